Context: an optimization exercise on an open-source flow, tuned for small area and a short achievable clock period. The choices shown serve that exercise and are no tape-out recipe.
Only simulation tests tie the RTL to the original design; equivalence was not proved.
Order is by start time. A run may have started before the one above it ended, and the first run may already hold edits.
The series may have gaps, and a smaller design here may also do less where the tests do not look.
No activity file was given, so power comes from the tool's default toggle rates.

<file path="design/flow/config.mk">
export PLATFORM = sky130hd
export DESIGN_NAME = top
export DESIGN_NICKNAME = top
export VERILOG_FILES = /design/flow/design.v
export SDC_FILE = /design/flow/constraint.sdc
export NUM_CORES = 4
export LEC_CHECK = 0
export CAP_MARGIN = 20
export CORE_MARGIN = 2
export CORE_UTILIZATION = 40
export PLACE_DENSITY = 0.6
export SLEW_MARGIN = 20
</file>
<file path="design/flow/run.sh">
#!/bin/bash
# synth_recipe.tcl (not shown) runs the flow's synth.tcl, then flattens the netlist and writes it again
# the make line also repeats each setting of config.mk as NAME=value (left out here)
make -C /OpenROAD-flow-scripts/flow DESIGN_CONFIG=/design/flow/config.mk WORK_HOME=/design/flow/orfs CLKGATE_MAP_FILE= SYNTH_SCRIPT=/design/flow/synth_recipe.tcl finish
</file>
<file path="design/flow/constraint.sdc">
create_clock -name core_clock -period 14.0 [get_ports {clk}]
set_input_delay 2.8000 -clock core_clock [delete_from_list [all_inputs] [get_ports {clk}]]
set_output_delay 2.8000 -clock core_clock [all_outputs]
set_load 0.01 [all_outputs]
</file>
<file path="design/flow/design.v">
module tmds(
	input wire clk,
	input wire rst,
	input wire [7:0] din,
	output reg [9:0] encoded
);
	logic [8:0] q_m;
	logic [9:0] q_out;
	logic signed [31:0] n1, n0, n1q7, n0q7;
	logic signed [31:0] cnt;
	logic signed [31:0] cnt_next;
	function logic signed [31:0] countones(input logic [7:0] in);
		countones = 0;
		for (int i = 0; i < 8; i++) begin
			countones = countones + {31'b0, in[i]};
		end
	endfunction
	always @(posedge clk) begin
		n1 = countones(din);
		cnt_next = cnt;
		if (n1 > 4 || (n1 == 4 && din[0] == 0)) begin
			q_m[0] = din[0];
			q_m[1] = !(q_m[0] ^ din[1]);
			q_m[2] = !(q_m[1] ^ din[2]);
			q_m[3] = !(q_m[2] ^ din[3]);
			q_m[4] = !(q_m[3] ^ din[4]);
			q_m[5] = !(q_m[4] ^ din[5]);
			q_m[6] = !(q_m[5] ^ din[6]);
			q_m[7] = !(q_m[6] ^ din[7]);
			q_m[8] = 0;
		end else begin
			q_m[0] = din[0];
			q_m[1] = q_m[0] ^ din[1];
			q_m[2] = q_m[1] ^ din[2];
			q_m[3] = q_m[2] ^ din[3];
			q_m[4] = q_m[3] ^ din[4];
			q_m[5] = q_m[4] ^ din[5];
			q_m[6] = q_m[5] ^ din[6];
			q_m[7] = q_m[6] ^ din[7];
			q_m[8] = 1;
		end
		n1q7 = countones(q_m[7:0]);
		n0q7 = 8 - n1q7;
		if (cnt_next == 0 || n1q7 == n0q7) begin
			q_out[9] = ~q_m[8];
			q_out[8] = q_m[8];
			q_out[7:0] = q_m[8] ? q_m[7:0] : ~q_m[7:0];
			if (q_m[8] == 0) begin
				cnt_next = cnt_next + (n0q7 - n1q7);
			end else begin
				cnt_next = cnt_next + (n1q7 - n0q7);
			end
		end else begin
			if ((cnt_next > 0 && n1q7 > n0q7) || (cnt_next < 0 && n0q7 > n1q7)) begin
				q_out[9] = 1;
				q_out[8] = q_m[8];
				q_out[7:0] = ~q_m[7:0];
				cnt_next = cnt_next + 2 * q_m[8] + (n0q7 - n1q7);
			end else begin
				q_out[9] = 0;
				q_out[8] = q_m[8];
				q_out[7:0] = q_m[7:0];
				cnt_next = cnt_next - 2 * !q_m[8] + (n1q7 - n0q7);
			end
		end
		encoded <= q_out;
		cnt <= rst ? 0 : cnt_next;
	end
endmodule
module gol(
	input wire clk,
	input wire rst,
	input wire [2:0] left,
	input wire [2:0] right,
	input logic [9:0] x,
	input logic [9:0] y,
	output logic [7:0] r,
	output logic [7:0] g,
	output logic [7:0] b
);
	parameter WIDTH  = 10;
	parameter HEIGHT = 9;
	parameter DELAY_BIT = 10;
	logic board[HEIGHT][WIDTH];
	assign board[0][0] = 1'b0;
	assign board[1][0] = 1'b0;
	assign board[2][0] = 1'b0;
	assign board[3][0] = left[0];
	assign board[4][0] = left[1];
	assign board[5][0] = left[2];
	assign board[6][0] = 1'b0;
	assign board[7][0] = 1'b0;
	assign board[8][0] = 1'b0;
	assign board[0][WIDTH - 1] = 1'b0;
	assign board[1][WIDTH - 1] = 1'b0;
	assign board[2][WIDTH - 1] = 1'b0;
	assign board[3][WIDTH - 1] = right[0];
	assign board[4][WIDTH - 1] = right[1];
	assign board[5][WIDTH - 1] = right[2];
	assign board[6][WIDTH - 1] = 1'b0;
	assign board[7][WIDTH - 1] = 1'b0;
	assign board[8][WIDTH - 1] = 1'b0;
	logic [9:0] l_score;
	logic [9:0] r_score;
	reg [DELAY_BIT:0] delay_counter;
	always @(posedge clk) begin
		if (rst) delay_counter <= 0;
		else delay_counter <= delay_counter[DELAY_BIT] ? 0 : delay_counter + 1;
	end
	wire step = !rst && delay_counter == {1'b0, {DELAY_BIT{1'b1}}};
	always @(posedge clk) begin
		if (rst) begin
			r_score <= 0;
			l_score <= 0;
		end else if (step) begin
			r_score <= r_score + ($countones({
			  1'b0, board[0][1], board[2][1]
			}) == 3) + ($countones({
			  board[0][1], board[1][1], board[2][1]
			}) == 3) + ($countones({
			  board[1][1], board[2][1], board[3][1]
			}) == 3) + ($countones({
			  board[5][1], board[6][1], board[7][1]
			}) == 3) + ($countones({
			  board[6][1], board[7][1], board[8][1]
			}) == 3) + ($countones({
			  board[7][1], board[8][1], board[0][1]
			}) == 3);
			l_score <= l_score + ($countones({
			  1'b0, board[0][8], board[2][8]
			}) == 3) + ($countones({
			  board[0][8], board[1][8], board[2][8]
			}) == 3) + ($countones({
			  board[1][8], board[2][8], board[3][8]
			}) == 3) + ($countones({
			  board[5][8], board[6][8], board[7][8]
			}) == 3) + ($countones({
			  board[6][8], board[7][8], board[8][8]
			}) == 3) + ($countones({
			  board[7][8], board[8][8], board[0][8]
			}) == 3);
		end
	end
always @(posedge clk) begin
if (rst) begin
for (int i = 0; i < HEIGHT; i++) begin
	for (int j = 1; j < WIDTH - 1; j++) begin
		board[i][j] <=
			(i == 6 && j == 6) ||
			(i == 7 && j == 7) ||
			(i == 8 && j == 5) ||
			(i == 8 && j == 6) ||
			(i == 8 && j == 7);
	end
end
end else if (step) begin
board[0][1] <= ((board[0][1] && $countones({
                  board[8][0],
                  board[8][1],
                  board[8][2],
                  board[0][0],
                  board[0][2],
                  board[1][0],
                  board[1][1],
                  board[1][2]
                })
             == 2) || $countones({
                  board[8][0],
                  board[8][1],
                  board[8][2],
                  board[0][0],
                  board[0][2],
                  board[1][0],
                  board[1][1],
                  board[1][2]
                })
             == 3);
board[1][1] <= ((board[1][1] && $countones({
                  board[0][0],
                  board[0][1],
                  board[0][2],
                  board[1][0],
                  board[1][2],
                  board[2][0],
                  board[2][1],
                  board[2][2]
                })
             == 2) || $countones({
                  board[0][0],
                  board[0][1],
                  board[0][2],
                  board[1][0],
                  board[1][2],
                  board[2][0],
                  board[2][1],
                  board[2][2]
                })
             == 3);
board[2][1] <= ((board[2][1] && $countones({
                  board[1][0],
                  board[1][1],
                  board[1][2],
                  board[2][0],
                  board[2][2],
                  board[3][0],
                  board[3][1],
                  board[3][2]
                })
             == 2) || $countones({
                  board[1][0],
                  board[1][1],
                  board[1][2],
                  board[2][0],
                  board[2][2],
                  board[3][0],
                  board[3][1],
                  board[3][2]
                })
             == 3);
board[3][1] <= ((board[3][1] && $countones({
                  board[2][0],
                  board[2][1],
                  board[2][2],
                  board[3][0],
                  board[3][2],
                  board[4][0],
                  board[4][1],
                  board[4][2]
                })
             == 2) || $countones({
                  board[2][0],
                  board[2][1],
                  board[2][2],
                  board[3][0],
                  board[3][2],
                  board[4][0],
                  board[4][1],
                  board[4][2]
                })
             == 3);
board[4][1] <= ((board[4][1] && $countones({
                  board[3][0],
                  board[3][1],
                  board[3][2],
                  board[4][0],
                  board[4][2],
                  board[5][0],
                  board[5][1],
                  board[5][2]
                })
             == 2) || $countones({
                  board[3][0],
                  board[3][1],
                  board[3][2],
                  board[4][0],
                  board[4][2],
                  board[5][0],
                  board[5][1],
                  board[5][2]
                })
             == 3);
board[5][1] <= ((board[5][1] && $countones({
                  board[4][0],
                  board[4][1],
                  board[4][2],
                  board[5][0],
                  board[5][2],
                  board[6][0],
                  board[6][1],
                  board[6][2]
                })
             == 2) || $countones({
                  board[4][0],
                  board[4][1],
                  board[4][2],
                  board[5][0],
                  board[5][2],
                  board[6][0],
                  board[6][1],
                  board[6][2]
                })
             == 3);
board[6][1] <= ((board[6][1] && $countones({
                  board[5][0],
                  board[5][1],
                  board[5][2],
                  board[6][0],
                  board[6][2],
                  board[7][0],
                  board[7][1],
                  board[7][2]
                })
             == 2) || $countones({
                  board[5][0],
                  board[5][1],
                  board[5][2],
                  board[6][0],
                  board[6][2],
                  board[7][0],
                  board[7][1],
                  board[7][2]
                })
             == 3);
board[7][1] <= ((board[7][1] && $countones({
                  board[6][0],
                  board[6][1],
                  board[6][2],
                  board[7][0],
                  board[7][2],
                  board[8][0],
                  board[8][1],
                  board[8][2]
                })
             == 2) || $countones({
                  board[6][0],
                  board[6][1],
                  board[6][2],
                  board[7][0],
                  board[7][2],
                  board[8][0],
                  board[8][1],
                  board[8][2]
                })
             == 3);
board[8][1] <= ((board[8][1] && $countones({
                  board[7][0],
                  board[7][1],
                  board[7][2],
                  board[8][0],
                  board[8][2],
                  board[0][0],
                  board[0][1],
                  board[0][2]
                })
             == 2) || $countones({
                  board[7][0],
                  board[7][1],
                  board[7][2],
                  board[8][0],
                  board[8][2],
                  board[0][0],
                  board[0][1],
                  board[0][2]
                })
             == 3);
board[0][2] <= ((board[0][2] && $countones({
                  board[8][1],
                  board[8][2],
                  board[8][3],
                  board[0][1],
                  board[0][3],
                  board[1][1],
                  board[1][2],
                  board[1][3]
                })
             == 2) || $countones({
                  board[8][1],
                  board[8][2],
                  board[8][3],
                  board[0][1],
                  board[0][3],
                  board[1][1],
                  board[1][2],
                  board[1][3]
                })
             == 3);
board[1][2] <= ((board[1][2] && $countones({
                  board[0][1],
                  board[0][2],
                  board[0][3],
                  board[1][1],
                  board[1][3],
                  board[2][1],
                  board[2][2],
                  board[2][3]
                })
             == 2) || $countones({
                  board[0][1],
                  board[0][2],
                  board[0][3],
                  board[1][1],
                  board[1][3],
                  board[2][1],
                  board[2][2],
                  board[2][3]
                })
             == 3);
board[2][2] <= ((board[2][2] && $countones({
                  board[1][1],
                  board[1][2],
                  board[1][3],
                  board[2][1],
                  board[2][3],
                  board[3][1],
                  board[3][2],
                  board[3][3]
                })
             == 2) || $countones({
                  board[1][1],
                  board[1][2],
                  board[1][3],
                  board[2][1],
                  board[2][3],
                  board[3][1],
                  board[3][2],
                  board[3][3]
                })
             == 3);
board[3][2] <= ((board[3][2] && $countones({
                  board[2][1],
                  board[2][2],
                  board[2][3],
                  board[3][1],
                  board[3][3],
                  board[4][1],
                  board[4][2],
                  board[4][3]
                })
             == 2) || $countones({
                  board[2][1],
                  board[2][2],
                  board[2][3],
                  board[3][1],
                  board[3][3],
                  board[4][1],
                  board[4][2],
                  board[4][3]
                })
             == 3);
board[4][2] <= ((board[4][2] && $countones({
                  board[3][1],
                  board[3][2],
                  board[3][3],
                  board[4][1],
                  board[4][3],
                  board[5][1],
                  board[5][2],
                  board[5][3]
                })
             == 2) || $countones({
                  board[3][1],
                  board[3][2],
                  board[3][3],
                  board[4][1],
                  board[4][3],
                  board[5][1],
                  board[5][2],
                  board[5][3]
                })
             == 3);
board[5][2] <= ((board[5][2] && $countones({
                  board[4][1],
                  board[4][2],
                  board[4][3],
                  board[5][1],
                  board[5][3],
                  board[6][1],
                  board[6][2],
                  board[6][3]
                })
             == 2) || $countones({
                  board[4][1],
                  board[4][2],
                  board[4][3],
                  board[5][1],
                  board[5][3],
                  board[6][1],
                  board[6][2],
                  board[6][3]
                })
             == 3);
board[6][2] <= ((board[6][2] && $countones({
                  board[5][1],
                  board[5][2],
                  board[5][3],
                  board[6][1],
                  board[6][3],
                  board[7][1],
                  board[7][2],
                  board[7][3]
                })
             == 2) || $countones({
                  board[5][1],
                  board[5][2],
                  board[5][3],
                  board[6][1],
                  board[6][3],
                  board[7][1],
                  board[7][2],
                  board[7][3]
                })
             == 3);
board[7][2] <= ((board[7][2] && $countones({
                  board[6][1],
                  board[6][2],
                  board[6][3],
                  board[7][1],
                  board[7][3],
                  board[8][1],
                  board[8][2],
                  board[8][3]
                })
             == 2) || $countones({
                  board[6][1],
                  board[6][2],
                  board[6][3],
                  board[7][1],
                  board[7][3],
                  board[8][1],
                  board[8][2],
                  board[8][3]
                })
             == 3);
board[8][2] <= ((board[8][2] && $countones({
                  board[7][1],
                  board[7][2],
                  board[7][3],
                  board[8][1],
                  board[8][3],
                  board[0][1],
                  board[0][2],
                  board[0][3]
                })
             == 2) || $countones({
                  board[7][1],
                  board[7][2],
                  board[7][3],
                  board[8][1],
                  board[8][3],
                  board[0][1],
                  board[0][2],
                  board[0][3]
                })
             == 3);
board[0][3] <= ((board[0][3] && $countones({
                  board[8][2],
                  board[8][3],
                  board[8][4],
                  board[0][2],
                  board[0][4],
                  board[1][2],
                  board[1][3],
                  board[1][4]
                })
             == 2) || $countones({
                  board[8][2],
                  board[8][3],
                  board[8][4],
                  board[0][2],
                  board[0][4],
                  board[1][2],
                  board[1][3],
                  board[1][4]
                })
             == 3);
board[1][3] <= ((board[1][3] && $countones({
                  board[0][2],
                  board[0][3],
                  board[0][4],
                  board[1][2],
                  board[1][4],
                  board[2][2],
                  board[2][3],
                  board[2][4]
                })
             == 2) || $countones({
                  board[0][2],
                  board[0][3],
                  board[0][4],
                  board[1][2],
                  board[1][4],
                  board[2][2],
                  board[2][3],
                  board[2][4]
                })
             == 3);
board[2][3] <= ((board[2][3] && $countones({
                  board[1][2],
                  board[1][3],
                  board[1][4],
                  board[2][2],
                  board[2][4],
                  board[3][2],
                  board[3][3],
                  board[3][4]
                })
             == 2) || $countones({
                  board[1][2],
                  board[1][3],
                  board[1][4],
                  board[2][2],
                  board[2][4],
                  board[3][2],
                  board[3][3],
                  board[3][4]
                })
             == 3);
board[3][3] <= ((board[3][3] && $countones({
                  board[2][2],
                  board[2][3],
                  board[2][4],
                  board[3][2],
                  board[3][4],
                  board[4][2],
                  board[4][3],
                  board[4][4]
                })
             == 2) || $countones({
                  board[2][2],
                  board[2][3],
                  board[2][4],
                  board[3][2],
                  board[3][4],
                  board[4][2],
                  board[4][3],
                  board[4][4]
                })
             == 3);
board[4][3] <= ((board[4][3] && $countones({
                  board[3][2],
                  board[3][3],
                  board[3][4],
                  board[4][2],
                  board[4][4],
                  board[5][2],
                  board[5][3],
                  board[5][4]
                })
             == 2) || $countones({
                  board[3][2],
                  board[3][3],
                  board[3][4],
                  board[4][2],
                  board[4][4],
                  board[5][2],
                  board[5][3],
                  board[5][4]
                })
             == 3);
board[5][3] <= ((board[5][3] && $countones({
                  board[4][2],
                  board[4][3],
                  board[4][4],
                  board[5][2],
                  board[5][4],
                  board[6][2],
                  board[6][3],
                  board[6][4]
                })
             == 2) || $countones({
                  board[4][2],
                  board[4][3],
                  board[4][4],
                  board[5][2],
                  board[5][4],
                  board[6][2],
                  board[6][3],
                  board[6][4]
                })
             == 3);
board[6][3] <= ((board[6][3] && $countones({
                  board[5][2],
                  board[5][3],
                  board[5][4],
                  board[6][2],
                  board[6][4],
                  board[7][2],
                  board[7][3],
                  board[7][4]
                })
             == 2) || $countones({
                  board[5][2],
                  board[5][3],
                  board[5][4],
                  board[6][2],
                  board[6][4],
                  board[7][2],
                  board[7][3],
                  board[7][4]
                })
             == 3);
board[7][3] <= ((board[7][3] && $countones({
                  board[6][2],
                  board[6][3],
                  board[6][4],
                  board[7][2],
                  board[7][4],
                  board[8][2],
                  board[8][3],
                  board[8][4]
                })
             == 2) || $countones({
                  board[6][2],
                  board[6][3],
                  board[6][4],
                  board[7][2],
                  board[7][4],
                  board[8][2],
                  board[8][3],
                  board[8][4]
                })
             == 3);
board[8][3] <= ((board[8][3] && $countones({
                  board[7][2],
                  board[7][3],
                  board[7][4],
                  board[8][2],
                  board[8][4],
                  board[0][2],
                  board[0][3],
                  board[0][4]
                })
             == 2) || $countones({
                  board[7][2],
                  board[7][3],
                  board[7][4],
                  board[8][2],
                  board[8][4],
                  board[0][2],
                  board[0][3],
                  board[0][4]
                })
             == 3);
board[0][4] <= ((board[0][4] && $countones({
                  board[8][3],
                  board[8][4],
                  board[8][5],
                  board[0][3],
                  board[0][5],
                  board[1][3],
                  board[1][4],
                  board[1][5]
                })
             == 2) || $countones({
                  board[8][3],
                  board[8][4],
                  board[8][5],
                  board[0][3],
                  board[0][5],
                  board[1][3],
                  board[1][4],
                  board[1][5]
                })
             == 3);
board[1][4] <= ((board[1][4] && $countones({
                  board[0][3],
                  board[0][4],
                  board[0][5],
                  board[1][3],
                  board[1][5],
                  board[2][3],
                  board[2][4],
                  board[2][5]
                })
             == 2) || $countones({
                  board[0][3],
                  board[0][4],
                  board[0][5],
                  board[1][3],
                  board[1][5],
                  board[2][3],
                  board[2][4],
                  board[2][5]
                })
             == 3);
board[2][4] <= ((board[2][4] && $countones({
                  board[1][3],
                  board[1][4],
                  board[1][5],
                  board[2][3],
                  board[2][5],
                  board[3][3],
                  board[3][4],
                  board[3][5]
                })
             == 2) || $countones({
                  board[1][3],
                  board[1][4],
                  board[1][5],
                  board[2][3],
                  board[2][5],
                  board[3][3],
                  board[3][4],
                  board[3][5]
                })
             == 3);
board[3][4] <= ((board[3][4] && $countones({
                  board[2][3],
                  board[2][4],
                  board[2][5],
                  board[3][3],
                  board[3][5],
                  board[4][3],
                  board[4][4],
                  board[4][5]
                })
             == 2) || $countones({
                  board[2][3],
                  board[2][4],
                  board[2][5],
                  board[3][3],
                  board[3][5],
                  board[4][3],
                  board[4][4],
                  board[4][5]
                })
             == 3);
board[4][4] <= ((board[4][4] && $countones({
                  board[3][3],
                  board[3][4],
                  board[3][5],
                  board[4][3],
                  board[4][5],
                  board[5][3],
                  board[5][4],
                  board[5][5]
                })
             == 2) || $countones({
                  board[3][3],
                  board[3][4],
                  board[3][5],
                  board[4][3],
                  board[4][5],
                  board[5][3],
                  board[5][4],
                  board[5][5]
                })
             == 3);
board[5][4] <= ((board[5][4] && $countones({
                  board[4][3],
                  board[4][4],
                  board[4][5],
                  board[5][3],
                  board[5][5],
                  board[6][3],
                  board[6][4],
                  board[6][5]
                })
             == 2) || $countones({
                  board[4][3],
                  board[4][4],
                  board[4][5],
                  board[5][3],
                  board[5][5],
                  board[6][3],
                  board[6][4],
                  board[6][5]
                })
             == 3);
board[6][4] <= ((board[6][4] && $countones({
                  board[5][3],
                  board[5][4],
                  board[5][5],
                  board[6][3],
                  board[6][5],
                  board[7][3],
                  board[7][4],
                  board[7][5]
                })
             == 2) || $countones({
                  board[5][3],
                  board[5][4],
                  board[5][5],
                  board[6][3],
                  board[6][5],
                  board[7][3],
                  board[7][4],
                  board[7][5]
                })
             == 3);
board[7][4] <= ((board[7][4] && $countones({
                  board[6][3],
                  board[6][4],
                  board[6][5],
                  board[7][3],
                  board[7][5],
                  board[8][3],
                  board[8][4],
                  board[8][5]
                })
             == 2) || $countones({
                  board[6][3],
                  board[6][4],
                  board[6][5],
                  board[7][3],
                  board[7][5],
                  board[8][3],
                  board[8][4],
                  board[8][5]
                })
             == 3);
board[8][4] <= ((board[8][4] && $countones({
                  board[7][3],
                  board[7][4],
                  board[7][5],
                  board[8][3],
                  board[8][5],
                  board[0][3],
                  board[0][4],
                  board[0][5]
                })
             == 2) || $countones({
                  board[7][3],
                  board[7][4],
                  board[7][5],
                  board[8][3],
                  board[8][5],
                  board[0][3],
                  board[0][4],
                  board[0][5]
                })
             == 3);
board[0][5] <= ((board[0][5] && $countones({
                  board[8][4],
                  board[8][5],
                  board[8][6],
                  board[0][4],
                  board[0][6],
                  board[1][4],
                  board[1][5],
                  board[1][6]
                })
             == 2) || $countones({
                  board[8][4],
                  board[8][5],
                  board[8][6],
                  board[0][4],
                  board[0][6],
                  board[1][4],
                  board[1][5],
                  board[1][6]
                })
             == 3);
board[1][5] <= ((board[1][5] && $countones({
                  board[0][4],
                  board[0][5],
                  board[0][6],
                  board[1][4],
                  board[1][6],
                  board[2][4],
                  board[2][5],
                  board[2][6]
                })
             == 2) || $countones({
                  board[0][4],
                  board[0][5],
                  board[0][6],
                  board[1][4],
                  board[1][6],
                  board[2][4],
                  board[2][5],
                  board[2][6]
                })
             == 3);
board[2][5] <= ((board[2][5] && $countones({
                  board[1][4],
                  board[1][5],
                  board[1][6],
                  board[2][4],
                  board[2][6],
                  board[3][4],
                  board[3][5],
                  board[3][6]
                })
             == 2) || $countones({
                  board[1][4],
                  board[1][5],
                  board[1][6],
                  board[2][4],
                  board[2][6],
                  board[3][4],
                  board[3][5],
                  board[3][6]
                })
             == 3);
board[3][5] <= ((board[3][5] && $countones({
                  board[2][4],
                  board[2][5],
                  board[2][6],
                  board[3][4],
                  board[3][6],
                  board[4][4],
                  board[4][5],
                  board[4][6]
                })
             == 2) || $countones({
                  board[2][4],
                  board[2][5],
                  board[2][6],
                  board[3][4],
                  board[3][6],
                  board[4][4],
                  board[4][5],
                  board[4][6]
                })
             == 3);
board[4][5] <= ((board[4][5] && $countones({
                  board[3][4],
                  board[3][5],
                  board[3][6],
                  board[4][4],
                  board[4][6],
                  board[5][4],
                  board[5][5],
                  board[5][6]
                })
             == 2) || $countones({
                  board[3][4],
                  board[3][5],
                  board[3][6],
                  board[4][4],
                  board[4][6],
                  board[5][4],
                  board[5][5],
                  board[5][6]
                })
             == 3);
board[5][5] <= ((board[5][5] && $countones({
                  board[4][4],
                  board[4][5],
                  board[4][6],
                  board[5][4],
                  board[5][6],
                  board[6][4],
                  board[6][5],
                  board[6][6]
                })
             == 2) || $countones({
                  board[4][4],
                  board[4][5],
                  board[4][6],
                  board[5][4],
                  board[5][6],
                  board[6][4],
                  board[6][5],
                  board[6][6]
                })
             == 3);
board[6][5] <= ((board[6][5] && $countones({
                  board[5][4],
                  board[5][5],
                  board[5][6],
                  board[6][4],
                  board[6][6],
                  board[7][4],
                  board[7][5],
                  board[7][6]
                })
             == 2) || $countones({
                  board[5][4],
                  board[5][5],
                  board[5][6],
                  board[6][4],
                  board[6][6],
                  board[7][4],
                  board[7][5],
                  board[7][6]
                })
             == 3);
board[7][5] <= ((board[7][5] && $countones({
                  board[6][4],
                  board[6][5],
                  board[6][6],
                  board[7][4],
                  board[7][6],
                  board[8][4],
                  board[8][5],
                  board[8][6]
                })
             == 2) || $countones({
                  board[6][4],
                  board[6][5],
                  board[6][6],
                  board[7][4],
                  board[7][6],
                  board[8][4],
                  board[8][5],
                  board[8][6]
                })
             == 3);
board[8][5] <= ((board[8][5] && $countones({
                  board[7][4],
                  board[7][5],
                  board[7][6],
                  board[8][4],
                  board[8][6],
                  board[0][4],
                  board[0][5],
                  board[0][6]
                })
             == 2) || $countones({
                  board[7][4],
                  board[7][5],
                  board[7][6],
                  board[8][4],
                  board[8][6],
                  board[0][4],
                  board[0][5],
                  board[0][6]
                })
             == 3);
board[0][6] <= ((board[0][6] && $countones({
                  board[8][5],
                  board[8][6],
                  board[8][7],
                  board[0][5],
                  board[0][7],
                  board[1][5],
                  board[1][6],
                  board[1][7]
                })
             == 2) || $countones({
                  board[8][5],
                  board[8][6],
                  board[8][7],
                  board[0][5],
                  board[0][7],
                  board[1][5],
                  board[1][6],
                  board[1][7]
                })
             == 3);
board[1][6] <= ((board[1][6] && $countones({
                  board[0][5],
                  board[0][6],
                  board[0][7],
                  board[1][5],
                  board[1][7],
                  board[2][5],
                  board[2][6],
                  board[2][7]
                })
             == 2) || $countones({
                  board[0][5],
                  board[0][6],
                  board[0][7],
                  board[1][5],
                  board[1][7],
                  board[2][5],
                  board[2][6],
                  board[2][7]
                })
             == 3);
board[2][6] <= ((board[2][6] && $countones({
                  board[1][5],
                  board[1][6],
                  board[1][7],
                  board[2][5],
                  board[2][7],
                  board[3][5],
                  board[3][6],
                  board[3][7]
                })
             == 2) || $countones({
                  board[1][5],
                  board[1][6],
                  board[1][7],
                  board[2][5],
                  board[2][7],
                  board[3][5],
                  board[3][6],
                  board[3][7]
                })
             == 3);
board[3][6] <= ((board[3][6] && $countones({
                  board[2][5],
                  board[2][6],
                  board[2][7],
                  board[3][5],
                  board[3][7],
                  board[4][5],
                  board[4][6],
                  board[4][7]
                })
             == 2) || $countones({
                  board[2][5],
                  board[2][6],
                  board[2][7],
                  board[3][5],
                  board[3][7],
                  board[4][5],
                  board[4][6],
                  board[4][7]
                })
             == 3);
board[4][6] <= ((board[4][6] && $countones({
                  board[3][5],
                  board[3][6],
                  board[3][7],
                  board[4][5],
                  board[4][7],
                  board[5][5],
                  board[5][6],
                  board[5][7]
                })
             == 2) || $countones({
                  board[3][5],
                  board[3][6],
                  board[3][7],
                  board[4][5],
                  board[4][7],
                  board[5][5],
                  board[5][6],
                  board[5][7]
                })
             == 3);
board[5][6] <= ((board[5][6] && $countones({
                  board[4][5],
                  board[4][6],
                  board[4][7],
                  board[5][5],
                  board[5][7],
                  board[6][5],
                  board[6][6],
                  board[6][7]
                })
             == 2) || $countones({
                  board[4][5],
                  board[4][6],
                  board[4][7],
                  board[5][5],
                  board[5][7],
                  board[6][5],
                  board[6][6],
                  board[6][7]
                })
             == 3);
board[6][6] <= ((board[6][6] && $countones({
                  board[5][5],
                  board[5][6],
                  board[5][7],
                  board[6][5],
                  board[6][7],
                  board[7][5],
                  board[7][6],
                  board[7][7]
                })
             == 2) || $countones({
                  board[5][5],
                  board[5][6],
                  board[5][7],
                  board[6][5],
                  board[6][7],
                  board[7][5],
                  board[7][6],
                  board[7][7]
                })
             == 3);
board[7][6] <= ((board[7][6] && $countones({
                  board[6][5],
                  board[6][6],
                  board[6][7],
                  board[7][5],
                  board[7][7],
                  board[8][5],
                  board[8][6],
                  board[8][7]
                })
             == 2) || $countones({
                  board[6][5],
                  board[6][6],
                  board[6][7],
                  board[7][5],
                  board[7][7],
                  board[8][5],
                  board[8][6],
                  board[8][7]
                })
             == 3);
board[8][6] <= ((board[8][6] && $countones({
                  board[7][5],
                  board[7][6],
                  board[7][7],
                  board[8][5],
                  board[8][7],
                  board[0][5],
                  board[0][6],
                  board[0][7]
                })
             == 2) || $countones({
                  board[7][5],
                  board[7][6],
                  board[7][7],
                  board[8][5],
                  board[8][7],
                  board[0][5],
                  board[0][6],
                  board[0][7]
                })
             == 3);
board[0][7] <= ((board[0][7] && $countones({
                  board[8][6],
                  board[8][7],
                  board[8][8],
                  board[0][6],
                  board[0][8],
                  board[1][6],
                  board[1][7],
                  board[1][8]
                })
             == 2) || $countones({
                  board[8][6],
                  board[8][7],
                  board[8][8],
                  board[0][6],
                  board[0][8],
                  board[1][6],
                  board[1][7],
                  board[1][8]
                })
             == 3);
board[1][7] <= ((board[1][7] && $countones({
                  board[0][6],
                  board[0][7],
                  board[0][8],
                  board[1][6],
                  board[1][8],
                  board[2][6],
                  board[2][7],
                  board[2][8]
                })
             == 2) || $countones({
                  board[0][6],
                  board[0][7],
                  board[0][8],
                  board[1][6],
                  board[1][8],
                  board[2][6],
                  board[2][7],
                  board[2][8]
                })
             == 3);
board[2][7] <= ((board[2][7] && $countones({
                  board[1][6],
                  board[1][7],
                  board[1][8],
                  board[2][6],
                  board[2][8],
                  board[3][6],
                  board[3][7],
                  board[3][8]
                })
             == 2) || $countones({
                  board[1][6],
                  board[1][7],
                  board[1][8],
                  board[2][6],
                  board[2][8],
                  board[3][6],
                  board[3][7],
                  board[3][8]
                })
             == 3);
board[3][7] <= ((board[3][7] && $countones({
                  board[2][6],
                  board[2][7],
                  board[2][8],
                  board[3][6],
                  board[3][8],
                  board[4][6],
                  board[4][7],
                  board[4][8]
                })
             == 2) || $countones({
                  board[2][6],
                  board[2][7],
                  board[2][8],
                  board[3][6],
                  board[3][8],
                  board[4][6],
                  board[4][7],
                  board[4][8]
                })
             == 3);
board[4][7] <= ((board[4][7] && $countones({
                  board[3][6],
                  board[3][7],
                  board[3][8],
                  board[4][6],
                  board[4][8],
                  board[5][6],
                  board[5][7],
                  board[5][8]
                })
             == 2) || $countones({
                  board[3][6],
                  board[3][7],
                  board[3][8],
                  board[4][6],
                  board[4][8],
                  board[5][6],
                  board[5][7],
                  board[5][8]
                })
             == 3);
board[5][7] <= ((board[5][7] && $countones({
                  board[4][6],
                  board[4][7],
                  board[4][8],
                  board[5][6],
                  board[5][8],
                  board[6][6],
                  board[6][7],
                  board[6][8]
                })
             == 2) || $countones({
                  board[4][6],
                  board[4][7],
                  board[4][8],
                  board[5][6],
                  board[5][8],
                  board[6][6],
                  board[6][7],
                  board[6][8]
                })
             == 3);
board[6][7] <= ((board[6][7] && $countones({
                  board[5][6],
                  board[5][7],
                  board[5][8],
                  board[6][6],
                  board[6][8],
                  board[7][6],
                  board[7][7],
                  board[7][8]
                })
             == 2) || $countones({
                  board[5][6],
                  board[5][7],
                  board[5][8],
                  board[6][6],
                  board[6][8],
                  board[7][6],
                  board[7][7],
                  board[7][8]
                })
             == 3);
board[7][7] <= ((board[7][7] && $countones({
                  board[6][6],
                  board[6][7],
                  board[6][8],
                  board[7][6],
                  board[7][8],
                  board[8][6],
                  board[8][7],
                  board[8][8]
                })
             == 2) || $countones({
                  board[6][6],
                  board[6][7],
                  board[6][8],
                  board[7][6],
                  board[7][8],
                  board[8][6],
                  board[8][7],
                  board[8][8]
                })
             == 3);
board[8][7] <= ((board[8][7] && $countones({
                  board[7][6],
                  board[7][7],
                  board[7][8],
                  board[8][6],
                  board[8][8],
                  board[0][6],
                  board[0][7],
                  board[0][8]
                })
             == 2) || $countones({
                  board[7][6],
                  board[7][7],
                  board[7][8],
                  board[8][6],
                  board[8][8],
                  board[0][6],
                  board[0][7],
                  board[0][8]
                })
             == 3);
board[0][8] <= ((board[0][8] && $countones({
                  board[8][7],
                  board[8][8],
                  board[8][9],
                  board[0][7],
                  board[0][9],
                  board[1][7],
                  board[1][8],
                  board[1][9]
                })
             == 2) || $countones({
                  board[8][7],
                  board[8][8],
                  board[8][9],
                  board[0][7],
                  board[0][9],
                  board[1][7],
                  board[1][8],
                  board[1][9]
                })
             == 3);
board[1][8] <= ((board[1][8] && $countones({
                  board[0][7],
                  board[0][8],
                  board[0][9],
                  board[1][7],
                  board[1][9],
                  board[2][7],
                  board[2][8],
                  board[2][9]
                })
             == 2) || $countones({
                  board[0][7],
                  board[0][8],
                  board[0][9],
                  board[1][7],
                  board[1][9],
                  board[2][7],
                  board[2][8],
                  board[2][9]
                })
             == 3);
board[2][8] <= ((board[2][8] && $countones({
                  board[1][7],
                  board[1][8],
                  board[1][9],
                  board[2][7],
                  board[2][9],
                  board[3][7],
                  board[3][8],
                  board[3][9]
                })
             == 2) || $countones({
                  board[1][7],
                  board[1][8],
                  board[1][9],
                  board[2][7],
                  board[2][9],
                  board[3][7],
                  board[3][8],
                  board[3][9]
                })
             == 3);
board[3][8] <= ((board[3][8] && $countones({
                  board[2][7],
                  board[2][8],
                  board[2][9],
                  board[3][7],
                  board[3][9],
                  board[4][7],
                  board[4][8],
                  board[4][9]
                })
             == 2) || $countones({
                  board[2][7],
                  board[2][8],
                  board[2][9],
                  board[3][7],
                  board[3][9],
                  board[4][7],
                  board[4][8],
                  board[4][9]
                })
             == 3);
board[4][8] <= ((board[4][8] && $countones({
                  board[3][7],
                  board[3][8],
                  board[3][9],
                  board[4][7],
                  board[4][9],
                  board[5][7],
                  board[5][8],
                  board[5][9]
                })
             == 2) || $countones({
                  board[3][7],
                  board[3][8],
                  board[3][9],
                  board[4][7],
                  board[4][9],
                  board[5][7],
                  board[5][8],
                  board[5][9]
                })
             == 3);
board[5][8] <= ((board[5][8] && $countones({
                  board[4][7],
                  board[4][8],
                  board[4][9],
                  board[5][7],
                  board[5][9],
                  board[6][7],
                  board[6][8],
                  board[6][9]
                })
             == 2) || $countones({
                  board[4][7],
                  board[4][8],
                  board[4][9],
                  board[5][7],
                  board[5][9],
                  board[6][7],
                  board[6][8],
                  board[6][9]
                })
             == 3);
board[6][8] <= ((board[6][8] && $countones({
                  board[5][7],
                  board[5][8],
                  board[5][9],
                  board[6][7],
                  board[6][9],
                  board[7][7],
                  board[7][8],
                  board[7][9]
                })
             == 2) || $countones({
                  board[5][7],
                  board[5][8],
                  board[5][9],
                  board[6][7],
                  board[6][9],
                  board[7][7],
                  board[7][8],
                  board[7][9]
                })
             == 3);
board[7][8] <= ((board[7][8] && $countones({
                  board[6][7],
                  board[6][8],
                  board[6][9],
                  board[7][7],
                  board[7][9],
                  board[8][7],
                  board[8][8],
                  board[8][9]
                })
             == 2) || $countones({
                  board[6][7],
                  board[6][8],
                  board[6][9],
                  board[7][7],
                  board[7][9],
                  board[8][7],
                  board[8][8],
                  board[8][9]
                })
             == 3);
board[8][8] <= ((board[8][8] && $countones({
                  board[7][7],
                  board[7][8],
                  board[7][9],
                  board[8][7],
                  board[8][9],
                  board[0][7],
                  board[0][8],
                  board[0][9]
                })
             == 2) || $countones({
                  board[7][7],
                  board[7][8],
                  board[7][9],
                  board[8][7],
                  board[8][9],
                  board[0][7],
                  board[0][8],
                  board[0][9]
                })
             == 3);
end
end
	always_comb begin
		if (x % 32 == 0 || y % 32 == 0) begin
			{r, g, b} = 24'h180802;
		end else if (x > 32 * 1 && x < 32 * 2 && y < 32 * 12 && y > 32 * 3) begin
			{r, g, b} = l_score[y / 32 - 3] ? 24'h8d479b : 0;
		end else if (x > 32 * 18 && x < 32 * 19 && y < 32 * 12 && y > 32 * 3) begin
			{r, g, b} = r_score[y / 32 - 3] ? 24'h479b7c : 0;
		end else if (x < 32 * 5 || x > 32 * 15 || y < 32 * 3 || y > 32 * 12) begin
			{r, g, b} = 24'h000000;
		end else begin
			{r, g, b} = board[y / 32 - 3][x / 32 - 5] ? 0 : 24'hffffff;
		end
	end
endmodule
`default_nettype none
module top(
	input wire clk,
	input wire rst,
	input wire [2:0] left,
	input wire [2:0] right,
	output wire [9:0] tmds_ch0,
	output wire [9:0] tmds_ch1,
	output wire [9:0] tmds_ch2,
	output wire [5:0] leds
);
	assign leds[5:0] = {left, right};
	localparam [9:0] FRAME_WIDTH = 800;
	localparam [9:0] FRAME_HEIGHT = 525;
	localparam [9:0] SCREEN_WIDTH = 640;
	localparam [9:0] SCREEN_HEIGHT = 480;
	localparam [9:0] HSYNC_PULSE_START = 16;
	localparam [9:0] HSYNC_PULSE_SIZE = 96;
	localparam [9:0] VSYNC_PULSE_START = 10;
	localparam [9:0] VSYNC_PULSE_SIZE = 2;
	wire pxl_clk = clk;
	logic [9:0] x;
	logic [9:0] y;
	logic hsync, vsync;
	logic data_enable;
	always @(posedge pxl_clk) begin
		if (rst) begin
			x <= 0;
			y <= 0;
		end else begin
			if (x == FRAME_WIDTH - 1) begin
				x <= 0;
				y <= y == FRAME_HEIGHT - 1 ? 0 : y + 1;
			end else x <= x + 1;
		end
	end
	always @(posedge pxl_clk) begin
		hsync <= !(SCREEN_WIDTH + HSYNC_PULSE_START <= x && x < SCREEN_WIDTH + HSYNC_PULSE_START + HSYNC_PULSE_SIZE);
		if (y == SCREEN_HEIGHT + VSYNC_PULSE_START) vsync <= !(x >= SCREEN_WIDTH + HSYNC_PULSE_START);
		else if (y == SCREEN_HEIGHT + VSYNC_PULSE_START + VSYNC_PULSE_SIZE) vsync <= 1'b0;  
		else vsync <= !(y >= SCREEN_HEIGHT + VSYNC_PULSE_START && y < SCREEN_HEIGHT + VSYNC_PULSE_START + VSYNC_PULSE_SIZE);
	end
	always @(posedge pxl_clk) begin
		if (rst) begin
			data_enable <= 0;
		end else begin
			data_enable <= x < SCREEN_WIDTH && y < SCREEN_HEIGHT;
		end
	end
	logic [7:0] r, g, b;
	logic [9:0] r_enc, g_enc, b_enc;
	tmds r_t(pxl_clk, rst, r, r_enc);
	tmds g_t(pxl_clk, rst, g, g_enc);
	tmds b_t(pxl_clk, rst, b, b_enc);
	gol gol(clk, rst, left, right, x, y, r, g, b);
	reg [9:0] tmds_logical_vals[2:0];
	always @(posedge pxl_clk) begin
		if (data_enable) begin
			tmds_logical_vals[0] <= b_enc;
		end else begin
		    case({vsync, hsync})
			2'b00: tmds_logical_vals[0] <= 10'b1101010100;
			2'b01: tmds_logical_vals[0] <= 10'b0010101011;
			2'b10: tmds_logical_vals[0] <= 10'b0101010100;
			2'b11: tmds_logical_vals[0] <= 10'b1010101011;
		    endcase
		end
		tmds_logical_vals[1] <= data_enable ? g_enc : 10'b1101010100;
		tmds_logical_vals[2] <= data_enable ? r_enc : 10'b1101010100;
	end
	assign tmds_ch0 = tmds_logical_vals[0];
	assign tmds_ch1 = tmds_logical_vals[1];
	assign tmds_ch2 = tmds_logical_vals[2];
endmodule
</file>
==> key figures, run 1 <==
Outcome
  – Status: timing/DRC/antenna clean

Power
  – Total power per unit cell area: 214 mW/mm^2
  – Leak pwr: about 26 nW
  – VDD IR max: ~160 uV
  – Overall power: 11.8 mW

Clock tree
  – Worst-skew pair later-pin latency: roughly 630 ps
  – CTS sink count: 278
  – CTS tree: built
  – CTS Hold Bufs: 0
  – Root Driver: clkbuf_16
  – # H-tree levels: 2
  – Clk slew on worst S/H paths: around 60 ps
  – Clk buf depth: 3
  – Number of buffers created by CTS: 42

Critical path
  – R2R setup slack: 840 ps
  – Critical Path Fanout Max: 3
  – Slowest CP cell: fa_1
  – WS Path Type: primary input to flip-flop
  – Critical R2R Launch: y[6]
  – Critical path's largest stage delay: approximately 570 ps
  – Critical path startpoint: right[2]
  – Reg-to-Reg End: g_t.cnt[31]
  – Most frequent cell on the critical path: fa_1
  – Critical path endpoint: r_t.cnt[30]
  – Setup crit end kind: flip-flop
  – Arr. time, crit path: around 14000 ps
  – Critical path data required time: approximately 15000 ps
  – R2R cell count: between 50 and 60
  – Startpoint Class: primary input

Final layout
  – Antenna Cells: 0
  – Final cell count without fillers: 7861
  – Post-layout util: between 40% and 50%
  – Final instance area: about 0.055 mm^2
  – Fraction of layout instances using a drive strength above 1: 6.26%
  – Most common cell after layout, fill and taps aside: inv_1
  – Area Overhead vs Synth: 9.85%
  – Nets@finish: around 7500
  – Filler instances: ~12000
  – Most frequent cells in the layout: inv_1, ha_1, fa_1

STA
  – Setup ws final: 541 ps
  – Final setup violation count: 0
  – Period utilization: a little over nine tenths
  – Slew HR: a little under a third
  – Hold Vio Cnt, Final: 0
  – Pins Over Slew Limit: 0
  – RSZ-0062 raised after global routing: true
  – F_max: roughly 74 MHz
  – Fin Hold WS: approximately 410 ps
  – Slew @ Worst Pin: ~1000 ps
  – Worst Clk Skew: 39.0 ps
  – Fin crit period: ~13000 ps
  – Setup TNS: 0 ps

Flow run
  – MaxCap Viol Count: 0

Placement
  – Dpl ws: -219 ps
  – IO Port Bufs: 43
  – Placed Area: about 0.054 mm^2
  – Detail Placement HPWL: between 100000 and 150000 um
  – Cell count after placement: slightly below 8000
  – Routability cong.: about 0.9

Synthesis
  – Syn Area/Cell: between 8 and 9 um^2
  – Post-Syn Area: between 0.05 and 0.06 mm^2
  – Seq/Total Area, Yosys: 11.0%
  – Seq cells post-synth: 278
  – FFs w/ async S/R, synth: 0%
  – Syn_nets: 7361
  – Synth unique cells: 108
  – Post-synth top flop: dfxtp_1
  – Syn. warnings: 5
  – Post-Synthesis Cells: roughly 6100
  – Post-synth EDFFs: 0

Die
  – Placeable core area: 0.125 mm^2
  – Die Height: 359 um
  – Die area: 0.129 mm^2
  – Row cnt: 130
  – Initial Util: approximately two fifths
  – Die width: ~360 um
  – IO Count: 44

Route
  – Starting DRT DRC Count: 2568
  – DR pass1 iterations: 6
  – Antenna viol nets, final: 0
  – Routed wire length: 144000 um
  – Drt drc: 0
  – Vias post-DR: ~42000
  – Number of vias per cell: approximately 5.4
  – WL/cell: between 15 and 20 um

Global route
  – Number of global-route vias before repair: roughly 43000
  – Largest net degree at the start of global routing: 74
  – First-pass GRT wire length: between 200000 and 250000 um
  – GRT overflow: 0
  – Initial antenna violation count: 1
  – Tot GR Track Use: approximately 22%

Min path
  – Hold Path Class: flip-flop to flip-flop
  – Worst Hold Depth: 1
-- Yosys cell counts (28+ instances only) --
master	n	area share, %
inv_1	1030	7.7
ha_1	835	21
fa_1	468	19
nor2_1	434	3.2
a21oi_1	423	4.2
nand2_1	312	2.3
dfxtp_1	278	11
o21ai_0	268	2.7
xnor2_1	260	4.5
nor3_1	175	1.7
xor2_1	160	2.8
a21o_1	108	1.6
clkbuf_1	106	0.79
a211oi_1	96	1.4
nand3_1	91	0.90
nor2b_1	65	0.81
o21a_1	65	0.97
nand2b_1	63	0.78
mux2i_1	57	1.1
a31oi_1	56	0.70
o21bai_1	54	0.80
o211ai_1	41	0.61
nor4_1	34	0.42
or3_1	33	0.41
and3_1	32	0.40
o211a_1	32	0.64
nand4_1	31	0.38
and2_1	30	0.37
a2111oi_0	28	0.49
buf_2	28	0.28
-- worst max-delay path: cells and delay by family --
family | cells | cell delay [ps]
AO/OA/AOI/OAI | 17 | 3550
AND/OR/NAND/NOR | 5 | 630
XOR/XNOR | 3 | 480
multiplexers | 1 | 530
buffers and inverters | 7 | 1130
adder cells (fa/ha/maj) | 13 | 4830
-- registers in the layout, summed over array words and instances, names as in the netlist --
name and cells:
b_t.cnt 32, b_t.encoded 8, data_enable 1, g_t.cnt 32
g_t.encoded 10, gol.board 72, gol.delay_counter 11, gol.l_score 10
gol.r_score 10, hsync 1, r_t.cnt 32, r_t.encoded 10
tmds_logical_vals 28, vsync 1, x 10, y 10
-- cells by family (layout without fill, tap and decap cells) --
group,after synthesis,count (layout),share of synthesized area [%]
compound gates,1414,1414,18.5
simple gates,1366,1366,12.8
fa+ha+maj,1303,1303,39.3
buf+inv,1189,1350,9.12
xor+xnor,426,426,7.54
flops,278,278,11.0
mux,74,74,1.68
-- cell type report --
class	instances	area [um^2]	share of cell area, %
timing repair buffer	244	1970	3.55
clock buffer	58	1180	2.14
clock inverter	16	226	0.409
tap	1650	2060	3.73
sequential	278	5570	10.1
inverter	1032	3880	7.01
multi-input combinational	4583	40500	73.1
-- how the worst min path moves through the flow --
stage                         from                      end  slack [ps]
floorplan           g_t.encoded[2]  tmds_logical_vals[1][2]         390
global placement    g_t.encoded[9]  tmds_logical_vals[1][9]         390
detailed placement  r_t.encoded[8]  tmds_logical_vals[2][8]         390
CTS                 g_t.encoded[9]  tmds_logical_vals[1][9]         410
global route        g_t.encoded[9]  tmds_logical_vals[1][9]         410
finish              g_t.encoded[9]  tmds_logical_vals[1][9]         410
-- report_power, final --
part / internal (mW) / switching, mW
clock network: 0.682 / 0.463
logic: 4.16 / 5.40
registers: 0.975 / 0.153
total: 5.82 / 6.02
-- routing by layer --
layer	vias to the layer above	part of all wire [%]	global-route usage [%]
met4	2	2.2	5.11
met3	176	4.2	2.15
met2	893	47	37.4
met5	-	0.0091	0
met1	20600	47	30.4
li1	20700	-	-
-- timing repair --
| item | in CTS | in global routing |
|---|---|---|
| setup buffers | 0 | 0 |
| gates resized for setup | 0 | 25 |
| setup endpoints to repair | 0 | 28 |
==> run 2, diff against run 1 <==
==> design/flow/design.v (replaced) <==
module tmds #(
	parameter [7:0] C0 = 8'h00,  
	parameter [7:0] C1 = 8'hff,  
	parameter [7:0] C2 = 8'h00,  
	parameter [7:0] C3 = 8'h00,  
	parameter [7:0] C4 = 8'h00   
) (
	input wire clk,
	input wire rst_c,
	input wire [2:0] cls,
	output wire [9:0] encoded
);
	function automatic [8:0] qm_of(input [7:0] d);
		integer i, n1;
		reg xn;
		begin
			n1 = 0;
			for (i = 0; i < 8; i = i + 1) n1 = n1 + d[i];
			xn = (n1 > 4) || (n1 == 4 && d[0] == 1'b0);
			qm_of[0] = d[0];
			for (i = 1; i < 8; i = i + 1) qm_of[i] = qm_of[i-1] ^ d[i] ^ xn;
			qm_of[8] = !xn;
		end
	endfunction
	function automatic signed [3:0] dh_of(input [8:0] q);
		integer i, n1;
		begin
			n1 = 0;
			for (i = 0; i < 8; i = i + 1) n1 = n1 + q[i];
			dh_of = n1 - 4;
		end
	endfunction
	localparam [8:0] Q0 = qm_of(C0), Q1 = qm_of(C1), Q2 = qm_of(C2), Q3 = qm_of(C3), Q4 = qm_of(C4);
	localparam signed [3:0] D0 = dh_of(Q0), D1 = dh_of(Q1), D2 = dh_of(Q2), D3 = dh_of(Q3), D4 = dh_of(Q4);
	reg [8:0] qm;
	reg signed [3:0] dh;
	always @(*) begin
		case (cls)
			3'd0: begin qm = Q0; dh = D0; end
			3'd1: begin qm = Q1; dh = D1; end
			3'd2: begin qm = Q2; dh = D2; end
			3'd3: begin qm = Q3; dh = D3; end
			default: begin qm = Q4; dh = D4; end
		endcase
	end
	reg signed [3:0] h;
	wire hz = h == 0;
	wire inv = hz ? !qm[8] : (h[3] == dh[3]);
	reg signed [3:0] h_next;
	always @(*) begin
		if (hz) h_next = qm[8] ? dh : -dh;
		else if (inv) h_next = h + {3'b0, qm[8]} - dh;
		else h_next = h - {3'b0, !qm[8]} + dh;
	end
	always @(posedge clk) h <= rst_c ? 4'sd0 : h_next;
	assign encoded = {inv, qm[8], qm[7:0] ^ {8{inv}}};
endmodule
module gol(
	input wire clk,
	input wire rst,
	input wire [2:0] left,
	input wire [2:0] right,
	input wire [9:0] x,
	input wire [9:0] y,
	output reg [2:0] cls
);
	localparam H = 9;
	reg [71:0] b;
	wire [9:0] fb[0:H-1];
	genvar gr, gc;
	generate
		for (gr = 0; gr < H; gr = gr + 1) begin : fbr
			assign fb[gr][0] = (gr >= 3 && gr <= 5) ? left[gr-3] : 1'b0;
			assign fb[gr][9] = (gr >= 3 && gr <= 5) ? right[gr-3] : 1'b0;
			assign fb[gr][8:1] = b[gr*8 +: 8];
		end
	endgenerate
	reg [10:0] dc;
	always @(posedge clk) begin
		if (rst) dc <= 0;
		else dc <= dc[10] ? 11'd0 : dc + 11'd1;
	end
	wire step = dc == 11'd1023;
	wire vs[0:H-1][0:9];
	wire vk[0:H-1][0:9];
	generate
		for (gr = 0; gr < H; gr = gr + 1) begin : vr
			for (gc = 0; gc < 10; gc = gc + 1) begin : vc
				wire a = fb[(gr + H - 1) % H][gc];
				wire m = fb[gr][gc];
				wire d = fb[(gr + 1) % H][gc];
				assign vs[gr][gc] = a ^ m ^ d;
				assign vk[gr][gc] = (a & m) | (a & d) | (m & d);
			end
		end
	endgenerate
	wire [71:0] nb;
	generate
		for (gr = 0; gr < H; gr = gr + 1) begin : nr
			for (gc = 1; gc < 9; gc = gc + 1) begin : nc
				wire s0 = vs[gr][gc-1] ^ vs[gr][gc] ^ vs[gr][gc+1];
				wire k0 = (vs[gr][gc-1] & vs[gr][gc]) | (vs[gr][gc-1] & vs[gr][gc+1]) | (vs[gr][gc] & vs[gr][gc+1]);
				wire m0 = vk[gr][gc-1] ^ vk[gr][gc] ^ vk[gr][gc+1];
				wire m1 = (vk[gr][gc-1] & vk[gr][gc]) | (vk[gr][gc-1] & vk[gr][gc+1]) | (vk[gr][gc] & vk[gr][gc+1]);
				wire one = !m1 & (m0 ^ k0);
				wire two = (m1 & !m0 & !k0) | (m0 & !m1 & k0);
				assign nb[gr*8 + gc-1] = s0 ? one : (two & b[gr*8 + gc-1]);
			end
		end
	endgenerate
	localparam [71:0] GLIDER = (72'd1 << (6*8 + 6-1)) | (72'd1 << (7*8 + 7-1))
		| (72'd1 << (8*8 + 5-1)) | (72'd1 << (8*8 + 6-1)) | (72'd1 << (8*8 + 7-1));
	always @(posedge clk) begin
		if (rst) b <= GLIDER;
		else if (step) b <= nb;
	end
	function automatic [2:0] tri_count(input [71:0] bb, input integer c);
		tri_count = (bb[0*8+c-1] & bb[1*8+c-1] & bb[2*8+c-1])
			+ (bb[1*8+c-1] & bb[2*8+c-1] & bb[3*8+c-1])
			+ (bb[5*8+c-1] & bb[6*8+c-1] & bb[7*8+c-1])
			+ (bb[6*8+c-1] & bb[7*8+c-1] & bb[8*8+c-1])
			+ (bb[7*8+c-1] & bb[8*8+c-1] & bb[0*8+c-1]);
	endfunction
	reg [8:0] l_score, r_score;
	always @(posedge clk) begin
		if (rst) begin
			l_score <= 0;
			r_score <= 0;
		end else if (step) begin
			r_score <= r_score + tri_count(b, 1);
			l_score <= l_score + tri_count(b, 8);
		end
	end
	wire [4:0] xc = x[9:5];
	wire [4:0] yc = y[9:5];
	wire grid = x[4:0] == 0 || y[4:0] == 0;
	wire yin = yc >= 3 && yc <= 11;
	wire [3:0] row = yc - 5'd3;
	wire [3:0] col = xc - 5'd5;
	reg alive;
	always @(*) begin
		alive = 1'b0;
		for (int r = 0; r < H; r++)
			for (int c = 0; c < 10; c++)
				if (row == r && col == c) alive = fb[r][c];
	end
	always @(*) begin
		if (grid) cls = 3'd2;
		else if (xc == 1 && yin) cls = l_score[row] ? 3'd3 : 3'd0;
		else if (xc == 18 && yin) cls = r_score[row] ? 3'd4 : 3'd0;
		else if (xc < 5 || xc > 14 || !yin) cls = 3'd0;
		else cls = alive ? 3'd0 : 3'd1;
	end
endmodule
`default_nettype none
module top(
	input wire clk,
	input wire rst,
	input wire [2:0] left,
	input wire [2:0] right,
	output wire [9:0] tmds_ch0,
	output wire [9:0] tmds_ch1,
	output wire [9:0] tmds_ch2,
	output wire [5:0] leds
);
	assign leds[5:0] = {left, right};
	reg [9:0] x;
	reg [9:0] y;
	always @(posedge clk) begin
		if (rst) begin
			x <= 0;
			y <= 0;
		end else if (x == 10'd799) begin
			x <= 0;
			y <= y == 10'd524 ? 10'd0 : y + 10'd1;
		end else x <= x + 10'd1;
	end
	wire [2:0] cls;
	gol gol(clk, rst, left, right, x, y, cls);
	reg [2:0] cls1;
	always @(posedge clk) cls1 <= rst ? 3'd7 : cls;
	wire x0 = x == 10'd0;
	wire de_p = x >= 10'd1 && x <= 10'd640 && y < 10'd480;
	wire hs_p = !(x >= 10'd657 && x <= 10'd752);
	wire vs_p = !((y == 10'd490 && x >= 10'd657) || y == 10'd491 || y == 10'd492 || (y == 10'd493 && x0));
	reg [3:0] s;
	always @(posedge clk) begin
		if (cls1 == 3'd7) s <= 4'b0111;
		else if (de_p) s <= {1'b1, cls1};
		else s <= {2'b00, vs_p, hs_p};
	end
	wire grid_pp = x[4:0] == 5'd2 || (x >= 10'd2 ? y[4:0] == 5'd0 : y[4:0] == 5'd1);
	wire [2:0] ecls = s[3] ? s[2:0] : (grid_pp ? 3'd2 : 3'd0);
	wire rst_c = !s[3] && s[2];
	wire [9:0] r_enc, g_enc, b_enc;
	tmds #(.C0(8'h00), .C1(8'hff), .C2(8'h18), .C3(8'h8d), .C4(8'h47)) r_t(clk, rst_c, ecls, r_enc);
	tmds #(.C0(8'h00), .C1(8'hff), .C2(8'h08), .C3(8'h47), .C4(8'h9b)) g_t(clk, rst_c, ecls, g_enc);
	tmds #(.C0(8'h00), .C1(8'hff), .C2(8'h02), .C3(8'h9b), .C4(8'h7c)) b_t(clk, rst_c, ecls, b_enc);
	reg [9:0] ctl;
	always @(*) begin
		case (s[1:0])
			2'b00: ctl = 10'b1101010100;
			2'b01: ctl = 10'b0010101011;
			2'b10: ctl = 10'b0101010100;
			default: ctl = 10'b1010101011;
		endcase
	end
	assign tmds_ch0 = s[3] ? b_enc : ctl;
	assign tmds_ch1 = s[3] ? g_enc : 10'b1101010100;
	assign tmds_ch2 = s[3] ? r_enc : 10'b1101010100;
endmodule
==> key figures, run 2 <==
Synthesis
  – Most frequent cell after synthesis: nor2_1
  – Post-synth top flop: dfxtp_1
  – Synth area leaders: fa_1, dfxtp_1, ha_1
  – Synth unique cells: 86 (-20%)
  – FFs w/ async S/R, synth: 0% (unchanged)
  – Post-synth EDFFs: 0 (unchanged)
  – Commonest cells in the netlist: nor2_1, inv_1, a21oi_1
  – Syn_nets: 2348 (-68%)
  – Synth top area share: 24.4% (+3.7 points)
  – Post-Synthesis Cells: 2029 (-66%)
  – Seq cells post-synth: 140 (-50%)
  – Syn. warnings: 5 (unchanged)
  – Seq/Total Area, Yosys: 16.3% (+5.3 points)
  – Yosys top cell by area: fa_1
  – Syn Area/Cell: 8.45 um^2 (+1.4%)
  – Post-Syn Area: 0.0171 mm^2 (-66%)

Placement
  – Routability cong.: 0.947 (+3.4%)
  – Detail Placement HPWL: 35100 um (-69%)
  – IO Port Bufs: 43 (unchanged)
  – Dpl ws: 6970 ps (+7190 ps)
  – Cell count after placement: 2539 (-67%)

Critical path
  – Critical path's largest stage delay: 800 ps (+230 ps)
  – Slowest CP cell: clkdlybuf4s50_1
  – Levels on crit path: 2 (-96%)
  – R2R cell count: 12 (-78%)
  – Startpoint Class: primary input
  – Most frequent cell on the critical path: clkdlybuf4s50_1
  – Setup crit end kind: output port
  – WS Path Type: primary input to output port
  – Critical path data required time: 11200 ps (-3340 ps)
  – Cell breakdown of the critical path: clkdlybuf4s50_1 -> clkdlybuf4s50_1
  – Arr. time, crit path: 4240 ps (-9760 ps)
  – CP bufs+invs: 2 (-5)
  – Critical Path Fanout Max: 5 (+2)
  – R2R setup slack: 9590 ps (+8750 ps)
  – CP delay by family, top: buffers and inverters

Die
  – IO Count: 44 (unchanged)
  – Die Height: 211 um (-41%)
  – Placeable core area: 0.0421 mm^2 (-66%)
  – Die width: 211 um (-41%)
  – Row cnt: 75 (-42%)
  – Initial Util: 40.7% (+0.45 points)
  – Die area: 0.0445 mm^2 (-65%)

Clock tree
  – Clk buf depth: 2 (-1)
  – Clk slew on worst S/H paths: 60 ps (about the same)
  – Number of buffers created by CTS: 17 (-60%)
  – Root Driver: clkbuf_16
  – CTS sink count: 140 (-50%)
  – # H-tree levels: 4 (+2)
  – Post-CTS Setup Repair Bufs: 0 (unchanged)
  – CTS tree: built
  – Worst-skew pair later-pin latency: 450 ps (-180 ps)
  – CTS Hold Bufs: 0 (unchanged)
  – Post-CTS sizing: 0 (unchanged)

Final layout
  – Nets@finish: 2338 (-69%)
  – Final cell count without fillers: 2570 (-67%)
  – Leading registers by flop count: gol.b x72, gol.dc x11
  – Area Overhead vs Synth: 8.28%
  – Most common cell after layout, fill and taps aside: nor2_1
  – Fraction of layout instances using a drive strength above 1: 5.96% (-0.31 points)
  – Max FFs per register: 72 (unchanged)
  – Antenna Cells: 0 (unchanged)
  – Most flop-heavy register: gol.b
  – Most frequent cells in the layout: nor2_1, inv_1, a21oi_1

STA
  – Worst Clk Skew: 8.55 ps (-30.5 ps)
  – Setup ws final: 6960 ps (+6420 ps)
  – Final setup violation count: 0 (unchanged)
  – Pins Over Slew Limit: 0 (unchanged)
  – Slew @ Worst Pin: 1040 ps (+16.9 ps)
  – F_max: 142 MHz (+91%)
  – Setup TNS: 0 ps (unchanged)
  – Fin crit period: 7040 ps (-6420 ps)
  – Slew HR: 30.4% (-1.2 points)
  – Period utilization: 50.3% (-46 points)
  – Hold Vio Cnt, Final: 0 (unchanged)
  – RSZ-0062 raised after global routing: false

Power
  – VDD IR max: 70.2 uV (-55%)
  – Leak pwr: 7.14 nW (-73%)
  – Total power per unit cell area: 85.0 mW/mm^2 (-60%)

Outcome
  – Status: timing/DRC/antenna clean

Global route
  – First-pass GRT wire length: 75500 um (-68%)
  – Number of global-route vias before repair: 14400 (-66%)
  – Initial antenna violation count: 0 (-1)
  – Largest net degree at the start of global routing: 73 (-1.4%)
  – GRT overflow: 0 (unchanged)
  – Tot GR Track Use: 21.4% (-0.69 points)

Route
  – Number of vias per cell: 5.63 (+4.4%)
  – Antenna viol nets, final: 0 (unchanged)
  – WL/cell: 18.0 um (-1.5%)
  – Starting DRT DRC Count: 1088 (-58%)
  – DR pass1 iterations: 5 (-1)
  – Drt drc: 0 (unchanged)
  – Vias post-DR: 14500 (-66%)
  – Routed wire length: 46200 um (-68%)

Min path
  – Hold Path Class: flip-flop to flip-flop
  – Worst Hold Depth: 1 (unchanged)

Flow run
  – MaxCap Viol Count: 0 (unchanged)
## run 2: cell count changes in the layout (fill, tap and decap cells not counted), moves of 136 or more
cell     delta
inv_1     -796
ha_1      -729
fa_1      -258
xnor2_1   -224
a21oi_1   -205
buf_4     -187
o21ai_0   -187
nor2_1    -175
nand2_1   -164
nor3_1    -155
dfxtp_1   -136
## run 2: area by class of cell
type | count | area, um^2
flip-flops and latches | 140 | 2810
inverters | 231 | 867
fillers | 4041 | 23600
well taps | 539 | 674
clock inverters | 12 | 139
clock buffers | 19 | 453
repair buffers | 55 | 515
multi-input cells | 1574 | 13100
## run 2: cell families (layout without fill, tap and decap cells)
kind of cell | Yosys count | count (layout) | synth area share (%)
flops | 140 | 140 | 16.3
fa+ha+maj | 311 | 311 | 31.9
mux | 37 | 37 | 2.54
simple gates | 645 | 645 | 18.4
compound gates | 463 | 463 | 17.6
xor+xnor | 118 | 118 | 6.07
buf+inv | 315 | 317 | 7.20
## run 2: stage by stage
| stage | utilization, % | power, mW | instance area (um^2) | hold slack [ps] |
|---|---|---|---|---|
| 2_1_floorplan | - | 0.930 | 17100 | 431 |
| 3_3_place_gp | 42.7 | 1.10 | 18000 | 444 |
| 3_5_place_dp | 42.7 | 1.12 | 18000 | 456 |
| 4_1_cts | 44.1 | 1.59 | 18600 | 470 |
| 5_1_grt | 44.1 | 1.70 | 18600 | 513 |
| 6_report | 44.1 | 1.58 | 18600 | 467 |
## run 2: worst paths after layout
path,from,endpoint
worst min register to register,gol.dc[0],gol.dc[0]
worst max register to register,x[5],b_t.h[1]
worst min-delay path,gol.dc[0],gol.dc[0]
worst max-delay path,right[1],leds[1]
## run 2: layer usage
layer	routed length, um	track usage (%)
met5	0	0
met4	1180	7.38
met3	2870	3.57
met2	21200	34.2
met1	21000	29.5
## run 2: report_power, final
group,internal (mW),switching [mW]
clock,0.272,0.199
sequential,0.424,0.0291
combinational,0.328,0.325
total,1.02,0.553
==> run 3, diff against run 2 <==
==> design/flow/design.v (replaced) <==
module tmds_r(
	input wire [3:0] h,
	input wire [2:0] c,
	output wire [3:0] hn,
	output wire inv
);
	assign hn[0] = (h[0] & h[2] & !c[1]) | (!h[0] & !h[2] & !h[3] & !c[1]) | (h[3] & c[1]) | (h[0] & !h[2] & c[1]) | (h[2] & !h[3] & c[2]) | (!h[0] & h[2] & !c[0] & c[1]);
	assign hn[1] = (h[1] & h[2] & !c[1]) | (!h[1] & !h[2] & c[0] & c[1]) | (h[2] & h[3] & !c[0] & !c[2]) | (!h[0] & h[1] & !c[0] & !c[1]) | (h[2] & h[3] & c[0] & !c[1]) | (h[0] & !h[1] & !h[2] & c[2]) | (h[0] & !h[1] & h[2] & !c[0] & c[1]) | (h[0] & h[1] & !h[2] & !c[0] & c[1]) | (!h[0] & !h[1] & !h[2] & !h[3] & c[0]);
	assign hn[2] = (h[1] & c[1]) | (!h[1] & !h[2] & !c[0] & !c[2]) | (h[2] & c[2]) | (h[2] & c[0] & c[1]) | (!h[2] & h[3] & !c[2]) | (!h[0] & h[1] & !c[2]) | (h[0] & !h[2] & c[0] & !c[1]) | (h[0] & h[1] & c[2]);
	assign hn[3] = (h[3] & c[2]) | (h[0] & !h[2] & !c[0] & !c[1] & !c[2]) | (!h[0] & h[1] & !c[0] & c[1]) | (h[1] & h[2] & c[0] & c[1]) | (!h[0] & h[2] & !h[3] & c[0] & c[1]) | (h[0] & h[1] & !h[2] & !c[1] & !c[2]);
	assign inv = (!h[2] & !h[3] & !c[0] & !c[2]) | (h[3] & c[0]) | (h[0] & h[2] & c[0]) | (h[3] & c[2]) | (h[0] & h[2] & c[2]) | (h[2] & c[0] & !c[1]);
endmodule
module tmds_g(
	input wire [3:0] h,
	input wire [2:0] c,
	output wire [3:0] hn,
	output wire inv
);
	assign hn[0] = (!h[2] & !h[3] & !c[1] & !c[2]) | (!h[0] & h[3] & c[1]) | (!h[0] & h[3] & c[2]) | (!h[0] & !h[1] & h[3] & c[0]) | (!h[0] & h[1] & !h[2] & !c[1]);
	assign hn[1] = (h[1] & c[1]) | (!h[1] & !h[3] & !c[1]) | (h[1] & c[2]) | (h[3] & c[0] & !c[1]) | (!h[2] & h[3] & c[1]) | (!h[1] & h[2] & !c[1] & !c[2]) | (!h[2] & c[2]);
	assign hn[2] = (h[0]) | (h[2] & !h[3]);
	assign hn[3] = (!h[1] & h[3] & c[1]) | (h[1] & !h[3] & !c[1] & !c[2]) | (!h[1] & h[3] & c[2]) | (h[2] & !h[3] & !c[1] & !c[2]) | (h[0] & h[2] & c[0]) | (h[1] & h[2] & !h[3] & !c[1]);
	assign inv = (!h[0] & !h[3] & c[1]) | (h[3] & !c[0] & !c[1]) | (!h[3] & c[0] & !c[1]) | (h[0] & c[2]);
endmodule
module tmds_b(
	input wire [3:0] h,
	input wire [2:0] c,
	output wire [3:0] hn,
	output wire inv
);
	assign hn[0] = (h[0] & !h[1] & !h[2]) | (h[2] & !h[3] & c[1]) | (!h[2] & h[3] & !c[1] & !c[2]) | (h[2] & c[2]) | (!h[0] & !h[3] & c[1]) | (!h[2] & h[3] & !c[0] & c[1]) | (h[0] & !h[2] & !c[1] & !c[2]) | (h[2] & c[0] & c[1]) | (!h[0] & !h[3] & c[2]) | (!h[0] & h[2] & !c[0] & !c[1]);
	assign hn[1] = (h[0] & c[1]) | (!h[1] & !h[3]) | (h[0] & c[2]) | (h[3] & c[0] & !c[1]) | (!h[0] & !h[1] & !c[0] & !c[2]) | (!h[3] & c[0] & c[1]);
	assign hn[2] = (!h[1] & !h[2] & !h[3] & c[1]) | (h[1] & h[2] & !c[1] & !c[2]) | (!h[0] & !h[2] & c[0] & c[1]) | (!h[0] & !h[1] & !h[2] & !c[0] & !c[1]) | (!h[1] & !h[2] & !h[3] & c[2]) | (h[0] & !h[1] & h[3] & !c[0] & c[1]) | (h[0] & !h[1] & h[3] & c[0] & !c[1]) | (h[1] & h[3] & !c[0] & !c[1] & !c[2]);
	assign hn[3] = (!h[2] & !h[3] & !c[1] & !c[2]) | (h[1] & h[2]) | (!h[0] & c[2]) | (!h[1] & h[3] & c[0] & c[1]) | (!h[1] & h[3] & c[2]) | (!h[0] & !h[1] & !h[2] & c[0]) | (!h[0] & !h[2] & h[3] & c[1]);
	assign inv = (!h[3] & c[2]) | (!h[3] & c[0] & !c[1]) | (h[3] & c[0] & c[1]) | (h[0] & !h[3] & !c[0] & c[1]) | (h[3] & !c[0] & !c[1] & !c[2]) | (!h[0] & h[1] & c[0]);
endmodule
module gol(
	input wire clk,
	input wire rst,
	input wire [2:0] left,
	input wire [2:0] right,
	input wire [9:0] x,
	input wire [9:0] y,
	output reg [2:0] cls
);
	function automatic life(input [1:0] vl, input [1:0] vr, input [1:0] u, input self);
		reg c0, n0, m0, m1;
		begin
			{c0, n0} = vl[0] + vr[0] + u[0];
			{m1, m0} = vl[1] + vr[1] + u[1];
			life = !m1 && (m0 ^ c0) && (n0 || self);
		end
	endfunction
	function automatic [1:0] vsum(input a, input b, input c);
		vsum = a + b + c;
	endfunction
	function automatic [1:0] hsum(input a, input b);
		hsum = a + b;
	endfunction
	reg [10:0] dc;
	always @(posedge clk) begin
		if (rst) dc <= 0;
		else dc <= dc[10] ? 11'd0 : dc + 11'd1;
	end
	wire step = dc == 11'd1023;
	wire turn = dc >= 11'd1014 && dc <= 11'd1022;
	reg [71:0] ring;
	wire [7:0] rrow[0:8];
	genvar gp;
	generate
		for (gp = 0; gp < 9; gp = gp + 1) begin : rr
			assign rrow[gp] = ring[gp*8 +: 8];
		end
	endgenerate
	wire [1:0] ev_v[0:9];
	wire [8:1] ev;
	genvar gc;
	generate
		assign ev_v[0] = 2'd0;
		assign ev_v[9] = 2'd0;
		for (gc = 1; gc <= 8; gc = gc + 1) begin : evv
			assign ev_v[gc] = vsum(rrow[1][gc-1], rrow[2][gc-1], rrow[3][gc-1]);
		end
		for (gc = 1; gc <= 8; gc = gc + 1) begin : evc
			assign ev[gc] = life(ev_v[gc-1], ev_v[gc+1], hsum(rrow[1][gc-1], rrow[3][gc-1]), rrow[2][gc-1]);
		end
	endgenerate
	reg [5:0] q[0:8];
	reg [1:0] z[0:3];
	integer i;
	always @(posedge clk) begin
		q[0] <= ev[7:2];
		for (i = 1; i < 9; i = i + 1) q[i] <= q[i-1];
		z[0] <= {ev[8], ev[1]};
		for (i = 1; i < 4; i = i + 1) z[i] <= z[i-1];
	end
	wire [4:0] el, er;
	wire [1:0] lv[2:6];
	wire [1:0] rv[2:6];
	assign lv[2] = vsum(1'b0, 1'b0, left[0]);
	assign lv[3] = vsum(1'b0, left[0], left[1]);
	assign lv[4] = vsum(left[0], left[1], left[2]);
	assign lv[5] = vsum(left[1], left[2], 1'b0);
	assign lv[6] = vsum(left[2], 1'b0, 1'b0);
	assign rv[2] = vsum(1'b0, 1'b0, right[0]);
	assign rv[3] = vsum(1'b0, right[0], right[1]);
	assign rv[4] = vsum(right[0], right[1], right[2]);
	assign rv[5] = vsum(right[1], right[2], 1'b0);
	assign rv[6] = vsum(right[2], 1'b0, 1'b0);
	generate
		for (gp = 2; gp <= 6; gp = gp + 1) begin : edge_cells
			wire [1:0] u1 = hsum(rrow[gp-1][0], rrow[gp+1][0]);
			wire [1:0] v2 = vsum(rrow[gp-1][1], rrow[gp][1], rrow[gp+1][1]);
			wire [1:0] v7 = vsum(rrow[gp-1][6], rrow[gp][6], rrow[gp+1][6]);
			wire [1:0] u8 = hsum(rrow[gp-1][7], rrow[gp+1][7]);
			assign el[gp-2] = life(lv[gp], v2, u1, rrow[gp][0]);
			assign er[gp-2] = life(v7, rv[gp], u8, rrow[gp][7]);
		end
	endgenerate
	wire [71:0] nb;
	generate
		for (gp = 0; gp < 9; gp = gp + 1) begin : nbr
			if (gp >= 2 && gp <= 6) begin : mid
				assign nb[gp*8 +: 8] = {er[gp-2], q[(10 - gp) % 9], el[gp-2]};
			end else begin : outer
				assign nb[gp*8 +: 8] = {z[(10 - gp) % 9][1], q[(10 - gp) % 9], z[(10 - gp) % 9][0]};
			end
		end
	endgenerate
	localparam [71:0] GLIDER = (72'd1 << (6*8 + 6-1)) | (72'd1 << (7*8 + 7-1))
		| (72'd1 << (8*8 + 5-1)) | (72'd1 << (8*8 + 6-1)) | (72'd1 << (8*8 + 7-1));
	always @(posedge clk) begin
		if (rst) ring <= GLIDER;
		else if (step) ring <= nb;
		else if (turn) ring <= {ring[7:0], ring[71:8]};
	end
	function automatic [2:0] tri_count(input [71:0] bb, input integer c);
		tri_count = (bb[0*8+c-1] & bb[1*8+c-1] & bb[2*8+c-1])
			+ (bb[1*8+c-1] & bb[2*8+c-1] & bb[3*8+c-1])
			+ (bb[5*8+c-1] & bb[6*8+c-1] & bb[7*8+c-1])
			+ (bb[6*8+c-1] & bb[7*8+c-1] & bb[8*8+c-1])
			+ (bb[7*8+c-1] & bb[8*8+c-1] & bb[0*8+c-1]);
	endfunction
	reg [8:0] l_score, r_score;
	always @(posedge clk) begin
		if (rst) begin
			l_score <= 0;
			r_score <= 0;
		end else if (step) begin
			r_score <= r_score + tri_count(ring, 1);
			l_score <= l_score + tri_count(ring, 8);
		end
	end
	wire [4:0] xc = x[9:5];
	wire [4:0] yc = y[9:5];
	wire grid = x[4:0] == 0 || y[4:0] == 0;
	wire yin = yc >= 3 && yc <= 11;
	wire [3:0] row = yc - 5'd3;
	wire [3:0] col = xc - 5'd5;
	wire [3:0] jt = dc[3:0] - 4'd6;
	wire [4:0] pd = {1'b0, row} + 5'd9 - {1'b0, jt};
	wire [3:0] pos = (turn && dc != 11'd1014) ? (pd >= 5'd9 ? pd - 5'd9 : pd) : row;
	wire [7:0] prow = rrow[pos];
	reg alive;
	always @(*) begin
		alive = 1'b0;
		for (int r = 0; r < 9; r++)
			for (int c = 1; c < 9; c++)
				alive = alive | (pos == r && col == c && rrow[r][c-1]);
		alive = alive | (col == 0 && ((row == 3 && left[0]) || (row == 4 && left[1]) || (row == 5 && left[2])));
		alive = alive | (col == 9 && ((row == 3 && right[0]) || (row == 4 && right[1]) || (row == 5 && right[2])));
	end
	always @(*) begin
		if (grid) cls = 3'd2;
		else if (xc == 1 && yin) cls = l_score[row] ? 3'd3 : 3'd0;
		else if (xc == 18 && yin) cls = r_score[row] ? 3'd4 : 3'd0;
		else if (xc < 5 || xc > 14 || !yin) cls = 3'd0;
		else cls = alive ? 3'd0 : 3'd1;
	end
endmodule
`default_nettype none
module top(
	input wire clk,
	input wire rst,
	input wire [2:0] left,
	input wire [2:0] right,
	output wire [9:0] tmds_ch0,
	output wire [9:0] tmds_ch1,
	output wire [9:0] tmds_ch2,
	output wire [5:0] leds
);
	assign leds[5:0] = {left, right};
	reg [9:0] x;
	reg [9:0] y;
	always @(posedge clk) begin
		if (rst) begin
			x <= 0;
			y <= 0;
		end else if (x == 10'd799) begin
			x <= 0;
			y <= y == 10'd524 ? 10'd0 : y + 10'd1;
		end else x <= x + 10'd1;
	end
	wire [2:0] cls;
	gol gol(clk, rst, left, right, x, y, cls);
	reg [2:0] cls1;
	always @(posedge clk) cls1 <= rst ? 3'd7 : cls;
	wire x0 = x == 10'd0;
	wire de_p = x >= 10'd1 && x <= 10'd640 && y < 10'd480;
	wire hs_p = !(x >= 10'd657 && x <= 10'd752);
	wire vs_p = !((y == 10'd490 && x >= 10'd657) || y == 10'd491 || y == 10'd492 || (y == 10'd493 && x0));
	reg [3:0] s;
	always @(posedge clk) begin
		if (cls1 == 3'd7) s <= 4'b0111;
		else if (de_p) s <= {1'b1, cls1};
		else s <= {2'b00, vs_p, hs_p};
	end
	wire grid_pp = x[4:0] == 5'd2 || (x >= 10'd2 ? y[4:0] == 5'd0 : y[4:0] == 5'd1);
	wire [2:0] ecls = s[3] ? s[2:0] : (grid_pp ? 3'd2 : 3'd0);
	wire rst_c = !s[3] && s[2];
	reg [3:0] h_r, h_g, h_b;
	wire [3:0] hn_r, hn_g, hn_b;
	wire inv_r, inv_g, inv_b;
	tmds_r r_t(h_r, ecls, hn_r, inv_r);
	tmds_g g_t(h_g, ecls, hn_g, inv_g);
	tmds_b b_t(h_b, ecls, hn_b, inv_b);
	always @(posedge clk) begin
		h_r <= rst_c ? 4'd4 : hn_r;
		h_g <= rst_c ? 4'd3 : hn_g;
		h_b <= rst_c ? 4'd2 : hn_b;
	end
	reg [8:0] qm_r, qm_g, qm_b;
	always @(*) begin
		case (s[2:0])
			3'd0: begin qm_r = 9'h100; qm_g = 9'h100; qm_b = 9'h100; end
			3'd1: begin qm_r = 9'h0ff; qm_g = 9'h0ff; qm_b = 9'h0ff; end
			3'd2: begin qm_r = 9'h108; qm_g = 9'h1f8; qm_b = 9'h1fe; end
			3'd3: begin qm_r = 9'h17b; qm_g = 9'h13d; qm_b = 9'h023; end
			default: begin qm_r = 9'h13d; qm_g = 9'h023; qm_b = 9'h07e; end
		endcase
	end
	wire [9:0] r_enc = {inv_r, qm_r[8], qm_r[7:0] ^ {8{inv_r}}};
	wire [9:0] g_enc = {inv_g, qm_g[8], qm_g[7:0] ^ {8{inv_g}}};
	wire [9:0] b_enc = {inv_b, qm_b[8], qm_b[7:0] ^ {8{inv_b}}};
	reg [9:0] ctl;
	always @(*) begin
		case (s[1:0])
			2'b00: ctl = 10'b1101010100;
			2'b01: ctl = 10'b0010101011;
			2'b10: ctl = 10'b0101010100;
			default: ctl = 10'b1010101011;
		endcase
	end
	assign tmds_ch0 = s[3] ? b_enc : ctl;
	assign tmds_ch1 = s[3] ? g_enc : 10'b1101010100;
	assign tmds_ch2 = s[3] ? r_enc : 10'b1101010100;
endmodule
==> key figures, run 3 <==
Power
  – Clock power share: 37.7% (+7.8 points)
  – Gate power share: 22.0% (-19 points)
  – Sw frac: 30.2% (-4.8 points)
  – Total power per unit cell area: 119 mW/mm^2 (+41%)
  – Internal power: 1.10 mW (+7.4%)
  – NetSw: 0.477 mW (-14%)
  – Overall power: 1.58 mW (about the same)
  – VDD IR max: 71.3 uV (+1.6%)
  – Leak pwr: 4.91 nW (-31%)
  – Sequential share of power: 40.4% (+12 points)

Clock tree
  – Worst-skew pair later-pin latency: 520 ps (+70 ps)
  – CTS tree: built
  – Clk slew on worst S/H paths: 70 ps (about the same)
  – Root Driver: clkbuf_16
  – CTS Hold Bufs: 0 (unchanged)
  – Post-CTS sizing: 0 (unchanged)
  – CTS sink count: 202 (+44%)
  – Number of buffers created by CTS: 23 (+6)
  – Post-CTS Setup Repair Bufs: 0 (unchanged)
  – # H-tree levels: 1 (-3)
  – Clk buf depth: 3 (+1)

Critical path
  – Critical path startpoint: x[7]
  – Critical path data required time: 11200 ps (about the same)
  – Slowest CP cell: or4_4
  – Critical R2R Launch: y[5]
  – Reg-to-Reg End: cls1[0]
  – Critical path's largest stage delay: 670 ps (-130 ps)
  – Arr. time, crit path: 4670 ps (+430 ps)
  – Startpoint Class: flip-flop
  – R2R cell count: 15 (+3)
  – WS Path Type: flip-flop to output port
  – Setup crit end kind: output port
  – R2R setup slack: 8870 ps (-720 ps)
  – Critical Path Fanout Max: 26 (+21)
  – Cell breakdown of the critical path: or4_4 -> o41ai_1 -> o2111a_2 -> or2_0 -> a211o_1 -> o21bai_1 -> a31oi_1 -> clkdlybuf4s50_1

Synthesis
  – Synth unique cells: 80 (-7.0%)
  – Commonest cells in the netlist: dfxtp_1, nand2_1, a21oi_1, nor2_1, inv_1
  – Post-synth EDFFs: 0 (unchanged)
  – Syn Area/Cell: 8.72 um^2 (+3.2%)
  – Synth top area share: 33.9% (+9.5 points)
  – Syn_nets: 1491 (-36%)
  – Most frequent cell after synthesis: dfxtp_1
  – Yosys top cell by area: dfxtp_1
  – Seq/Total Area, Yosys: 33.9% (+18 points)
  – Synth area leaders: dfxtp_1, fa_1, ha_1
  – Syn. warnings: 4 (-1)
  – Post-Synthesis Cells: 1367 (-33%)
  – Post-Syn Area: 0.0119 mm^2 (-30%)
  – Post-synth top flop: dfxtp_1
  – Seq cells post-synth: 202 (+44%)
  – FFs w/ async S/R, synth: 0% (unchanged)

Min path
  – Hold Path Class: flip-flop to flip-flop
  – Hold Crit Start: gol.q[3][3]
  – Worst Hold Depth: 0 (-1)
  – Min-Delay Endpoint: gol.q[4][3]

Global route
  – Tot GR Track Use: 19.7% (-1.7 points)
  – Number of global-route vias before repair: 9285 (-36%)
  – GRT overflow: 0 (unchanged)
  – Largest net degree at the start of global routing: 70 (-4.1%)
  – First-pass GRT wire length: 49800 um (-34%)
  – Initial antenna violation count: 0 (unchanged)

Outcome
  – Status: timing/DRC/antenna clean

Final layout
  – Nets@finish: 1475 (-37%)
  – Most frequent cells in the layout: dfxtp_1, nand2_1, a21oi_1
  – Most flop-heavy register: gol.ring
  – Most common cell after layout, fill and taps aside: dfxtp_1
  – Fraction of layout instances using a drive strength above 1: 6.22% (+0.26 points)
  – Leading registers by flop count: gol.ring x72, gol.q x54, gol.dc x11
  – Antenna Cells: 0 (unchanged)
  – Area Overhead vs Synth: 10.9%
  – Filler instances: 2891 (-28%)
  – Post-layout util: 44.8% (+0.75 points)
  – Max FFs per register: 72 (unchanged)

STA
  – F_max: 134 MHz (-5.7%)
  – Slew HR: 34.6% (+4.2 points)
  – Final setup violation count: 0 (unchanged)
  – Setup TNS: 0 ps (unchanged)
  – Period utilization: 53.3% (+3.0 points)
  – Worst Clk Skew: 26.8 ps (+18.3 ps)
  – Pins Over Slew Limit: 0 (unchanged)
  – Hold Vio Cnt, Final: 0 (unchanged)
  – Slew @ Worst Pin: 977 ps (-64.5 ps)
  – Fin crit period: 7470 ps (+426 ps)
  – RSZ-0062 raised after global routing: false

Die
  – Die Height: 177 um (-16%)
  – Initial Util: 40.4% (-0.26 points)
  – Row cnt: 63 (-16%)
  – Placeable core area: 0.0295 mm^2 (-30%)
  – Die area: 0.0312 mm^2 (-30%)
  – Die width: 177 um (-16%)
  – IO Count: 44 (unchanged)

Route
  – Starting DRT DRC Count: 804 (-26%)
  – DR pass1 iterations: 7 (+2)
  – WL/cell: 17.4 um (-3.2%)
  – Drt drc: 0 (unchanged)
  – Routed wire length: 30600 um (-34%)
  – Vias post-DR: 9823 (-32%)
  – Antenna viol nets, final: 0 (unchanged)
  – Number of vias per cell: 5.59 (-0.66%)

Placement
  – Routability cong.: 0.913 (-3.6%)
  – Detail Placement HPWL: 21800 um (-38%)
  – IO Port Bufs: 43 (unchanged)

Flow run
  – MaxCap Viol Count: 0 (unchanged)
## run 3: how the worst max path moves through the flow
stage                              to  slack (ps)
after global placement        leds[5]        7110
after CTS                 tmds_ch0[4]        6560
after floorplan           tmds_ch0[5]        8170
after detailed placement      leds[5]        7110
final                     tmds_ch0[4]        6530
after global routing      tmds_ch0[2]        6270
## run 3: stage by stage
| step | setup WS, ps | cells | hold WS (ps) | cell area (um^2) |
|---|---|---|---|---|
| floorplan | 8170 | 1367 | 331 | 11900 |
| global placement | 7110 | 1716 | 336 | 12500 |
| detailed placement | 7110 | 1716 | 336 | 12500 |
| CTS | 6560 | 1757 | 333 | 13200 |
| global route | 6270 | 1757 | 341 | 13200 |
| finish | 6530 | 1757 | 331 | 13200 |
## run 3: logic make-up after synthesis
family | share of synthesized area, %
AND/OR/NAND/NOR | 16.2
AO/OA/AOI/OAI | 19.7
flip-flops | 33.9
buffers and inverters | 6.99
adder cells (fa/ha/maj) | 15.5
XOR/XNOR | 4.56
multiplexers | 3.15
## run 3: layout make-up
type / instances / area [um^2] / area share [%]
Inverter: 102 / 383 / 2.90
Sequential cell: 202 / 4040 / 30.6
Tap cell: 390 / 488 / 3.69
Clock buffer: 27 / 621 / 4.70
Timing Repair Buffer: 52 / 495 / 3.75
Multi-Input combinational cell: 970 / 7060 / 53.4
Clock inverter: 14 / 124 / 0.938
## run 3: metal layers
layer	global-route usage (%)	vias up	part of all wire, %
met4	3.62	0	1.3
met5	0	-	0
met1	27.9	4761	47
met3	4.09	30	6.6
met2	31.3	250	45
li1	-	4782	-
## run 3: power by group through the flow
stage,Sequential (mW),Clock [mW],Combinational [mW]
after floorplan,0.619,0,0.274
after CTS,0.636,0.606,0.348
after detailed placement,0.648,0,0.347
after global placement,0.648,0,0.344
final,0.637,0.594,0.347
after global routing,0.642,0.628,0.384
## run 3: worst max-delay path, delay by kind of cell (launching register included)
| family | cells | cell delay [ps] |
|---|---|---|
| compound gates | 5 | 1650 |
| buf+inv | 1 | 600 |
| flops | 1 | 580 |
| simple gates | 2 | 1310 |
==> run 4, diff against run 3 <==
==> design/flow/flow/run.sh (new file) <==
#!/bin/bash
# The standard layout (standard.sh, unchanged synthesis and steps),
# except that the port buffers are sky130_fd_sc_hd__buf_4 rather than the
# cell buffer_ports picks by itself (a slow clkdlybuf4s50_1).
set -euo pipefail
cd "$(dirname "$0")/.."
export BUFFER_PORTS_ARGS="-buffer_cell sky130_fd_sc_hd__buf_4"
bash standard.sh finish > flow_standard.log 2>&1
==> design/flow/standard.sh (new file) <==
#!/bin/bash
# synth_recipe.tcl (not shown) runs the flow's synth.tcl, then flattens the netlist and writes it again
# the make line also repeats each setting of config.mk as NAME=value (left out here)
make -C /OpenROAD-flow-scripts/flow DESIGN_CONFIG=/design/flow/config.mk WORK_HOME=/design/flow/orfs CLKGATE_MAP_FILE= SYNTH_SCRIPT=/design/flow/synth_recipe.tcl "${@:-finish}"
removed: design/flow/run.sh
==> key figures, run 4 <==
Clock tree
  – Worst-skew pair later-pin latency: 510 ps (about the same)
  – Clk buf depth: 3 (unchanged)
  – CTS sink count: 202 (unchanged)
  – CTS tree: built
  – Clk slew on worst S/H paths: 60 ps (about the same)
  – # H-tree levels: 1 (unchanged)
  – Post-CTS Setup Repair Bufs: 0 (unchanged)
  – Root Driver: clkbuf_16
  – CTS Hold Bufs: 0 (unchanged)
  – Post-CTS sizing: 0 (unchanged)
  – Number of buffers created by CTS: 23 (unchanged)

Final layout
  – Leading registers by flop count: gol.ring x72, gol.q x54, gol.dc x11
  – Nets@finish: 1472 (-0.20%)
  – Most frequent cells in the layout: dfxtp_1, nand2_1, a21oi_1
  – Final instance area: 0.0131 mm^2 (-0.78%)
  – Filler instances: 2942 (+1.8%)
  – Fraction of layout instances using a drive strength above 1: 8.95% (+2.7 points)
  – Area Overhead vs Synth: 10.0%
  – Max FFs per register: 72 (unchanged)
  – Most flop-heavy register: gol.ring
  – Post-layout util: 44.5% (-0.35 points)
  – Most common cell after layout, fill and taps aside: dfxtp_1

Global route
  – Initial antenna violation count: 1 (+1)
  – Tot GR Track Use: 19.6% (-0.091 points)
  – GRT overflow: 0 (unchanged)
  – Number of global-route vias before repair: 9087 (-2.1%)
  – Largest net degree at the start of global routing: 70 (unchanged)
  – First-pass GRT wire length: 49600 um (-0.43%)

Placement
  – Routability cong.: 0.906 (-0.79%)
  – IO Port Bufs: 43 (unchanged)
  – Dpl ws: 7580 ps (+475 ps)
  – Placed Area: 0.0123 mm^2 (-1.0%)
  – Detail Placement HPWL: 21400 um (-1.8%)

STA
  – Final setup violation count: 0 (unchanged)
  – Worst Clk Skew: 12.2 ps (-14.6 ps)
  – Period utilization: 49.9% (-3.5 points)
  – Slew @ Worst Pin: 1130 ps (+150 ps)
  – Setup ws final: 7020 ps (+485 ps)
  – Slew HR: 23.8% (-11 points)
  – F_max: 143 MHz (+6.9%)
  – Fin crit period: 6980 ps (-485 ps)
  – Pins Over Slew Limit: 0 (unchanged)
  – Setup TNS: 0 ps (unchanged)
  – Hold Vio Cnt, Final: 0 (unchanged)
  – RSZ-0062 raised after global routing: false

Critical path
  – CP bufs+invs: 1 (unchanged)
  – WS Path Type: flip-flop to output port
  – CP delay by family, top: compound AO/OA/AOI/OAI gates
  – Arr. time, crit path: 4180 ps (-490 ps)
  – Startpoint Class: flip-flop
  – Setup crit end kind: output port
  – Cell breakdown of the critical path: or4_4 -> o41ai_1 -> o2111a_2 -> or2_0 -> a211o_1 -> o21bai_1 -> a31oi_1 -> buf_4
  – Slowest CP cell: or4_4
  – Critical path data required time: 11200 ps (about the same)
  – Critical Path Fanout Max: 26 (unchanged)
  – Critical path's largest stage delay: 660 ps (about the same)

Die
  – Row cnt: 63 (unchanged)
  – Die area: 0.0312 mm^2 (unchanged)
  – Initial Util: 40.4% (unchanged)
  – Die Height: 177 um (unchanged)
  – IO Count: 44 (unchanged)
  – Placeable core area: 0.0295 mm^2 (unchanged)
  – Die width: 177 um (unchanged)

Route
  – Antenna viol nets, final: 0 (unchanged)
  – Number of vias per cell: 5.59 (about the same)
  – Routed wire length: 30400 um (-0.57%)
  – WL/cell: 17.3 um (-0.40%)
  – Starting DRT DRC Count: 957 (+19%)
  – Vias post-DR: 9807 (-0.16%)
  – DR pass1 iterations: 5 (-2)
  – Drt drc: 0 (unchanged)

Synthesis
  – Post-Syn Area: 0.0119 mm^2 (unchanged)
  – Post-Synthesis Cells: 1367 (unchanged)
  – Post-synth top flop: dfxtp_1
  – Most frequent cell after synthesis: dfxtp_1
  – Syn. warnings: 4 (unchanged)
  – Synth top area share: 33.9% (unchanged)
  – Seq/Total Area, Yosys: 33.9% (unchanged)
  – Synth unique cells: 80 (unchanged)
  – Commonest cells in the netlist: dfxtp_1, nand2_1, a21oi_1, nor2_1, inv_1
  – Post-synth EDFFs: 0 (unchanged)
  – Yosys top cell by area: dfxtp_1
  – Synth area leaders: dfxtp_1, fa_1, ha_1
  – FFs w/ async S/R, synth: 0% (unchanged)
  – Seq cells post-synth: 202 (unchanged)
  – Syn_nets: 1491 (unchanged)
  – Syn Area/Cell: 8.72 um^2 (unchanged)

Flow run
  – MaxCap Viol Count: 0 (unchanged)

Power
  – Internal power: 1.11 mW (+1.1%)
  – Clock power share: 38.6% (+0.9 points)
  – Gate power share: 20.7% (-1.3 points)
  – VDD IR max: 66.9 uV (-6.2%)
  – Leak pwr: 4.95 nW (+0.75%)
  – NetSw: 0.464 mW (-2.7%)
  – Sw frac: 29.4% (-0.80 points)
  – Sequential share of power: 40.6% (+0.2 points)
  – Total power per unit cell area: 120 mW/mm^2 (+0.69%)

Outcome
  – Status: timing/DRC/antenna clean

Min path
  – Hold Path Class: flip-flop to flip-flop
## run 4: cell counts after synthesis
Identical to the previous run, type by type.
## run 4: layout make-up
type | instances | area (um^2) | area share [%]
Inverter | 102 | 383 | 2.92
Clock inverter | 9 | 101 | 0.773
Timing Repair Buffer | 49 | 368 | 2.81
Clock buffer | 31 | 666 | 5.08
Tap cell | 390 | 488 | 3.72
Sequential cell | 202 | 4040 | 30.9
Multi-Input combinational cell | 970 | 7060 | 53.8
Antenna cell | 1 | 2.50 | 0.0191
## run 4: path summary, 6_finish.rpt
path,from,end,slack (ps),depth (start not counted)
worst max register to register,y[5],cls1[0],8800,15
worst min register to register,gol.q[3][2],gol.q[4][2],340,0
worst max-delay path,x[7],tmds_ch0[4],7020,8
worst min-delay path,gol.q[3][2],gol.q[4][2],340,0
## run 4: routing by layer
metal	share of wire, %	wire length, um	vias to the layer above	track usage (%)
li1	-	-	4767	-
met1	48	14500	4705	28.6
met2	44	13400	295	30.9
met3	6.4	1940	40	3.14
met4	1.6	491	0	3.68
met5	0	0	-	0
## run 4: through the flow
step | total power [mW] | cells | hold WS [ps]
floorplan | 0.893 | 1367 | 331
global placement | 0.974 | 1713 | 334
detailed placement | 0.979 | 1713 | 335
CTS | 1.59 | 1753 | 345
global route | 1.66 | 1753 | 348
finish | 1.58 | 1754 | 344
## run 4: kinds of logic after synthesis
| group | count (synthesis) | synth area share, % |
|---|---|---|
| adder cells (fa/ha/maj) | 116 | 15.5 |
| flip-flops | 202 | 33.9 |
| multiplexers | 29 | 3.15 |
| AO/OA/AOI/OAI | 357 | 19.7 |
| buffers and inverters | 195 | 6.99 |
| AND/OR/NAND/NOR | 406 | 16.2 |
| XOR/XNOR | 62 | 4.56 |
## run 4: power groups by stage
| stage | logic [mW] | registers, mW | clock network, mW |
|---|---|---|---|
| after global routing | 0.366 | 0.647 | 0.644 |
| after CTS | 0.328 | 0.639 | 0.622 |
| after global placement | 0.323 | 0.651 | 0 |
| after detailed placement | 0.327 | 0.652 | 0 |
| after floorplan | 0.274 | 0.619 | 0 |
| final | 0.326 | 0.641 | 0.609 |
==> run 5, diff against run 4 <==
--- a/design/flow/design.v
+++ b/design/flow/design.v
@@ -1,9 +1,12 @@
 module tmds_r(
-	input wire [3:0] h,
+	input wire clk,
+	input wire rst_c,
 	input wire [2:0] c,
-	output wire [3:0] hn,
 	output wire inv
 );
+	reg [3:0] h;
+	wire [3:0] hn;
+	always @(posedge clk) h <= rst_c ? 4'd4 : hn;
 	assign hn[0] = (h[0] & h[2] & !c[1]) | (!h[0] & !h[2] & !h[3] & !c[1]) | (h[3] & c[1]) | (h[0] & !h[2] & c[1]) | (h[2] & !h[3] & c[2]) | (!h[0] & h[2] & !c[0] & c[1]);
 	assign hn[1] = (h[1] & h[2] & !c[1]) | (!h[1] & !h[2] & c[0] & c[1]) | (h[2] & h[3] & !c[0] & !c[2]) | (!h[0] & h[1] & !c[0] & !c[1]) | (h[2] & h[3] & c[0] & !c[1]) | (h[0] & !h[1] & !h[2] & c[2]) | (h[0] & !h[1] & h[2] & !c[0] & c[1]) | (h[0] & h[1] & !h[2] & !c[0] & c[1]) | (!h[0] & !h[1] & !h[2] & !h[3] & c[0]);
 	assign hn[2] = (h[1] & c[1]) | (!h[1] & !h[2] & !c[0] & !c[2]) | (h[2] & c[2]) | (h[2] & c[0] & c[1]) | (!h[2] & h[3] & !c[2]) | (!h[0] & h[1] & !c[2]) | (h[0] & !h[2] & c[0] & !c[1]) | (h[0] & h[1] & c[2]);
@@ -11,11 +14,14 @@
 	assign inv = (!h[2] & !h[3] & !c[0] & !c[2]) | (h[3] & c[0]) | (h[0] & h[2] & c[0]) | (h[3] & c[2]) | (h[0] & h[2] & c[2]) | (h[2] & c[0] & !c[1]);
 endmodule
 module tmds_g(
-	input wire [3:0] h,
+	input wire clk,
+	input wire rst_c,
 	input wire [2:0] c,
-	output wire [3:0] hn,
 	output wire inv
 );
+	reg [3:0] h;
+	wire [3:0] hn;
+	always @(posedge clk) h <= rst_c ? 4'd3 : hn;
 	assign hn[0] = (!h[2] & !h[3] & !c[1] & !c[2]) | (!h[0] & h[3] & c[1]) | (!h[0] & h[3] & c[2]) | (!h[0] & !h[1] & h[3] & c[0]) | (!h[0] & h[1] & !h[2] & !c[1]);
 	assign hn[1] = (h[1] & c[1]) | (!h[1] & !h[3] & !c[1]) | (h[1] & c[2]) | (h[3] & c[0] & !c[1]) | (!h[2] & h[3] & c[1]) | (!h[1] & h[2] & !c[1] & !c[2]) | (!h[2] & c[2]);
 	assign hn[2] = (h[0]) | (h[2] & !h[3]);
@@ -23,11 +29,14 @@
 	assign inv = (!h[0] & !h[3] & c[1]) | (h[3] & !c[0] & !c[1]) | (!h[3] & c[0] & !c[1]) | (h[0] & c[2]);
 endmodule
 module tmds_b(
-	input wire [3:0] h,
+	input wire clk,
+	input wire rst_c,
 	input wire [2:0] c,
-	output wire [3:0] hn,
 	output wire inv
 );
+	reg [3:0] h;
+	wire [3:0] hn;
+	always @(posedge clk) h <= rst_c ? 4'd2 : hn;
 	assign hn[0] = (h[0] & !h[1] & !h[2]) | (h[2] & !h[3] & c[1]) | (!h[2] & h[3] & !c[1] & !c[2]) | (h[2] & c[2]) | (!h[0] & !h[3] & c[1]) | (!h[2] & h[3] & !c[0] & c[1]) | (h[0] & !h[2] & !c[1] & !c[2]) | (h[2] & c[0] & c[1]) | (!h[0] & !h[3] & c[2]) | (!h[0] & h[2] & !c[0] & !c[1]);
 	assign hn[1] = (h[0] & c[1]) | (!h[1] & !h[3]) | (h[0] & c[2]) | (h[3] & c[0] & !c[1]) | (!h[0] & !h[1] & !c[0] & !c[2]) | (!h[3] & c[0] & c[1]);
 	assign hn[2] = (!h[1] & !h[2] & !h[3] & c[1]) | (h[1] & h[2] & !c[1] & !c[2]) | (!h[0] & !h[2] & c[0] & c[1]) | (!h[0] & !h[1] & !h[2] & !c[0] & !c[1]) | (!h[1] & !h[2] & !h[3] & c[2]) | (h[0] & !h[1] & h[3] & !c[0] & c[1]) | (h[0] & !h[1] & h[3] & c[0] & !c[1]) | (h[1] & h[3] & !c[0] & !c[1] & !c[2]);
@@ -170,12 +179,13 @@
 		alive = alive | (col == 0 && ((row == 3 && left[0]) || (row == 4 && left[1]) || (row == 5 && left[2])));
 		alive = alive | (col == 9 && ((row == 3 && right[0]) || (row == 4 && right[1]) || (row == 5 && right[2])));
 	end
-	always @(*) begin
-		if (grid) cls = 3'd2;
-		else if (xc == 1 && yin) cls = l_score[row] ? 3'd3 : 3'd0;
-		else if (xc == 18 && yin) cls = r_score[row] ? 3'd4 : 3'd0;
-		else if (xc < 5 || xc > 14 || !yin) cls = 3'd0;
-		else cls = alive ? 3'd0 : 3'd1;
+	localparam [2:0] CK = 3'd0, CW = 3'd1, CG = 3'd2, CL = 3'd3, CR = 3'd4, CX = 3'd7;
+	always @(*) begin
+		if (grid) cls = CG;
+		else if (xc == 1 && yin) cls = l_score[row] ? CL : CK;
+		else if (xc == 18 && yin) cls = r_score[row] ? CR : CK;
+		else if (xc < 5 || xc > 14 || !yin) cls = CK;
+		else cls = alive ? CK : CW;
 	end
 endmodule
 `default_nettype none
@@ -204,38 +214,32 @@
 	wire [2:0] cls;
 	gol gol(clk, rst, left, right, x, y, cls);
 	reg [2:0] cls1;
-	always @(posedge clk) cls1 <= rst ? 3'd7 : cls;
+	localparam [2:0] CK = 3'd0, CW = 3'd1, CG = 3'd2, CL = 3'd3, CR = 3'd4, CX = 3'd7;
+	always @(posedge clk) cls1 <= rst ? CX : cls;
 	wire x0 = x == 10'd0;
 	wire de_p = x >= 10'd1 && x <= 10'd640 && y < 10'd480;
 	wire hs_p = !(x >= 10'd657 && x <= 10'd752);
 	wire vs_p = !((y == 10'd490 && x >= 10'd657) || y == 10'd491 || y == 10'd492 || (y == 10'd493 && x0));
-	reg [3:0] s;
-	always @(posedge clk) begin
-		if (cls1 == 3'd7) s <= 4'b0111;
-		else if (de_p) s <= {1'b1, cls1};
-		else s <= {2'b00, vs_p, hs_p};
-	end
-	wire grid_pp = x[4:0] == 5'd2 || (x >= 10'd2 ? y[4:0] == 5'd0 : y[4:0] == 5'd1);
-	wire [2:0] ecls = s[3] ? s[2:0] : (grid_pp ? 3'd2 : 3'd0);
-	wire rst_c = !s[3] && s[2];
-	reg [3:0] h_r, h_g, h_b;
-	wire [3:0] hn_r, hn_g, hn_b;
+	reg [2:0] c2;
+	reg de2, vs2, hs2;
+	always @(posedge clk) begin
+		c2 <= cls1;
+		de2 <= de_p;
+		vs2 <= vs_p;
+		hs2 <= hs_p;
+	end
+	wire rst_c = c2 == CX;
 	wire inv_r, inv_g, inv_b;
-	tmds_r r_t(h_r, ecls, hn_r, inv_r);
-	tmds_g g_t(h_g, ecls, hn_g, inv_g);
-	tmds_b b_t(h_b, ecls, hn_b, inv_b);
-	always @(posedge clk) begin
-		h_r <= rst_c ? 4'd4 : hn_r;
-		h_g <= rst_c ? 4'd3 : hn_g;
-		h_b <= rst_c ? 4'd2 : hn_b;
-	end
+	tmds_r r_t(clk, rst_c, c2, inv_r);
+	tmds_g g_t(clk, rst_c, c2, inv_g);
+	tmds_b b_t(clk, rst_c, c2, inv_b);
 	reg [8:0] qm_r, qm_g, qm_b;
 	always @(*) begin
-		case (s[2:0])
-			3'd0: begin qm_r = 9'h100; qm_g = 9'h100; qm_b = 9'h100; end
-			3'd1: begin qm_r = 9'h0ff; qm_g = 9'h0ff; qm_b = 9'h0ff; end
-			3'd2: begin qm_r = 9'h108; qm_g = 9'h1f8; qm_b = 9'h1fe; end
-			3'd3: begin qm_r = 9'h17b; qm_g = 9'h13d; qm_b = 9'h023; end
+		case (c2)
+			CK: begin qm_r = 9'h100; qm_g = 9'h100; qm_b = 9'h100; end
+			CW: begin qm_r = 9'h0ff; qm_g = 9'h0ff; qm_b = 9'h0ff; end
+			CG: begin qm_r = 9'h108; qm_g = 9'h1f8; qm_b = 9'h1fe; end
+			CL: begin qm_r = 9'h17b; qm_g = 9'h13d; qm_b = 9'h023; end
 			default: begin qm_r = 9'h13d; qm_g = 9'h023; qm_b = 9'h07e; end
 		endcase
 	end
@@ -244,14 +248,14 @@
 	wire [9:0] b_enc = {inv_b, qm_b[8], qm_b[7:0] ^ {8{inv_b}}};
 	reg [9:0] ctl;
 	always @(*) begin
-		case (s[1:0])
+		case ({vs2, hs2})
 			2'b00: ctl = 10'b1101010100;
 			2'b01: ctl = 10'b0010101011;
 			2'b10: ctl = 10'b0101010100;
 			default: ctl = 10'b1010101011;
 		endcase
 	end
-	assign tmds_ch0 = s[3] ? b_enc : ctl;
-	assign tmds_ch1 = s[3] ? g_enc : 10'b1101010100;
-	assign tmds_ch2 = s[3] ? r_enc : 10'b1101010100;
-endmodule
+	assign tmds_ch0 = de2 ? b_enc : ctl;
+	assign tmds_ch1 = de2 ? g_enc : 10'b1101010100;
+	assign tmds_ch2 = de2 ? r_enc : 10'b1101010100;
+endmodule
==> key figures, run 5 <==
Outcome
  – Status: timing/DRC/antenna clean

Critical path
  – CP delay by family, top: buffers and inverters
  – Arr. time, crit path: 3090 ps (-1090 ps)
  – CP bufs+invs: 2 (+1)
  – Setup crit end kind: output port
  – Most frequent cell on the critical path: buf_4
  – Slowest CP cell: buf_4
  – Cell breakdown of the critical path: buf_4 -> buf_4
  – Critical Path Fanout Max: 5 (-81%)
  – R2R setup slack: 8770 ps (-30 ps)
  – Critical path data required time: 11200 ps (about the same)
  – WS Path Type: primary input to output port
  – Critical path's largest stage delay: 150 ps (-510 ps)
  – Startpoint Class: primary input

Placement
  – Routability cong.: 0.862 (-4.9%)
  – IO Port Bufs: 43 (unchanged)
  – Cell count after placement: 1712 (-0.058%)
  – Detail Placement HPWL: 20500 um (-4.2%)
  – Placed Area: 0.0126 mm^2 (+2.5%)

Min path
  – Hold Path Class: flip-flop to flip-flop

Clock tree
  – Clk slew on worst S/H paths: 60 ps (about the same)
  – CTS Hold Bufs: 0 (unchanged)
  – Clk buf depth: 3 (unchanged)
  – CTS sink count: 204 (+0.99%)
  – Worst-skew pair later-pin latency: 530 ps (+20 ps)
  – Number of buffers created by CTS: 23 (unchanged)
  – Root Driver: clkbuf_16
  – # H-tree levels: 1 (unchanged)
  – Post-CTS sizing: 0 (unchanged)
  – Post-CTS Setup Repair Bufs: 0 (unchanged)
  – CTS tree: built

Final layout
  – Fraction of layout instances using a drive strength above 1: 8.82% (-0.13 points)
  – Area Overhead vs Synth: 10.3%
  – Nets@finish: 1470 (-0.14%)
  – Antenna Cells: 0 (-1)
  – Final cell count without fillers: 1751 (-0.17%)
  – Final instance area: 0.0134 mm^2 (+2.3%)
  – Filler instances: 2925 (-0.58%)
  – Most common cell after layout, fill and taps aside: dfxtp_1
  – Most frequent cells in the layout: dfxtp_1, nor2_1, mux2i_1
  – Most flop-heavy register: gol.ring
  – Leading registers by flop count: gol.ring x72, gol.q x54, gol.dc x11
  – Max FFs per register: 72 (unchanged)

STA
  – Setup TNS: 0 ps (unchanged)
  – Hold Vio Cnt, Final: 0 (unchanged)
  – F_max: 170 MHz (+19%)
  – Final setup violation count: 0 (unchanged)
  – RSZ-0062 raised after global routing: false
  – Worst Clk Skew: 23.6 ps (+11.4 ps)
  – Fin crit period: 5890 ps (-1090 ps)
  – Slew @ Worst Pin: 993 ps (-134 ps)
  – Slew HR: 33.7% (+9.9 points)
  – Period utilization: 42.1% (-7.8 points)
  – Pins Over Slew Limit: 0 (unchanged)

Route
  – WL/cell: 16.7 um (-3.5%)
  – Drt drc: 0 (unchanged)
  – Antenna viol nets, final: 0 (unchanged)
  – DR pass1 iterations: 5 (unchanged)
  – Number of vias per cell: 5.43 (-2.9%)
  – Routed wire length: 29300 um (-3.7%)
  – Starting DRT DRC Count: 642 (-33%)
  – Vias post-DR: 9502 (-3.1%)

Die
  – Die width: 178 um (+0.99%)
  – IO Count: 44 (unchanged)
  – Row cnt: 63 (unchanged)
  – Die Height: 178 um (+0.99%)
  – Initial Util: 40.8% (+0.38 points)
  – Placeable core area: 0.0298 mm^2 (+1.1%)
  – Die area: 0.0318 mm^2 (+2.0%)

Global route
  – Largest net degree at the start of global routing: 78 (+11%)
  – GRT overflow: 0 (unchanged)
  – Tot GR Track Use: 18.8% (-0.85 points)
  – First-pass GRT wire length: 48500 um (-2.2%)
  – Initial antenna violation count: 0 (-1)
  – Number of global-route vias before repair: 9087 (unchanged)

Synthesis
  – Synth area leaders: dfxtp_1, fa_1, mux2i_1
  – Post-Synthesis Cells: 1362 (-0.37%)
  – Synth top area share: 33.6% (-0.34 points)
  – Synth unique cells: 78 (-2.5%)
  – Seq/Total Area, Yosys: 33.6% (-0.34 points)
  – Yosys top cell by area: dfxtp_1
  – Most frequent cell after synthesis: dfxtp_1
  – Syn Area/Cell: 8.93 um^2 (+2.4%)
  – Post-synth EDFFs: 0 (unchanged)
  – Post-Syn Area: 0.0122 mm^2 (+2.0%)
  – Syn. warnings: 7 (+3)
  – Syn_nets: 1485 (-0.40%)
  – Commonest cells in the netlist: dfxtp_1, nor2_1, mux2i_1
  – Post-synth top flop: dfxtp_1
  – FFs w/ async S/R, synth: 0% (unchanged)
  – Seq cells post-synth: 204 (+0.99%)

Flow run
  – MaxCap Viol Count: 0 (unchanged)

Power
  – VDD IR max: 75.5 uV (+13%)
  – Total power per unit cell area: 111 mW/mm^2 (-7.7%)
  – Leak pwr: 5.14 nW (+3.9%)
run 5: per-stage QoR:
stage	setup WS [ps]	util [%]	hold WS, ps	total power [mW]
6_report	8110	45.0	326	1.49
5_1_grt	7880	45.0	341	1.56
4_1_cts	8080	45.0	326	1.50
3_5_place_dp	8110	42.4	312	0.891
3_3_place_gp	8110	42.4	312	0.887
2_1_floorplan	8280	-	310	0.818
run 5: path summary, 6_finish.rpt:
kind,from,endpoint,cells after the start
max,right[0],leds[0],2
min,cls1[1],c2[1],0
max reg2reg,y[5],cls1[0],16
min reg2reg,cls1[1],c2[1],0
run 5: kinds of logic (layout without fill, tap and decap cells):
group	after synthesis	count (layout)	share of synthesized area [%]
AO/OA/AOI/OAI	278	278	15.4
XOR/XNOR	64	64	4.61
adder cells (fa/ha/maj)	116	116	15.2
buffers and inverters	188	187	6.28
flip-flops	204	204	33.6
multiplexers	110	110	9.67
AND/OR/NAND/NOR	402	402	15.3
run 5: cell type report:
cell class                 count  area, um^2  share of cell area, %
clock buffer                  31         656                   4.89
clock inverter                 8         105                  0.784
inverter                      96         360                   2.69
multi-input combinational    970        7330                   54.6
sequential                   204        4080                   30.5
tap                          390         488                   3.64
timing repair buffer          52         390                   2.91
run 5: metal layers:
metal / share of wire [%] / track usage [%] / vias to the layer above / wire (um)
met3: 3.4 / 2.17 / 33 / 1000
met2: 46 / 30.3 / 147 / 13500
met1: 48 / 26.8 / 4600 / 14100
met5: 0 / 0 / - / 0
met4: 2.2 / 4.64 / 0 / 645
li1: - / - / 4722 / -
run 5: power breakdown:
part           internal (mW)  switching [mW]
Sequential             0.596          0.0432
Combinational          0.114           0.125
Clock                  0.365           0.245
==> run 6, diff against run 5 <==
==> design/flow/flow/run.sh (replaced) <==
#!/bin/bash
# The standard layout (standard.sh, unchanged synthesis and steps),
# except that the port buffers are sky130_fd_sc_hd__buf_2 rather than the
# cell buffer_ports picks by itself (a slow clkdlybuf4s50_1).
set -euo pipefail
cd "$(dirname "$0")/.."
export BUFFER_PORTS_ARGS="-buffer_cell sky130_fd_sc_hd__buf_2"
bash standard.sh finish > flow_standard.log 2>&1
--- a/design/flow/config.mk
+++ b/design/flow/config.mk
@@ -8,5 +8,6 @@
 export CAP_MARGIN = 20
 export CORE_MARGIN = 2
 export CORE_UTILIZATION = 40
+export CTS_BUF_LIST = sky130_fd_sc_hd__clkbuf_2 sky130_fd_sc_hd__clkbuf_4
 export PLACE_DENSITY = 0.6
 export SLEW_MARGIN = 20
==> key figures, run 6 <==
Outcome
  – Status: timing/DRC/antenna clean

Power
  – Internal power: 0.960 mW (-11%)
  – Overall power: 1.38 mW (-7.3%)
  – VDD IR max: 91.3 uV (+21%)
  – NetSw: 0.419 mW (+1.5%)
  – Sw frac: 30.4% (+2.6 points)
  – Leak pwr: 5.15 nW (about the same)
  – Gate power share: 16.1% (about the same)
  – Total power per unit cell area: 104 mW/mm^2 (-6.3%)
  – Sequential share of power: 46.1% (+3.2 points)
  – Clock power share: 37.8% (-3.2 points)

Critical path
  – CP delay by family, top: buffers and inverters
  – Critical path data required time: 11200 ps (about the same)
  – Levels on crit path: 2 (unchanged)
  – Cell breakdown of the critical path: buf_2 -> buf_2
  – WS Path Type: primary input to output port
  – Arr. time, crit path: 3140 ps (+50 ps)
  – Startpoint Class: primary input
  – Critical Path Fanout Max: 5 (unchanged)
  – R2R cell count: 16 (unchanged)
  – Slowest CP cell: buf_2
  – Critical path's largest stage delay: 180 ps (+30 ps)
  – Setup crit end kind: output port
  – CP bufs+invs: 2 (unchanged)
  – Most frequent cell on the critical path: buf_2

Synthesis
  – Post-synth top flop: dfxtp_1
  – Post-synth EDFFs: 0 (unchanged)
  – Synth unique cells: 78 (unchanged)
  – Syn_nets: 1485 (unchanged)
  – Post-Syn Area: 0.0122 mm^2 (unchanged)
  – Seq cells post-synth: 204 (unchanged)
  – Post-Synthesis Cells: 1362 (unchanged)
  – Commonest cells in the netlist: dfxtp_1, nor2_1, mux2i_1
  – Synth area leaders: dfxtp_1, fa_1, mux2i_1
  – Yosys top cell by area: dfxtp_1
  – FFs w/ async S/R, synth: 0% (unchanged)
  – Synth top area share: 33.6% (unchanged)
  – Seq/Total Area, Yosys: 33.6% (unchanged)
  – Syn. warnings: 7 (unchanged)
  – Most frequent cell after synthesis: dfxtp_1
  – Syn Area/Cell: 8.93 um^2 (unchanged)

Route
  – Drt drc: 0 (unchanged)
  – Antenna viol nets, final: 0 (unchanged)
  – Routed wire length: 29500 um (+0.67%)
  – Vias post-DR: 9681 (+1.9%)
  – Number of vias per cell: 5.34 (-1.7%)
  – Starting DRT DRC Count: 573 (-11%)
  – WL/cell: 16.3 um (-2.8%)
  – DR pass1 iterations: 5 (unchanged)

Final layout
  – Most flop-heavy register: gol.ring
  – Nets@finish: 1504 (+2.3%)
  – Final cell count without fillers: 1814 (+3.6%)
  – Fraction of layout instances using a drive strength above 1: 12.1% (+3.3 points)
  – Area Overhead vs Synth: 9.16%
  – Most common cell after layout, fill and taps aside: dfxtp_1
  – Leading registers by flop count: gol.ring x72, gol.q x54, gol.dc x11
  – Most frequent cells in the layout: dfxtp_1, nor2_1, mux2i_1
  – Max FFs per register: 72 (unchanged)

STA
  – Period utilization: 42.4% (+0.36 points)
  – Fin Hold WS: 326 ps (+0.782 ps)
  – Slew @ Worst Pin: 1010 ps (+12.9 ps)
  – Pins Over Slew Limit: 0 (unchanged)
  – Final setup violation count: 0 (unchanged)
  – RSZ-0062 raised after global routing: false
  – Fin crit period: 5940 ps (+50.9 ps)
  – Worst Clk Skew: 29.9 ps (+6.24 ps)
  – Hold Vio Cnt, Final: 0 (unchanged)
  – Setup ws final: 8060 ps (-50.9 ps)
  – Setup TNS: 0 ps (unchanged)
  – Slew HR: 32.4% (-1.2 points)
  – F_max: 168 MHz (-0.86%)

Die
  – IO Count: 44 (unchanged)
  – Die area: 0.0318 mm^2 (unchanged)
  – Row cnt: 63 (unchanged)
  – Initial Util: 40.8% (unchanged)
  – Die width: 178 um (unchanged)
  – Die Height: 178 um (unchanged)
  – Placeable core area: 0.0298 mm^2 (unchanged)

Clock tree
  – CTS sink count: 204 (unchanged)
  – Post-CTS sizing: 0 (unchanged)
  – Number of buffers created by CTS: 55 (+140%)
  – Worst-skew pair later-pin latency: 670 ps (+140 ps)
  – CTS Hold Bufs: 0 (unchanged)
  – Post-CTS Setup Repair Bufs: 0 (unchanged)
  – Clk slew on worst S/H paths: 60 ps (about the same)
  – CTS tree: built
  – Root Driver: clkbuf_4
  – # H-tree levels: 2 (+1)
  – Clk buf depth: 3 (unchanged)

Global route
  – Largest net degree at the start of global routing: 97 (+24%)
  – Tot GR Track Use: 19.3% (+0.46 points)
  – First-pass GRT wire length: 49300 um (+1.8%)
  – Number of global-route vias before repair: 9565 (+5.3%)
  – Initial antenna violation count: 1 (+1)
  – GRT overflow: 0 (unchanged)

Placement
  – Routability cong.: 0.827 (-4.0%)
  – Dpl ws: 8060 ps (-42.8 ps)
  – IO Port Bufs: 43 (unchanged)
  – Cell count after placement: 1713 (+0.058%)
  – Detail Placement HPWL: 20500 um (-0.13%)

Min path
  – Worst Hold Depth: 0 (unchanged)
  – Hold Path Class: flip-flop to flip-flop

Flow run
  – MaxCap Viol Count: 0 (unchanged)
[run 6: cell count changes in the layout (fill, tap and decap cells not counted), sizes merged]
cell | previous run | this run
clkinvlp | 0 | 2
clkbuf | 31 | 81
diode | 0 | 1
bufinv | 2 | 0
buf | 52 | 54
clkinv | 7 | 17
[run 6: cell type report]
class                      instances  area [um^2]
antenna                            1         2.50
clock buffer                      81          608
clock inverter                    18         82.6
fill                            2947        16500
inverter                          96          360
multi-input combinational        970         7330
sequential                       204         4080
tap                              390          488
timing repair buffer              54          320
[run 6: per-layer routing]
layer / vias to the layer above / track usage (%) / share of wire [%]
met1: 4588 / 26.2 / 47
li1: 4819 / - / -
met3: 60 / 3.41 / 4.6
met5: - / 0 / 0
met2: 214 / 30.8 / 46
met4: 0 / 6.61 / 2.7
[run 6: final timing paths]
| kind | to | start | slack [ps] |
|---|---|---|---|
| hold reg to reg | c2[2] | cls1[2] | 330 |
| setup / recovery | leds[0] | right[0] | 8060 |
| setup reg to reg | cls1[0] | y[5] | 8880 |
| hold / removal | c2[2] | cls1[2] | 330 |
[run 6: metrics by stage]
stage	util (%)	instance area [um^2]
floorplan	-	12200
global placement	42.1	12600
detailed placement	42.1	12600
CTS	44.4	13200
global route	44.5	13300
finish	44.5	13300
[run 6: power by group through the flow]
| stage | Clock, mW | Combinational, mW | Sequential (mW) |
|---|---|---|---|
| after floorplan | 0 | 0.203 | 0.615 |
| after detailed placement | 0 | 0.223 | 0.648 |
| after global routing | 0.575 | 0.253 | 0.642 |
| final | 0.522 | 0.222 | 0.636 |
| after global placement | 0 | 0.220 | 0.649 |
| after CTS | 0.540 | 0.224 | 0.635 |
[run 6: cell families (layout without fill, tap and decap cells)]
group | after synthesis | after routing | synth area share, %
flip-flops | 204 | 204 | 33.6
XOR/XNOR | 64 | 64 | 4.61
buffers and inverters | 188 | 249 | 6.28
AO/OA/AOI/OAI | 278 | 278 | 15.4
other | 0 | 1 | 0
multiplexers | 110 | 110 | 9.67
AND/OR/NAND/NOR | 402 | 402 | 15.3
adder cells (fa/ha/maj) | 116 | 116 | 15.2
[run 6: worst register-to-register path, delay by kind of cell (launching register included)]
kind	cells	cell delay [ps]
adder cells (fa/ha/maj)	4	1620
AO/OA/AOI/OAI	5	1010
flip-flops	1	730
buffers and inverters	4	480
AND/OR/NAND/NOR	3	1220
==> run 7, diff against run 6 <==
==> design/flow/flow/run.sh (replaced) <==
#!/bin/bash
# The standard layout (standard.sh, unchanged synthesis and steps),
# except that the port buffers are sky130_fd_sc_hd__buf_4 rather than the
# cell buffer_ports picks by itself (a slow clkdlybuf4s50_1).
set -euo pipefail
cd "$(dirname "$0")/.."
export BUFFER_PORTS_ARGS="-buffer_cell sky130_fd_sc_hd__buf_4"
bash standard.sh finish > flow_standard.log 2>&1
--- a/design/flow/config.mk
+++ b/design/flow/config.mk
@@ -8,6 +8,6 @@
 export CAP_MARGIN = 20
 export CORE_MARGIN = 2
 export CORE_UTILIZATION = 40
-export CTS_BUF_LIST = sky130_fd_sc_hd__clkbuf_2 sky130_fd_sc_hd__clkbuf_4
+export CTS_BUF_LIST = sky130_fd_sc_hd__clkbuf_4
 export PLACE_DENSITY = 0.6
 export SLEW_MARGIN = 20
==> key figures, run 7 <==
Route
  – Vias post-DR: 9697 (+0.17%)
  – WL/cell: 16.4 um (+0.62%)
  – Number of vias per cell: 5.37 (+0.55%)
  – Routed wire length: 29600 um (+0.23%)
  – Starting DRT DRC Count: 615 (+7.3%)
  – DR pass1 iterations: 5 (unchanged)
  – Drt drc: 0 (unchanged)
  – Antenna viol nets, final: 0 (unchanged)

Clock tree
  – CTS tree: built
  – CTS Hold Bufs: 0 (unchanged)
  – Post-CTS sizing: 0 (unchanged)
  – # H-tree levels: 2 (unchanged)
  – Post-CTS Setup Repair Bufs: 0 (unchanged)
  – Number of buffers created by CTS: 55 (unchanged)
  – Clk buf depth: 3 (unchanged)
  – Clk slew on worst S/H paths: 70 ps (about the same)
  – CTS sink count: 204 (unchanged)
  – Worst-skew pair later-pin latency: 720 ps (+50 ps)
  – Root Driver: clkbuf_4

Final layout
  – Fraction of layout instances using a drive strength above 1: 11.7% (-0.36 points)
  – Nets@finish: 1502 (-0.13%)
  – Most frequent cells in the layout: dfxtp_1, nor2_1, mux2i_1
  – Leading registers by flop count: gol.ring x72, gol.q x54, gol.dc x11
  – Final cell count without fillers: 1807 (-0.39%)
  – Area Overhead vs Synth: 9.58%
  – Most common cell after layout, fill and taps aside: dfxtp_1
  – Most flop-heavy register: gol.ring
  – Max FFs per register: 72 (unchanged)
  – Post-layout util: 44.7% (+0.17 points)
  – Final instance area: 0.0133 mm^2 (+0.39%)

Outcome
  – Status: timing/DRC/antenna clean

Power
  – Sequential share of power: 45.9% (-0.2 points)
  – Gate power share: 17.2% (+1.1 points)
  – Clock power share: 36.9% (-0.9 points)
  – Total power per unit cell area: 105 mW/mm^2 (+0.52%)
  – NetSw: 0.421 mW (+0.47%)
  – VDD IR max: 60.3 uV (-34%)
  – Leak pwr: 5.16 nW (+0.33%)
  – Sw frac: 30.3% (-0.13 points)
  – Internal power: 0.971 mW (+1.1%)

Synthesis
  – Synth top area share: 33.6% (unchanged)
  – Seq cells post-synth: 204 (unchanged)
  – Yosys top cell by area: dfxtp_1
  – Post-Synthesis Cells: 1362 (unchanged)
  – Commonest cells in the netlist: dfxtp_1, nor2_1, mux2i_1
  – Syn Area/Cell: 8.93 um^2 (unchanged)
  – Most frequent cell after synthesis: dfxtp_1
  – Seq/Total Area, Yosys: 33.6% (unchanged)
  – Syn. warnings: 7 (unchanged)
  – Post-synth EDFFs: 0 (unchanged)
  – Post-synth top flop: dfxtp_1
  – FFs w/ async S/R, synth: 0% (unchanged)
  – Post-Syn Area: 0.0122 mm^2 (unchanged)
  – Synth area leaders: dfxtp_1, fa_1, mux2i_1
  – Syn_nets: 1485 (unchanged)
  – Synth unique cells: 78 (unchanged)

Critical path
  – R2R setup slack: 8800 ps (-80 ps)
  – Slowest CP cell: dfxtp_1
  – CP bufs+invs: 1 (-1)
  – Cell breakdown of the critical path: nor2_1 -> mux2i_1 -> o221ai_1 -> a21oi_1 -> xor2_1 -> nor2_1 -> nor2_1 -> buf_4
  – Most frequent cell on the critical path: nor2_1
  – Setup crit end kind: output port
  – Critical Path Fanout Max: 29 (+24)
  – Reg-to-Reg End: cls1[0]
  – Arr. time, crit path: 3240 ps (+100 ps)
  – Startpoint Class: flip-flop
  – Critical path's largest stage delay: 980 ps (+800 ps)
  – CP delay by family, top: flip-flops
  – R2R cell count: 16 (unchanged)
  – WS Path Type: flip-flop to output port
  – Critical R2R Launch: y[5]
  – Critical path data required time: 11200 ps (about the same)

Placement
  – IO Port Bufs: 43 (unchanged)
  – Placed Area: 0.0126 mm^2 (+0.78%)
  – Routability cong.: 0.862 (+4.2%)
  – Cell count after placement: 1712 (-0.058%)
  – Detail Placement HPWL: 20500 um (+0.13%)

STA
  – Setup TNS: 0 ps (unchanged)
  – Hold Vio Cnt, Final: 0 (unchanged)
  – Fin Hold WS: 312 ps (-14.6 ps)
  – Worst Clk Skew: 88.7 ps (+58.8 ps)
  – Slew @ Worst Pin: 1010 ps (+0.853 ps)
  – Period utilization: 43.2% (+0.74 points)
  – Slew HR: 32.8% (+0.33 points)
  – Pins Over Slew Limit: 0 (unchanged)
  – F_max: 165 MHz (-1.7%)
  – Final setup violation count: 0 (unchanged)
  – RSZ-0062 raised after global routing: false
  – Fin crit period: 6040 ps (+103 ps)

Die
  – Placeable core area: 0.0298 mm^2 (unchanged)
  – Initial Util: 40.8% (unchanged)
  – Die width: 178 um (unchanged)
  – Die Height: 178 um (unchanged)
  – Row cnt: 63 (unchanged)
  – IO Count: 44 (unchanged)
  – Die area: 0.0318 mm^2 (unchanged)

Min path
  – Min-Delay Endpoint: gol.q[7][3]
  – Hold Crit Start: gol.q[6][3]
  – Worst Hold Depth: 0 (unchanged)
  – Hold Path Class: flip-flop to flip-flop

Global route
  – GRT overflow: 0 (unchanged)
  – Initial antenna violation count: 1 (unchanged)
  – First-pass GRT wire length: 49100 um (-0.47%)
  – Tot GR Track Use: 19.1% (-0.13 points)
  – Number of global-route vias before repair: 9399 (-1.7%)
  – Largest net degree at the start of global routing: 78 (-20%)

Flow run
  – MaxCap Viol Count: 0 (unchanged)
[run 7: cell counts after synthesis]
Identical to the previous run, type by type.
[run 7: worst max-delay path by stage]
stage | from | end | slack, ps | depth (start not counted)
2_1_floorplan | right[0] | leds[0] | 8280 | 1
3_3_place_gp | right[0] | leds[0] | 8110 | 2
3_5_place_dp | right[0] | leds[0] | 8110 | 2
4_1_cts | c2[2] | tmds_ch0[2] | 7900 | 8
5_1_grt | c2[2] | tmds_ch0[2] | 7680 | 8
6_report | c2[2] | tmds_ch0[2] | 7960 | 8
[run 7: layer usage]
layer / share of wire [%] / track usage [%] / vias to the layer above
li1: - / - / 4818
met1: 48 / 26.6 / 4659
met2: 46 / 30.1 / 181
met3: 4.3 / 3.28 / 39
met4: 2.1 / 6.23 / 0
met5: 0 / 0 / -
[run 7: cells by family (layout without fill, tap and decap cells)]
group | count (synthesis) | count (layout) | synth area share, %
adders and majority gates | 116 | 116 | 15.2
other | 0 | 1 | 0
AOI/OAI and AO/OA | 278 | 278 | 15.4
xor gates and xnor gates | 64 | 64 | 4.61
muxes | 110 | 110 | 9.67
DFF | 204 | 204 | 33.6
buffers and inverters | 188 | 242 | 6.28
and+or+nand+nor | 402 | 402 | 15.3
[run 7: layout make-up]
cell class | count | area [um^2]
fillers | 2966 | 16500
multi-input cells | 970 | 7330
flip-flops and latches | 204 | 4080
clock buffers | 72 | 541
well taps | 390 | 488
repair buffers | 52 | 390
inverters | 96 | 360
clock inverters | 22 | 131
diodes | 1 | 2.50
[run 7: worst reg2reg max path: cells and delay by family (launching register included)]
| kind | cells | cell delay, ps |
|---|---|---|
| adder cells (fa/ha/maj) | 4 | 1620 |
| AO/OA/AOI/OAI | 5 | 1020 |
| buffers and inverters | 4 | 490 |
| flip-flops | 1 | 770 |
| AND/OR/NAND/NOR | 3 | 1220 |
[run 7: through the flow]
step                worst slack, ps  power [mW]
floorplan                      8280       0.818
global placement               8110       0.887
detailed placement             8110       0.891
CTS                            7900        1.41
global route                   7680        1.48
finish                         7960        1.39
[run 7: power by group through the flow]
stage	clock [mW]	sequential, mW	combinational (mW)
4_1_cts	0.534	0.637	0.241
5_1_grt	0.567	0.644	0.268
2_1_floorplan	0	0.615	0.203
3_3_place_gp	0	0.650	0.237
6_report	0.514	0.639	0.239
3_5_place_dp	0	0.651	0.240
==> run 8, diff against run 7 <==
==> design/flow/flow/run.sh (replaced) <==
#!/bin/bash
# The standard layout (standard.sh: ORFS with the standard flow's synthesis script
# and steps), with two changes:
#  - synthesis maps the logic with flow/abc.script, an area-oriented ABC
#    script, in place of ORFS's abc_speed.script (a copy of ORFS's scripts
#    folder with that one file replaced; everything else is unchanged, so
#    the registers and their names are those of the standard synthesis);
#  - the port buffers are sky130_fd_sc_hd__buf_2 rather than the cell
#    buffer_ports picks by itself (a slow clkdlybuf4s50_1).
set -euo pipefail
cd "$(dirname "$0")/.."
rm -rf scripts_abc
cp -r "$FLOW_HOME/scripts" scripts_abc
cp flow/abc.script scripts_abc/abc_speed.script
export BUFFER_PORTS_ARGS="-buffer_cell sky130_fd_sc_hd__buf_2"
bash standard.sh SCRIPTS_DIR="$PWD/scripts_abc" finish > flow_standard.log 2>&1
==> design/flow/flow/abc.script (new file) <==
strash
&get -n
&st
&dch -f
&nf -R 1000
&put
mfs2 -a
strash
&get -n
&st
&dch -f
&nf -R 1000
&put
mfs2 -a
strash
&get -n
&st
&dch -f
&nf -R 1000
&put
mfs2 -a
strash
&get -n
&st
&dch -f
&nf -R 1000
&put
topo
--- a/design/flow/config.mk
+++ b/design/flow/config.mk
@@ -7,7 +7,9 @@
 export LEC_CHECK = 0
 export CAP_MARGIN = 20
 export CORE_MARGIN = 2
-export CORE_UTILIZATION = 40
-export CTS_BUF_LIST = sky130_fd_sc_hd__clkbuf_4
-export PLACE_DENSITY = 0.6
+export CORE_UTILIZATION = 60
+export CTS_BUF_LIST = sky130_fd_sc_hd__clkbuf_4 sky130_fd_sc_hd__clkbuf_8
+export CTS_CLUSTER_DIAMETER = 60
+export CTS_CLUSTER_SIZE = 16
+export PLACE_DENSITY = 0.8
 export SLEW_MARGIN = 20
==> key figures, run 8 <==
Flow run
  – MaxCap Viol Count: 0 (unchanged)

Critical path
  – Levels on crit path: 2 (-6)
  – CP bufs+invs: 2 (+1)
  – Slowest CP cell: buf_2
  – WS Path Type: primary input to output port
  – Startpoint Class: primary input
  – CP delay by family, top: buffers and inverters
  – Most frequent cell on the critical path: buf_2
  – Critical path's largest stage delay: 210 ps (-770 ps)
  – Cell breakdown of the critical path: buf_2 -> buf_2
  – Critical path data required time: 11200 ps (about the same)
  – Setup crit end kind: output port
  – Critical Path Fanout Max: 5 (-83%)
  – Arr. time, crit path: 3190 ps (-50 ps)
  – R2R cell count: 19 (+3)

Final layout
  – Most frequent cells in the layout: dfxtp_1, nor2_1, clkinv_1
  – Leading registers by flop count: gol.ring x72, gol.q x54, gol.dc x11
  – Area Overhead vs Synth: 7.80%
  – Fraction of layout instances using a drive strength above 1: 6.83% (-4.9 points)
  – Max FFs per register: 72 (unchanged)
  – Most common cell after layout, fill and taps aside: dfxtp_1
  – Filler instances: 1390 (-53%)
  – Antenna Cells: 0 (-1)
  – Nets@finish: 1303 (-13%)
  – Most flop-heavy register: gol.ring

STA
  – Slew @ Worst Pin: 976 ps (-31.3 ps)
  – Setup ws final: 8010 ps (+58.8 ps)
  – Pins Over Slew Limit: 0 (unchanged)
  – Final setup violation count: 0 (unchanged)
  – RSZ-0062 raised after global routing: false
  – Worst Clk Skew: 31.2 ps (-57.5 ps)
  – F_max: 167 MHz (+0.98%)
  – Hold Vio Cnt, Final: 0 (unchanged)
  – Period utilization: 42.8% (-0.42 points)
  – Fin crit period: 5990 ps (-58.8 ps)
  – Setup TNS: 0 ps (unchanged)
  – Slew HR: 35.0% (+2.2 points)

Synthesis
  – Main combinational cell family by area after synthesis: compound AO/OA/AOI/OAI gates
  – Commonest cells in the netlist: dfxtp_1, nor2_1, clkinv_1
  – Synth top area share: 38.9% (+5.3 points)
  – Mux cell area share after synthesis: 1.05% (-8.6 points)
  – Syn_nets: 1245 (-16%)
  – FFs w/ async S/R, synth: 0% (unchanged)
  – Yosys top cell by area: dfxtp_1
  – Post-Synthesis Cells: 1122 (-18%)
  – Post-Synth Simple-Gate Area: 16.3% (+1.0 points)
  – Most frequent cell after synthesis: dfxtp_1
  – Post-synth EDFFs: 0 (unchanged)
  – Syn. warnings: 7 (unchanged)
  – Syn Area/Cell: 9.36 um^2 (+4.9%)
  – Seq/Total Area, Yosys: 38.9% (+5.3 points)
  – Compound-gate portion of the synthesized area: 19.0% (+3.7 points)
  – Post-Syn Area: 0.0105 mm^2 (-14%)
  – Post-synth top flop: dfxtp_1
  – Synth area leaders: dfxtp_1, fa_1, ha_1
  – Seq cells post-synth: 204 (unchanged)
  – Xor/xnor share of the synthesized area: 3.25% (-1.4 points)
  – Adder-Cell Fraction of Synth Area: 17.5% (+2.3 points)
  – Synth unique cells: 52 (-33%)

Power
  – Leak pwr: 4.32 nW (-16%)
  – VDD IR max: 87.7 uV (+45%)
  – Total power per unit cell area: 105 mW/mm^2 (+0.75%)

Clock tree
  – Worst-skew pair later-pin latency: 530 ps (-190 ps)
  – Clk buf depth: 3 (unchanged)
  – Post-CTS Setup Repair Bufs: 0 (unchanged)
  – Root Driver: clkbuf_8
  – Post-CTS sizing: 0 (unchanged)
  – Number of buffers created by CTS: 18 (-67%)
  – CTS Hold Bufs: 0 (unchanged)
  – CTS sink count: 204 (unchanged)
  – CTS tree: built
  – Clk slew on worst S/H paths: 90 ps (+20 ps)
  – # H-tree levels: 1 (-1)

Global route
  – Tot GR Track Use: 27.1% (+8.0 points)
  – Number of global-route vias before repair: 8069 (-14%)
  – Largest net degree at the start of global routing: 77 (-1.3%)
  – GRT overflow: 0 (unchanged)
  – First-pass GRT wire length: 40600 um (-17%)
  – Initial antenna violation count: 0 (-1)

Die
  – Die area: 0.0186 mm^2 (-42%)
  – Placeable core area: 0.0172 mm^2 (-42%)
  – Initial Util: 60.9% (+20 points)
  – Row cnt: 48 (-24%)
  – Die width: 136 um (-24%)
  – Die Height: 136 um (-24%)
  – IO Count: 44 (unchanged)

Route
  – Antenna viol nets, final: 0 (unchanged)
  – Vias post-DR: 8763 (-9.6%)
  – WL/cell: 17.5 um (+6.9%)
  – Drt drc: 0 (unchanged)
  – Routed wire length: 24700 um (-17%)
  – Number of vias per cell: 6.21 (+16%)
  – Starting DRT DRC Count: 1156 (+88%)
  – DR pass1 iterations: 9 (+4)

Placement
  – Dpl ws: 7990 ps (-116 ps)
  – IO Port Bufs: 43 (unchanged)
  – Routability cong.: 0.851 (-1.3%)
  – Detail Placement HPWL: 17400 um (-15%)

Outcome
  – Status: timing/DRC/antenna clean

Min path
  – Worst Hold Depth: 0 (unchanged)
  – Hold Path Class: flip-flop to flip-flop
-- run 8: cell types whose count changed after synthesis, moves of 65 or more --
cell | previous run | this run
a211oi_1 | 74 | 7
a222oi_1 | 0 | 70
inv_1 | 94 | 0
clkinv_1 | 2 | 92
clkbuf_1 | 65 | 0
mux2i_1 | 95 | 2
-- run 8: per-layer routing --
metal  track usage, %  part of all wire (%)
met3             4.47                   6.6
met4             9.38                   2.9
met5                0                     0
met1             37.9                    45
met2             42.8                    46
-- run 8: area by class of cell --
class                           instances  area, um^2  area share (%)
Clock buffer                           22         303            2.67
Clock inverter                          4        41.3           0.365
Inverter                               92         345            3.05
Multi-Input combinational cell        816        6020            53.1
Sequential cell                       204        4080            36.1
Tap cell                              225         282            2.49
Timing Repair Buffer                   48         253            2.23
-- run 8: power by group --
part	switching (mW)	internal (mW)	total, mW	leakage, nW
clock	0.200	0.146	0.346	0.174
sequential	0.0379	0.598	0.636	1.65
combinational	0.118	0.0934	0.211	2.50
-- run 8: metrics by stage --
stage          instances  cell area, um^2  total power [mW]  hold WS (ps)  utilization (%)
4_1_cts             1410            11300              1.20           337             65.7
3_5_place_dp        1384            11000             0.858           314             63.7
3_3_place_gp        1384            11000             0.854           313             63.7
6_report            1411            11300              1.19           334             65.7
2_1_floorplan       1122            10500             0.796           310                -
5_1_grt             1411            11300              1.25           345             65.7
-- run 8: kinds of logic (layout without fill, tap and decap cells) --
kind of cell,after synthesis,count (layout)
XOR/XNOR,39,39
AO/OA/AOI/OAI,280,280
multiplexers,6,6
AND/OR/NAND/NOR,376,376
adder cells (fa/ha/maj),115,115
flip-flops,204,204
buffers and inverters,102,166
-- run 8: worst paths after layout --
path         endpoint  startpoint  slack, ps
max           leds[0]    right[0]       8010
min             c2[0]     cls1[0]        330
max reg2reg   cls1[0]        y[5]       8930
min reg2reg     c2[0]     cls1[0]        330
==> run 9, diff against run 8 <==
==> design/flow/config.mk (replaced) <==
export PLATFORM = sky130hd
export DESIGN_NAME = top
export DESIGN_NICKNAME = top
export VERILOG_FILES = /design/flow/design.v
export SDC_FILE = /design/flow/constraint.sdc
export NUM_CORES = 4
export LEC_CHECK = 0
export CAP_MARGIN = 20
export CORE_MARGIN = 2
export CORE_UTILIZATION = 40
export CTS_BUF_LIST = sky130_fd_sc_hd__clkbuf_8
export CTS_CLUSTER_DIAMETER = 60
export CTS_CLUSTER_SIZE = 16
export PLACE_DENSITY = 0.6
export SLEW_MARGIN = 20
==> key figures, run 9 <==
Global route
  – Met3 Resource Use GR: 2.74% (-1.7 points)
  – Initial antenna violation count: 0 (unchanged)
  – GRT overflow: 0 (unchanged)
  – Largest net degree at the start of global routing: 77 (unchanged)
  – GRT Max-Usage Layer: met2
  – Met1 usage: 27.5% (-10 points)
  – First-pass GRT wire length: 43700 um (+7.4%)
  – Tot GR Track Use: 19.0% (-8.1 points)
  – Met2 usage: 30.4% (-12 points)
  – Number of global-route vias before repair: 8149 (+0.99%)

Synthesis
  – Seq/Total Area, Yosys: 38.9% (unchanged)
  – Post-Syn Area: 0.0105 mm^2 (unchanged)
  – Commonest cells in the netlist: dfxtp_1, nor2_1, clkinv_1
  – Seq cells post-synth: 204 (unchanged)
  – Post-synth EDFFs: 0 (unchanged)
  – Syn Area/Cell: 9.36 um^2 (unchanged)
  – Synth unique cells: 52 (unchanged)
  – Syn_nets: 1245 (unchanged)
  – FFs w/ async S/R, synth: 0% (unchanged)
  – Post-synth top flop: dfxtp_1
  – Syn. warnings: 7 (unchanged)
  – Yosys top cell by area: dfxtp_1
  – Synth area leaders: dfxtp_1, fa_1, ha_1
  – Synth top area share: 38.9% (unchanged)
  – Post-Synthesis Cells: 1122 (unchanged)
  – Most frequent cell after synthesis: dfxtp_1

Placement
  – Dpl ws: 7970 ps (-15.2 ps)
  – Placed Area: 0.0111 mm^2 (+1.5%)
  – Detail Placement HPWL: 18100 um (+4.3%)
  – IO Port Bufs: 43 (unchanged)
  – Routability cong.: 0.819 (-3.7%)

Critical path
  – Slowest CP cell: buf_2
  – Critical path data required time: 11200 ps (about the same)
  – Levels on crit path: 2 (unchanged)
  – Most frequent cell on the critical path: buf_2
  – CP bufs+invs: 2 (unchanged)
  – R2R cell count: 22 (+3)
  – Critical Path Fanout Max: 5 (unchanged)
  – Cell breakdown of the critical path: buf_2 -> buf_2
  – Critical path's largest stage delay: 230 ps (+20 ps)
  – Arr. time, crit path: 3210 ps (+20 ps)
  – Setup crit end kind: output port
  – CP delay by family, top: buffers and inverters
  – Startpoint Class: primary input
  – WS Path Type: primary input to output port

Outcome
  – Status: timing/DRC/antenna clean

Final layout
  – Antenna Cells: 0 (unchanged)
  – Most frequent cells in the layout: dfxtp_1, nor2_1, clkinv_1
  – Area Overhead vs Synth: 10.2%
  – Nets@finish: 1309 (+0.46%)
  – Max FFs per register: 72 (unchanged)
  – Most flop-heavy register: gol.ring
  – Fraction of layout instances using a drive strength above 1: 7.60% (+0.77 points)
  – Post-layout util: 44.7% (-21 points)
  – Leading registers by flop count: gol.ring x72, gol.q x54, gol.dc x11
  – Filler instances: 2537 (+83%)
  – Most common cell after layout, fill and taps aside: dfxtp_1
  – Final instance area: 0.0116 mm^2 (+2.2%)

Die
  – IO Count: 44 (unchanged)
  – Die width: 166 um (+22%)
  – Die Height: 166 um (+22%)
  – Row cnt: 59 (+23%)
  – Die area: 0.0276 mm^2 (+48%)
  – Initial Util: 40.5% (-20 points)
  – Placeable core area: 0.0259 mm^2 (+50%)

Clock tree
  – Clk slew on worst S/H paths: 80 ps (about the same)
  – CTS tree: built
  – Root Driver: clkbuf_8
  – Clk buf depth: 3 (unchanged)
  – Worst-skew pair later-pin latency: 570 ps (+40 ps)
  – # H-tree levels: 1 (unchanged)
  – CTS Hold Bufs: 0 (unchanged)
  – Number of buffers created by CTS: 21 (+3)
  – CTS sink count: 204 (unchanged)
  – Post-CTS Setup Repair Bufs: 0 (unchanged)
  – Post-CTS sizing: 0 (unchanged)

STA
  – Pins Over Slew Limit: 0 (unchanged)
  – Final setup violation count: 0 (unchanged)
  – RSZ-0062 raised after global routing: false
  – Setup TNS: 0 ps (unchanged)
  – F_max: 166 MHz (-0.41%)
  – Slew @ Worst Pin: 916 ps (-59.2 ps)
  – Fin crit period: 6010 ps (+24.7 ps)
  – Period utilization: 42.9% (+0.18 points)
  – Setup ws final: 7990 ps (-24.7 ps)
  – Worst Clk Skew: 41.0 ps (+9.78 ps)
  – Slew HR: 38.9% (+3.9 points)
  – Hold Vio Cnt, Final: 0 (unchanged)

Power
  – Leak pwr: 4.39 nW (+1.5%)
  – VDD IR max: 75.2 uV (-14%)
  – Gate power share: 16.9% (-0.8 points)
  – Internal power: 0.866 mW (+3.5%)
  – NetSw: 0.386 mW (+8.7%)
  – Sequential share of power: 50.8% (-2.5 points)
  – Clock power share: 32.4% (+3.4 points)
  – Total power per unit cell area: 108 mW/mm^2 (+2.8%)
  – Sw frac: 30.8% (+1.0 points)
  – Overall power: 1.25 mW (+5.1%)

Route
  – Starting DRT DRC Count: 952 (-18%)
  – WL/cell: 17.2 um (-1.5%)
  – Drt drc: 0 (unchanged)
  – Routed wire length: 26400 um (+7.0%)
  – Vias post-DR: 8799 (+0.41%)
  – Number of vias per cell: 5.74 (-7.5%)
  – Antenna viol nets, final: 0 (unchanged)
  – DR pass1 iterations: 10 (+1)

Flow run
  – MaxCap Viol Count: 0 (unchanged)

Min path
  – Worst Hold Depth: 0 (unchanged)
  – Hold Path Class: flip-flop to flip-flop
-- run 9: area by class of cell --
class | instances | area (um^2) | share of cell area (%)
clock buffer | 22 | 303 | 2.62
clock inverter | 12 | 130 | 1.12
inverter | 92 | 345 | 2.98
multi-input combinational | 816 | 6020 | 52.0
sequential | 204 | 4080 | 35.3
tap | 335 | 419 | 3.62
timing repair buffer | 51 | 275 | 2.38
-- run 9: metal layers --
metal  vias to the layer above  part of all wire (%)  wire [um]
met3                        44                   6.0       1570
met5                         -                     0          0
met4                         0                   1.8        476
met1                      4268                    47      12500
li1                       4241                     -          -
met2                       246                    45      11900
-- run 9: path summary, 6_finish.rpt --
path              startpoint  endpoint  slack [ps]
hold / removal       cls1[2]     c2[2]         330
hold reg to reg      cls1[2]     c2[2]         330
setup reg to reg        y[5]   cls1[0]        8860
setup / recovery    right[0]   leds[0]        7990
-- run 9: power groups by stage --
stage / clock, mW / combinational, mW / sequential (mW)
2_1_floorplan: 0 / 0.158 / 0.638
3_3_place_gp: 0 / 0.209 / 0.648
3_5_place_dp: 0 / 0.212 / 0.648
4_1_cts: 0.415 / 0.212 / 0.635
5_1_grt: 0.442 / 0.242 / 0.641
6_report: 0.405 / 0.211 / 0.636
-- run 9: kinds of logic (layout without fill, tap and decap cells) --
group	Yosys count	after routing	share of synthesized area, %
compound gates	280	280	19.0
xor+xnor	39	39	3.25
fa+ha+maj	115	115	17.5
buf+inv	102	177	4.00
flops	204	204	38.9
mux	6	6	1.05
simple gates	376	376	16.3
-- run 9: per-stage QoR --
stage | instances | hold slack, ps
6_report | 1532 | 331
5_1_grt | 1532 | 340
4_1_cts | 1531 | 330
3_5_place_dp | 1497 | 312
3_3_place_gp | 1497 | 311
2_1_floorplan | 1122 | 310
==> run 10, diff against run 9 <==
--- a/design/flow/design.v
+++ b/design/flow/design.v
@@ -53,11 +53,10 @@
 	output reg [2:0] cls
 );
 	function automatic life(input [1:0] vl, input [1:0] vr, input [1:0] u, input self);
-		reg c0, n0, m0, m1;
+		reg [3:0] n;
 		begin
-			{c0, n0} = vl[0] + vr[0] + u[0];
-			{m1, m0} = vl[1] + vr[1] + u[1];
-			life = !m1 && (m0 ^ c0) && (n0 || self);
+			n = vl + vr + u;
+			life = n == 4'd3 || (n == 4'd2 && self);
 		end
 	endfunction
 	function automatic [1:0] vsum(input a, input b, input c);
@@ -166,10 +165,18 @@
 	wire yin = yc >= 3 && yc <= 11;
 	wire [3:0] row = yc - 5'd3;
 	wire [3:0] col = xc - 5'd5;
-	wire [3:0] jt = dc[3:0] - 4'd6;
-	wire [4:0] pd = {1'b0, row} + 5'd9 - {1'b0, jt};
-	wire [3:0] pos = (turn && dc != 11'd1014) ? (pd >= 5'd9 ? pd - 5'd9 : pd) : row;
-	wire [7:0] prow = rrow[pos];
+	reg [3:0] pos;
+	wire row_up = x == 10'd799 && y[4:0] == 5'd31;
+	wire frame_up = x == 10'd799 && y == 10'd524;
+	always @(posedge clk) begin
+		if (rst) pos <= 4'd6;
+		else case ({row_up, frame_up, turn})
+			3'b100, 3'b011: pos <= pos == 4'd8 ? 4'd0 : pos + 4'd1;
+			3'b010: pos <= pos >= 4'd7 ? pos - 4'd7 : pos + 4'd2;
+			3'b001: pos <= pos == 4'd0 ? 4'd8 : pos - 4'd1;
+			default: pos <= pos;
+		endcase
+	end
 	reg alive;
 	always @(*) begin
 		alive = 1'b0;
==> design/flow/flow/run.sh (replaced) <==
#!/bin/bash
# The standard layout (standard.sh: ORFS with the standard flow's synthesis script
# and steps), with these changes:
#  - synthesis maps the logic with flow/abc.script, an area-oriented ABC
#    script, in place of ORFS's abc_speed.script (a copy of ORFS's scripts
#    folder with that one file replaced), and without the adder step
#    (ADDER_MAP_FILE empty), so ABC maps all of the logic. The registers
#    and their names are those of the standard synthesis;
#  - the port buffers are sky130_fd_sc_hd__buf_2 rather than the cell
#    buffer_ports picks by itself (a slow clkdlybuf4s50_1).
#  - clock tree synthesis inserts no dummy loads.
# ORFS's own logs are under orfs/logs; make's output is in flow_standard.log.
set -euo pipefail
cd "$(dirname "$0")/.."
rm -rf scripts_abc
cp -r "$FLOW_HOME/scripts" scripts_abc
cp flow/abc.script scripts_abc/abc_speed.script
export BUFFER_PORTS_ARGS="-buffer_cell sky130_fd_sc_hd__buf_2"
export CTS_ARGS="-sink_clustering_enable -repair_clock_nets -sink_clustering_size 16 -sink_clustering_max_diameter 60 -buf_list sky130_fd_sc_hd__clkbuf_8 -dont_use_dummy_load"
bash standard.sh SCRIPTS_DIR="$PWD/scripts_abc" ADDER_MAP_FILE= finish > flow_standard.log 2>&1
==> key figures, run 10 <==
Global route
  – Number of global-route vias before repair: 8120 (-0.36%)
  – Largest net degree at the start of global routing: 79 (+2.6%)
  – Tot GR Track Use: 20.2% (+1.1 points)
  – First-pass GRT wire length: 43600 um (about the same)
  – GRT overflow: 0 (unchanged)
  – Initial antenna violation count: 1 (+1)

Synthesis
  – Syn Area/Cell: 8.53 um^2 (-8.9%)
  – Syn_nets: 1175 (-5.6%)
  – Synth top area share: 41.8% (+2.9 points)
  – Seq cells post-synth: 208 (+2.0%)
  – Most frequent cell after synthesis: dfxtp_1
  – Commonest cells in the netlist: dfxtp_1, nor2_1, a21oi_1
  – Seq/Total Area, Yosys: 41.8% (+2.9 points)
  – Post-synth top flop: dfxtp_1
  – Post-synth EDFFs: 0 (unchanged)
  – Synth unique cells: 53 (+1.9%)
  – Synth area leaders: dfxtp_1, nor2_1, a222oi_1
  – Yosys top cell by area: dfxtp_1
  – Post-Synthesis Cells: 1167 (+4.0%)
  – FFs w/ async S/R, synth: 0% (unchanged)
  – Post-Syn Area: 0.00996 mm^2 (-5.2%)
  – Syn. warnings: 7 (unchanged)

Critical path
  – Arr. time, crit path: 3170 ps (-40 ps)
  – Cell breakdown of the critical path: clkinv_1 -> nor2_1 -> a211oi_1 -> o21ai_0 -> a21oi_1 -> xor2_1 -> nand2_1 -> nand2_1 -> o21ai_0 -> buf_2
  – Critical R2R Launch: gol.dc[8]
  – Critical path data required time: 11200 ps (about the same)
  – CP delay by family, top: simple AND/OR/NAND/NOR gates
  – WS Path Type: flip-flop to output port
  – Slowest CP cell: dfxtp_1
  – Startpoint Class: flip-flop
  – CP bufs+invs: 2 (unchanged)
  – Setup crit end kind: output port
  – Critical Path Fanout Max: 14 (+9)
  – R2R setup slack: 10400 ps (+1540 ps)
  – R2R cell count: 11 (-50%)
  – Reg-to-Reg End: gol.r_score[8]
  – Critical path's largest stage delay: 610 ps (+380 ps)

Route
  – Drt drc: 0 (unchanged)
  – DR pass1 iterations: 7 (-3)
  – Number of vias per cell: 5.95 (+3.5%)
  – Routed wire length: 27000 um (+2.3%)
  – Antenna viol nets, final: 0 (unchanged)
  – Vias post-DR: 9215 (+4.7%)
  – WL/cell: 17.4 um (+1.1%)
  – Starting DRT DRC Count: 927 (-2.6%)

Power
  – VDD IR max: 57.6 uV (-23%)
  – Overall power: 1.10 mW (-12%)
  – NetSw: 0.308 mW (-20%)
  – Sequential share of power: 58.3% (+7.5 points)
  – Clock power share: 28.4% (-4.0 points)
  – Gate power share: 13.2% (-3.7 points)
  – Internal power: 0.790 mW (-8.8%)
  – Sw frac: 28.1% (-2.8 points)
  – Leak pwr: 3.64 nW (-17%)
  – Total power per unit cell area: 101 mW/mm^2 (-6.4%)

Final layout
  – Area Overhead vs Synth: 8.81%
  – Fraction of layout instances using a drive strength above 1: 6.04% (-1.6 points)
  – Final instance area: 0.0108 mm^2 (-6.4%)
  – Leading registers by flop count: gol.ring x72, gol.q x54, gol.dc x11
  – Most common cell after layout, fill and taps aside: dfxtp_1
  – Most flop-heavy register: gol.ring
  – Filler instances: 2444 (-3.7%)
  – Nets@finish: 1235 (-5.7%)
  – Most frequent cells in the layout: dfxtp_1, nor2_1, a21oi_1
  – Max FFs per register: 72 (unchanged)

Placement
  – Detail Placement HPWL: 18500 um (+2.2%)
  – Placed Area: 0.0106 mm^2 (-5.1%)
  – Routability cong.: 0.924 (+13%)
  – IO Port Bufs: 43 (unchanged)

STA
  – Fin crit period: 5970 ps (-41.1 ps)
  – Hold Vio Cnt, Final: 0 (unchanged)
  – Final setup violation count: 0 (unchanged)
  – Period utilization: 42.6% (-0.29 points)
  – Slew @ Worst Pin: 927 ps (+10.9 ps)
  – Pins Over Slew Limit: 0 (unchanged)
  – Slew HR: 37.6% (-1.3 points)
  – RSZ-0062 raised after global routing: false
  – F_max: 168 MHz (+0.69%)
  – Fin Hold WS: 304 ps (-27.6 ps)
  – Worst Clk Skew: 70.9 ps (+29.9 ps)
  – Setup TNS: 0 ps (unchanged)

Die
  – Die area: 0.0262 mm^2 (-5.1%)
  – Initial Util: 40.8% (+0.27 points)
  – IO Count: 44 (unchanged)
  – Placeable core area: 0.0244 mm^2 (-5.9%)
  – Row cnt: 57 (-3.4%)
  – Die width: 162 um (-2.6%)
  – Die Height: 162 um (-2.6%)

Min path
  – Hold Path Class: flip-flop to flip-flop
  – Min-Delay Endpoint: gol.q[8][5]
  – Hold Crit Start: gol.q[7][5]
  – Worst Hold Depth: 0 (unchanged)

Flow run
  – MaxCap Viol Count: 0 (unchanged)

Clock tree
  – CTS Hold Bufs: 0 (unchanged)
  – Post-CTS Setup Repair Bufs: 0 (unchanged)
  – CTS tree: built
  – CTS sink count: 208 (+2.0%)
  – Worst-skew pair later-pin latency: 550 ps (-20 ps)
  – # H-tree levels: 1 (unchanged)
  – Clk buf depth: 3 (unchanged)
  – Post-CTS sizing: 0 (unchanged)
  – Number of buffers created by CTS: 19 (-9.5%)
  – Clk slew on worst S/H paths: 90 ps (about the same)
  – Root Driver: clkbuf_8

Outcome
  – Status: timing/DRC/antenna clean
## run 10: cell types whose count changed after synthesis, sizes merged, moves of 15 or more
| cell | delta |
|---|---|
| ha | -62 |
| xnor2 | +56 |
| nor3 | +21 |
| nor2 | +35 |
| clkinv | -69 |
| nand2 | +21 |
| a21oi | +21 |
| fa | -53 |
| maj3 | +15 |
## run 10: cells by family (layout without fill, tap and decap cells)
logic type                 after synthesis  after routing  synth area share, %
muxes                                    4              4                0.779
adders and majority gates               15             15                 1.51
xor gates and xnor gates               108            108                 9.50
and+or+nand+nor                        451            451                 20.2
buffers and inverters                   33             91                 1.62
AOI/OAI and AO/OA                      348            348                 24.6
DFF                                    208            208                 41.8
other                                    0              1                    0
## run 10: power by group through the flow
| stage | registers (mW) | logic [mW] | clock network (mW) |
|---|---|---|---|
| global route | 0.644 | 0.164 | 0.346 |
| finish | 0.640 | 0.145 | 0.312 |
| CTS | 0.639 | 0.146 | 0.323 |
| detailed placement | 0.653 | 0.145 | 0 |
| floorplan | 0.643 | 0.109 | 0 |
| global placement | 0.653 | 0.144 | 0 |
## run 10: layout make-up
type	count	area, um^2	area share (%)
sequential	208	4160	38.4
antenna	1	2.50	0.0231
inverter	23	86.3	0.797
clock buffer	19	262	2.41
multi-input combinational	926	5650	52.2
tap	324	405	3.74
timing repair buffer	49	263	2.43
## run 10: routing by layer
layer	share of wire, %	track usage [%]
met1	46	28.3
met2	45	32.5
met3	5.9	2.73
met4	2.8	5.87
met5	0	0
## run 10: worst reg2reg max path, delay by kind of cell (launching register included)
kind | cells | cell delay, ps
xor gates and xnor gates | 1 | 130
AOI/OAI and AO/OA | 1 | 270
buffers and inverters | 1 | 630
and+or+nand+nor | 8 | 2050
DFF | 1 | 400
## run 10: worst max path at each step
stage	startpoint	end	slack, ps	cells after the start
finish	c2[0]	tmds_ch0[4]	8030	10
global route	c2[0]	tmds_ch0[4]	7670	10
CTS	c2[0]	tmds_ch0[4]	8010	10
detailed placement	left[0]	leds[3]	8060	2
global placement	left[0]	leds[3]	8060	2
floorplan	gol.dc[1]	gol.pos[3]	6150	8
## run 10: stage by stage
| step | utilization, % | cells | setup WS, ps |
|---|---|---|---|
| 2_1_floorplan | - | 1167 | 6150 |
| 3_3_place_gp | 43.3 | 1530 | 8060 |
| 3_5_place_dp | 43.3 | 1530 | 8060 |
| 4_1_cts | 44.4 | 1549 | 8010 |
| 5_1_grt | 44.4 | 1549 | 7670 |
| 6_report | 44.4 | 1550 | 8030 |
==> run 11, diff against run 10 <==
--- a/design/flow/flow/run.sh
+++ b/design/flow/flow/run.sh
@@ -8,7 +8,6 @@
 #    and their names are those of the standard synthesis;
 #  - the port buffers are sky130_fd_sc_hd__buf_2 rather than the cell
 #    buffer_ports picks by itself (a slow clkdlybuf4s50_1).
-#  - clock tree synthesis inserts no dummy loads.
 # ORFS's own logs are under orfs/logs; make's output is in flow_standard.log.
 set -euo pipefail
 cd "$(dirname "$0")/.."
@@ -16,5 +15,4 @@
 cp -r "$FLOW_HOME/scripts" scripts_abc
 cp flow/abc.script scripts_abc/abc_speed.script
 export BUFFER_PORTS_ARGS="-buffer_cell sky130_fd_sc_hd__buf_2"
-export CTS_ARGS="-sink_clustering_enable -repair_clock_nets -sink_clustering_size 16 -sink_clustering_max_diameter 60 -buf_list sky130_fd_sc_hd__clkbuf_8 -dont_use_dummy_load"
 bash standard.sh SCRIPTS_DIR="$PWD/scripts_abc" ADDER_MAP_FILE= finish > flow_standard.log 2>&1
==> key figures, run 11 <==
Route
  – Vias post-DR: 9206 (-0.098%)
  – Starting DRT DRC Count: 990 (+6.8%)
  – Routed wire length: 27000 um (-0.16%)
  – WL/cell: 17.3 um (-0.73%)
  – DR pass1 iterations: 7 (unchanged)
  – Drt drc: 0 (unchanged)
  – Number of vias per cell: 5.91 (-0.67%)
  – Antenna viol nets, final: 0 (unchanged)

Min path
  – Worst Hold Depth: 0 (unchanged)
  – Hold Path Class: flip-flop to flip-flop
  – Min-Delay Endpoint: c2[0]
  – Hold Crit Start: cls1[0]

Global route
  – Initial antenna violation count: 1 (unchanged)
  – First-pass GRT wire length: 43800 um (+0.49%)
  – Number of global-route vias before repair: 8167 (+0.58%)
  – Tot GR Track Use: 20.3% (+0.086 points)
  – Largest net degree at the start of global routing: 79 (unchanged)
  – GRT overflow: 0 (unchanged)

Final layout
  – Max FFs per register: 72 (unchanged)
  – Leading registers by flop count: gol.ring x72, gol.q x54, gol.dc x11
  – Most flop-heavy register: gol.ring
  – Nets@finish: 1235 (unchanged)
  – Fraction of layout instances using a drive strength above 1: 6.73% (+0.69 points)
  – Most common cell after layout, fill and taps aside: dfxtp_1
  – Area Overhead vs Synth: 9.98%
  – Most frequent cells in the layout: dfxtp_1, nor2_1, a21oi_1
  – Filler instances: 2437 (-0.29%)

Clock tree
  – CTS sink count: 208 (unchanged)
  – Post-CTS Setup Repair Bufs: 0 (unchanged)
  – Clk slew on worst S/H paths: 90 ps (about the same)
  – Post-CTS sizing: 0 (unchanged)
  – Number of buffers created by CTS: 19 (unchanged)
  – Worst-skew pair later-pin latency: 550 ps (about the same)
  – # H-tree levels: 1 (unchanged)
  – Root Driver: clkbuf_8
  – CTS Hold Bufs: 0 (unchanged)
  – Clk buf depth: 3 (unchanged)
  – CTS tree: built

STA
  – Worst Clk Skew: 32.6 ps (-38.3 ps)
  – Pins Over Slew Limit: 0 (unchanged)
  – RSZ-0062 raised after global routing: false
  – Slew @ Worst Pin: 914 ps (-13.7 ps)
  – Setup TNS: 0 ps (unchanged)
  – Final setup violation count: 0 (unchanged)
  – Hold Vio Cnt, Final: 0 (unchanged)
  – F_max: 167 MHz (-0.52%)
  – Period utilization: 42.9% (+0.22 points)
  – Slew HR: 38.6% (+0.92 points)
  – Fin crit period: 6000 ps (+31.3 ps)

Synthesis
  – FFs w/ async S/R, synth: 0% (unchanged)
  – Seq cells post-synth: 208 (unchanged)
  – Yosys top cell by area: dfxtp_1
  – Post-Synthesis Cells: 1167 (unchanged)
  – Synth unique cells: 53 (unchanged)
  – Seq/Total Area, Yosys: 41.8% (unchanged)
  – Syn. warnings: 7 (unchanged)
  – Post-Syn Area: 0.00996 mm^2 (unchanged)
  – Most frequent cell after synthesis: dfxtp_1
  – Post-synth EDFFs: 0 (unchanged)
  – Syn_nets: 1175 (unchanged)
  – Synth top area share: 41.8% (unchanged)
  – Commonest cells in the netlist: dfxtp_1, nor2_1, a21oi_1
  – Syn Area/Cell: 8.53 um^2 (unchanged)
  – Synth area leaders: dfxtp_1, nor2_1, a222oi_1
  – Post-synth top flop: dfxtp_1

Die
  – IO Count: 44 (unchanged)
  – Die width: 162 um (unchanged)
  – Die Height: 162 um (unchanged)
  – Die area: 0.0262 mm^2 (unchanged)
  – Placeable core area: 0.0244 mm^2 (unchanged)
  – Row cnt: 57 (unchanged)
  – Initial Util: 40.8% (unchanged)

Critical path
  – Critical Path Fanout Max: 14 (unchanged)
  – Reg-to-Reg End: gol.r_score[8]
  – Arr. time, crit path: 3200 ps (+30 ps)
  – Setup crit end kind: output port
  – Critical path data required time: 11200 ps (about the same)
  – Startpoint Class: flip-flop
  – WS Path Type: flip-flop to output port
  – R2R cell count: 11 (unchanged)
  – Cell breakdown of the critical path: clkinv_1 -> nor2_1 -> a211oi_1 -> o21ai_0 -> a21oi_1 -> xor2_1 -> nand2_1 -> nand2_1 -> o21ai_0 -> buf_2
  – Critical path's largest stage delay: 620 ps (about the same)
  – R2R setup slack: 10410 ps (about the same)
  – Slowest CP cell: dfxtp_1
  – Critical R2R Launch: gol.dc[8]

Placement
  – IO Port Bufs: 43 (unchanged)
  – Routability cong.: 0.924 (unchanged)
  – Detail Placement HPWL: 18500 um (unchanged)

Power
  – VDD IR max: 76.9 uV (+34%)
  – Overall power: 1.16 mW (+5.5%)
  – Total power per unit cell area: 106 mW/mm^2 (+4.4%)
  – Leak pwr: 3.69 nW (+1.5%)

Outcome
  – Status: timing/DRC/antenna clean

Flow run
  – MaxCap Viol Count: 0 (unchanged)
-- run 11: stage by stage --
step / util [%] / hold WS [ps] / std cells / worst slack [ps] / area [um^2]
2_1_floorplan: - / 310 / 1167 / 6150 / 9960
3_3_place_gp: 43.3 / 313 / 1530 / 8060 / 10600
3_5_place_dp: 43.3 / 315 / 1530 / 8060 / 10600
4_1_cts: 44.9 / 338 / 1558 / 8000 / 10900
5_1_grt: 44.9 / 348 / 1558 / 7650 / 10900
6_report: 44.9 / 335 / 1559 / 8000 / 10900
-- run 11: cell type report --
| cell class | instances | area [um^2] | share of cell area (%) |
|---|---|---|---|
| Sequential cell | 208 | 4160 | 38.0 |
| Antenna cell | 1 | 2.50 | 0.0229 |
| Multi-Input combinational cell | 926 | 5650 | 51.6 |
| Clock buffer | 21 | 289 | 2.64 |
| Clock inverter | 7 | 88.8 | 0.811 |
| Timing Repair Buffer | 49 | 263 | 2.40 |
| Inverter | 23 | 86.3 | 0.788 |
| Tap cell | 324 | 405 | 3.70 |
-- run 11: logic make-up after synthesis --
| logic type | share of synthesized area [%] |
|---|---|
| xor gates and xnor gates | 9.50 |
| buffers and inverters | 1.62 |
| adders and majority gates | 1.51 |
| and+or+nand+nor | 20.2 |
| DFF | 41.8 |
| AOI/OAI and AO/OA | 24.6 |
| muxes | 0.779 |
-- run 11: per-layer routing --
layer  track usage (%)  part of all wire (%)  vias up
li1                  -                     -     4529
met1              28.4                    47     4347
met2              32.5                    45      290
met3              2.76                   5.6       40
met4              6.11                   2.9        0
met5                 0                     0        -
-- run 11: critical path, delay by kind of cell (launching register included) --
| family | cells | cell delay, ps |
|---|---|---|
| simple gates | 3 | 750 |
| compound gates | 4 | 690 |
| buf+inv | 2 | 380 |
| xor+xnor | 1 | 220 |
| flops | 1 | 620 |
-- run 11: how the worst max path moves through the flow --
stage	from	endpoint	depth (start not counted)
after floorplan	gol.dc[1]	gol.pos[3]	8
after global placement	left[0]	leds[3]	2
after detailed placement	left[0]	leds[3]	2
after CTS	c2[0]	tmds_ch0[4]	10
after global routing	c2[0]	tmds_ch0[4]	10
final	c2[0]	tmds_ch0[4]	10
-- run 11: where the power goes --
part | internal [mW] | switching, mW | leakage [nW]
Combinational | 0.0629 | 0.0826 | 1.82
Sequential | 0.605 | 0.0348 | 1.68
Clock | 0.161 | 0.212 | 0.189
Total | 0.830 | 0.329 | 3.69
==> run 12, diff against run 11 <==
--- a/design/flow/flow/run.sh
+++ b/design/flow/flow/run.sh
@@ -8,6 +8,7 @@
 #    and their names are those of the standard synthesis;
 #  - the port buffers are sky130_fd_sc_hd__buf_2 rather than the cell
 #    buffer_ports picks by itself (a slow clkdlybuf4s50_1).
+#  - clock tree synthesis inserts no dummy loads.
 # ORFS's own logs are under orfs/logs; make's output is in flow_standard.log.
 set -euo pipefail
 cd "$(dirname "$0")/.."
@@ -15,4 +16,5 @@
 cp -r "$FLOW_HOME/scripts" scripts_abc
 cp flow/abc.script scripts_abc/abc_speed.script
 export BUFFER_PORTS_ARGS="-buffer_cell sky130_fd_sc_hd__buf_2"
-bash standard.sh SCRIPTS_DIR="$PWD/scripts_abc" ADDER_MAP_FILE= finish > flow_standard.log 2>&1
+export CTS_ARGS="-sink_clustering_enable -repair_clock_nets -sink_clustering_size 16 -sink_clustering_max_diameter 60 -buf_list sky130_fd_sc_hd__clkbuf_8 -dont_use_dummy_load"
+bash standard.sh SCRIPTS_DIR="$PWD/scripts_abc" ADDER_MAP_FILE= SETUP_SLACK_MARGIN=8.2 finish > flow_standard.log 2>&1
==> key figures, run 12 <==
Global route
  – Initial antenna violation count: 0 (-1)
  – GRT overflow: 0 (unchanged)
  – Tot GR Track Use: 20.3% (+0.021 points)
  – First-pass GRT wire length: 43800 um (-0.14%)
  – Largest net degree at the start of global routing: 79 (unchanged)
  – Number of global-route vias before repair: 8147 (-0.24%)

Final layout
  – Most frequent cells in the layout: dfxtp_1, nor2_1, a21oi_1
  – Leading registers by flop count: gol.ring x72, gol.q x54, gol.dc x11
  – Final instance area: 0.0110 mm^2 (+0.79%)
  – Antenna Cells: 0 (-1)
  – Max FFs per register: 72 (unchanged)
  – Final cell count without fillers: 1558 (-0.064%)
  – Most flop-heavy register: gol.ring
  – Nets@finish: 1244 (+0.73%)
  – Fraction of layout instances using a drive strength above 1: 7.21% (+0.49 points)
  – Area Overhead vs Synth: 10.8%
  – Post-layout util: 45.2% (+0.35 points)
  – Most common cell after layout, fill and taps aside: dfxtp_1

STA
  – Slew @ Worst Pin: 868 ps (-46.1 ps)
  – Slew HR: 41.6% (+3.1 points)
  – Worst Clk Skew: 33.8 ps (+1.18 ps)
  – Final setup violation count: 0 (unchanged)
  – Pins Over Slew Limit: 0 (unchanged)
  – Hold Vio Cnt, Final: 0 (unchanged)
  – RSZ-0062 raised after global routing: true
  – Period utilization: 41.6% (-1.3 points)
  – Fin crit period: 5820 ps (-182 ps)
  – Setup TNS: 0 ps (unchanged)
  – F_max: 172 MHz (+3.1%)

Clock tree
  – # H-tree levels: 1 (unchanged)
  – CTS sink count: 208 (unchanged)
  – Worst-skew pair later-pin latency: 540 ps (about the same)
  – Root Driver: clkbuf_8
  – Clk buf depth: 3 (unchanged)
  – Number of buffers created by CTS: 19 (unchanged)
  – Clk slew on worst S/H paths: 100 ps (about the same)
  – CTS Hold Bufs: 0 (unchanged)
  – CTS tree: built

Synthesis
  – Seq cells post-synth: 208 (unchanged)
  – Post-Syn Area: 0.00996 mm^2 (unchanged)
  – Most frequent cell after synthesis: dfxtp_1
  – Synth unique cells: 53 (unchanged)
  – Seq/Total Area, Yosys: 41.8% (unchanged)
  – Post-synth EDFFs: 0 (unchanged)
  – Post-synth top flop: dfxtp_1
  – Synth area leaders: dfxtp_1, nor2_1, a222oi_1
  – Syn_nets: 1175 (unchanged)
  – Yosys top cell by area: dfxtp_1
  – Syn Area/Cell: 8.53 um^2 (unchanged)
  – Synth top area share: 41.8% (unchanged)
  – Commonest cells in the netlist: dfxtp_1, nor2_1, a21oi_1
  – Post-Synthesis Cells: 1167 (unchanged)
  – FFs w/ async S/R, synth: 0% (unchanged)
  – Syn. warnings: 7 (unchanged)

Power
  – Total power per unit cell area: 99.8 mW/mm^2 (-5.7%)
  – Leak pwr: 3.72 nW (+0.89%)
  – Overall power: 1.10 mW (-4.9%)
  – VDD IR max: 59.1 uV (-23%)

Critical path
  – Critical path startpoint: left[0]
  – CP bufs+invs: 2 (unchanged)
  – WS Path Type: primary input to output port
  – Arr. time, crit path: 3020 ps (-180 ps)
  – Slowest CP cell: buf_12
  – Critical R2R Launch: gol.dc[8]
  – Critical path's largest stage delay: 110 ps (-510 ps)
  – CP delay by family, top: buffers and inverters
  – Setup crit end kind: output port
  – Startpoint Class: primary input
  – Critical Path Fanout Max: 5 (-9)
  – Cell breakdown of the critical path: buf_12 -> buf_6
  – Critical path data required time: 11200 ps (about the same)

Route
  – WL/cell: 17.2 um (-0.51%)
  – DR pass1 iterations: 9 (+2)
  – Drt drc: 0 (unchanged)
  – Starting DRT DRC Count: 933 (-5.8%)
  – Routed wire length: 26800 um (-0.58%)
  – Number of vias per cell: 5.88 (-0.50%)
  – Antenna viol nets, final: 0 (unchanged)
  – Vias post-DR: 9154 (-0.56%)

Flow run
  – MaxCap Viol Count: 0 (unchanged)

Die
  – Placeable core area: 0.0244 mm^2 (unchanged)
  – Row cnt: 57 (unchanged)
  – IO Count: 44 (unchanged)
  – Die area: 0.0262 mm^2 (unchanged)
  – Die Height: 162 um (unchanged)
  – Die width: 162 um (unchanged)
  – Initial Util: 40.8% (unchanged)

Min path
  – Hold Path Class: flip-flop to flip-flop
  – Hold Crit Start: gol.q[2][0]

Placement
  – Detail Placement HPWL: 18400 um (-0.41%)
  – IO Port Bufs: 43 (unchanged)
  – Cell count after placement: 1530 (unchanged)
  – Placed Area: 0.0106 mm^2 (unchanged)
  – Routability cong.: 0.909 (-1.6%)

Outcome
  – Status: timing/DRC/antenna clean
-- run 12: cell count changes in the layout (fill, tap and decap cells not counted), moves of 3 or more --
| cell | before | now |
|---|---|---|
| buf_2 | 42 | 30 |
| buf_12 | 0 | 4 |
| dfxtp_1 | 208 | 205 |
| buf_4 | 7 | 16 |
| buf_6 | 0 | 6 |
| dfxtp_2 | 0 | 3 |
-- run 12: stage by stage --
stage                     hold slack, ps  setup WS, ps
after global routing                 305          8180
after floorplan                      310          8280
after detailed placement             316          8050
after global placement               316          8060
final                                308          8180
after CTS                            312          8110
-- run 12: metal layers --
metal / vias up / wire length (um) / track usage [%]
met4: 0 / 723 / 5.95
met2: 273 / 12000 / 32.0
met5: - / 0 / 0
li1: 4540 / - / -
met3: 44 / 1610 / 3.37
met1: 4297 / 12500 / 28.6
-- run 12: report_power, final --
part	internal [mW]	switching (mW)
combinational	0.0685	0.0841
clock	0.122	0.188
sequential	0.605	0.0343
total	0.796	0.306
-- run 12: path summary, 6_finish.rpt --
kind                                        to  slack [ps]  depth (start not counted)
worst max register to register  gol.r_score[8]       10390                         11
worst min register to register     gol.q[3][0]         310                          0
worst max-delay path                   leds[3]        8180                          2
worst min-delay path               gol.q[3][0]         310                          0
-- run 12: kinds of logic after synthesis --
logic type                 Yosys count  share of synthesized area, %
AOI/OAI and AO/OA                  348                          24.6
xor gates and xnor gates           108                          9.50
adders and majority gates           15                          1.51
buffers and inverters               33                          1.62
DFF                                208                          41.8
muxes                                4                         0.779
and+or+nand+nor                    451                          20.2
-- run 12: final cells by class --
type | instances | area (um^2)
Clock buffer | 19 | 262
Sequential cell | 208 | 4170
Multi-Input combinational cell | 926 | 5670
Fill cell | 2400 | 13400
Tap cell | 324 | 405
Timing Repair Buffer | 58 | 448
Inverter | 23 | 86.3
-- run 12: repair_timing --
| item | 4_1_cts | 5_1_grt |
|---|---|---|
| endpoints found under the setup margin | 12 | 24 |
| setup buffers | 5 | 4 |
| resized for setup | 26 | 10 |
==> run 13, diff against run 12 <==
--- a/design/flow/flow/run.sh
+++ b/design/flow/flow/run.sh
@@ -15,6 +15,6 @@
 rm -rf scripts_abc
 cp -r "$FLOW_HOME/scripts" scripts_abc
 cp flow/abc.script scripts_abc/abc_speed.script
-export BUFFER_PORTS_ARGS="-buffer_cell sky130_fd_sc_hd__buf_2"
+export BUFFER_PORTS_ARGS="-buffer_cell sky130_fd_sc_hd__buf_1"
 export CTS_ARGS="-sink_clustering_enable -repair_clock_nets -sink_clustering_size 16 -sink_clustering_max_diameter 60 -buf_list sky130_fd_sc_hd__clkbuf_8 -dont_use_dummy_load"
 bash standard.sh SCRIPTS_DIR="$PWD/scripts_abc" ADDER_MAP_FILE= SETUP_SLACK_MARGIN=8.2 finish > flow_standard.log 2>&1
==> key figures, run 13 <==
Outcome
  – Status: timing/DRC/antenna clean

Global route
  – Initial antenna violation count: 0 (unchanged)
  – Largest net degree at the start of global routing: 79 (unchanged)
  – Tot GR Track Use: 20.3% (about the same)
  – First-pass GRT wire length: 43700 um (-0.17%)
  – Number of global-route vias before repair: 8157 (+0.12%)
  – GRT overflow: 0 (unchanged)

Clock tree
  – Root Driver: clkbuf_8
  – Number of buffers created by CTS: 20 (+1)
  – Clk buf depth: 3 (unchanged)
  – Clk slew on worst S/H paths: 100 ps (about the same)
  – # H-tree levels: 1 (unchanged)
  – CTS Hold Bufs: 0 (unchanged)
  – CTS sink count: 208 (unchanged)
  – CTS tree: built
  – Worst-skew pair later-pin latency: 550 ps (about the same)

Final layout
  – Area of the multi-input gates: 0.00566 mm^2 (about the same)
  – Filler instances: 2465 (+2.7%)
  – Max FFs per register: 72 (unchanged)
  – Most common cell after layout, fill and taps aside: dfxtp_1
  – Most frequent cells in the layout: dfxtp_1, nor2_1, a21oi_1
  – Most flop-heavy register: gol.ring
  – Nets@finish: 1242 (-0.16%)
  – Antenna Cells: 0 (unchanged)
  – Fraction of layout instances using a drive strength above 1: 4.63% (-2.6 points)
  – Register area: 0.00417 mm^2 (unchanged)
  – Leading registers by flop count: gol.ring x72, gol.q x54, gol.dc x11
  – Area Overhead vs Synth: 10.4%
  – Post-layout util: 45.1% (-0.19 points)

STA
  – Worst Clk Skew: 61.4 ps (+27.7 ps)
  – Period utilization: 41.5% (about the same)
  – Pins Over Slew Limit: 0 (unchanged)
  – RSZ-0062 raised after global routing: true
  – Setup ws final: 8180 ps (+2.16 ps)
  – F_max: 172 MHz (about the same)
  – Hold Vio Cnt, Final: 0 (unchanged)
  – Final setup violation count: 0 (unchanged)
  – Setup TNS: 0 ps (unchanged)
  – Slew HR: 40.2% (-1.4 points)
  – Fin crit period: 5820 ps (-2.16 ps)
  – Slew @ Worst Pin: 893 ps (+25.4 ps)

Route
  – Vias post-DR: 9141 (-0.14%)
  – Starting DRT DRC Count: 1023 (+9.6%)
  – Number of vias per cell: 5.87 (about the same)
  – Routed wire length: 27200 um (+1.4%)
  – Drt drc: 0 (unchanged)
  – WL/cell: 17.5 um (+1.5%)
  – Antenna viol nets, final: 0 (unchanged)
  – DR pass1 iterations: 8 (-1)

Critical path
  – CP bufs+invs: 2 (unchanged)
  – WS Path Type: primary input to output port
  – Setup crit end kind: output port
  – Startpoint Class: primary input
  – Cell breakdown of the critical path: buf_8 -> buf_6
  – Critical R2R Launch: gol.dc[8]
  – CP delay by family, top: buffers and inverters
  – Critical Path Fanout Max: 2 (-3)
  – R2R setup slack: 10380 ps (about the same)
  – Critical path data required time: 11200 ps (about the same)
  – Arr. time, crit path: 3020 ps (about the same)
  – Reg-to-Reg End: gol.r_score[8]
  – R2R cell count: 11 (unchanged)
  – Slowest CP cell: buf_6
  – Critical path's largest stage delay: 110 ps (about the same)

Die
  – Die width: 162 um (unchanged)
  – IO Count: 44 (unchanged)
  – Die Height: 162 um (unchanged)
  – Initial Util: 40.8% (unchanged)
  – Placeable core area: 0.0244 mm^2 (unchanged)
  – Row cnt: 57 (unchanged)
  – Die area: 0.0262 mm^2 (unchanged)

Placement
  – IO Port Bufs: 43 (unchanged)
  – Dpl ws: 7870 ps (-183 ps)
  – Detail Placement HPWL: 18600 um (+0.85%)
  – Routability cong.: 0.906 (-0.26%)

Synthesis
  – Yosys top cell by area: dfxtp_1
  – Seq/Total Area, Yosys: 41.8% (unchanged)
  – Post-synth top flop: dfxtp_1
  – Seq cells post-synth: 208 (unchanged)
  – Post-Syn Area: 0.00996 mm^2 (unchanged)
  – Synth area leaders: dfxtp_1, nor2_1, a222oi_1
  – Syn. warnings: 7 (unchanged)
  – Syn Area/Cell: 8.53 um^2 (unchanged)
  – Syn_nets: 1175 (unchanged)
  – Most frequent cell after synthesis: dfxtp_1
  – Commonest cells in the netlist: dfxtp_1, nor2_1, a21oi_1
  – FFs w/ async S/R, synth: 0% (unchanged)
  – Post-Synthesis Cells: 1167 (unchanged)
  – Synth unique cells: 53 (unchanged)
  – Post-synth EDFFs: 0 (unchanged)
  – Synth top area share: 41.8% (unchanged)

Min path
  – Hold Crit Start: gol.q[5][1]
  – Worst Hold Depth: 0 (unchanged)
  – Min-Delay Endpoint: gol.q[6][1]
  – Hold Path Class: flip-flop to flip-flop

Power
  – Leak pwr: 3.63 nW (-2.3%)
  – Total power per unit cell area: 101 mW/mm^2 (+0.83%)
  – VDD IR max: 70.5 uV (+19%)
  – Overall power: 1.11 mW (+0.40%)

Flow run
  – MaxCap Viol Count: 0 (unchanged)
run 13: worst reg2reg max path, cell delays in order, from the launching register on:
cell and delay, ps:
dfxtp_1 390, nand2_1 80, nor4_1 710, and2_2 280
buf_4 670, o21ai_0 280, nor2_1 210, and3_1 220
and2_0 250, and3_1 230, xnor2_1 120, nor2_1 50
run 13: repair_timing:
| item | 4_1_cts | 5_1_grt |
|---|---|---|
| gates cloned | 0 | 0 |
| resized for setup | 40 | 8 |
| pin swaps | 0 | 0 |
| setup buffers | 5 | 1 |
| hold endpoints to repair | 0 | 0 |
| setup endpoints to repair | 13 | 18 |
run 13: kinds of logic (layout without fill, tap and decap cells):
| logic type | Yosys count | in the layout | share of synthesized area, % |
|---|---|---|---|
| flops | 208 | 208 | 41.8 |
| buf+inv | 33 | 98 | 1.62 |
| simple gates | 451 | 451 | 20.2 |
| fa+ha+maj | 15 | 15 | 1.51 |
| mux | 4 | 4 | 0.779 |
| compound gates | 348 | 348 | 24.6 |
| xor+xnor | 108 | 108 | 9.50 |
run 13: per-stage QoR:
stage | cell area (um^2) | std cells | hold WS (ps)
floorplan | 9960 | 1167 | 310
global placement | 10500 | 1530 | 314
detailed placement | 10500 | 1530 | 314
CTS | 11000 | 1555 | 320
global route | 11000 | 1556 | 336
finish | 11000 | 1556 | 324
run 13: routing by layer:
metal | share of wire [%] | vias up | global-route usage, % | routed length, um
met5 | 0 | - | 0 | 0
met4 | 2.5 | 0 | 5.59 | 670
met3 | 6.2 | 40 | 2.99 | 1680
met2 | 45 | 283 | 33.2 | 12300
met1 | 46 | 4279 | 28.1 | 12500
li1 | - | 4539 | - | -
run 13: power by group:
part           total, mW  switching [mW]  leakage [nW]  internal (mW)
combinational      0.148          0.0853          1.81         0.0629
clock              0.318           0.190         0.144          0.128
sequential         0.640          0.0344          1.68          0.605
run 13: worst max-delay path by stage:
stage              from  depth (start not counted)      end
6_report       right[0]                          2  leds[0]
5_1_grt        right[0]                          2  leds[0]
4_1_cts        right[1]                          2  leds[1]
3_5_place_dp    left[2]                          2  leds[5]
3_3_place_gp    left[0]                          2  leds[3]
2_1_floorplan  right[0]                          1  leds[0]
run 13: cell type report:
| cell class | instances | share of cell area (%) |
|---|---|---|
| repair buffers | 55 | 3.58 |
| multi-input cells | 926 | 51.5 |
| well taps | 324 | 3.69 |
| flip-flops and latches | 208 | 37.9 |
| inverters | 23 | 0.786 |
| clock buffers | 20 | 2.50 |
==> run 14, diff against run 13 <==
--- a/design/flow/flow/run.sh
+++ b/design/flow/flow/run.sh
@@ -6,9 +6,11 @@
 #    folder with that one file replaced), and without the adder step
 #    (ADDER_MAP_FILE empty), so ABC maps all of the logic. The registers
 #    and their names are those of the standard synthesis;
-#  - the port buffers are sky130_fd_sc_hd__buf_2 rather than the cell
+#  - the port buffers are sky130_fd_sc_hd__buf_1 rather than the cell
 #    buffer_ports picks by itself (a slow clkdlybuf4s50_1).
-#  - clock tree synthesis inserts no dummy loads.
+#  - clock tree synthesis inserts no dummy loads;
+#  - repair_timing aims for 8.2 ns of setup slack (SETUP_SLACK_MARGIN), so
+#    it sizes up the few gates and buffers on the longest paths.
 # ORFS's own logs are under orfs/logs; make's output is in flow_standard.log.
 set -euo pipefail
 cd "$(dirname "$0")/.."
==> key figures, run 14 <==
Power
  – Total power per unit cell area: 101 mW/mm^2 (unchanged)
  – VDD IR max: 70.5 uV (unchanged)
  – Overall power: 1.11 mW (unchanged)
  – Leak pwr: 3.63 nW (unchanged)

Route
  – Number of vias per cell: 5.87 (unchanged)
  – DR pass1 iterations: 8 (unchanged)
  – Antenna viol nets, final: 0 (unchanged)
  – WL/cell: 17.5 um (unchanged)
  – Starting DRT DRC Count: 1023 (unchanged)
  – Routed wire length: 27200 um (unchanged)
  – Drt drc: 0 (unchanged)
  – Vias post-DR: 9141 (unchanged)

STA
  – Worst Clk Skew: 61.4 ps (unchanged)
  – Slew @ Worst Pin: 893 ps (unchanged)
  – F_max: 172 MHz (unchanged)
  – Setup ws final: 8180 ps (unchanged)
  – RSZ-0062 raised after global routing: true
  – Hold Vio Cnt, Final: 0 (unchanged)
  – Pins Over Slew Limit: 0 (unchanged)
  – Setup TNS: 0 ps (unchanged)
  – Period utilization: 41.5% (unchanged)
  – Slew HR: 40.2% (unchanged)
  – Fin crit period: 5820 ps (unchanged)
  – Final setup violation count: 0 (unchanged)

Synthesis
  – Syn Area/Cell: 8.53 um^2 (unchanged)
  – Syn_nets: 1175 (unchanged)
  – Most frequent cell after synthesis: dfxtp_1
  – Commonest cells in the netlist: dfxtp_1, nor2_1, a21oi_1
  – Post-Syn Area: 0.00996 mm^2 (unchanged)
  – Seq/Total Area, Yosys: 41.8% (unchanged)
  – Synth unique cells: 53 (unchanged)
  – Seq cells post-synth: 208 (unchanged)
  – Yosys top cell by area: dfxtp_1
  – Post-synth top flop: dfxtp_1
  – FFs w/ async S/R, synth: 0% (unchanged)
  – Synth top area share: 41.8% (unchanged)
  – Post-Synthesis Cells: 1167 (unchanged)
  – Synth area leaders: dfxtp_1, nor2_1, a222oi_1
  – Syn. warnings: 7 (unchanged)
  – Post-synth EDFFs: 0 (unchanged)

Critical path
  – WS Path Type: primary input to output port
  – Startpoint Class: primary input
  – Critical Path Fanout Max: 2 (unchanged)
  – Critical path data required time: 11200 ps (about the same)
  – Levels on crit path: 2 (unchanged)
  – R2R cell count: 11 (unchanged)
  – Cell breakdown of the critical path: buf_8 -> buf_6
  – Critical path's largest stage delay: 110 ps (about the same)
  – Arr. time, crit path: 3020 ps (about the same)
  – CP delay by family, top: buffers and inverters
  – Slowest CP cell: buf_6
  – Setup crit end kind: output port
  – CP bufs+invs: 2 (unchanged)

Clock tree
  – Worst-skew pair later-pin latency: 550 ps (about the same)
  – CTS sink count: 208 (unchanged)
  – CTS tree: built
  – CTS Hold Bufs: 0 (unchanged)
  – # H-tree levels: 1 (unchanged)
  – Root Driver: clkbuf_8
  – Clk slew on worst S/H paths: 100 ps (about the same)
  – Clk buf depth: 3 (unchanged)
  – Number of buffers created by CTS: 20 (unchanged)

Final layout
  – Final cell count without fillers: 1556 (unchanged)
  – Area of the multi-input gates: 0.00566 mm^2 (unchanged)
  – Filler instances: 2465 (unchanged)
  – Register area: 0.00417 mm^2 (unchanged)
  – Antenna Cells: 0 (unchanged)
  – Post-layout util: 45.1% (unchanged)
  – Leading registers by flop count: gol.ring x72, gol.q x54, gol.dc x11
  – Most common cell after layout, fill and taps aside: dfxtp_1
  – Fraction of layout instances using a drive strength above 1: 4.63% (unchanged)
  – Max FFs per register: 72 (unchanged)
  – Most flop-heavy register: gol.ring
  – Most frequent cells in the layout: dfxtp_1, nor2_1, a21oi_1
  – Area Overhead vs Synth: 10.4% (unchanged)
  – Nets@finish: 1242 (unchanged)

Placement
  – Cell count after placement: 1530 (unchanged)
  – Routability cong.: 0.906 (unchanged)
  – Dpl ws: 7870 ps (unchanged)
  – IO Port Bufs: 43 (unchanged)
  – Detail Placement HPWL: 18600 um (unchanged)

Outcome
  – Status: timing/DRC/antenna clean

Flow run
  – MaxCap Viol Count: 0 (unchanged)

Global route
  – First-pass GRT wire length: 43700 um (unchanged)
  – Met2 usage: 33.2% (unchanged)
  – Tot GR Track Use: 20.3% (unchanged)
  – Met3 Resource Use GR: 2.99% (unchanged)
  – GRT Max-Usage Layer: met2
  – GRT overflow: 0 (unchanged)
  – Largest net degree at the start of global routing: 79 (unchanged)
  – Number of global-route vias before repair: 8157 (unchanged)
  – Initial antenna violation count: 0 (unchanged)
  – Met1 usage: 28.1% (unchanged)

Min path
  – Worst Hold Depth: 0 (unchanged)
  – Hold Path Class: flip-flop to flip-flop

Die
  – IO Count: 44 (unchanged)
  – Die area: 0.0262 mm^2 (unchanged)
  – Row cnt: 57 (unchanged)
  – Die Height: 162 um (unchanged)
  – Initial Util: 40.8% (unchanged)
  – Placeable core area: 0.0244 mm^2 (unchanged)
  – Die width: 162 um (unchanged)
[run 14: logic make-up (layout without fill, tap and decap cells)]
family                     Yosys count  in the layout  synth area share, %
AOI/OAI and AO/OA                  348            348                 24.6
xor gates and xnor gates           108            108                 9.50
adders and majority gates           15             15                 1.51
buffers and inverters               33             98                 1.62
DFF                                208            208                 41.8
muxes                                4              4                0.779
and+or+nand+nor                    451            451                 20.2
[run 14: area by class of cell]
| cell class | instances | area share [%] |
|---|---|---|
| timing repair buffer | 55 | 3.58 |
| sequential | 208 | 37.9 |
| multi-input combinational | 926 | 51.5 |
| inverter | 23 | 0.786 |
| clock buffer | 20 | 2.50 |
| tap | 324 | 3.69 |
[run 14: per-layer routing]
metal	part of all wire [%]	wire (um)
met3	6.2	1680
met4	2.5	670
met1	46	12500
met2	45	12300
met5	0	0
[run 14: what timing repair did]
item	4_1_cts	5_1_grt
setup endpoints to repair	13	18
setup buffers	5	1
gates resized for setup	40	8
pin swaps	0	0
[run 14: path summary, 6_finish.rpt]
path / endpoint / slack (ps) / start
max: leds[0] / 8180 / right[0]
min: gol.q[6][1] / 320 / gol.q[5][1]
max reg2reg: gol.r_score[8] / 10380 / gol.dc[8]
min reg2reg: gol.q[6][1] / 320 / gol.q[5][1]
[run 14: per-stage QoR]
stage / area (um^2) / hold WS (ps)
6_report: 11000 / 324
5_1_grt: 11000 / 336
4_1_cts: 11000 / 320
3_5_place_dp: 10500 / 314
3_3_place_gp: 10500 / 314
2_1_floorplan: 9960 / 310
[run 14: power by group]
group | leakage, nW | internal (mW) | switching (mW)
registers | 1.68 | 0.605 | 0.0344
clock network | 0.144 | 0.128 | 0.190
logic | 1.81 | 0.0629 | 0.0853
total | 3.63 | 0.796 | 0.310
==> run 15, diff against run 14 <==
==> design/flow/config.mk (replaced) <==
export PLATFORM = sky130hd
export DESIGN_NAME = top
export DESIGN_NICKNAME = top
export VERILOG_FILES = /design/flow/design.v
export SDC_FILE = /design/flow/constraint.sdc
export NUM_CORES = 4
export LEC_CHECK = 0
export CAP_MARGIN = 20
export CORE_MARGIN = 2
export CORE_UTILIZATION = 60
export PLACE_DENSITY = 0.8
export SLEW_MARGIN = 20
==> key figures, run 15 <==
Route
  – WL/cell: 17.8 um (+1.9%)
  – Antenna viol nets, final: 0 (unchanged)
  – Routed wire length: 25800 um (-5.1%)
  – DR pass1 iterations: 9 (+1)
  – Drt drc: 0 (unchanged)
  – Starting DRT DRC Count: 1341 (+31%)
  – Number of vias per cell: 6.48 (+10%)
  – Vias post-DR: 9395 (+2.8%)

Power
  – Clock power share: 27.7% (-1.1 points)
  – Internal power: 0.783 mW (-1.6%)
  – VDD IR max: 84.7 uV (+20%)
  – Leak pwr: 3.61 nW (-0.72%)
  – Total power per unit cell area: 101 mW/mm^2 (about the same)
  – Sw frac: 28.0% (-0.059 points)
  – Sequential share of power: 58.8% (+1.0 points)
  – NetSw: 0.304 mW (-1.9%)
  – Gate power share: 13.5% (about the same)

STA
  – Fin crit period: 5810 ps (-6.29 ps)
  – Worst Clk Skew: 42.2 ps (-19.3 ps)
  – F_max: 172 MHz (+0.11%)
  – RSZ-0062 raised after global routing: true
  – Setup TNS: 0 ps (unchanged)
  – Hold Vio Cnt, Final: 0 (unchanged)
  – Pins Over Slew Limit: 0 (unchanged)
  – Period utilization: 41.5% (-0.045 points)
  – Final setup violation count: 0 (unchanged)
  – Slew @ Worst Pin: 1020 ps (+128 ps)
  – Slew HR: 31.7% (-8.6 points)
  – Setup ws final: 8190 ps (+6.29 ps)

Placement
  – Detail Placement HPWL: 17300 um (-6.6%)
  – Placed Area: 0.0104 mm^2 (-1.4%)
  – Routability cong.: 0.899 (-0.78%)
  – IO Port Bufs: 43 (unchanged)
  – Dpl ws: 7900 ps (+25.9 ps)
  – Cell count after placement: 1424 (-6.9%)

Critical path
  – Cell breakdown of the critical path: buf_12 -> buf_6
  – Arr. time, crit path: 3010 ps (about the same)
  – R2R setup slack: 10430 ps (+50 ps)
  – CP bufs+invs: 2 (unchanged)
  – Critical path startpoint: right[0]
  – Critical path data required time: 11200 ps (about the same)
  – Startpoint Class: primary input
  – CP delay by family, top: buffers and inverters
  – Critical path's largest stage delay: 110 ps (about the same)
  – Setup crit end kind: output port
  – Critical R2R Launch: gol.dc[8]
  – WS Path Type: primary input to output port
  – Slowest CP cell: buf_6
  – Critical Path Fanout Max: 2 (unchanged)

Clock tree
  – CTS tree: built
  – Worst-skew pair later-pin latency: 520 ps (-30 ps)
  – Clk buf depth: 3 (unchanged)
  – CTS sink count: 208 (unchanged)
  – Clk slew on worst S/H paths: 90 ps (about the same)
  – Number of buffers created by CTS: 18 (-10%)
  – Root Driver: clkbuf_8
  – # H-tree levels: 1 (unchanged)

Final layout
  – Most common cell after layout, fill and taps aside: dfxtp_1
  – Area Overhead vs Synth: 8.52%
  – Most flop-heavy register: gol.ring
  – Fraction of layout instances using a drive strength above 1: 4.23% (-0.40 points)
  – Final instance area: 0.0108 mm^2 (-1.7%)
  – Max FFs per register: 72 (unchanged)
  – Final cell count without fillers: 1449 (-6.9%)
  – Nets@finish: 1239 (-0.24%)
  – Most frequent cells in the layout: dfxtp_1, nor2_1, a21oi_1
  – Antenna Cells: 0 (unchanged)
  – Leading registers by flop count: gol.ring x72, gol.q x54, gol.dc x11

Synthesis
  – Synth unique cells: 53 (unchanged)
  – Post-synth EDFFs: 0 (unchanged)
  – FFs w/ async S/R, synth: 0% (unchanged)
  – Post-Synthesis Cells: 1167 (unchanged)
  – Post-synth top flop: dfxtp_1
  – Seq cells post-synth: 208 (unchanged)
  – Syn. warnings: 7 (unchanged)
  – Seq/Total Area, Yosys: 41.8% (unchanged)
  – Synth top area share: 41.8% (unchanged)
  – Yosys top cell by area: dfxtp_1
  – Post-Syn Area: 0.00996 mm^2 (unchanged)
  – Synth area leaders: dfxtp_1, nor2_1, a222oi_1
  – Syn Area/Cell: 8.53 um^2 (unchanged)
  – Most frequent cell after synthesis: dfxtp_1
  – Commonest cells in the netlist: dfxtp_1, nor2_1, a21oi_1
  – Syn_nets: 1175 (unchanged)

Outcome
  – Status: timing/DRC/antenna clean

Die
  – Initial Util: 60.7% (+20 points)
  – Placeable core area: 0.0164 mm^2 (-33%)
  – Die width: 133 um (-18%)
  – Die area: 0.0176 mm^2 (-33%)
  – Die Height: 133 um (-18%)
  – Row cnt: 47 (-18%)
  – IO Count: 44 (unchanged)

Global route
  – Met1 usage: 39.5% (+11 points)
  – Met2 usage: 45.4% (+12 points)
  – Met3 Resource Use GR: 4.67% (+1.7 points)
  – Tot GR Track Use: 28.4% (+8.1 points)
  – Largest net degree at the start of global routing: 78 (-1.3%)
  – GRT overflow: 0 (unchanged)
  – Number of global-route vias before repair: 8401 (+3.0%)
  – Initial antenna violation count: 0 (unchanged)
  – First-pass GRT wire length: 42000 um (-4.0%)
  – GRT Max-Usage Layer: met2

Min path
  – Hold Crit Start: cls1[2]
  – Hold Path Class: flip-flop to flip-flop

Flow run
  – MaxCap Viol Count: 0 (unchanged)
-- run 15: cell counts after synthesis --
Identical to the previous run, type by type.
-- run 15: path summary, 6_finish.rpt --
path,end,depth (start not counted)
worst max-delay path,leds[0],2
worst min-delay path,c2[2],0
worst max register to register,gol.pos[0],13
worst min register to register,c2[2],0
-- run 15: area by class of cell --
cell class,count,area (um^2)
Multi-Input combinational cell,926,5660
Fill cell,1397,5600
Sequential cell,208,4170
Timing Repair Buffer,54,370
Tap cell,220,275
Clock buffer,18,248
Inverter,23,86.3
-- run 15: layer usage --
metal  vias up  routed length, um
met5         -                  0
met1      4440              11300
met4         0                614
met3        51               2010
met2       380              11800
li1       4524                  -
-- run 15: metrics by stage --
stage	util (%)	hold slack (ps)	power (mW)
after floorplan	-	310	0.753
after global placement	63.2	312	0.787
after detailed placement	63.2	314	0.792
after CTS	65.7	337	1.09
after global routing	65.9	351	1.14
final	65.9	334	1.09
-- run 15: cell families (layout without fill, tap and decap cells) --
logic type                 after synthesis  count (layout)  synth area share, %
xor gates and xnor gates               108             108                 9.50
adders and majority gates               15              15                 1.51
buffers and inverters                   33              95                 1.62
AOI/OAI and AO/OA                      348             348                 24.6
and+or+nand+nor                        451             451                 20.2
muxes                                    4               4                0.779
DFF                                    208             208                 41.8
-- run 15: what timing repair did --
action | 4_1_cts | 5_1_grt
resized for setup | 37 | 5
hold buffers | 0 | 0
buffers inserted | 5 | 2
endpoints found under the setup margin | 9 | 21
-- run 15: power by group through the flow --
| stage | sequential [mW] | clock [mW] | combinational (mW) |
|---|---|---|---|
| floorplan | 0.643 | 0 | 0.109 |
| global placement | 0.651 | 0 | 0.136 |
| detailed placement | 0.653 | 0 | 0.139 |
| CTS | 0.638 | 0.307 | 0.144 |
| global route | 0.644 | 0.328 | 0.164 |
| finish | 0.640 | 0.301 | 0.147 |
==> run 16, diff against run 15 <==
--- a/design/flow/design.v
+++ b/design/flow/design.v
@@ -84,8 +84,8 @@
 	wire [8:1] ev;
 	genvar gc;
 	generate
-		assign ev_v[0] = 2'd0;
-		assign ev_v[9] = 2'd0;
+		assign ev_v[0] = {1'b0, step && left[0]};
+		assign ev_v[9] = {1'b0, step && right[0]};
 		for (gc = 1; gc <= 8; gc = gc + 1) begin : evv
 			assign ev_v[gc] = vsum(rrow[1][gc-1], rrow[2][gc-1], rrow[3][gc-1]);
 		end
@@ -103,20 +103,20 @@
 		for (i = 1; i < 4; i = i + 1) z[i] <= z[i-1];
 	end
 	wire [4:0] el, er;
-	wire [1:0] lv[2:6];
-	wire [1:0] rv[2:6];
-	assign lv[2] = vsum(1'b0, 1'b0, left[0]);
+	wire [1:0] lv[3:6];
+	wire [1:0] rv[3:6];
 	assign lv[3] = vsum(1'b0, left[0], left[1]);
 	assign lv[4] = vsum(left[0], left[1], left[2]);
 	assign lv[5] = vsum(left[1], left[2], 1'b0);
 	assign lv[6] = vsum(left[2], 1'b0, 1'b0);
-	assign rv[2] = vsum(1'b0, 1'b0, right[0]);
 	assign rv[3] = vsum(1'b0, right[0], right[1]);
 	assign rv[4] = vsum(right[0], right[1], right[2]);
 	assign rv[5] = vsum(right[1], right[2], 1'b0);
 	assign rv[6] = vsum(right[2], 1'b0, 1'b0);
 	generate
-		for (gp = 2; gp <= 6; gp = gp + 1) begin : edge_cells
+		assign el[0] = ev[1];
+		assign er[0] = ev[8];
+		for (gp = 3; gp <= 6; gp = gp + 1) begin : edge_cells
 			wire [1:0] u1 = hsum(rrow[gp-1][0], rrow[gp+1][0]);
 			wire [1:0] v2 = vsum(rrow[gp-1][1], rrow[gp][1], rrow[gp+1][1]);
 			wire [1:0] v7 = vsum(rrow[gp-1][6], rrow[gp][6], rrow[gp+1][6]);
==> key figures, run 16 <==
Synthesis
  – Synth area leaders: dfxtp_1, nor2_1, a222oi_1
  – Synth top area share: 42.1% (+0.23 points)
  – Seq cells post-synth: 208 (unchanged)
  – Post-synth EDFFs: 0 (unchanged)
  – Syn Area/Cell: 8.45 um^2 (-0.98%)
  – Seq/Total Area, Yosys: 42.1% (+0.23 points)
  – Syn_nets: 1180 (+0.43%)
  – Commonest cells in the netlist: nor2_1, dfxtp_1, nand2_1
  – Post-Syn Area: 0.00990 mm^2 (-0.55%)
  – Post-synth top flop: dfxtp_1
  – Syn. warnings: 7 (unchanged)
  – FFs w/ async S/R, synth: 0% (unchanged)
  – Most frequent cell after synthesis: nor2_1
  – Synth unique cells: 48 (-9.4%)
  – Post-Synthesis Cells: 1172 (+0.43%)
  – Yosys top cell by area: dfxtp_1

Die
  – Die Height: 132 um (-0.27%)
  – Initial Util: 61.9% (+1.2 points)
  – IO Count: 44 (unchanged)
  – Placeable core area: 0.0160 mm^2 (-2.5%)
  – Die area: 0.0175 mm^2 (-0.54%)
  – Die width: 132 um (-0.27%)
  – Row cnt: 46 (-2.1%)

Final layout
  – Max FFs per register: 72 (unchanged)
  – Most frequent cells in the layout: nor2_1, dfxtp_1, nand2_1
  – Final cell count without fillers: 1451 (+0.14%)
  – Area of the multi-input gates: 0.00566 mm^2 (about the same)
  – Fraction of layout instances using a drive strength above 1: 4.13% (-0.10 points)
  – Register area: 0.00417 mm^2 (unchanged)
  – Filler instances: 1393 (-0.29%)
  – Antenna Cells: 0 (unchanged)
  – Leading registers by flop count: gol.ring x72, gol.q x54, gol.dc x11
  – Area Overhead vs Synth: 8.72%
  – Most flop-heavy register: gol.ring
  – Most common cell after layout, fill and taps aside: nor2_1
  – Nets@finish: 1245 (+0.48%)

Global route
  – Number of global-route vias before repair: 8275 (-1.5%)
  – Met1 usage: 38.0% (-1.5 points)
  – Initial antenna violation count: 0 (unchanged)
  – Tot GR Track Use: 27.6% (-0.77 points)
  – GRT overflow: 0 (unchanged)
  – Met3 Resource Use GR: 4.02% (-0.65 points)
  – Met2 usage: 45.0% (-0.35 points)
  – First-pass GRT wire length: 40900 um (-2.6%)
  – Largest net degree at the start of global routing: 75 (-3.8%)
  – GRT Max-Usage Layer: met2

Power
  – Total power per unit cell area: 99.1 mW/mm^2 (-1.6%)
  – Overall power: 1.07 mW (-1.9%)
  – VDD IR max: 88.2 uV (+4.1%)
  – Leak pwr: 3.68 nW (+1.9%)

Clock tree
  – # H-tree levels: 1 (unchanged)
  – CTS tree: built
  – CTS sink count: 208 (unchanged)
  – Clk slew on worst S/H paths: 90 ps (about the same)
  – Number of buffers created by CTS: 18 (unchanged)
  – Clk buf depth: 3 (unchanged)
  – CTS Hold Bufs: 0 (unchanged)
  – Worst-skew pair later-pin latency: 520 ps (about the same)
  – Root Driver: clkbuf_8

Route
  – Drt drc: 0 (unchanged)
  – Starting DRT DRC Count: 1236 (-7.8%)
  – WL/cell: 17.3 um (-3.0%)
  – Routed wire length: 25000 um (-2.9%)
  – DR pass1 iterations: 11 (+2)
  – Antenna viol nets, final: 0 (unchanged)
  – Number of vias per cell: 6.40 (-1.3%)
  – Vias post-DR: 9284 (-1.2%)

Min path
  – Worst Hold Depth: 0 (unchanged)
  – Hold Path Class: flip-flop to flip-flop
  – Hold Crit Start: cls1[0]
  – Min-Delay Endpoint: c2[0]

STA
  – F_max: 172 MHz (-0.29%)
  – Hold Vio Cnt, Final: 0 (unchanged)
  – Period utilization: 41.6% (+0.12 points)
  – Fin crit period: 5830 ps (+17.1 ps)
  – RSZ-0062 raised after global routing: true
  – Worst Clk Skew: 42.0 ps (-0.223 ps)
  – Fin Hold WS: 331 ps (-3.00 ps)
  – Slew @ Worst Pin: 838 ps (-183 ps)
  – Final setup violation count: 0 (unchanged)
  – Slew HR: 43.9% (+12 points)
  – Setup TNS: 0 ps (unchanged)
  – Pins Over Slew Limit: 0 (unchanged)

Critical path
  – Critical R2R Launch: gol.dc[0]
  – Cell breakdown of the critical path: buf_12 -> buf_6
  – CP delay by family, top: buffers and inverters
  – Arr. time, crit path: 3030 ps (+20 ps)
  – Startpoint Class: primary input
  – Critical Path Fanout Max: 2 (unchanged)
  – Setup crit end kind: output port
  – Slowest CP cell: buf_6
  – CP bufs+invs: 2 (unchanged)
  – Levels on crit path: 2 (unchanged)
  – R2R cell count: 10 (-3)
  – R2R setup slack: 10570 ps (+140 ps)
  – Critical path data required time: 11200 ps (about the same)
  – WS Path Type: primary input to output port
  – Critical path's largest stage delay: 120 ps (about the same)
  – Reg-to-Reg End: gol.r_score[8]

Placement
  – IO Port Bufs: 43 (unchanged)
  – Cell count after placement: 1425 (+0.070%)
  – Routability cong.: 0.894 (-0.52%)
  – Detail Placement HPWL: 17200 um (-1.0%)

Flow run
  – MaxCap Viol Count: 0 (unchanged)

Outcome
  – Status: timing/DRC/antenna clean
## run 16: cells by family after synthesis
logic type,after synthesis,synth area share (%)
compound gates,312,22.5
xor+xnor,106,9.38
fa+ha+maj,18,1.82
buf+inv,21,1.18
flops,208,42.1
mux,2,0.215
simple gates,505,22.9
## run 16: power breakdown
| group | switching, mW | internal (mW) |
|---|---|---|
| Sequential | 0.0309 | 0.604 |
| Clock | 0.182 | 0.116 |
| Combinational | 0.0766 | 0.0571 |
## run 16: layout make-up
cell class	instances	share of cell area, %
sequential	208	38.7
inverter	11	0.384
multi-input combinational	943	52.5
tap	216	2.51
clock buffer	18	2.30
timing repair buffer	55	3.56
## run 16: repair_timing
action                                  4_1_cts  5_1_grt
buffers inserted                              6        2
resized for setup                            40        3
endpoints found under the setup margin        6       17
## run 16: layer usage
layer / vias to the layer above / wire length [um]
li1: 4509 / -
met1: 4334 / 10900
met2: 381 / 11600
met3: 60 / 1790
met4: 0 / 750
met5: - / 0
## run 16: how the worst max path moves through the flow
stage | startpoint | endpoint | slack [ps]
after global placement | left[0] | leds[3] | 7830
after floorplan | right[0] | leds[0] | 8280
final | left[0] | leds[3] | 8170
after detailed placement | left[0] | leds[3] | 7820
after CTS | left[0] | leds[3] | 8170
after global routing | left[0] | leds[3] | 8170
## run 16: per-stage QoR
stage,worst slack (ps),util [%],cell area (um^2)
after floorplan,8280,-,9900
after global placement,7830,64.4,10300
after detailed placement,7820,64.5,10300
after CTS,8170,67.1,10700
after global routing,8170,67.3,10800
final,8170,67.3,10800
==> run 17, diff against run 16 <==
--- a/design/flow/flow/run.sh
+++ b/design/flow/flow/run.sh
@@ -18,5 +18,5 @@
 cp -r "$FLOW_HOME/scripts" scripts_abc
 cp flow/abc.script scripts_abc/abc_speed.script
 export BUFFER_PORTS_ARGS="-buffer_cell sky130_fd_sc_hd__buf_1"
-export CTS_ARGS="-sink_clustering_enable -repair_clock_nets -sink_clustering_size 16 -sink_clustering_max_diameter 60 -buf_list sky130_fd_sc_hd__clkbuf_8 -dont_use_dummy_load"
+export CTS_ARGS="-sink_clustering_enable -repair_clock_nets -sink_clustering_size 10 -sink_clustering_max_diameter 40 -buf_list sky130_fd_sc_hd__clkbuf_4 -dont_use_dummy_load"
 bash standard.sh SCRIPTS_DIR="$PWD/scripts_abc" ADDER_MAP_FILE= SETUP_SLACK_MARGIN=8.2 finish > flow_standard.log 2>&1
==> key figures, run 17 <==
STA
  – Period utilization: 41.6% (about the same)
  – RSZ-0062 raised after global routing: true
  – F_max: 172 MHz (about the same)
  – Pins Over Slew Limit: 0 (unchanged)
  – Hold Vio Cnt, Final: 0 (unchanged)
  – Worst Clk Skew: 43.3 ps (+1.31 ps)
  – Fin Hold WS: 325 ps (-6.34 ps)
  – Final setup violation count: 0 (unchanged)
  – Fin crit period: 5830 ps (+2.30 ps)
  – Setup TNS: 0 ps (unchanged)
  – Slew @ Worst Pin: 835 ps (-3.00 ps)
  – Slew HR: 44.1% (+0.20 points)

Clock tree
  – Clk slew on worst S/H paths: 100 ps (about the same)
  – CTS tree: built
  – # H-tree levels: 1 (unchanged)
  – Worst-skew pair later-pin latency: 670 ps (+150 ps)
  – Root Driver: clkbuf_4
  – CTS sink count: 208 (unchanged)
  – Clk buf depth: 3 (unchanged)
  – CTS Hold Bufs: 0 (unchanged)
  – Number of buffers created by CTS: 29 (+11)

Die
  – IO Count: 44 (unchanged)
  – Initial Util: 61.9% (unchanged)
  – Die width: 132 um (unchanged)
  – Die area: 0.0175 mm^2 (unchanged)
  – Placeable core area: 0.0160 mm^2 (unchanged)
  – Die Height: 132 um (unchanged)
  – Row cnt: 46 (unchanged)

Critical path
  – Slowest CP cell: buf_6
  – Startpoint Class: primary input
  – Cell breakdown of the critical path: buf_12 -> buf_6
  – Setup crit end kind: output port
  – CP bufs+invs: 2 (unchanged)
  – Critical path's largest stage delay: 120 ps (about the same)
  – Critical Path Fanout Max: 3 (+1)
  – Critical path data required time: 11200 ps (about the same)
  – WS Path Type: primary input to output port
  – Arr. time, crit path: 3030 ps (about the same)
  – CP delay by family, top: buffers and inverters

Global route
  – GRT overflow: 0 (unchanged)
  – Number of global-route vias before repair: 8347 (+0.87%)
  – Tot GR Track Use: 27.9% (+0.26 points)
  – Largest net degree at the start of global routing: 75 (unchanged)
  – Initial antenna violation count: 1 (+1)
  – First-pass GRT wire length: 41200 um (+0.81%)

Final layout
  – Area Overhead vs Synth: 8.33%
  – Max FFs per register: 72 (unchanged)
  – Most common cell after layout, fill and taps aside: nor2_1
  – Final instance area: 0.0107 mm^2 (-0.36%)
  – Final cell count without fillers: 1461 (+0.69%)
  – Most frequent cells in the layout: nor2_1, dfxtp_1, nand2_1
  – Leading registers by flop count: gol.ring x72, gol.q x54, gol.dc x11
  – Nets@finish: 1254 (+0.72%)
  – Most flop-heavy register: gol.ring
  – Fraction of layout instances using a drive strength above 1: 4.98% (+0.85 points)

Power
  – Total power per unit cell area: 97.8 mW/mm^2 (-1.4%)
  – VDD IR max: 64.5 uV (-27%)
  – Overall power: 1.05 mW (-1.7%)
  – Leak pwr: 3.67 nW (-0.13%)

Synthesis
  – Post-Syn Area: 0.00990 mm^2 (unchanged)
  – Syn_nets: 1180 (unchanged)
  – Syn. warnings: 7 (unchanged)
  – Seq/Total Area, Yosys: 42.1% (unchanged)
  – Commonest cells in the netlist: nor2_1, dfxtp_1, nand2_1
  – Syn Area/Cell: 8.45 um^2 (unchanged)
  – Synth area leaders: dfxtp_1, nor2_1, a222oi_1
  – Most frequent cell after synthesis: nor2_1
  – FFs w/ async S/R, synth: 0% (unchanged)
  – Post-synth EDFFs: 0 (unchanged)
  – Synth unique cells: 48 (unchanged)
  – Seq cells post-synth: 208 (unchanged)
  – Post-Synthesis Cells: 1172 (unchanged)
  – Synth top area share: 42.1% (unchanged)
  – Post-synth top flop: dfxtp_1
  – Yosys top cell by area: dfxtp_1

Route
  – Starting DRT DRC Count: 1195 (-3.3%)
  – Number of vias per cell: 6.39 (-0.11%)
  – Highest routed metal layer: met4
  – WL/cell: 17.2 um (-0.20%)
  – Met2 wire len: 11500 um (-0.54%)
  – Drt drc: 0 (unchanged)
  – Vias post-DR: 9338 (+0.58%)
  – Routed wire length: 25200 um (+0.49%)
  – Antenna viol nets, final: 0 (unchanged)
  – DR pass1 iterations: 13 (+2)
  – Routed wl met3: 2040 um (+14%)
  – Wl on met1: 10900 um (about the same)

Placement
  – Cell count after placement: 1425 (unchanged)
  – Detail Placement HPWL: 17200 um (unchanged)
  – Routability cong.: 0.894 (unchanged)
  – Placed Area: 0.0103 mm^2 (unchanged)
  – IO Port Bufs: 43 (unchanged)

Outcome
  – Status: timing/DRC/antenna clean

Min path
  – Hold Path Class: flip-flop to flip-flop

Flow run
  – MaxCap Viol Count: 0 (unchanged)
[run 17: cell counts after synthesis]
No cell type changed its count.
[run 17: final cells by class]
| cell class | instances | area [um^2] |
|---|---|---|
| fillers | 1395 | 5280 |
| inverters | 11 | 41.3 |
| flip-flops and latches | 208 | 4170 |
| diodes | 1 | 2.50 |
| clock buffers | 29 | 218 |
| well taps | 216 | 270 |
| repair buffers | 53 | 368 |
| multi-input cells | 943 | 5660 |
[run 17: path summary, 6_finish.rpt]
| path | slack, ps | cells after the start | from | to |
|---|---|---|---|---|
| max | 8170 | 2 | left[0] | leds[3] |
| min | 320 | 0 | gol.q[7][4] | gol.q[8][4] |
| max reg2reg | 10580 | 10 | gol.dc[0] | gol.r_score[8] |
| min reg2reg | 320 | 0 | gol.q[7][4] | gol.q[8][4] |
[run 17: report_power, final]
part	total [mW]	internal, mW	leakage, nW	switching (mW)
Combinational	0.134	0.0568	1.86	0.0767
Clock	0.280	0.0945	0.133	0.185
Sequential	0.635	0.604	1.68	0.0307
Total	1.05	0.756	3.67	0.293
[run 17: cells by family (layout without fill, tap and decap cells)]
kind of cell / count (synthesis) / in the layout / synth area share, %
and+or+nand+nor: 505 / 505 / 22.9
other: 0 / 1 / 0
DFF: 208 / 208 / 42.1
xor gates and xnor gates: 106 / 106 / 9.38
adders and majority gates: 18 / 18 / 1.82
buffers and inverters: 21 / 93 / 1.18
AOI/OAI and AO/OA: 312 / 312 / 22.5
muxes: 2 / 2 / 0.215
[run 17: what timing repair did]
item                       in CTS  in global routing
setup endpoints to repair      17                 23
resized for setup              37                  8
pin swaps                       0                  0
buffers inserted                5                  1
[run 17: metal layers]
metal / track usage (%) / vias to the layer above
li1: - / 4545
met3: 5.02 / 56
met4: 9.14 / 0
met2: 44.5 / 384
met5: 1.39 / -
met1: 38.2 / 4353
[run 17: metrics by stage]
stage | setup WS [ps] | utilization, %
after floorplan | 8280 | -
after global placement | 7830 | 64.4
after detailed placement | 7820 | 64.5
after CTS | 8090 | 66.8
after global routing | 8170 | 67.0
final | 8170 | 67.0
==> run 18, diff against run 17 <==
--- a/design/flow/config.mk
+++ b/design/flow/config.mk
@@ -7,6 +7,6 @@
 export LEC_CHECK = 0
 export CAP_MARGIN = 20
 export CORE_MARGIN = 2
-export CORE_UTILIZATION = 60
-export PLACE_DENSITY = 0.8
+export CORE_UTILIZATION = 70
+export PLACE_DENSITY = 0.9
 export SLEW_MARGIN = 20
==> key figures, run 18 <==
Critical path
  – CP bufs+invs: 2 (unchanged)
  – CP delay by family, top: buffers and inverters
  – Critical path data required time: 11200 ps (about the same)
  – Arr. time, crit path: 3030 ps (about the same)
  – Reg-to-Reg End: gol.r_score[8]
  – R2R cell count: 14 (+4)
  – Critical path's largest stage delay: 120 ps (about the same)
  – Critical R2R Launch: gol.ring[16]
  – Cell breakdown of the critical path: buf_12 -> buf_6
  – Setup crit end kind: output port
  – Critical Path Fanout Max: 4 (+1)
  – Startpoint Class: primary input
  – Slowest CP cell: buf_6
  – R2R setup slack: 10600 ps (+20 ps)
  – WS Path Type: primary input to output port

Clock tree
  – Clk slew on worst S/H paths: 100 ps (about the same)
  – # H-tree levels: 1 (unchanged)
  – CTS sink count: 208 (unchanged)
  – Number of buffers created by CTS: 30 (+3.4%)
  – CTS Hold Bufs: 0 (unchanged)
  – Worst-skew pair later-pin latency: 670 ps (about the same)
  – CTS tree: built
  – Root Driver: clkbuf_4
  – Clk buf depth: 3 (unchanged)

Flow run
  – MaxCap Viol Count: 0 (unchanged)

Synthesis
  – Syn. warnings: 7 (unchanged)
  – Seq cells post-synth: 208 (unchanged)
  – Commonest cells in the netlist: nor2_1, dfxtp_1, nand2_1
  – Yosys top cell by area: dfxtp_1
  – Syn Area/Cell: 8.45 um^2 (unchanged)
  – Synth area leaders: dfxtp_1, nor2_1, a222oi_1
  – Most frequent cell after synthesis: nor2_1
  – Seq/Total Area, Yosys: 42.1% (unchanged)
  – Post-Synthesis Cells: 1172 (unchanged)
  – FFs w/ async S/R, synth: 0% (unchanged)
  – Post-synth top flop: dfxtp_1
  – Syn_nets: 1180 (unchanged)
  – Synth top area share: 42.1% (unchanged)
  – Synth unique cells: 48 (unchanged)
  – Post-Syn Area: 0.00990 mm^2 (unchanged)
  – Post-synth EDFFs: 0 (unchanged)

Power
  – Leak pwr: 3.69 nW (+0.52%)
  – VDD IR max: 83.7 uV (+30%)
  – Total power per unit cell area: 98.1 mW/mm^2 (+0.31%)

Route
  – WL/cell: 17.4 um (+1.2%)
  – Routed wire length: 24900 um (-1.0%)
  – DR pass1 iterations: 10 (-3)
  – Starting DRT DRC Count: 1569 (+31%)
  – Vias post-DR: 9509 (+1.8%)
  – Antenna viol nets, final: 0 (unchanged)
  – Number of vias per cell: 6.65 (+4.1%)
  – Drt drc: 0 (unchanged)

Global route
  – Tot GR Track Use: 32.9% (+5.0 points)
  – First-pass GRT wire length: 40400 um (-2.0%)
  – Largest net degree at the start of global routing: 75 (unchanged)
  – Number of global-route vias before repair: 8304 (-0.52%)
  – GRT overflow: 0 (unchanged)
  – Initial antenna violation count: 0 (-1)

Outcome
  – Status: timing/DRC/antenna clean

STA
  – Pins Over Slew Limit: 0 (unchanged)
  – Hold Vio Cnt, Final: 0 (unchanged)
  – Slew @ Worst Pin: 822 ps (-13.1 ps)
  – Final setup violation count: 0 (unchanged)
  – Fin crit period: 5830 ps (-0.540 ps)
  – RSZ-0062 raised after global routing: true
  – Setup TNS: 0 ps (unchanged)
  – Worst Clk Skew: 61.3 ps (+18.0 ps)
  – Slew HR: 45.2% (+1.1 points)
  – Period utilization: 41.6% (about the same)
  – F_max: 172 MHz (about the same)

Final layout
  – Most common cell after layout, fill and taps aside: nor2_1
  – Fraction of layout instances using a drive strength above 1: 5.20% (+0.22 points)
  – Filler instances: 1003 (-28%)
  – Area of the multi-input gates: 0.00565 mm^2 (-0.18%)
  – Most flop-heavy register: gol.ring
  – Most frequent cells in the layout: nor2_1, dfxtp_1, nand2_1
  – Register area: 0.00417 mm^2 (unchanged)
  – Leading registers by flop count: gol.ring x72, gol.q x54, gol.dc x11
  – Antenna Cells: 0 (-1)
  – Final cell count without fillers: 1429 (-2.2%)
  – Nets@finish: 1259 (+0.40%)
  – Area Overhead vs Synth: 8.23% (about the same)
  – Max FFs per register: 72 (unchanged)

Die
  – Row cnt: 43 (-6.5%)
  – Placeable core area: 0.0138 mm^2 (-14%)
  – Initial Util: 71.6% (+9.7 points)
  – Die width: 123 um (-7.2%)
  – Die Height: 123 um (-7.2%)
  – IO Count: 44 (unchanged)
  – Die area: 0.0151 mm^2 (-14%)

Placement
  – Cell count after placement: 1391 (-2.4%)
  – IO Port Bufs: 43 (unchanged)
  – Routability cong.: 0.899 (+0.55%)
  – Detail Placement HPWL: 16600 um (-3.3%)

Min path
  – Hold Path Class: flip-flop to flip-flop
  – Worst Hold Depth: 0 (unchanged)
  – Min-Delay Endpoint: gol.q[4][5]
  – Hold Crit Start: gol.q[3][5]
==> run 18: changes by cell type in the layout (fill, tap and decap cells not counted) <==
cell / delta
nor3_1: +2
nor3_2: -2
diode_2: -1
buf_4: +4
buf_12: +2
buf_8: -2
clkbuf_4: +1
==> run 18: metal layers <==
metal / share of wire, % / vias up / routed length [um] / global-route usage [%]
met4: 3.3 / 0 / 828 / 13.4
met1: 41 / 4375 / 10300 / 44.3
met2: 46 / 499 / 11400 / 53.6
met5: 0 / - / 0 / 0
li1: - / 4568 / - / -
met3: 9.3 / 67 / 2320 / 4.15
==> run 18: area by class of cell <==
type                       instances  area share (%)
inverter                          11           0.385
multi-input combinational        943            52.7
clock buffer                      30            2.10
timing repair buffer              57            3.81
sequential                       208            38.9
tap                              180            2.10
==> run 18: worst max path at each step <==
stage	start	end	slack, ps	cells past startpoint
3_3_place_gp	left[0]	leds[3]	7860	2
3_5_place_dp	left[0]	leds[3]	7840	2
4_1_cts	left[0]	leds[3]	8100	2
6_report	left[0]	leds[3]	8170	2
2_1_floorplan	right[0]	leds[0]	8280	1
5_1_grt	left[0]	leds[3]	8170	2
==> run 18: what timing repair did <==
| action | CTS | global route |
|---|---|---|
| endpoints found under the setup margin | 11 | 22 |
| buffers inserted | 5 | 3 |
| resized for setup | 39 | 8 |
==> run 18: through the flow <==
step	cell area (um^2)	hold WS (ps)	total power, mW	worst slack, ps	utilization, %
2_1_floorplan	9900	310	0.738	8280	-
3_3_place_gp	10300	311	0.769	7860	74.4
3_5_place_dp	10300	313	0.773	7840	74.4
4_1_cts	10700	286	1.05	8100	77.2
5_1_grt	10700	292	1.10	8170	77.5
6_report	10700	284	1.05	8170	77.5
==> run 18: power by group <==
group / internal, mW / total, mW / switching (mW)
clock network: 0.0975 / 0.281 / 0.184
registers: 0.604 / 0.635 / 0.0303
logic: 0.0575 / 0.135 / 0.0774
total: 0.759 / 1.05 / 0.291
==> run 18: cells by family after synthesis <==
logic type	synth area share, %
xor gates and xnor gates	9.38
AOI/OAI and AO/OA	22.5
buffers and inverters	1.18
and+or+nand+nor	22.9
adders and majority gates	1.82
muxes	0.215
DFF	42.1
==> run 19, diff against run 18 <==
--- a/design/flow/flow/run.sh
+++ b/design/flow/flow/run.sh
@@ -8,7 +8,8 @@
 #    and their names are those of the standard synthesis;
 #  - the port buffers are sky130_fd_sc_hd__buf_1 rather than the cell
 #    buffer_ports picks by itself (a slow clkdlybuf4s50_1).
-#  - clock tree synthesis inserts no dummy loads;
+#  - clock tree synthesis uses sky130_fd_sc_hd__clkbuf_4 in clusters of at
+#    most 10 flip-flops within 40 um, and inserts no dummy loads;
 #  - repair_timing aims for 8.2 ns of setup slack (SETUP_SLACK_MARGIN), so
 #    it sizes up the few gates and buffers on the longest paths.
 # ORFS's own logs are under orfs/logs; make's output is in flow_standard.log.
--- a/design/flow/config.mk
+++ b/design/flow/config.mk
@@ -7,6 +7,6 @@
 export LEC_CHECK = 0
 export CAP_MARGIN = 20
 export CORE_MARGIN = 2
-export CORE_UTILIZATION = 70
-export PLACE_DENSITY = 0.9
+export CORE_UTILIZATION = 60
+export PLACE_DENSITY = 0.8
 export SLEW_MARGIN = 20
==> key figures, run 19 <==
Outcome
  – Status: timing/DRC/antenna clean

Power
  – Sw frac: 27.9% (+0.20 points)
  – Clock power share: 26.7% (about the same)
  – Gate power share: 12.7% (about the same)
  – Total power per unit cell area: 97.8 mW/mm^2 (-0.31%)
  – NetSw: 0.293 mW (+0.50%)
  – VDD IR max: 64.5 uV (-23%)
  – Sequential share of power: 60.6% (+0.2 points)
  – Internal power: 0.756 mW (-0.50%)
  – Leak pwr: 3.67 nW (-0.52%)

STA
  – Period utilization: 41.6% (about the same)
  – Final setup violation count: 0 (unchanged)
  – Fin crit period: 5830 ps (+0.540 ps)
  – Hold Vio Cnt, Final: 0 (unchanged)
  – Slew HR: 44.1% (-1.1 points)
  – RSZ-0062 raised after global routing: true
  – Pins Over Slew Limit: 0 (unchanged)
  – Setup TNS: 0 ps (unchanged)
  – F_max: 172 MHz (about the same)
  – Setup ws final: 8170 ps (-0.540 ps)
  – Worst Clk Skew: 43.3 ps (-18.0 ps)
  – Slew @ Worst Pin: 835 ps (+13.1 ps)

Global route
  – Initial antenna violation count: 1 (+1)
  – First-pass GRT wire length: 41200 um (+2.1%)
  – Largest net degree at the start of global routing: 75 (unchanged)
  – Number of global-route vias before repair: 8347 (+0.52%)
  – Tot GR Track Use: 27.9% (-5.0 points)
  – GRT overflow: 0 (unchanged)

Min path
  – Worst Hold Depth: 0 (unchanged)
  – Hold Path Class: flip-flop to flip-flop
  – Min-Delay Endpoint: gol.q[8][4]
  – Hold Crit Start: gol.q[7][4]

Final layout
  – Most frequent cells in the layout: nor2_1, dfxtp_1, nand2_1
  – Most common cell after layout, fill and taps aside: nor2_1
  – Fraction of layout instances using a drive strength above 1: 4.98% (-0.22 points)
  – Final instance area: 0.0107 mm^2 (about the same)
  – Nets@finish: 1254 (-0.40%)
  – Most flop-heavy register: gol.ring
  – Max FFs per register: 72 (unchanged)
  – Leading registers by flop count: gol.ring x72, gol.q x54, gol.dc x11
  – Filler instances: 1395 (+39%)
  – Area Overhead vs Synth: 8.33% (about the same)

Critical path
  – R2R setup slack: 10580 ps (-20 ps)
  – Cell breakdown of the critical path: buf_12 -> buf_6
  – Slowest CP cell: buf_6
  – Critical R2R Launch: gol.dc[0]
  – Arr. time, crit path: 3030 ps (about the same)
  – Setup crit end kind: output port
  – Critical path's largest stage delay: 120 ps (about the same)
  – CP delay by family, top: buffers and inverters
  – R2R cell count: 10 (-4)
  – Critical path data required time: 11200 ps (about the same)
  – WS Path Type: primary input to output port
  – Reg-to-Reg End: gol.r_score[8]
  – CP bufs+invs: 2 (unchanged)
  – Critical Path Fanout Max: 3 (-1)
  – Startpoint Class: primary input

Synthesis
  – Post-Synthesis Cells: 1172 (unchanged)
  – Synth top area share: 42.1% (unchanged)
  – Synth unique cells: 48 (unchanged)
  – Syn Area/Cell: 8.45 um^2 (unchanged)
  – Seq/Total Area, Yosys: 42.1% (unchanged)
  – Syn_nets: 1180 (unchanged)
  – Commonest cells in the netlist: nor2_1, dfxtp_1, nand2_1
  – Post-Syn Area: 0.00990 mm^2 (unchanged)
  – Post-synth EDFFs: 0 (unchanged)
  – Most frequent cell after synthesis: nor2_1
  – Seq cells post-synth: 208 (unchanged)
  – Yosys top cell by area: dfxtp_1
  – Synth area leaders: dfxtp_1, nor2_1, a222oi_1
  – FFs w/ async S/R, synth: 0% (unchanged)
  – Syn. warnings: 7 (unchanged)
  – Post-synth top flop: dfxtp_1

Clock tree
  – Clk buf depth: 3 (unchanged)
  – Number of buffers created by CTS: 29 (-3.3%)
  – Worst-skew pair later-pin latency: 670 ps (about the same)
  – # H-tree levels: 1 (unchanged)
  – CTS sink count: 208 (unchanged)
  – Root Driver: clkbuf_4
  – Clk slew on worst S/H paths: 100 ps (about the same)
  – CTS tree: built

Die
  – IO Count: 44 (unchanged)
  – Die area: 0.0175 mm^2 (+16%)
  – Die width: 132 um (+7.7%)
  – Placeable core area: 0.0160 mm^2 (+16%)
  – Row cnt: 46 (+7.0%)
  – Initial Util: 61.9% (-9.7 points)
  – Die Height: 132 um (+7.7%)

Placement
  – Placed Area: 0.0103 mm^2 (+0.34%)
  – IO Port Bufs: 43 (unchanged)
  – Routability cong.: 0.894 (-0.54%)
  – Detail Placement HPWL: 17200 um (+3.4%)
  – Dpl ws: 7820 ps (-22.5 ps)

Flow run
  – MaxCap Viol Count: 0 (unchanged)

Route
  – DR pass1 iterations: 13 (+3)
  – Number of vias per cell: 6.39 (-3.9%)
  – Antenna viol nets, final: 0 (unchanged)
  – Vias post-DR: 9338 (-1.8%)
  – Starting DRT DRC Count: 1195 (-24%)
  – Routed wire length: 25200 um (+1.0%)
  – Drt drc: 0 (unchanged)
  – WL/cell: 17.2 um (-1.2%)
## run 19: layout make-up
cell class	count	area [um^2]	share of cell area (%)
diodes	1	2.50	0.0233
clock buffers	29	218	2.03
inverters	11	41.3	0.385
multi-input cells	943	5660	52.8
flip-flops and latches	208	4170	38.9
well taps	216	270	2.52
repair buffers	53	368	3.43
## run 19: kinds of logic (layout without fill, tap and decap cells)
family          count (synthesis)  after routing  synth area share (%)
compound gates                312            312                  22.5
other cells                     0              1                     0
xor+xnor                      106            106                  9.38
flops                         208            208                  42.1
buf+inv                        21             93                  1.18
fa+ha+maj                      18             18                  1.82
mux                             2              2                 0.215
simple gates                  505            505                  22.9
## run 19: power groups by stage
stage	logic, mW	clock network (mW)	registers (mW)
global placement	0.123	0	0.647
global route	0.148	0.313	0.638
finish	0.134	0.280	0.635
floorplan	0.0989	0	0.639
detailed placement	0.126	0	0.647
CTS	0.132	0.287	0.633
## run 19: worst max path at each step
stage / end / start / depth (start not counted)
floorplan: leds[0] / right[0] / 1
global placement: leds[3] / left[0] / 2
detailed placement: leds[3] / left[0] / 2
CTS: leds[3] / left[0] / 2
global route: leds[3] / left[0] / 2
finish: leds[3] / left[0] / 2
## run 19: metrics by stage
stage	total power, mW	utilization [%]	std cells	hold WS (ps)
2_1_floorplan	0.738	-	1172	310
3_3_place_gp	0.770	64.4	1425	313
3_5_place_dp	0.773	64.5	1425	312
4_1_cts	1.05	66.8	1459	294
5_1_grt	1.10	67.0	1461	326
6_report	1.05	67.0	1461	325
## run 19: timing repair
item | 4_1_cts | 5_1_grt
setup endpoints to repair | 17 | 23
gates resized for setup | 37 | 8
hold buffers | 0 | 0
pin swaps | 0 | 0
setup buffers | 5 | 1
## run 19: per-layer routing
layer,global-route usage [%],vias to the layer above,wire length [um],part of all wire (%)
li1,-,4545,-,-
met1,38.2,4353,10900,43
met2,44.5,384,11500,46
met3,5.02,56,2040,8.1
met4,9.14,0,691,2.7
met5,1.39,-,0,0
==> run 20, diff against run 19 <==
--- a/design/flow/flow/run.sh
+++ b/design/flow/flow/run.sh
@@ -20,4 +20,4 @@
 cp flow/abc.script scripts_abc/abc_speed.script
 export BUFFER_PORTS_ARGS="-buffer_cell sky130_fd_sc_hd__buf_1"
 export CTS_ARGS="-sink_clustering_enable -repair_clock_nets -sink_clustering_size 10 -sink_clustering_max_diameter 40 -buf_list sky130_fd_sc_hd__clkbuf_4 -dont_use_dummy_load"
-bash standard.sh SCRIPTS_DIR="$PWD/scripts_abc" ADDER_MAP_FILE= SETUP_SLACK_MARGIN=8.2 finish > flow_standard.log 2>&1
+bash standard.sh SCRIPTS_DIR="$PWD/scripts_abc" ADDER_MAP_FILE= SETUP_SLACK_MARGIN=8.3 finish > flow_standard.log 2>&1
==> key figures, run 20 <==
Die
  – Die Height: 132 um (unchanged)
  – Row cnt: 46 (unchanged)
  – Die area: 0.0175 mm^2 (unchanged)
  – Placeable core area: 0.0160 mm^2 (unchanged)
  – Initial Util: 61.9% (unchanged)
  – IO Count: 44 (unchanged)
  – Die width: 132 um (unchanged)

Route
  – WL/cell: 17.2 um (-0.45%)
  – Vias post-DR: 9386 (+0.51%)
  – Antenna viol nets, final: 0 (unchanged)
  – DR pass1 iterations: 12 (-1)
  – Number of vias per cell: 6.40 (+0.17%)
  – Drt drc: 0 (unchanged)
  – Starting DRT DRC Count: 1314 (+10%)
  – Routed wire length: 25100 um (-0.11%)

Final layout
  – Most flop-heavy register: gol.ring
  – Max FFs per register: 72 (unchanged)
  – Final instance area: 0.0108 mm^2 (+0.36%)
  – Area Overhead vs Synth: 8.72%
  – Filler instances: 1364 (-2.2%)
  – Fraction of layout instances using a drive strength above 1: 5.36% (+0.38 points)
  – Leading registers by flop count: gol.ring x72, gol.q x54, gol.dc x11
  – Most frequent cells in the layout: nor2_1, dfxtp_1, nand2_1
  – Most common cell after layout, fill and taps aside: nor2_1
  – Nets@finish: 1259 (+0.40%)

Critical path
  – Arr. time, crit path: 3030 ps (about the same)
  – WS Path Type: primary input to output port
  – Cell breakdown of the critical path: buf_12 -> buf_8
  – Critical path's largest stage delay: 120 ps (about the same)
  – Slowest CP cell: buf_8
  – Critical Path Fanout Max: 4 (+1)
  – Setup crit end kind: output port
  – CP bufs+invs: 2 (unchanged)
  – Critical path data required time: 11200 ps (about the same)
  – Startpoint Class: primary input
  – CP delay by family, top: buffers and inverters

Synthesis
  – Syn. warnings: 7 (unchanged)
  – Commonest cells in the netlist: nor2_1, dfxtp_1, nand2_1
  – Post-synth top flop: dfxtp_1
  – Post-Synthesis Cells: 1172 (unchanged)
  – Syn Area/Cell: 8.45 um^2 (unchanged)
  – Synth unique cells: 48 (unchanged)
  – Post-Syn Area: 0.00990 mm^2 (unchanged)
  – Synth top area share: 42.1% (unchanged)
  – Seq/Total Area, Yosys: 42.1% (unchanged)
  – Seq cells post-synth: 208 (unchanged)
  – Yosys top cell by area: dfxtp_1
  – FFs w/ async S/R, synth: 0% (unchanged)
  – Synth area leaders: dfxtp_1, nor2_1, a222oi_1
  – Syn_nets: 1180 (unchanged)
  – Post-synth EDFFs: 0 (unchanged)
  – Most frequent cell after synthesis: nor2_1

Placement
  – Detail Placement HPWL: 17000 um (-1.1%)
  – Placed Area: 0.0103 mm^2 (about the same)
  – Routability cong.: 0.906 (+1.3%)
  – IO Port Bufs: 43 (unchanged)

Global route
  – First-pass GRT wire length: 41600 um (+1.0%)
  – Largest net degree at the start of global routing: 79 (+5.3%)
  – Tot GR Track Use: 28.1% (+0.19 points)
  – Initial antenna violation count: 1 (unchanged)
  – Number of global-route vias before repair: 8498 (+1.8%)
  – GRT overflow: 0 (unchanged)

STA
  – Setup TNS: 0 ps (unchanged)
  – RSZ-0062 raised after global routing: true
  – Slew HR: 44.0% (-0.15 points)
  – F_max: 171 MHz (about the same)
  – Pins Over Slew Limit: 0 (unchanged)
  – Slew @ Worst Pin: 841 ps (+5.31 ps)
  – Worst Clk Skew: 58.9 ps (+15.7 ps)
  – Fin crit period: 5830 ps (+3.07 ps)
  – Final setup violation count: 0 (unchanged)
  – Hold Vio Cnt, Final: 0 (unchanged)
  – Period utilization: 41.7% (about the same)

Power
  – Total power per unit cell area: 98.1 mW/mm^2 (+0.36%)
  – Leak pwr: 3.69 nW (+0.56%)
  – VDD IR max: 77.1 uV (+20%)

Clock tree
  – CTS tree: built
  – CTS sink count: 208 (unchanged)
  – Root Driver: clkbuf_4
  – Worst-skew pair later-pin latency: 680 ps (about the same)
  – Clk buf depth: 3 (unchanged)
  – Clk slew on worst S/H paths: 100 ps (about the same)
  – CTS Hold Bufs: 0 (unchanged)
  – # H-tree levels: 1 (unchanged)
  – Number of buffers created by CTS: 31 (+6.9%)

Flow run
  – MaxCap Viol Count: 0 (unchanged)

Outcome
  – Status: timing/DRC/antenna clean

Min path
  – Hold Path Class: flip-flop to flip-flop
==> run 20: cell counts after synthesis <==
No cell type changed its count.
==> run 20: report_power, final <==
group	internal (mW)	total, mW	switching (mW)
sequential	0.604	0.634	0.0297
clock	0.100	0.289	0.189
combinational	0.0572	0.133	0.0754
==> run 20: final cells by class <==
class | instances | area, um^2 | share of cell area [%]
timing repair buffer | 56 | 394 | 3.66
sequential | 208 | 4170 | 38.7
antenna | 1 | 2.50 | 0.0232
inverter | 11 | 41.3 | 0.384
multi-input combinational | 943 | 5660 | 52.5
clock buffer | 31 | 233 | 2.16
tap | 216 | 270 | 2.51
==> run 20: path summary, 6_finish.rpt <==
check | startpoint | end | slack (ps) | cells past startpoint
setup / recovery | left[0] | leds[3] | 8170 | 2
hold / removal | gol.z[1][1] | gol.z[2][1] | 280 | 0
setup reg to reg | gol.dc[0] | gol.ring[16] | 10210 | 12
hold reg to reg | gol.z[1][1] | gol.z[2][1] | 280 | 0
==> run 20: repair_timing <==
action                                  CTS  global route
endpoints found under the setup margin   17            24
cloned                                    0             0
resized for setup                        37            11
buffers inserted                          5             3
==> run 20: worst reg2reg max path, cell delays in order, from the launching register on <==
cell and delay [ps]:
dfxtp_1 400, and3_1 230, and2_0 550, and2_2 690, buf_4 570, nand2_1 190, xnor2_1 180, a21oi_1 230
o21ai_0 120, o211ai_1 110, nor2_1 70, a222oi_1 260, nor2_1 70
==> run 20: per-layer routing <==
| layer | wire, um | global-route usage [%] |
|---|---|---|
| met1 | 11100 | 38.7 |
| met3 | 1990 | 4.52 |
| met5 | 0 | 0 |
| met4 | 670 | 9.56 |
| met2 | 11400 | 44.9 |
==> run 20: per-stage QoR <==
stage | hold slack [ps] | setup slack, ps | utilization, % | cells | power, mW
after floorplan | 310 | 8300 | - | 1172 | 0.738
after global placement | 314 | 7840 | 64.5 | 1426 | 0.769
after detailed placement | 314 | 7840 | 64.5 | 1426 | 0.772
after CTS | 262 | 8060 | 66.9 | 1462 | 1.06
after global routing | 259 | 8170 | 67.3 | 1466 | 1.11
final | 280 | 8170 | 67.3 | 1466 | 1.06
==> run 20: cell families after synthesis <==
kind of cell / count (synthesis) / synth area share (%)
xor gates and xnor gates: 106 / 9.38
adders and majority gates: 18 / 1.82
buffers and inverters: 21 / 1.18
muxes: 2 / 0.215
AOI/OAI and AO/OA: 312 / 22.5
and+or+nand+nor: 505 / 22.9
DFF: 208 / 42.1
==> run 21, diff against run 20 <==
--- a/design/flow/flow/run.sh
+++ b/design/flow/flow/run.sh
@@ -18,6 +18,6 @@
 rm -rf scripts_abc
 cp -r "$FLOW_HOME/scripts" scripts_abc
 cp flow/abc.script scripts_abc/abc_speed.script
-export BUFFER_PORTS_ARGS="-buffer_cell sky130_fd_sc_hd__buf_1"
+export BUFFER_PORTS_ARGS="-buffer_cell sky130_fd_sc_hd__buf_2"
 export CTS_ARGS="-sink_clustering_enable -repair_clock_nets -sink_clustering_size 10 -sink_clustering_max_diameter 40 -buf_list sky130_fd_sc_hd__clkbuf_4 -dont_use_dummy_load"
 bash standard.sh SCRIPTS_DIR="$PWD/scripts_abc" ADDER_MAP_FILE= SETUP_SLACK_MARGIN=8.3 finish > flow_standard.log 2>&1
==> key figures, run 21 <==
Outcome
  – Status: timing/DRC/antenna clean

Synthesis
  – Synth unique cells: 48 (unchanged)
  – Seq cells post-synth: 208 (unchanged)
  – Seq/Total Area, Yosys: 42.1% (unchanged)
  – Yosys top cell by area: dfxtp_1
  – FFs w/ async S/R, synth: 0% (unchanged)
  – Most frequent cell after synthesis: nor2_1
  – Synth top area share: 42.1% (unchanged)
  – Commonest cells in the netlist: nor2_1, dfxtp_1, nand2_1
  – Post-Syn Area: 0.00990 mm^2 (unchanged)
  – Syn. warnings: 7 (unchanged)
  – Synth area leaders: dfxtp_1, nor2_1, a222oi_1
  – Post-synth EDFFs: 0 (unchanged)
  – Syn Area/Cell: 8.45 um^2 (unchanged)
  – Syn_nets: 1180 (unchanged)
  – Post-Synthesis Cells: 1172 (unchanged)
  – Post-synth top flop: dfxtp_1

Final layout
  – Leading registers by flop count: gol.ring x72, gol.q x54, gol.dc x11
  – Max FFs per register: 72 (unchanged)
  – Area Overhead vs Synth: 9.00%
  – Most flop-heavy register: gol.ring
  – Filler instances: 1399 (+2.6%)
  – Fraction of layout instances using a drive strength above 1: 7.54% (+2.2 points)
  – Most common cell after layout, fill and taps aside: nor2_1
  – Most frequent cells in the layout: nor2_1, dfxtp_1, nand2_1
  – Nets@finish: 1256 (-0.24%)

Critical path
  – Setup crit end kind: output port
  – Critical Path Fanout Max: 4 (unchanged)
  – CP bufs+invs: 2 (unchanged)
  – Cell breakdown of the critical path: buf_12 -> buf_8
  – Critical path's largest stage delay: 120 ps (about the same)
  – CP delay by family, top: buffers and inverters
  – Startpoint Class: primary input
  – Slowest CP cell: buf_8
  – Arr. time, crit path: 3030 ps (about the same)
  – Critical path data required time: 11200 ps (about the same)
  – WS Path Type: primary input to output port

Clock tree
  – # H-tree levels: 1 (unchanged)
  – CTS sink count: 208 (unchanged)
  – Root Driver: clkbuf_4
  – CTS Hold Bufs: 0 (unchanged)
  – Clk buf depth: 3 (unchanged)
  – CTS tree: built
  – Number of buffers created by CTS: 29 (-6.5%)
  – Clk slew on worst S/H paths: 90 ps (about the same)
  – Worst-skew pair later-pin latency: 680 ps (about the same)

Power
  – VDD IR max: 71.0 uV (-7.9%)
  – Internal power: 0.761 mW (-0.11%)
  – NetSw: 0.288 mW (-2.0%)
  – Gate power share: 13.2% (+0.6 points)
  – Overall power: 1.05 mW (-0.65%)
  – Leak pwr: 3.77 nW (+2.1%)
  – Sw frac: 27.4% (-0.39 points)
  – Sequential share of power: 60.5% (+0.5 points)
  – Total power per unit cell area: 97.2 mW/mm^2 (-0.90%)
  – Clock power share: 26.4% (-1.0 points)

Global route
  – Largest net degree at the start of global routing: 74 (-6.3%)
  – First-pass GRT wire length: 40800 um (-2.1%)
  – Initial antenna violation count: 1 (unchanged)
  – Number of global-route vias before repair: 8138 (-4.2%)
  – Tot GR Track Use: 27.5% (-0.52 points)
  – GRT overflow: 0 (unchanged)

Route
  – WL/cell: 16.9 um (-1.4%)
  – Antenna viol nets, final: 0 (unchanged)
  – Vias post-DR: 9377 (-0.096%)
  – Number of vias per cell: 6.41 (+0.11%)
  – Starting DRT DRC Count: 1181 (-10%)
  – Drt drc: 0 (unchanged)
  – DR pass1 iterations: 10 (-2)
  – Routed wire length: 24700 um (-1.6%)

STA
  – Worst Clk Skew: 106 ps (+46.6 ps)
  – Fin crit period: 5830 ps (-2.45 ps)
  – RSZ-0062 raised after global routing: true
  – Slew @ Worst Pin: 821 ps (-19.5 ps)
  – Slew HR: 45.3% (+1.3 points)
  – Pins Over Slew Limit: 0 (unchanged)
  – Final setup violation count: 0 (unchanged)
  – Hold Vio Cnt, Final: 0 (unchanged)
  – Period utilization: 41.6% (about the same)
  – F_max: 172 MHz (about the same)
  – Setup TNS: 0 ps (unchanged)

Min path
  – Hold Path Class: flip-flop to flip-flop

Placement
  – IO Port Bufs: 43 (unchanged)
  – Routability cong.: 0.936 (+3.4%)
  – Detail Placement HPWL: 17000 um (+0.32%)

Die
  – Row cnt: 46 (unchanged)
  – Die area: 0.0175 mm^2 (unchanged)
  – Die Height: 132 um (unchanged)
  – Die width: 132 um (unchanged)
  – Placeable core area: 0.0160 mm^2 (unchanged)
  – Initial Util: 61.9% (unchanged)
  – IO Count: 44 (unchanged)

Flow run
  – MaxCap Viol Count: 0 (unchanged)
## run 21: metal layers
metal	track usage, %	share of wire [%]	wire length [um]	up-vias
li1	-	-	-	4560
met1	38.8	44	11000	4390
met2	43.3	46	11300	383
met3	4.71	7.9	1950	44
met4	8.66	2.2	533	0
met5	0	0	0	-
## run 21: cell type report
cell class                 count  area, um^2  area share [%]
timing repair buffer          55         434            4.02
inverter                      11        41.3           0.383
clock buffer                  29         218            2.02
multi-input combinational    943        5660            52.4
sequential                   208        4170            38.6
antenna                        1        2.50          0.0232
tap                          216         270            2.50
## run 21: repair_timing
action                     in CTS  in global routing
resized for setup              30                  6
setup endpoints to repair      17                 24
setup buffers                   5                  3
## run 21: worst paths after layout
path                   from           end  slack, ps  cells after the start
setup / recovery    left[0]       leds[3]       8170                      2
hold / removal      cls1[2]         c2[2]        330                      0
setup reg to reg  gol.dc[0]  gol.ring[16]      10410                     12
hold reg to reg     cls1[2]         c2[2]        330                      0
## run 21: logic make-up after synthesis
family                     Yosys count  share of synthesized area (%)
AOI/OAI and AO/OA                  312                           22.5
xor gates and xnor gates           106                           9.38
adders and majority gates           18                           1.82
buffers and inverters               21                           1.18
DFF                                208                           42.1
muxes                                2                          0.215
and+or+nand+nor                    505                           22.9
## run 21: stage by stage
step	setup slack, ps	util, %	cells	cell area (um^2)	hold slack [ps]
floorplan	8300	-	1172	9930	310
global placement	8040	64.8	1425	10400	312
detailed placement	8030	64.8	1425	10400	314
CTS	8150	67.1	1459	10700	333
global route	8170	67.4	1463	10800	346
finish	8170	67.4	1463	10800	331
## run 21: power by group through the flow
stage | clock, mW | sequential [mW] | combinational [mW]
2_1_floorplan | 0 | 0.639 | 0.0994
3_3_place_gp | 0 | 0.647 | 0.128
5_1_grt | 0.309 | 0.638 | 0.155
4_1_cts | 0.286 | 0.633 | 0.137
6_report | 0.277 | 0.634 | 0.138
3_5_place_dp | 0 | 0.646 | 0.131

==> what the ideal ports hide <==
How much do the figures lean on ideal ports? The routed layouts below were timed once more, with nothing changed but the port constraints.
Step 1 (the two cells are an assumption about what drives the block):
set clk [get_ports {clk}]
set_driving_cell -lib_cell sky130_fd_sc_hd__clkbuf_16 $clk
set_driving_cell -lib_cell sky130_fd_sc_hd__buf_2 [delete_from_list [all_inputs] $clk]
Step 2 times the ports against the registers' clock, not the clock port: input delays grow and output delays shrink by t, the midpoint of the rising clock arrivals with the driver on.
Slacks: ideal ports / drivers / drivers and shift; pairs: ideal ports / drivers.
| run | t, ns | setup WS [ns] | hold WS [ns] | worst data-port slew with drivers (ns) |
|---|---|---|---|---|
| run 1 | 0.676 | 0.541 / 0.581 / -0.096 | 0.408 / 0.408 / 0.408 | 0.07 |
| run 2 | 0.494 | 6.958 / 6.936 / 6.936 | 0.467 / 0.467 / 0.467 | 0.03 |
| run 3 | 0.565 | 6.531 / 6.478 / 7.029 | 0.331 / 0.331 / 0.331 | 0.06 |
| run 4 | 0.555 | 7.016 / 6.964 / 7.519 | 0.344 / 0.344 / 0.344 | 0.07 |
| run 5 | 0.562 | 8.109 / 8.067 / 8.087 | 0.326 / 0.326 / 0.326 | 0.04 |
| run 6 | 0.703 | 8.058 / 8.039 / 8.039 | 0.326 / 0.326 / 0.326 | 0.04 |
| run 7 | 0.719 | 7.955 / 7.916 / 8.086 | 0.312 / 0.312 / 0.312 | 0.04 |
| run 8 | 0.554 | 8.014 / 7.991 / 7.991 | 0.334 / 0.334 / 0.334 | 0.04 |
| run 9 | 0.587 | 7.990 / 7.964 / 7.964 | 0.331 / 0.331 / 0.331 | 0.04 |
| run 10 | 0.552 | 8.031 / 7.988 / 7.997 | 0.304 / 0.304 / 0.304 | 0.06 |
| run 11 | 0.571 | 7.999 / 7.956 / 8.004 | 0.335 / 0.335 / 0.335 | 0.06 |
| run 12 | 0.552 | 8.181 / 8.121 / 8.046 | 0.308 / 0.308 / 0.308 | 0.08 |
| run 13 | 0.556 | 8.183 / 8.119 / 8.119 | 0.324 / 0.324 / 0.324 | 0.09 |
| run 14 | 0.556 | 8.183 / 8.119 / 8.119 | 0.324 / 0.324 / 0.324 | 0.09 |
| run 15 | 0.537 | 8.190 / 8.135 / 8.135 | 0.334 / 0.334 / 0.334 | 0.07 |
| run 16 | 0.531 | 8.173 / 8.126 / 8.108 | 0.331 / 0.331 / 0.331 | 0.08 |
| run 17 | 0.689 | 8.170 / 8.125 / 8.125 | 0.325 / 0.325 / 0.325 | 0.07 |
| run 18 | 0.672 | 8.171 / 8.117 / 8.070 | 0.284 / 0.284 / 0.284 | 0.07 |
| run 19 | 0.689 | 8.170 / 8.125 / 8.125 | 0.325 / 0.325 / 0.325 | 0.07 |
| run 20 | 0.695 | 8.167 / 8.122 / 8.122 | 0.280 / 0.280 / 0.280 | 0.06 |
| run 21 | 0.664 | 8.170 / 8.124 / 8.124 | 0.331 / 0.331 / 0.331 | 0.06 |
With both steps, setup timing fails in run 1, where it was met with ideal ports. The setup slack of run 1, which loses most, moves by +0.040 ns with the drivers and by -0.637 ns with both steps.
